What follows belongs to an exercise in optimizing a design on an open flow for small area; a production flow would make more cautious choices. RTL that was checked went through simulation tests only; none was proved equivalent to the original. Runs are listed by start time; runs that overlapped did not see each other's results, and the first one shown may already differ from the original design. Some runs may be left out. An edit can pass the tests and still lose a function that they never use. No functional check of the RTL was part of runs 3, 11 and 12. The clock cells of runs 6 to 16 come from the design's own scripts or RTL, not from TritonCTS. The flow treats the clock pin as an ideal source. Dropping or thinning the clock tree relies on that and would not hold on a real chip. Power figures rest on the tool's default switching activity, not on a simulated workload.

--- flow/config.mk ---
export PLATFORM = sky130hd
export DESIGN_NAME = counter
export DESIGN_NICKNAME = counter
export VERILOG_FILES = /design/flow/design.v
export SDC_FILE = /design/flow/constraint.sdc
export NUM_CORES = 4
export LEC_CHECK = 0
export ABC_AREA = 1
export CAP_MARGIN = 20
export CORE_MARGIN = 2
export CORE_UTILIZATION = 40
export SLEW_MARGIN = 20
--- flow/constraint.sdc ---
create_clock -name core_clock -period 10.0 [get_ports {clk_50M}]
set_input_delay 2.0000 -clock core_clock [delete_from_list [all_inputs] [get_ports {clk_50M}]]
set_output_delay 2.0000 -clock core_clock [all_outputs]
set_load 0.01 [all_outputs]
--- flow/design.v ---
`timescale 1ns / 1ps
module debounce(
    input  lap,
    input  clk,
    input  ce,
    input  reset,
    output event_o
    );
reg [1:0] run;    
reg       s;
always @(posedge clk or posedge reset)
    if (reset) begin
        run <= 2'd0;
        s   <= 1'b0;
    end else if (ce) begin
        run <= lap ? ((&run) ? run : run + 2'd1) : 2'd0;
        s   <= &run;
    end
assign event_o = s & ~(&run);
endmodule
`timescale 1ns / 1ps
`timescale 1ns / 1ps
module decoder_2to4(
    input [1:0] in,
    output [3:0] out
    );
assign out = ~(4'b0001 << in);
endmodule
`timescale 1ns / 1ps
module hex7seg(
    input [3:0] x,
    output [6:0] a_to_g
    );
assign a_to_g[6] = (~x[3] & ~x[2] & ~x[1] & x[0]) | (x[2] & ~x[1] & ~x[0]);
assign a_to_g[5] = x[2] & (x[1] ^ x[0]);
assign a_to_g[4] = ~x[2] & x[1] & ~x[0];
assign a_to_g[3] = (~x[3] & ~x[2] & ~x[1] & x[0]) | (x[2] & ~x[1] & ~x[0]) | (x[2] & x[1] & x[0]);
assign a_to_g[2] = (x[2] & ~x[1]) | x[0];
assign a_to_g[1] = (~x[3] & ~x[2] & x[0]) | (~x[2] & x[1]) | (x[1] & x[0]);
assign a_to_g[0] = (~x[3] & ~x[2] & ~x[1]) | (x[2] & x[1] & x[0]);
endmodule
`timescale 1ns / 1ps
module counter(
        input reset,
        input pause,
        input lap,
        input lap1,
        input lap2,
        input lap3,
        input clk_50M,
        output [6:0] seven_seg,
        output [3:0] an,
        output led0,
        output led1,
        output led2,
        output led3,
        output led4,
        output led5,
        output led6,
        output led7,
        output dp
    );
    reg [5:0] m;         
    reg       started;   
    wire [5:0] ph = ~m;
    always @(posedge clk_50M or posedge reset)
        if (reset) begin
            m       <= 6'b000000;    
            started <= 1'b0;
        end else begin
            m       <= ~(ph + 6'd1);
            started <= 1'b1;
        end
    wire tick = (ph == 6'd30);
    wire [1:0] pos = started ? ph[3:2] : 2'b00;
    wire lap_event;
    debounce DB(.lap(lap), .clk(clk_50M), .ce(tick), .reset(reset), .event_o(lap_event));
    reg [3:0] cen, dec, s0, mn;
    reg [2:0] s1;
    wire e0 = tick & ~pause;
    wire e1 = e0 & cen[3] & cen[0];
    wire e2 = e1 & dec[3] & dec[0];
    wire e3 = e2 & s0[3] & s0[0];
    wire e4 = e3 & s1[2] & s1[0];
    always @(posedge clk_50M or posedge reset)
        if (reset) begin
            cen <= 4'd0; dec <= 4'd0; s0 <= 4'd0; s1 <= 3'd0; mn <= 4'd0;
        end else begin
            cen <= bcd_next(cen, e0);
            dec <= bcd_next(dec, e1);
            s0  <= bcd_next(s0,  e2);
            s1  <= {s1[2] ^ (e3 & s1[0] & (s1[1] | s1[2])),
                    s1[1] ^ (e3 & s1[0] & ~s1[2]),
                    s1[0] ^ e3};
            mn  <= {mn[3] ^ (e4 & (mn[3] | (mn[2] & mn[1] & mn[0]))),
                    mn[2] ^ (e4 & mn[1] & mn[0]),
                    mn[1] ^ (e4 & mn[0]),
                    mn[0] ^ (e4 & ~mn[3])};
        end
    function [3:0] bcd_next(input [3:0] d, input en);
        bcd_next = {d[3] ^ (en & d[0] & (d[3] | (d[2] & d[1]))),
                    d[2] ^ (en & d[1] & d[0]),
                    d[1] ^ (en & d[0] & ~d[3]),
                    d[0] ^ en};
    endfunction
    reg [1:0] lap_count;
    wire take = tick & lap_event;
    always @(posedge clk_50M or posedge reset)
        if (reset)
            lap_count <= 2'd0;
        else if (take && lap_count != 2'd3)
            lap_count <= lap_count + 2'd1;
    wire [18:0] now = {mn, s1, s0, dec, cen};
    reg  [18:0] mem1, mem2, mem3;
    always @(posedge clk_50M) begin
        if (take && lap_count == 2'd0) mem1 <= now;
        if (take && lap_count == 2'd1) mem2 <= now;
        if (take && lap_count == 2'd2) mem3 <= now;
    end
    wire v1 = lap1 & (lap_count != 2'd0);
    wire v2 = ~lap1 & lap2 & lap_count[1];
    wire v3 = ~lap1 & ~lap2 & lap3 & (lap_count == 2'd3);
    wire vt = ~lap1 & ~lap2 & ~lap3;
    wire [18:0] src = ({19{v1}} & mem1) | ({19{v2}} & mem2) |
                      ({19{v3}} & mem3) | ({19{vt}} & now);
    reg [3:0] digit;
    always @(*)
        case (pos)
            2'd0: digit = src[3:0];
            2'd1: digit = src[7:4];
            2'd2: digit = src[11:8];
            default: digit = {1'b0, src[14:12]};
        endcase
    wire [3:0] mins = src[18:15];
    decoder_2to4 D24(.in(pos), .out(an));
    hex7seg H1(.x(digit), .a_to_g(seven_seg));
    assign dp = ~(pos == 2'd2);
    assign led0 = |mins;
    assign led1 = mins[3] | mins[2] | mins[1];
    assign led2 = mins[3] | mins[2] | (mins[1] & mins[0]);
    assign led3 = mins[3] | mins[2];
    assign led4 = mins[3] | (mins[2] & (mins[1] | mins[0]));
    assign led5 = mins[3] | (mins[2] & mins[1]);
    assign led6 = mins[3] | (mins[2] & mins[1] & mins[0]);
    assign led7 = mins[3];
endmodule
--- flow/run.sh ---
#!/bin/bash
# synth_recipe.tcl (not shown) runs the flow's synth.tcl, then flattens the netlist and writes it again
# the make line also repeats each setting of config.mk as NAME=value (left out here)
make -C /OpenROAD-flow-scripts/flow DESIGN_CONFIG=/design/flow/config.mk WORK_HOME=/design/flow/orfs CLKGATE_MAP_FILE= SYNTH_SCRIPT=/design/flow/synth_recipe.tcl finish
==> results by group, run 1 <==
Placed design
  • Placer Congestion: 0.826
  • Post-DP Area: 4520 um^2
  • Port buffer count: 26
  • Detailed Place HPWL: 5840 um

Finish
  • Share of layout cells above drive strength 1: 0.117
  • Fill cells: 947
  • N_diodes: 0
  • Cell area after layout: 4670 um^2
  • # nets final: 434
  • Layout area overhead: 13.3%

Drt
  • DRC: 0
  • Final ANT Viol Nets: 0
  • Drt total wl: 8510 um
  • Wirelength per Cell: 15.3 um
  • Detailed Routing Iterations Pass 1: 4
  • Iter 0 DRT Violations: 173
  • Via density: 4.97
  • Via count: 2760

Synth
  • Top post-synthesis cells by count: nand2_1 (73), edfxtp_1 (57), inv_1 (51)
  • Mapped cell area: 4120 um^2
  • Syn nets: 399
  • Cells after Synth: 380
  • Largest area contributor in the synthesized netlist: edfxtp_1
  • Most numerous cell in the Yosys netlist: nand2_1
  • Yosys warning count: 2
  • EDFF count, synth: 57
  • Synthesized area per cell: 10.9 um^2
  • Register area share after synthesis: 0.603
  • Top-area cell type share of the netlist area: 0.415
  • Register bit total from synthesis: 88
  • Count of different cell masters after synthesis: 38
  • Ranking of synthesized cells by area: edfxtp_1 (42%), dfrtp_1 (19%), nand2_1 (6.6%)
  • Post-synth ARST share: 0.352
  • Post-synth top flop: edfxtp_1

Setup path
  • CP max stage delay: 690 ps
  • Crit path launch type: input port
  • Critical path's slowest cell: clkdlybuf4s50_1
  • CP Max Fanout: 20
  • Worst Path Required: 8000 ps
  • CP Class: in2out
  • CP arrival: 4910 ps
  • Cell chain of the critical path: clkdlybuf4s50_1 -> nor2_2 -> buf_4 -> nand2_1 -> o21ai_0 -> o21ai_1 -> nand4_2 -> ha_1 -> inv_1 -> nor2_1 -> clkdlybuf4s50_1
  • Crit path top cell by count: clkdlybuf4s50_1
  • Critical Path Sink Type: output port

Global route
  • First-pass GRT wire length: 14000 um
  • GR Overflow Total: 0
  • Tot GR Track Use: 0.166
  • Largest net degree at the start of global routing: 32
  • Number of global-route vias before repair: 2743
  • Initial antenna violation count: 0

Power and ir drop
  • Total power: 0.000607 W
  • Leakage: 1.97 nW
  • Pwr dens: 130 nW/um^2
  • IR drop worst, VDD: 0.0522 mV

Timing
  • Final hold violations: 0
  • Skew final: 13.7 ps
  • RSZ-0062 raised after global routing: no
  • Setup-failing EPs final: 0
  • Post-route minimum period: 6910 ps
  • Max-slew violations: 0
  • Setup tns final: 0 ps
  • Crit share post-route: 0.691
  • Fmax: 145 MHz
  • Worst slew pin tran: 744 ps
  • Final hold slack: 464 ps
  • Max-slew headroom: 0.501

CTS
  • Largest buffer count on any clock path: 2
  • Clock Sinks: 88
  • Clock latency on the worst-skew pair: 350 ps
  • TritonCTS Buffers: 9
  • H-tree lvl count: 3
  • Clock transition at the registers of the reported paths: 70 ps
  • CTS tree: built
  • Post-CTS setup repair buffer count: 0
  • Post-CTS Resized: 0
  • Clk root buf: clkbuf_8
  • CTS hold repair buffers: 0

Die
  • Die area: 11100 um^2
  • Die Wd: 106 um
  • Core area: 10200 um^2
  • Standard-cell rows: 37
  • I/O pin cnt: 27
  • Initial Util: 0.405
  • Die height: 106 um

Min path
  • Worst hold path class: reg2reg

Job
  • MaxCap Viol Count: 0

Outcome
  • Status: no timing/DRC/antenna violations
[metal layers]
layer  vias to the layer above  wire [um]  global-route usage
met4                         0        164              0.0865
met3                        12        311              0.0247
met1                      1341       4090               0.229
met2                        57       3940               0.254
li1                       1350          -                   -
met5                         -          0                   0
[where the power goes]
part | leakage, nW | switching (W) | internal (W)
combinational | 1.01 | 0.0000117 | 0.00000727
clock | 0.0770 | 0.000116 | 0.0000864
sequential | 0.882 | 0.000000583 | 0.000384
total | 1.97 | 0.000129 | 0.000478
[flip-flops by register name, summed over array words and instances, names as in the netlist, 2 cells and up]
name and cells:
mn 4, mem3 19, mem1 19, mem2 19, s0 4, m 6, s1 3, DB.run 2
cen 4, dec 4, lap_count 2
[kinds of logic after synthesis]
kind of cell	count (synthesis)	share of synthesized area
AND/OR/NAND/NOR	155	0.194
flip-flops	88	0.603
buffers and inverters	64	0.0698
AO/OA/AOI/OAI	48	0.0704
XOR/XNOR	12	0.0255
adder cells (fa/ha/maj)	12	0.0364
other	1	0.000909
[critical path, delay by kind of cell]
kind                     cells  cell delay, ps
AO/OA/AOI/OAI                2             340
buffers and inverters        4            1480
AND/OR/NAND/NOR              4             740
adder cells (fa/ha/maj)      1             330
[layout make-up]
class                      count  area [um^2]  share of cell area
multi-input combinational    228         1350               0.289
clock inverter                 5         25.0             0.00536
inverter                      57          214              0.0458
clock buffer                  10          128              0.0273
sequential                    88         2490               0.533
tap                          136          170              0.0364
timing repair buffer          31          298              0.0638
[metrics by stage]
step | util | std cells | worst slack, ps
floorplan | - | 380 | 4690
global placement | 0.444 | 540 | 3200
detailed placement | 0.444 | 540 | 3110
CTS | 0.459 | 555 | 3100
global route | 0.459 | 555 | 2830
finish | 0.459 | 555 | 3090
[placed cells by master (no fill, tap or decap), types with 3 or more instances in the layout]
master / instances
clkdlybuf4s50_1: 26
dfrtp_1: 31
o21ai_2: 4
nor2_1: 17
inv_1: 51
buf_4: 5
o21ai_0: 18
nor2_2: 4
nand3_1: 26
nand2_1: 73
inv_2: 6
nand4_1: 15
o21ai_1: 13
xnor2_1: 5
nand3_2: 7
clkbuf_8: 9
edfxtp_1: 57
xor2_1: 7
nor3_1: 3
a21oi_1: 6
ha_1: 12
[final timing paths]
path	depth (start not counted)	slack, ps	start	endpoint
hold / removal	1	460	m[0]$_DFF_PP0_	m[0]$_DFF_PP0_
hold reg to reg	1	460	m[0]$_DFF_PP0_	m[0]$_DFF_PP0_
max in group asynchronous	3	7650	reset	mn[0]$_DFF_PP0_
setup / recovery	11	3090	lap2	seven_seg[5]
min in group asynchronous	3	2040	reset	cen[1]$_DFF_PP0_
setup reg to reg	9	7850	m[1]$_DFF_PP0_	s1[1]$_DFF_PP0_
==> inputs of run 2 (changes only) <==
==> flow/flow/run.sh (new file) <==
#!/bin/bash
# Layout flow: the standard ORFS flow, with
#  - an area-only ABC mapping script for synthesis (registers untouched),
#  - the smallest buffer for the port buffers.
# Each tool's output goes to a log file of its own in the work folder.
set -euo pipefail
cd "$(dirname "$0")/.."
WORK=$PWD

# ORFS scripts folder identical to the original except for abc_area.script
mkdir -p "$WORK/scripts_area"
for f in "$FLOW_HOME"/scripts/*; do
    ln -sf "$f" "$WORK/scripts_area/"
done
rm -f "$WORK/scripts_area/abc_area.script"
cp "$WORK/flow/abc_area.script" "$WORK/scripts_area/abc_area.script"

bash standard.sh synth SCRIPTS_DIR="$WORK/scripts_area" ABC_AREA=1 > "$WORK/synth.log" 2>&1
bash standard.sh finish BUFFER_PORTS_ARGS="-buffer_cell sky130_fd_sc_hd__buf_1" > "$WORK/layout.log" 2>&1
==> flow/flow/abc_area.script (new file) <==
strash
&get -n
&dch -f
&nf -R 1000
&put
topo
==> flow/standard.sh (new file) <==
#!/bin/bash
# synth_recipe.tcl (not shown) runs the flow's synth.tcl, then flattens the netlist and writes it again
# the make line also repeats each setting of config.mk as NAME=value (left out here)
make -C /OpenROAD-flow-scripts/flow DESIGN_CONFIG=/design/flow/config.mk WORK_HOME=/design/flow/orfs CLKGATE_MAP_FILE= SYNTH_SCRIPT=/design/flow/synth_recipe.tcl "${@:-finish}"
removed: flow/run.sh
==> run 2 against run 1 <==
Effect of this change: final cell count fell by 24%; wire length fell by 16%; via count fell by 18%; final area fell by 12%; die area fell by 12%; clock skew fell by 2.6 ps; register-to-register slack got worse by 410 ps; setup slack improved by 260 ps; critical path depth rose by 2; synthesized cell count fell by 29%; utilization rose by 1.0 points; still clean on timing, DRC and antenna; largest power group unchanged; combinational power fell by about 50%.
==> results by group, run 2 <==
Setup path
  • Crit path launch type: input port
  • CP delay by family, top: simple AND/OR/NAND/NOR gates
  • Cell chain of the critical path: buf_1 -> nor2_1 -> buf_4 -> a222oi_1 -> a21oi_1 -> nor3_1 -> o21ai_0 -> or4_1 -> clkinv_1 -> nand2_1 -> a21boi_0 -> nand2b_1 -> buf_1
  • CP Class: in2out
  • Critical path's slowest cell: or4_1
  • Worst Path Required: 8000 ps
  • Crit path top cell by count: buf_1
  • CP max stage delay: 590 ps
  • Critical Path Sink Type: output port
  • CP Max Fanout: 19
  • CP arrival: 4650 ps
  • Crit path buffers/inverters: 4

Die
  • Core area: 8760 um^2
  • Initial Util: 0.414
  • Die area: 9840 um^2
  • I/O pin cnt: 27
  • Standard-cell rows: 34
  • Die height: 99.2 um
  • Die Wd: 99.2 um

Global route
  • Number of global-route vias before repair: 2202
  • GR Overflow Total: 0
  • First-pass GRT wire length: 11400 um
  • Tot GR Track Use: 0.153
  • Largest net degree at the start of global routing: 32
  • Initial antenna violation count: 0

Synth
  • Yosys warning count: 2
  • Largest area contributor in the synthesized netlist: edfxtp_1
  • Count of different cell masters after synthesis: 31
  • Most numerous cell in the Yosys netlist: edfxtp_1
  • Ranking of synthesized cells by area: edfxtp_1 (47%), dfrtp_1 (21%), a222oi_1 (4.7%)
  • Post-synth top flop: edfxtp_1
  • Syn nets: 287
  • Top-area cell type share of the netlist area: 0.472
  • Post-synth ARST share: 0.352
  • Mapped cell area: 3630 um^2
  • Top post-synthesis cells by count: edfxtp_1 (57), dfrtp_1 (31), nand2_1 (31)
  • Register bit total from synthesis: 88
  • Register area share after synthesis: 0.686
  • EDFF count, synth: 57
  • Synthesized area per cell: 13.5 um^2
  • Cells after Synth: 268

Timing
  • Fmax: 150 MHz
  • Setup tns final: 0 ps
  • Max-slew headroom: 0.327
  • PnR worst setup slack: 3350 ps
  • Post-route minimum period: 6650 ps
  • Final hold violations: 0
  • RSZ-0062 raised after global routing: no
  • Crit share post-route: 0.665
  • Worst slew pin tran: 1010 ps
  • Max-slew violations: 0
  • Skew final: 11.1 ps
  • Setup-failing EPs final: 0

CTS
  • CTS hold repair buffers: 0
  • CTS tree: built
  • Post-CTS setup repair buffer count: 0
  • Clock latency on the worst-skew pair: 350 ps
  • TritonCTS Buffers: 9
  • Clock transition at the registers of the reported paths: 90 ps
  • H-tree lvl count: 3
  • Post-CTS Resized: 0
  • Clock Sinks: 88
  • Largest buffer count on any clock path: 2
  • Clk root buf: clkbuf_8

Power and ir drop
  • Total power: 0.000657 W
  • Internal power: 0.000527 W
  • IR drop worst, VDD: 0.0808 mV
  • Net Sw Power: 0.000130 W
  • Net Sw Frac: 0.198
  • Clock power frac: 0.397
  • Comb pwr share: 0.014
  • Sequential share of power: 0.589
  • Pwr dens: 160 nW/um^2
  • Leakage: 1.44 nW

Finish
  • Cell area after layout: 4110 um^2
  • Regs by FF count: mem1 x19, mem2 x19, mem3 x19
  • Share of layout cells above drive strength 1: 0.0671
  • Most frequent cells in the layout: edfxtp_1 (57), dfrtp_1 (31), nand2_1 (31)
  • N_diodes: 0
  • Fill cells: 796
  • Most common cell after layout, fill and taps aside: edfxtp_1
  • # nets final: 328
  • Layout area overhead: 13.3%

Drt
  • Wirelength per Cell: 17.1 um
  • Final ANT Viol Nets: 0
  • Iter 0 DRT Violations: 177
  • Drt total wl: 7180 um
  • Via count: 2255
  • DRC: 0
  • Via density: 5.36
  • Detailed Routing Iterations Pass 1: 5

Placed design
  • Post-DP Area: 3900 um^2
  • Detailed Place HPWL: 4540 um
  • Placement Setup Slack: 3380 ps
  • Port buffer count: 26
  • Placer Congestion: 0.714

Job
  • MaxCap Viol Count: 0

Outcome
  • Status: no timing/DRC/antenna violations

Min path
  • Worst hold path class: reg2reg
-- run 2: changes by cell type in the layout (fill, tap and decap cells not counted), moves of 14 or more --
cell,before,now
clkdlybuf4s50_1,26,0
nand2_1,73,31
a222oi_1,0,17
nand3_1,26,7
inv_1,51,0
nand4_1,15,1
buf_1,0,26
-- run 2: worst paths after layout --
check / cells after the start / slack (ps) / endpoint / startpoint
max in group asynchronous: 3 / 8000 / s0[2]$_DFF_PP0_ / reset
hold / removal: 1 / 470 / m[5]$_DFF_PP0_ / m[5]$_DFF_PP0_
min in group asynchronous: 3 / 1690 / cen[0]$_DFF_PP0_ / reset
setup reg to reg: 10 / 7440 / mn[2]$_DFF_PP0_ / m[2]$_DFF_PP0_
setup / recovery: 13 / 3350 / seven_seg[3] / lap1
hold reg to reg: 1 / 470 / m[5]$_DFF_PP0_ / m[5]$_DFF_PP0_
-- run 2: cell type report --
class                           count  area (um^2)  area share
Timing Repair Buffer               31          135      0.0329
Sequential cell                    88         2490       0.606
Clock buffer                        9          124      0.0302
Tap cell                          108          135      0.0329
Inverter                           12         45.0      0.0110
Multi-Input combinational cell    167         1100       0.267
Clock inverter                      6         85.1      0.0207
-- run 2: logic make-up (layout without fill, tap and decap cells) --
group,count (synthesis),count (layout),share of synthesized area
other,1,1,0.00103
buffers and inverters,13,58,0.0145
AND/OR/NAND/NOR,85,85,0.116
flip-flops,88,88,0.686
AO/OA/AOI/OAI,54,54,0.105
adder cells (fa/ha/maj),12,12,0.0414
XOR/XNOR,15,15,0.0362
-- run 2: power by group through the flow --
stage                     Sequential, W  Clock [W]  Combinational, W
after global placement         0.000395          0        0.00000957
after floorplan                0.000394          0        0.00000527
final                          0.000387   0.000261        0.00000949
after global routing           0.000387   0.000284         0.0000111
after detailed placement       0.000395          0        0.00000982
after CTS                      0.000387   0.000265        0.00000983
-- run 2: per-stage QoR --
step                hold WS [ps]  cells   util
floorplan                    442    268      -
global placement             459    406  0.445
detailed placement           461    406  0.445
CTS                          476    421  0.469
global route                 492    421  0.469
finish                       472    421  0.469
-- run 2: metal layers --
layer	global-route usage	vias to the layer above	share of wire
li1	-	1090	-
met1	0.211	1102	0.48
met2	0.242	54	0.47
met3	0.0358	9	0.037
met4	0.0464	0	0.013
met5	0	-	0
==> inputs of run 3 (changes only) <==
--- a/flow/design.v
+++ b/flow/design.v
@@ -13,7 +13,7 @@
         run <= 2'd0;
         s   <= 1'b0;
     end else if (ce) begin
-        run <= lap ? ((&run) ? run : run + 2'd1) : 2'd0;
+        run <= {2{lap}} & {run[1] | run[0], run[1] | ~run[0]};
         s   <= &run;
     end
 assign event_o = s & ~(&run);
@@ -68,9 +68,12 @@
             m       <= 6'b000000;    
             started <= 1'b0;
         end else begin
-            m       <= ~(ph + 6'd1);
+            m       <= ~inc6(ph);
             started <= 1'b1;
         end
+    function [5:0] inc6(input [5:0] x);
+        inc6 = x ^ {&x[4:0], &x[3:0], &x[2:0], &x[1:0], x[0], 1'b1};
+    endfunction
     wire tick = (ph == 6'd30);
     wire [1:0] pos = started ? ph[3:2] : 2'b00;
     wire lap_event;
@@ -109,7 +112,7 @@
         if (reset)
             lap_count <= 2'd0;
         else if (take && lap_count != 2'd3)
-            lap_count <= lap_count + 2'd1;
+            lap_count <= {lap_count[1] ^ lap_count[0], ~lap_count[0]};
     wire [18:0] now = {mn, s1, s0, dec, cen};
     reg  [18:0] mem1, mem2, mem3;
     always @(posedge clk_50M) begin
==> flow/flow/run.sh (replaced) <==
#!/bin/bash
# Layout flow: the standard ORFS flow, with
#  - an area-only ABC mapping script for synthesis and no half-adder
#    extraction (registers are untouched by both),
#  - the smallest buffer for the port buffers,
#  - a small clock tree without dummy loads.
# Each tool's output goes to a log file of its own in the work folder.
set -euo pipefail
cd "$(dirname "$0")/.."
WORK=$PWD
CTS_BUF=${CTS_BUF:-sky130_fd_sc_hd__clkbuf_8}
CTS_SIZE=${CTS_SIZE:-30}

# ORFS scripts folder identical to the original except for abc_area.script
mkdir -p "$WORK/scripts_area"
for f in "$FLOW_HOME"/scripts/*; do
    ln -sf "$f" "$WORK/scripts_area/"
done
rm -f "$WORK/scripts_area/abc_area.script"
cp "$WORK/flow/abc_area.script" "$WORK/scripts_area/abc_area.script"

bash standard.sh synth SCRIPTS_DIR="$WORK/scripts_area" ABC_AREA=1 ADDER_MAP_FILE= \
    > "$WORK/synth.log" 2>&1
bash standard.sh finish \
    BUFFER_PORTS_ARGS="-buffer_cell sky130_fd_sc_hd__buf_1" \
    CTS_ARGS="-sink_clustering_enable -sink_clustering_size $CTS_SIZE -sink_clustering_max_diameter 200 -buf_list $CTS_BUF -root_buf $CTS_BUF -dont_use_dummy_load -repair_clock_nets" \
    > "$WORK/layout.log" 2>&1
==> run 3 against run 2 <==
Effect of this change: critical path type unchanged; still clean on timing, DRC and antenna; count of clock-buffer cells in the layout stayed put; global-route usage hardly changed; non-clock buffer count is 2 higher; highest routed layer unchanged; final area is 4.2% lower; critical path depth is 1 lower; clock skew is 13 ps higher; power is 12% lower.
==> results by group, run 3 <==
Drt
  • Drt total wl: 6820 um
  • Wirelength per Cell: 16.4 um
  • DRC: 0
  • Iter 0 DRT Violations: 230
  • WL met3: 255 um
  • Metal-1 WL: 2970 um
  • Detailed Routing Iterations Pass 1: 6
  • Via count: 2263
  • Top sig layer: met4
  • Metal2 WL: 3490 um
  • Via density: 5.45
  • Final ANT Viol Nets: 0

CTS
  • CTS tree: built
  • Clock Sinks: 88
  • H-tree lvl count: 3
  • Largest buffer count on any clock path: 2
  • Post-CTS setup repair buffer count: 0
  • Clock latency on the worst-skew pair: 340 ps
  • Clock transition at the registers of the reported paths: 70 ps
  • Post-CTS Resized: 0
  • CTS hold repair buffers: 0
  • TritonCTS Buffers: 9
  • Clk root buf: clkbuf_8

Setup path
  • CP Class: in2out
  • Critical Path Sink Type: output port
  • CP arrival: 4890 ps
  • Reg-to-reg startpoint: m[0]$_DFF_PP0_
  • Crit path launch type: input port
  • CP startpoint: lap1
  • Flop2flop setup slack: 6720 ps
  • Reg2reg end: mn[2]$_DFF_PP0_
  • Setup crit end: seven_seg[3]
  • Register-to-Register Path Depth: 11
  • CP Max Fanout: 19
  • Worst Path Required: 8000 ps

Timing
  • Final hold slack: 477 ps
  • Worst slew pin tran: 936 ps
  • PnR worst setup slack: 3110 ps
  • RSZ-0062 raised after global routing: no
  • Final hold violations: 0
  • Fmax: 145 MHz
  • Max-slew headroom: 0.370
  • Max-slew violations: 0
  • Skew final: 24.5 ps
  • Setup-failing EPs final: 0
  • Post-route minimum period: 6890 ps
  • Crit share post-route: 0.689
  • Setup tns final: 0 ps

Synth
  • Most numerous cell in the Yosys netlist: edfxtp_1
  • Register bit total from synthesis: 88
  • Ranking of synthesized cells by area: edfxtp_1 (49%), dfrtp_1 (22%), a222oi_1 (5.4%)
  • Count of different cell masters after synthesis: 28
  • Post-synth ARST share: 0.352
  • Post-synthesis mux area share: 0
  • Syn nets: 273
  • EDFF count, synth: 57
  • Xor and xnor area share after synthesis: 0.0350
  • Synth Area in Compound Gates: 0.125
  • Register area share after synthesis: 0.709
  • Post-Synth Simple-Gate Area: 0.117
  • Synthesized area per cell: 13.2 um^2
  • Top post-synthesis cells by count: edfxtp_1 (57), nand2_1 (41), dfrtp_1 (31)
  • Top-area cell type share of the netlist area: 0.488
  • Mapped cell area: 3510 um^2
  • Adder-Cell Fraction of Synth Area: 0
  • Post-synth top flop: edfxtp_1
  • Cells after Synth: 266
  • Yosys warning count: 2
  • Largest family of logic cells by synthesized area: compound AO/OA/AOI/OAI gates
  • Largest area contributor in the synthesized netlist: edfxtp_1

Power and ir drop
  • Net Sw Frac: 0.189
  • IR drop worst, VDD: 0.0676 mV
  • Total power: 0.000578 W
  • Sequential share of power: 0.670
  • Pwr dens: 147 nW/um^2
  • Leakage: 1.29 nW
  • Clock power frac: 0.314
  • Internal power: 0.000469 W
  • Comb pwr share: 0.016
  • Net Sw Power: 0.000109 W

Finish
  • Share of layout cells above drive strength 1: 0.0684
  • Multi-input logic area: 1000 um^2
  • Layout area overhead: 12.2%
  • # nets final: 316
  • Most frequent cells in the layout: edfxtp_1 (57), nand2_1 (41), dfrtp_1 (31)
  • Cell area after layout: 3930 um^2
  • Most common cell after layout, fill and taps aside: edfxtp_1
  • Fill cells: 798
  • FF+latch area: 2490 um^2
  • N_diodes: 0
  • Regs by FF count: mem1 x19, mem2 x19, mem3 x19

Die
  • Die area: 9530 um^2
  • Die Wd: 97.6 um
  • Initial Util: 0.408
  • Standard-cell rows: 34
  • I/O pin cnt: 27
  • Core area: 8590 um^2
  • Die height: 97.6 um

Placed design
  • Placement Setup Slack: 3100 ps
  • Post-DP Area: 3810 um^2
  • Placer Congestion: 0.726
  • Detailed Place HPWL: 4400 um
  • Port buffer count: 26

Global route
  • Number of global-route vias before repair: 2191
  • First-pass GRT wire length: 11300 um
  • GR Overflow Total: 0
  • Tot GR Track Use: 0.153
  • Initial antenna violation count: 0
  • Largest net degree at the start of global routing: 32

Min path
  • Worst hold path class: reg2reg

Outcome
  • Status: no timing/DRC/antenna violations

Job
  • MaxCap Viol Count: 0
==> run 3: critical path, stage by stage <==
cell,delay (ps)
buf_1,120
o21a_1,390
a222oi_1,430
a21oi_1,110
or3_1,400
a21oi_1,310
clkinv_1,150
nor4_1,350
nand2b_1,110
a21boi_0,230
nand2b_1,130
buf_1,150
==> run 3: kinds of logic after synthesis <==
kind of cell,count (synthesis)
other cells,1
xor+xnor,14
compound gates,63
buf+inv,11
flops,88
simple gates,89
==> run 3: power by group through the flow <==
stage | sequential [W] | combinational (W) | clock, W
floorplan | 0.000395 | 0.00000537 | 0
global placement | 0.000395 | 0.00000936 | 0
detailed placement | 0.000395 | 0.00000968 | 0
CTS | 0.000387 | 0.00000971 | 0.000189
global route | 0.000387 | 0.0000110 | 0.000200
finish | 0.000387 | 0.00000939 | 0.000182
==> run 3: cell type report <==
| cell class | count | area share |
|---|---|---|
| Multi-Input combinational cell | 167 | 0.254 |
| Timing Repair Buffer | 33 | 0.0382 |
| Sequential cell | 88 | 0.632 |
| Clock buffer | 9 | 0.0315 |
| Tap cell | 108 | 0.0344 |
| Inverter | 10 | 0.00954 |
==> run 3: worst min path at each step <==
stage / start / end / slack (ps) / cells after the start
6_report: m[5]$_DFF_PP0_ / m[5]$_DFF_PP0_ / 480 / 1
5_1_grt: m[5]$_DFF_PP0_ / m[5]$_DFF_PP0_ / 500 / 1
4_1_cts: m[5]$_DFF_PP0_ / m[5]$_DFF_PP0_ / 490 / 1
3_5_place_dp: m[5]$_DFF_PP0_ / m[5]$_DFF_PP0_ / 470 / 1
3_3_place_gp: m[5]$_DFF_PP0_ / m[5]$_DFF_PP0_ / 460 / 1
2_1_floorplan: m[5]$_DFF_PP0_ / m[5]$_DFF_PP0_ / 450 / 1
==> run 3: per-layer routing <==
layer / global-route usage / vias to the layer above
met5: 0 / -
met1: 0.195 / 1111
li1: - / 1087
met3: 0.0245 / 8
met4: 0.0609 / 0
met2: 0.262 / 57
==> run 3: stage by stage <==
step           std cells  utilization
2_1_floorplan        266            -
3_3_place_gp         406        0.443
3_5_place_dp         406        0.443
4_1_cts              415        0.458
5_1_grt              415        0.458
6_report             415        0.458
==> inputs of run 4 (changes only) <==
--- a/flow/design.v
+++ b/flow/design.v
@@ -78,27 +78,37 @@
     wire [1:0] pos = started ? ph[3:2] : 2'b00;
     wire lap_event;
     debounce DB(.lap(lap), .clk(clk_50M), .ce(tick), .reset(reset), .event_o(lap_event));
-    reg [3:0] cen, dec, s0, mn;
-    reg [2:0] s1;
+    reg [3:0] cen, dec, s0;
+    reg [2:0] sf, mf;
     wire e0 = tick & ~pause;
     wire e1 = e0 & cen[3] & cen[0];
     wire e2 = e1 & dec[3] & dec[0];
     wire e3 = e2 & s0[3] & s0[0];
-    wire e4 = e3 & s1[2] & s1[0];
+    wire is8 = sf[2] & sf[1];
+    wire [2:0] sf_inc = {sf[2] | (sf[1] & sf[0]), sf[1] ^ sf[0], ~sf[0]};    
+    wire [2:0] mf_inc = {mf[2] ^ (mf[1] & mf[0]), mf[1] ^ mf[0], ~mf[0]};    
     always @(posedge clk_50M or posedge reset)
         if (reset) begin
-            cen <= 4'd0; dec <= 4'd0; s0 <= 4'd0; s1 <= 3'd0; mn <= 4'd0;
+            cen <= 4'd0; dec <= 4'd0; s0 <= 4'd0; sf <= 3'd0; mf <= 3'd0;
         end else begin
             cen <= bcd_next(cen, e0);
             dec <= bcd_next(dec, e1);
             s0  <= bcd_next(s0,  e2);
-            s1  <= {s1[2] ^ (e3 & s1[0] & (s1[1] | s1[2])),
-                    s1[1] ^ (e3 & s1[0] & ~s1[2]),
-                    s1[0] ^ e3};
-            mn  <= {mn[3] ^ (e4 & (mn[3] | (mn[2] & mn[1] & mn[0]))),
-                    mn[2] ^ (e4 & mn[1] & mn[0]),
-                    mn[1] ^ (e4 & mn[0]),
-                    mn[0] ^ (e4 & ~mn[3])};
+            if (e3) begin
+                if (is8) begin
+                    if (mf[2] & mf[0]) begin           
+                        sf <= 3'd0; mf <= 3'd0;
+                    end else
+                        mf <= mf_inc;
+                end else if (sf[2] & sf[0]) begin      
+                    if (&mf) begin                     
+                        sf <= 3'd6; mf <= 3'd0;
+                    end else begin
+                        sf <= 3'd0; mf <= mf_inc;
+                    end
+                end else
+                    sf <= sf_inc;
+            end
         end
     function [3:0] bcd_next(input [3:0] d, input en);
         bcd_next = {d[3] ^ (en & d[0] & (d[3] | (d[2] & d[1]))),
@@ -113,8 +123,8 @@
             lap_count <= 2'd0;
         else if (take && lap_count != 2'd3)
             lap_count <= {lap_count[1] ^ lap_count[0], ~lap_count[0]};
-    wire [18:0] now = {mn, s1, s0, dec, cen};
-    reg  [18:0] mem1, mem2, mem3;
+    wire [17:0] now = {mf, sf, s0, dec, cen};
+    reg  [17:0] mem1, mem2, mem3;
     always @(posedge clk_50M) begin
         if (take && lap_count == 2'd0) mem1 <= now;
         if (take && lap_count == 2'd1) mem2 <= now;
@@ -124,26 +134,28 @@
     wire v2 = ~lap1 & lap2 & lap_count[1];
     wire v3 = ~lap1 & ~lap2 & lap3 & (lap_count == 2'd3);
     wire vt = ~lap1 & ~lap2 & ~lap3;
-    wire [18:0] src = ({19{v1}} & mem1) | ({19{v2}} & mem2) |
-                      ({19{v3}} & mem3) | ({19{vt}} & now);
+    wire [17:0] src = ({18{v1}} & mem1) | ({18{v2}} & mem2) |
+                      ({18{v3}} & mem3) | ({18{vt}} & now);
+    wire [2:0] src_sf = src[14:12];
+    wire [2:0] src_mf = src[17:15];
+    wire src8 = src_sf[2] & src_sf[1];
     reg [3:0] digit;
     always @(*)
         case (pos)
             2'd0: digit = src[3:0];
             2'd1: digit = src[7:4];
             2'd2: digit = src[11:8];
-            default: digit = {1'b0, src[14:12]};
+            default: digit = {1'b0, src8 ? src_mf : src_sf};
         endcase
-    wire [3:0] mins = src[18:15];
     decoder_2to4 D24(.in(pos), .out(an));
     hex7seg H1(.x(digit), .a_to_g(seven_seg));
     assign dp = ~(pos == 2'd2);
-    assign led0 = |mins;
-    assign led1 = mins[3] | mins[2] | mins[1];
-    assign led2 = mins[3] | mins[2] | (mins[1] & mins[0]);
-    assign led3 = mins[3] | mins[2];
-    assign led4 = mins[3] | (mins[2] & (mins[1] | mins[0]));
-    assign led5 = mins[3] | (mins[2] & mins[1]);
-    assign led6 = mins[3] | (mins[2] & mins[1] & mins[0]);
-    assign led7 = mins[3];
+    assign led0 = src8 | (|src_mf);
+    assign led1 = src8 | src_mf[2] | src_mf[1];
+    assign led2 = src8 | src_mf[2] | (src_mf[1] & src_mf[0]);
+    assign led3 = src8 | src_mf[2];
+    assign led4 = src8 | (src_mf[2] & (src_mf[1] | src_mf[0]));
+    assign led5 = src8 | (src_mf[2] & src_mf[1]);
+    assign led6 = src8 | (&src_mf);
+    assign led7 = src8;
 endmodule
--- a/flow/config.mk
+++ b/flow/config.mk
@@ -6,7 +6,8 @@
 export NUM_CORES = 4
 export LEC_CHECK = 0
 export ABC_AREA = 1
-export CAP_MARGIN = 20
+export CAP_MARGIN = 0
 export CORE_MARGIN = 2
 export CORE_UTILIZATION = 40
-export SLEW_MARGIN = 20
+export GPL_TIMING_DRIVEN = 0
+export SLEW_MARGIN = 0
==> run 4 against run 3 <==
Effect of this change: still clean; clock skew is 2.7 ps higher; first-iteration DRC count fell by 9.1%; maximum frequency shrank 2.7%; final area up 0.19%; critical path type unchanged; largest power group unchanged.
==> results by group, run 4 <==
Die
  • Die Wd: 96.9 um
  • Core area: 8300 um^2
  • Initial Util: 0.416
  • I/O pin cnt: 27
  • Die height: 96.9 um
  • Standard-cell rows: 33
  • Die area: 9390 um^2

Drt
  • Iter 0 DRT Violations: 209
  • Final ANT Viol Nets: 0
  • Wirelength per Cell: 17.3 um
  • Via count: 2362
  • Detailed Routing Iterations Pass 1: 5
  • DRC: 0
  • Via density: 5.60
  • Drt total wl: 7310 um

CTS
  • TritonCTS Buffers: 9
  • Clock Sinks: 84
  • Post-CTS setup repair buffer count: 0
  • Largest buffer count on any clock path: 2
  • CTS hold repair buffers: 0
  • H-tree lvl count: 3
  • Clk root buf: clkbuf_8
  • Clock transition at the registers of the reported paths: 70 ps
  • CTS tree: built
  • Post-CTS Resized: 0
  • Clock latency on the worst-skew pair: 350 ps

Finish
  • Most common cell after layout, fill and taps aside: edfxtp_1
  • Most frequent cells in the layout: edfxtp_1 (54), nand2_1 (38), dfrtp_1 (30)
  • # nets final: 326
  • Fill cells: 745
  • Regs by FF count: mem1 x18, mem2 x18, mem3 x18
  • Share of layout cells above drive strength 1: 0.0757
  • N_diodes: 0
  • Layout area overhead: 14.2%

Timing
  • Fmax: 141 MHz
  • Setup tns final: 0 ps
  • Max-slew headroom: 0.393
  • Setup-failing EPs final: 0
  • Final hold slack: 477 ps
  • Worst slew pin tran: 909 ps
  • Crit share post-route: 0.708
  • Final hold violations: 0
  • Skew final: 27.2 ps
  • RSZ-0062 raised after global routing: no
  • Post-route minimum period: 7080 ps
  • Max-slew violations: 0

Synth
  • Top-area cell type share of the netlist area: 0.470
  • Mapped cell area: 3450 um^2
  • Ranking of synthesized cells by area: edfxtp_1 (47%), dfrtp_1 (22%), a222oi_1 (5.2%)
  • Syn nets: 281
  • Largest area contributor in the synthesized netlist: edfxtp_1
  • Yosys warning count: 2
  • Synthesized area per cell: 12.6 um^2
  • Register area share after synthesis: 0.687
  • Count of different cell masters after synthesis: 29
  • Register bit total from synthesis: 84
  • EDFF count, synth: 54
  • Post-synth top flop: edfxtp_1
  • Most numerous cell in the Yosys netlist: edfxtp_1
  • Top post-synthesis cells by count: edfxtp_1 (54), nand2_1 (38), dfrtp_1 (30)
  • Cells after Synth: 274
  • Post-synth ARST share: 0.357

Job
  • MaxCap Viol Count: 0

Power and ir drop
  • Pwr dens: 142 nW/um^2
  • Total power: 0.000560 W
  • IR drop worst, VDD: 0.0613 mV
  • Leakage: 1.28 nW

Setup path
  • Critical Path Sink Type: output port
  • CP Max Fanout: 18
  • CP Class: in2out
  • Cell chain of the critical path: buf_1 -> o21a_1 -> a222oi_1 -> a21boi_0 -> a21oi_1 -> a21oi_1 -> clkinv_1 -> nor4_1 -> nand2b_1 -> a21boi_0 -> nand2b_1 -> buf_1
  • Crit path buffers/inverters: 3
  • Critical path's slowest cell: a21boi_0
  • Worst Path Required: 8000 ps
  • CP arrival: 5080 ps
  • Crit path launch type: input port
  • Reg-to-reg startpoint: m[0]$_DFF_PP0_
  • CP delay by family, top: compound AO/OA/AOI/OAI gates
  • CP startpoint: lap1
  • CP max stage delay: 520 ps

Global route
  • Tot GR Track Use: 0.160
  • Initial antenna violation count: 0
  • Number of global-route vias before repair: 2320
  • First-pass GRT wire length: 11800 um
  • GR Overflow Total: 0
  • Largest net degree at the start of global routing: 31

Placed design
  • Port buffer count: 26
  • Detailed Place HPWL: 4950 um
  • Placer Congestion: 0.733

Outcome
  • Status: no timing/DRC/antenna violations

Min path
  • Min-delay src: m[5]$_DFF_PP0_
  • Worst hold path class: reg2reg
[run 4: changes by cell type after synthesis, sizes merged, moves of 2 or more]
cell    change
clkinv      +2
a22o        +2
nor3b       -2
nor3        +2
nand2       -3
nand3       +3
xnor2       -3
o21ai       +4
a31oi       +4
edfxtp      -3
[run 4: through the flow]
step                      std cells   util  setup slack [ps]  cell area, um^2
after floorplan                 274      -              3300             3450
after global placement          405  0.443              2090             3680
after detailed placement        412  0.457              2930             3790
after CTS                       421  0.472              2920             3910
after global routing            422  0.475              2530             3940
final                           422  0.475              2920             3940
[run 4: final cells by class]
| class | count | area, um^2 | area share |
|---|---|---|---|
| Inverter | 12 | 45.0 | 0.0114 |
| Multi-Input combinational cell | 177 | 1050 | 0.267 |
| Buffer | 1 | 7.51 | 0.00190 |
| Timing Repair Buffer | 34 | 208 | 0.0527 |
| Clock buffer | 9 | 124 | 0.0314 |
| Tap cell | 105 | 131 | 0.0333 |
| Sequential cell | 84 | 2370 | 0.602 |
[run 4: layer usage]
layer / track usage / vias up / wire length [um]
li1: - / 1134 / -
met4: 0.0693 / 0 / 119
met1: 0.226 / 1149 / 3440
met5: 0 / - / 0
met3: 0.0217 / 10 / 319
met2: 0.251 / 69 / 3440
[run 4: worst register-to-register path: cells and delay by family (launching register included)]
family	cells	cell delay, ps
flip-flops	1	420
AO/OA/AOI/OAI	2	310
AND/OR/NAND/NOR	8	2240
buffers and inverters	1	100
[run 4: logic make-up (layout without fill, tap and decap cells)]
family,after synthesis,after routing,synth area share
xor+xnor,11,11,0.0279
simple gates,90,90,0.121
flops,84,84,0.687
other cells,1,1,0.00109
compound gates,75,75,0.147
buf+inv,13,56,0.0152
[run 4: worst paths after layout]
path / end / slack (ps) / depth (start not counted)
max: seven_seg[3] / 2920 / 12
min: m[5]$_DFF_PP0_ / 480 / 1
max reg2reg: mf[1]$_DFFE_PP0P_ / 6850 / 11
min reg2reg: m[5]$_DFF_PP0_ / 480 / 1
max in group asynchronous: s0[1]$_DFF_PP0_ / 7930 / 3
min in group asynchronous: dec[1]$_DFF_PP0_ / 1600 / 2
[run 4: power by group]
part | total (W) | switching [W] | internal, W
sequential | 0.000370 | 0.00000159 | 0.000368
combinational | 0.0000104 | 0.00000678 | 0.00000358
clock | 0.000180 | 0.0000998 | 0.0000805
total | 0.000560 | 0.000108 | 0.000452
==> inputs of run 5 (changes only) <==
--- a/flow/config.mk
+++ b/flow/config.mk
@@ -6,8 +6,7 @@
 export NUM_CORES = 4
 export LEC_CHECK = 0
 export ABC_AREA = 1
-export CAP_MARGIN = 0
+export CAP_MARGIN = 20
 export CORE_MARGIN = 2
 export CORE_UTILIZATION = 40
-export GPL_TIMING_DRIVEN = 0
-export SLEW_MARGIN = 0
+export SLEW_MARGIN = 20
==> run 5 against run 4 <==
Effect of this change: combinational power shrank 14%; count of clock-buffer cells in the layout is the same; final area shrank 1.7%; setup slack gained 150 ps; power grew 0.18%; largest cell class unchanged.
==> results by group, run 5 <==
Setup path
  • Cell chain of the critical path: buf_1 -> o21a_1 -> a222oi_1 -> a21boi_0 -> a21oi_1 -> a21oi_1 -> clkinv_1 -> nor4_1 -> nand2b_1 -> a21boi_0 -> nand2b_1 -> buf_1
  • Reg-to-reg startpoint: m[2]$_DFF_PP0_
  • Crit path buffers/inverters: 3
  • Crit path launch type: input port
  • Critical path's slowest cell: a222oi_1
  • CP Class: in2out
  • CP delay by family, top: compound AO/OA/AOI/OAI gates
  • Register-to-Register Path Depth: 10
  • Flop2flop setup slack: 6890 ps
  • Reg2reg end: mf[1]$_DFFE_PP0P_
  • CP Max Fanout: 18
  • CP arrival: 4930 ps
  • Critical Path Sink Type: output port
  • CP max stage delay: 440 ps
  • Worst Path Required: 8000 ps

CTS
  • CTS tree: built
  • Clock latency on the worst-skew pair: 350 ps
  • TritonCTS Buffers: 9
  • CTS hold repair buffers: 0
  • Clk root buf: clkbuf_8
  • Post-CTS setup repair buffer count: 0
  • Clock Sinks: 84
  • Post-CTS Resized: 0
  • H-tree lvl count: 3
  • Largest buffer count on any clock path: 2
  • Clock transition at the registers of the reported paths: 70 ps

Synth
  • Top post-synthesis cells by count: edfxtp_1 (54), nand2_1 (38), dfrtp_1 (30)
  • Post-synth top flop: edfxtp_1
  • Count of different cell masters after synthesis: 29
  • Register area share after synthesis: 0.687
  • Most numerous cell in the Yosys netlist: edfxtp_1
  • Post-synth ARST share: 0.357
  • Register bit total from synthesis: 84
  • Mapped cell area: 3450 um^2
  • Syn nets: 281
  • Cells after Synth: 274
  • Synthesized area per cell: 12.6 um^2
  • Top-area cell type share of the netlist area: 0.470
  • Largest area contributor in the synthesized netlist: edfxtp_1
  • Yosys warning count: 2
  • EDFF count, synth: 54
  • Ranking of synthesized cells by area: edfxtp_1 (47%), dfrtp_1 (22%), a222oi_1 (5.2%)

Power and ir drop
  • Comb pwr share: 0.016
  • Internal power: 0.000451 W
  • Net Sw Power: 0.000110 W
  • Leakage: 1.26 nW
  • IR drop worst, VDD: 0.0626 mV
  • Sequential share of power: 0.658
  • Net Sw Frac: 0.196
  • Pwr dens: 145 nW/um^2
  • Clock power frac: 0.326

Finish
  • Share of layout cells above drive strength 1: 0.0667
  • Regs by FF count: mem1 x18, mem2 x18, mem3 x18
  • Layout area overhead: 12.3%
  • Most common cell after layout, fill and taps aside: edfxtp_1
  • Cell area after layout: 3870 um^2
  • Most frequent cells in the layout: edfxtp_1 (54), nand2_1 (38), dfrtp_1 (30)
  • Final core utilization: 0.467
  • # nets final: 324
  • N_diodes: 0

Timing
  • Final hold slack: 475 ps
  • PnR worst setup slack: 3070 ps
  • Max-slew headroom: 0.458
  • Final hold violations: 0
  • RSZ-0062 raised after global routing: no
  • Setup-failing EPs final: 0
  • Post-route minimum period: 6930 ps
  • Setup tns final: 0 ps
  • Worst slew pin tran: 806 ps
  • Crit share post-route: 0.693
  • Fmax: 144 MHz
  • Skew final: 21.2 ps
  • Max-slew violations: 0

Die
  • Die height: 96.9 um
  • Standard-cell rows: 33
  • Initial Util: 0.416
  • Die area: 9390 um^2
  • Die Wd: 96.9 um
  • Core area: 8300 um^2
  • I/O pin cnt: 27

Global route
  • Number of global-route vias before repair: 2265
  • Largest net degree at the start of global routing: 31
  • First-pass GRT wire length: 11900 um
  • Initial antenna violation count: 0
  • GR Overflow Total: 0
  • Tot GR Track Use: 0.162

Drt
  • Iter 0 DRT Violations: 194
  • Detailed Routing Iterations Pass 1: 5
  • Wirelength per Cell: 17.1 um
  • Drt total wl: 7180 um
  • Final ANT Viol Nets: 0
  • Via count: 2329
  • Via density: 5.55
  • DRC: 0

Min path
  • Hold path cells: 1
  • Min-delay src: m[5]$_DFF_PP0_
  • Worst hold path class: reg2reg
  • Hold endpoint: m[5]$_DFF_PP0_

Placed design
  • Detailed Place HPWL: 4630 um
  • Post-DP Area: 3750 um^2
  • Placer Congestion: 0.729
  • Placement Setup Slack: 3070 ps
  • Port buffer count: 26

Outcome
  • Status: no timing/DRC/antenna violations

Job
  • MaxCap Viol Count: 0
[run 5: cell type report]
type | count | area [um^2]
inverters | 12 | 45.0
fillers | 775 | 4430
repair buffers | 33 | 150
multi-input cells | 177 | 1050
well taps | 105 | 131
flip-flops and latches | 84 | 2370
clock buffers | 9 | 124
[run 5: power groups by stage]
| stage | registers [W] | clock network [W] | logic (W) |
|---|---|---|---|
| CTS | 0.000370 | 0.000189 | 0.00000927 |
| detailed placement | 0.000377 | 0 | 0.00000928 |
| global route | 0.000370 | 0.000201 | 0.0000103 |
| floorplan | 0.000377 | 0 | 0.00000511 |
| finish | 0.000370 | 0.000183 | 0.00000894 |
| global placement | 0.000377 | 0 | 0.00000913 |
[run 5: metal layers]
metal / wire length [um] / up-vias / global-route usage
li1: - / 1126 / -
met1: 3470 / 1143 / 0.232
met2: 3300 / 53 / 0.244
met3: 296 / 7 / 0.0224
met4: 115 / 0 / 0.0780
met5: 0 / - / 0
[run 5: cell families after synthesis]
| family | count (synthesis) | share of synthesized area |
|---|---|---|
| buf+inv | 13 | 0.0152 |
| simple gates | 90 | 0.121 |
| xor+xnor | 11 | 0.0279 |
| compound gates | 75 | 0.147 |
| flops | 84 | 0.687 |
| other cells | 1 | 0.00109 |
[run 5: worst max-delay path by stage]
| stage | from | to | slack [ps] | cells past startpoint |
|---|---|---|---|---|
| after global placement | lap1 | seven_seg[3] | 3230 | 12 |
| after CTS | lap1 | seven_seg[3] | 3060 | 12 |
| after floorplan | lap3 | seven_seg[3] | 3300 | 12 |
| after global routing | lap1 | seven_seg[3] | 2730 | 12 |
| final | lap1 | seven_seg[3] | 3070 | 12 |
| after detailed placement | lap1 | seven_seg[3] | 3070 | 12 |
[run 5: per-stage QoR]
| step | total power [W] | instances |
|---|---|---|
| 6_report | 0.000561 | 420 |
| 3_5_place_dp | 0.000386 | 411 |
| 5_1_grt | 0.000581 | 420 |
| 2_1_floorplan | 0.000382 | 274 |
| 4_1_cts | 0.000568 | 420 |
| 3_3_place_gp | 0.000386 | 411 |
==> inputs of run 6 (changes only) <==
==> flow/flow/run.sh (replaced) <==
#!/bin/bash
# Layout flow: the standard ORFS flow (standard.sh), with
#  - an area-only ABC mapping script for synthesis and no half-adder
#    extraction (registers are untouched by both),
#  - the smallest buffer for the port buffers,
#  - a small two-level clock tree (flow/cts.tcl: ORFS's cts.tcl with
#    clock_tree_synthesis replaced by a root buffer and 5 leaf buffers,
#    each driving one cluster of registers).
# Each tool's output goes to a log file of its own in the work folder.
set -euo pipefail
cd "$(dirname "$0")/.."
WORK=$PWD
S=$WORK/scripts_custom

# ORFS scripts folder identical to the original except for two files
mkdir -p "$S"
for f in "$FLOW_HOME"/scripts/*; do
    ln -sf "$f" "$S/"
done
rm -f "$S/abc_area.script" "$S/cts.tcl"
cp "$WORK/flow/abc_area.script" "$S/abc_area.script"
cp "$WORK/flow/cts.tcl" "$S/cts.tcl"

bash standard.sh synth SCRIPTS_DIR="$S" ABC_AREA=1 ADDER_MAP_FILE= \
    > "$WORK/synth.log" 2>&1
bash standard.sh finish SCRIPTS_DIR="$S" \
    BUFFER_PORTS_ARGS="-buffer_cell sky130_fd_sc_hd__buf_1" \
    MANUAL_CTS_LEAVES=5 \
    MANUAL_CTS_LEAF=sky130_fd_sc_hd__clkbuf_8 \
    MANUAL_CTS_ROOT=sky130_fd_sc_hd__clkbuf_4 \
    > "$WORK/layout.log" 2>&1
==> flow/flow/cts.tcl (new file) <==
utl::set_metrics_stage "cts__{}"
source $::env(SCRIPTS_DIR)/load.tcl
source $::env(SCRIPTS_DIR)/lec_check.tcl
erase_non_stage_variables cts
load_design 3_place.odb 3_place.sdc
source_step_tcl PRE CTS

# Clone clock tree inverters next to register loads
# so cts does not try to buffer the inverted clocks.
repair_clock_inverters

proc save_progress { stage } {
  puts "Run 'make gui_$stage.odb' to load progress snapshot"
  orfs_write_db $::env(RESULTS_DIR)/$stage.odb
  orfs_write_sdc $::env(RESULTS_DIR)/$stage.sdc
}

# Manual clock tree: one root buffer on the clock port driving N leaf
# buffers, each driving one cluster of registers (k-means on location).
proc manual_cts {nleaf leafcell rootcell} {
  set db [ord::get_db]
  set block [ord::get_db_block]
  set clknet [$block findNet clk_50M]
  set sinks {}
  foreach it [$clknet getITerms] {
    lappend sinks $it
  }
  set n [llength $sinks]
  set xs {}; set ys {}
  foreach it $sinks {
    set inst [$it getInst]
    set bb [$inst getBBox]
    lappend xs [expr {([$bb xMin] + [$bb xMax]) / 2.0}]
    lappend ys [expr {([$bb yMin] + [$bb yMax]) / 2.0}]
  }
  # k-means, seeded by sorting on x+y
  set order [lsort -real -indices [lmap x $xs y $ys {expr {$x + 0.7 * $y}}]]
  set cx {}; set cy {}
  for {set k 0} {$k < $nleaf} {incr k} {
    set i [lindex $order [expr {int(($k + 0.5) * $n / $nleaf)}]]
    lappend cx [lindex $xs $i]; lappend cy [lindex $ys $i]
  }
  set cap [expr {int(ceil(double($n) / $nleaf)) + 2}]
  for {set iter 0} {$iter < 30} {incr iter} {
    # balanced assignment: greedy by distance with a cap per cluster
    set pairs {}
    for {set i 0} {$i < $n} {incr i} {
      for {set k 0} {$k < $nleaf} {incr k} {
        set d [expr {abs([lindex $xs $i] - [lindex $cx $k]) + abs([lindex $ys $i] - [lindex $cy $k])}]
        lappend pairs [list $d $i $k]
      }
    }
    set pairs [lsort -real -index 0 $pairs]
    set asg [lrepeat $n -1]
    set cnt [lrepeat $nleaf 0]
    foreach p $pairs {
      lassign $p d i k
      if {[lindex $asg $i] >= 0} continue
      if {[lindex $cnt $k] >= $cap} continue
      lset asg $i $k
      lset cnt $k [expr {[lindex $cnt $k] + 1}]
    }
    set sx [lrepeat $nleaf 0.0]; set sy [lrepeat $nleaf 0.0]
    for {set i 0} {$i < $n} {incr i} {
      set k [lindex $asg $i]
      lset sx $k [expr {[lindex $sx $k] + [lindex $xs $i]}]
      lset sy $k [expr {[lindex $sy $k] + [lindex $ys $i]}]
    }
    for {set k 0} {$k < $nleaf} {incr k} {
      if {[lindex $cnt $k] > 0} {
        lset cx $k [expr {[lindex $sx $k] / [lindex $cnt $k]}]
        lset cy $k [expr {[lindex $sy $k] / [lindex $cnt $k]}]
      }
    }
  }
  puts "manual_cts: $n sinks, cluster sizes $cnt"
  set lmaster [$db findMaster $leafcell]
  set rmaster [$db findMaster $rootcell]
  # root
  set rnet [odb::dbNet_create $block clknet_root]
  $rnet setSigType CLOCK
  set root [odb::dbInst_create $block $rmaster clkbuf_root]
  set ax 0.0; set ay 0.0
  foreach x $cx y $cy { set ax [expr {$ax + $x}]; set ay [expr {$ay + $y}] }
  set ax [expr {int($ax / $nleaf)}]; set ay [expr {int($ay / $nleaf)}]
  $root setLocation $ax $ay
  $root setPlacementStatus PLACED
  [$root findITerm A] connect $clknet
  [$root findITerm X] connect $rnet
  # leaves
  set nets {}
  for {set k 0} {$k < $nleaf} {incr k} {
    set net [odb::dbNet_create $block clknet_leaf_$k]
    $net setSigType CLOCK
    set b [odb::dbInst_create $block $lmaster clkbuf_leaf_$k]
    $b setLocation [expr {int([lindex $cx $k])}] [expr {int([lindex $cy $k])}]
    $b setPlacementStatus PLACED
    [$b findITerm A] connect $rnet
    [$b findITerm X] connect $net
    lappend nets $net
  }
  for {set i 0} {$i < $n} {incr i} {
    set it [lindex $sinks $i]
    $it disconnect
    $it connect [lindex $nets [lindex $asg $i]]
  }
  $clknet setSigType CLOCK
}

# Clock tree: a root buffer on the clock port and a few leaf buffers, each
# driving one cluster of registers (instead of clock_tree_synthesis).
set_dont_use $::env(DONT_USE_CELLS)
log_cmd manual_cts $::env(MANUAL_CTS_LEAVES) $::env(MANUAL_CTS_LEAF) $::env(MANUAL_CTS_ROOT)
set_propagated_clock [all_clocks]


utl::push_metrics_stage "cts__{}__pre_repair_timing"
log_cmd estimate_parasitics -placement
if { $::env(DETAILED_METRICS) } {
  report_metrics 4 "cts pre-repair-timing"
}
utl::pop_metrics_stage

set_placement_padding -global \
  -left $::env(CELL_PAD_IN_SITES_DETAIL_PLACEMENT) \
  -right $::env(CELL_PAD_IN_SITES_DETAIL_PLACEMENT)

set result [catch { detailed_placement } msg]
if { $result != 0 } {
  save_progress 4_1_error
  error "Detailed placement failed in CTS: $msg"
}

log_cmd estimate_parasitics -placement

if { $::env(CTS_SNAPSHOTS) } {
  save_progress 4_1_pre_repair_hold_setup
}

if { !$::env(SKIP_CTS_REPAIR_TIMING) } {
  if { $::env(EQUIVALENCE_CHECK) } {
    write_eqy_verilog 4_before_rsz.v
  }
  if { $::env(LEC_CHECK) } {
    write_lec_verilog 4_before_rsz_lec.v
  }

  repair_timing_helper

  if { $::env(EQUIVALENCE_CHECK) } {
    run_equivalence_test
  }
  if { $::env(LEC_CHECK) } {
    write_lec_verilog 4_after_rsz_lec.v
    run_lec_test 4_rsz 4_before_rsz_lec.v 4_after_rsz_lec.v
  }

  set result [catch { detailed_placement } msg]
  if { $result != 0 } {
    save_progress 4_1_error
    error "Detailed placement failed in CTS: $msg"
  }

  check_placement -verbose
}

report_metrics 4 "cts final"

source_step_tcl POST CTS

orfs_write_db $::env(RESULTS_DIR)/4_1_cts.odb
orfs_write_sdc $::env(RESULTS_DIR)/4_cts.sdc
==> run 6 against run 5 <==
Effect of this change: still clean on timing, DRC and antenna; die area stayed put; synthesized cell count stayed put; worst hold slack improved by 4.2 ps; clock skew grew 6.3 ps; final cell count decreased by 0.71%; sequential cell count unchanged; setup slack got worse by 5.2 ps; synthesized area unchanged; maximum frequency about the same; power down 6.9%; critical path type unchanged; largest power group unchanged.
==> results by group, run 6 <==
Setup path
  • CP startpoint: lap1
  • Worst Path Required: 8000 ps
  • CP max stage delay: 440 ps
  • Crit path launch type: input port
  • Register-to-Register Path Depth: 10
  • Cell chain of the critical path: buf_1 -> o21a_1 -> a222oi_1 -> a21boi_0 -> a21oi_1 -> a21oi_1 -> clkinv_1 -> nor4_1 -> nand2b_1 -> a21boi_0 -> nand2b_1 -> buf_1
  • CP Max Fanout: 18
  • Critical Path Sink Type: output port
  • Critical path's slowest cell: a222oi_1
  • Crit path buffers/inverters: 3
  • CP Class: in2out
  • Reg-to-reg startpoint: m[2]$_DFF_PP0_
  • CP delay by family, top: compound AO/OA/AOI/OAI gates
  • CP arrival: 4940 ps
  • CP Depth: 12

Finish
  • Most frequent cells in the layout: edfxtp_1 (54), nand2_1 (38), dfrtp_1 (30)
  • Fill cells: 775
  • Layout area overhead: 10.9%
  • Final core utilization: 0.461
  • N_diodes: 0
  • # nets final: 321
  • Regs by FF count: mem1 x18, mem2 x18, mem3 x18
  • Share of layout cells above drive strength 1: 0.0577
  • Most common cell after layout, fill and taps aside: edfxtp_1

Drt
  • Via count: 2294
  • DRC: 0
  • Detailed Routing Iterations Pass 1: 5
  • Iter 0 DRT Violations: 179
  • Via density: 5.50
  • Wirelength per Cell: 17.0 um
  • Drt total wl: 7090 um
  • Final ANT Viol Nets: 0

Timing
  • Setup-failing EPs final: 0
  • Skew final: 27.5 ps
  • Max-slew headroom: 0.464
  • Final hold violations: 0
  • Max-slew violations: 0
  • Worst slew pin tran: 798 ps
  • PnR worst setup slack: 3060 ps
  • Crit share post-route: 0.694
  • Setup tns final: 0 ps
  • Final hold slack: 479 ps
  • RSZ-0062 raised after global routing: no
  • Post-route minimum period: 6940 ps
  • Fmax: 144 MHz

Synth
  • Syn nets: 281
  • Top post-synthesis cells by count: edfxtp_1 (54), nand2_1 (38), dfrtp_1 (30)
  • Top-area cell type share of the netlist area: 0.470
  • Register bit total from synthesis: 84
  • Ranking of synthesized cells by area: edfxtp_1 (47%), dfrtp_1 (22%), a222oi_1 (5.2%)
  • Post-synth top flop: edfxtp_1
  • Post-synth ARST share: 0.357
  • EDFF count, synth: 54
  • Register area share after synthesis: 0.687
  • Cells after Synth: 274
  • Synthesized area per cell: 12.6 um^2
  • Mapped cell area: 3450 um^2
  • Largest area contributor in the synthesized netlist: edfxtp_1
  • Yosys warning count: 2
  • Count of different cell masters after synthesis: 29
  • Most numerous cell in the Yosys netlist: edfxtp_1

Min path
  • Worst hold path class: reg2reg
  • Min-delay src: m[5]$_DFF_PP0_
  • Hold path cells: 1

Power and ir drop
  • Leakage: 1.24 nW
  • Total power: 0.000522 W
  • IR drop worst, VDD: 0.0793 mV
  • Pwr dens: 137 nW/um^2

Die
  • Core area: 8300 um^2
  • Standard-cell rows: 33
  • I/O pin cnt: 27
  • Die Wd: 96.9 um
  • Die height: 96.9 um
  • Initial Util: 0.416
  • Die area: 9390 um^2

Placed design
  • Placer Congestion: 0.729
  • Placement Setup Slack: 3070 ps
  • Detailed Place HPWL: 4630 um
  • Port buffer count: 26

Global route
  • GR Overflow Total: 0
  • Initial antenna violation count: 0
  • Largest net degree at the start of global routing: 31
  • Tot GR Track Use: 0.150
  • Number of global-route vias before repair: 2252
  • First-pass GRT wire length: 11800 um

CTS
  • Post-CTS setup repair buffer count: 0
  • Post-CTS Resized: 0
  • CTS hold repair buffers: 0
  • Clock transition at the registers of the reported paths: 110 ps
  • Clock latency on the worst-skew pair: 400 ps

Job
  • MaxCap Viol Count: 0

Outcome
  • Status: no timing/DRC/antenna violations
run 6: cell counts after synthesis:
No cell type changed its count.
run 6: final timing paths:
path / end / slack [ps]
hold reg to reg: m[5]$_DFF_PP0_ / 480
max in group asynchronous: s0[3]$_DFF_PP0_ / 8050
setup / recovery: seven_seg[3] / 3060
min in group asynchronous: m[4]$_DFF_PP0_ / 1620
hold / removal: m[5]$_DFF_PP0_ / 480
setup reg to reg: mf[1]$_DFFE_PP0P_ / 6870
run 6: routing by layer:
| metal | vias up | GRT usage | part of all wire |
|---|---|---|---|
| met5 | - | 0 | 0 |
| met4 | 0 | 0.0141 | 0.0096 |
| met3 | 5 | 0.0152 | 0.043 |
| met2 | 54 | 0.249 | 0.46 |
| met1 | 1119 | 0.222 | 0.48 |
| li1 | 1116 | - | - |
run 6: through the flow:
stage	cells	cell area, um^2
after floorplan	274	3450
after global placement	411	3750
after detailed placement	411	3750
after CTS	417	3830
after global routing	417	3830
final	417	3830
run 6: report_power, final:
part           internal, W  switching, W    total, W
sequential        0.000368    0.00000149    0.000369
clock            0.0000499     0.0000942    0.000144
combinational   0.00000265    0.00000636  0.00000901
total             0.000420      0.000102    0.000522
run 6: cell type report:
type,count,area [um^2],share of cell area
multi-input combinational,177,1050,0.275
sequential,84,2370,0.620
timing repair buffer,33,150,0.0392
buffer,6,76.3,0.0199
inverter,12,45.0,0.0118
tap,105,131,0.0343
run 6: cell families after synthesis:
| logic type | after synthesis | synth area share |
|---|---|---|
| and+or+nand+nor | 90 | 0.121 |
| DFF | 84 | 0.687 |
| AOI/OAI and AO/OA | 75 | 0.147 |
| buffers and inverters | 13 | 0.0152 |
| xor gates and xnor gates | 11 | 0.0279 |
| other | 1 | 0.00109 |
==> inputs of run 7 (changes only) <==
--- a/flow/design.v
+++ b/flow/design.v
@@ -84,9 +84,12 @@
     wire e1 = e0 & cen[3] & cen[0];
     wire e2 = e1 & dec[3] & dec[0];
     wire e3 = e2 & s0[3] & s0[0];
-    wire is8 = sf[2] & sf[1];
-    wire [2:0] sf_inc = {sf[2] | (sf[1] & sf[0]), sf[1] ^ sf[0], ~sf[0]};    
-    wire [2:0] mf_inc = {mf[2] ^ (mf[1] & mf[0]), mf[1] ^ mf[0], ~mf[0]};    
+    wire [2:0] sf_t = {(sf[1] & sf[0]) | (sf[2] & sf[0] & ~(&mf)) | (sf[2] & sf[1] & mf[2] & mf[0]),
+                       (~sf[2] & sf[0]) | (sf[2] & sf[1] & mf[2] & mf[0]) | (sf[0] & (&mf)),
+                       ~(sf[2] & sf[1])};
+    wire [2:0] mf_t = {(sf[2] & sf[1] & mf[2] & mf[0]) | (sf[2] & sf[1] & mf[1] & mf[0]) | (sf[2] & sf[0] & mf[1] & mf[0]),
+                       (sf[2] & sf[0] & mf[0]) | (sf[2] & sf[1] & ~mf[2] & mf[0]),
+                       sf[2] & (sf[1] | sf[0])};
     always @(posedge clk_50M or posedge reset)
         if (reset) begin
             cen <= 4'd0; dec <= 4'd0; s0 <= 4'd0; sf <= 3'd0; mf <= 3'd0;
@@ -94,21 +97,8 @@
             cen <= bcd_next(cen, e0);
             dec <= bcd_next(dec, e1);
             s0  <= bcd_next(s0,  e2);
-            if (e3) begin
-                if (is8) begin
-                    if (mf[2] & mf[0]) begin           
-                        sf <= 3'd0; mf <= 3'd0;
-                    end else
-                        mf <= mf_inc;
-                end else if (sf[2] & sf[0]) begin      
-                    if (&mf) begin                     
-                        sf <= 3'd6; mf <= 3'd0;
-                    end else begin
-                        sf <= 3'd0; mf <= mf_inc;
-                    end
-                end else
-                    sf <= sf_inc;
-            end
+            sf  <= sf ^ ({3{e3}} & sf_t);
+            mf  <= mf ^ ({3{e3}} & mf_t);
         end
     function [3:0] bcd_next(input [3:0] d, input en);
         bcd_next = {d[3] ^ (en & d[0] & (d[3] | (d[2] & d[1]))),
--- a/flow/config.mk
+++ b/flow/config.mk
@@ -6,7 +6,7 @@
 export NUM_CORES = 4
 export LEC_CHECK = 0
 export ABC_AREA = 1
-export CAP_MARGIN = 20
+export CAP_MARGIN = 0
 export CORE_MARGIN = 2
 export CORE_UTILIZATION = 40
-export SLEW_MARGIN = 20
+export SLEW_MARGIN = 0
==> run 7 against run 6 <==
Effect of this change: register-to-register slack got worse by 50 ps; wire length shrank 3.8%; die area is 0.59% lower; worst hold slack improved by 0.72 ps; power up 0.58%; sequential power hardly changed; via count fell by 1.5%; clock skew shrank 3.5 ps.
==> results by group, run 7 <==
CTS
  • Post-CTS Resized: 0
  • CTS hold repair buffers: 0
  • Clock transition at the registers of the reported paths: 110 ps
  • Post-CTS setup repair buffer count: 0
  • Clock latency on the worst-skew pair: 400 ps

Finish
  • Share of layout cells above drive strength 1: 0.0583
  • Most frequent cells in the layout: edfxtp_1 (54), nand2_1 (42), dfrtp_1 (30)
  • # nets final: 318
  • FF+latch area: 2370 um^2
  • Most common cell after layout, fill and taps aside: edfxtp_1
  • Multi-input logic area: 1040 um^2
  • Layout Cells excl Fill: 414
  • Fill cells: 783
  • N_diodes: 0
  • Layout area overhead: 10.9%
  • Regs by FF count: mem1 x18, mem2 x18, mem3 x18

Timing
  • Fmax: 148 MHz
  • Crit share post-route: 0.677
  • Setup-failing EPs final: 0
  • PnR worst setup slack: 3230 ps
  • Setup tns final: 0 ps
  • Max-slew headroom: 0.401
  • Post-route minimum period: 6770 ps
  • Final hold slack: 480 ps
  • RSZ-0062 raised after global routing: no
  • Worst slew pin tran: 890 ps
  • Max-slew violations: 0
  • Skew final: 23.9 ps
  • Final hold violations: 0

Synth
  • Largest family of logic cells by synthesized area: compound AO/OA/AOI/OAI gates
  • Largest area contributor in the synthesized netlist: edfxtp_1
  • Post-synthesis mux area share: 0
  • Top-area cell type share of the netlist area: 0.473
  • Post-synth ARST share: 0.357
  • Cells after Synth: 271
  • Syn nets: 278
  • Xor and xnor area share after synthesis: 0.0409
  • Post-Synth Simple-Gate Area: 0.123
  • EDFF count, synth: 54
  • Register bit total from synthesis: 84
  • Register area share after synthesis: 0.692
  • Synthesized area per cell: 12.7 um^2
  • Yosys warning count: 2
  • Top post-synthesis cells by count: edfxtp_1 (54), nand2_1 (42), dfrtp_1 (30)
  • Count of different cell masters after synthesis: 26
  • Adder-Cell Fraction of Synth Area: 0
  • Mapped cell area: 3430 um^2
  • Synth Area in Compound Gates: 0.130
  • Most numerous cell in the Yosys netlist: edfxtp_1
  • Post-synth top flop: edfxtp_1
  • Ranking of synthesized cells by area: edfxtp_1 (47%), dfrtp_1 (22%), a222oi_1 (5.3%)

Setup path
  • Register-to-Register Path Depth: 12
  • CP max stage delay: 640 ps
  • CP Max Fanout: 18
  • Crit path launch type: input port
  • CP Class: in2out
  • CP delay by family, top: compound AO/OA/AOI/OAI gates
  • Critical Path Sink Type: output port
  • Reg2reg end: mf[2]$_DFF_PP0_
  • Flop2flop setup slack: 6820 ps
  • Worst Path Required: 8000 ps
  • Critical path's slowest cell: nor4_1
  • Reg-to-reg startpoint: m[0]$_DFF_PP0_
  • CP arrival: 4770 ps
  • Crit path buffers/inverters: 2
  • Cell chain of the critical path: buf_1 -> o21a_1 -> a222oi_1 -> a21boi_0 -> a21oi_1 -> nor4_1 -> nand3b_1 -> a21boi_0 -> nand2b_1 -> buf_1

Global route
  • Initial antenna violation count: 0
  • Largest net degree at the start of global routing: 31
  • Tot GR Track Use: 0.154
  • GR Overflow Total: 0
  • Number of global-route vias before repair: 2095
  • First-pass GRT wire length: 11200 um

Die
  • Die height: 96.6 um
  • Initial Util: 0.415
  • Core area: 8260 um^2
  • Die Wd: 96.6 um
  • I/O pin cnt: 27
  • Die area: 9330 um^2
  • Standard-cell rows: 33

Placed design
  • Port buffer count: 26
  • Detailed Place HPWL: 4390 um
  • Placed Instances: 408
  • Placement Setup Slack: 3240 ps
  • Placer Congestion: 0.737

Min path
  • Worst hold path class: reg2reg
  • Min-delay src: m[5]$_DFF_PP0_
  • Hold path cells: 1
  • Hold endpoint: m[5]$_DFF_PP0_

Power and ir drop
  • Leakage: 1.23 nW
  • Pwr dens: 138 nW/um^2
  • IR drop worst, VDD: 0.0609 mV

Drt
  • DRC: 0
  • Via density: 5.46
  • Final ANT Viol Nets: 0
  • Iter 0 DRT Violations: 225
  • Drt total wl: 6820 um
  • Wirelength per Cell: 16.5 um
  • Via count: 2259
  • Detailed Routing Iterations Pass 1: 7

Outcome
  • Status: no timing/DRC/antenna violations

Job
  • MaxCap Viol Count: 0
-- run 7: cell types whose count changed after synthesis, sizes merged, moves of 2 or more --
| cell | before | now |
|---|---|---|
| a22o | 2 | 0 |
| and3 | 5 | 2 |
| clkinv | 12 | 10 |
| nand2 | 38 | 42 |
| nor2 | 13 | 15 |
| nor2b | 0 | 3 |
| o211ai | 0 | 2 |
| o21ai | 12 | 10 |
| xnor2 | 9 | 11 |
| xor2 | 2 | 5 |
-- run 7: area by class of cell --
cell class | instances | area share
repair buffers | 33 | 0.0395
inverters | 10 | 0.00987
multi-input cells | 176 | 0.273
flip-flops and latches | 84 | 0.623
well taps | 105 | 0.0345
plain buffers | 6 | 0.0201
-- run 7: worst max path at each step --
stage	endpoint	startpoint	slack, ps	cells past startpoint
after floorplan	seven_seg[3]	lap2	3240	9
after global placement	seven_seg[3]	lap1	3360	10
after detailed placement	seven_seg[3]	lap1	3240	10
after CTS	seven_seg[3]	lap1	3220	10
after global routing	seven_seg[3]	lap1	2810	10
final	seven_seg[3]	lap1	3230	10
-- run 7: cell families (layout without fill, tap and decap cells) --
kind of cell    Yosys count  in the layout
simple gates             93             93
xor+xnor                 16             16
compound gates           66             66
buf+inv                  11             49
other cells               1              1
flops                    84             84
-- run 7: through the flow --
stage,util,area [um^2],power (W)
global route,0.461,3800,0.000547
CTS,0.461,3800,0.000531
floorplan,-,3430,0.000382
detailed placement,0.452,3730,0.000386
finish,0.461,3800,0.000525
global placement,0.452,3730,0.000386
-- run 7: per-layer routing --
| metal | vias up | routed length (um) | global-route usage |
|---|---|---|---|
| met5 | - | 0 | 0 |
| met4 | 0 | 95 | 0.0200 |
| met3 | 9 | 396 | 0.0132 |
| met2 | 57 | 3100 | 0.247 |
| met1 | 1098 | 3220 | 0.237 |
| li1 | 1095 | - | - |
-- run 7: worst register-to-register path, cell delays in order, from the launching register on --
cell	delay, ps
dfrtp_1	430
clkinv_1	100
nor4_1	270
nand3_1	260
nor2_1	190
and2_0	340
and3_1	360
and3_1	330
nand2_1	170
nor2_1	250
nand3_1	120
o211ai_1	110
o21ai_0	100
-- run 7: power by group --
part           switching, W  internal, W
sequential       0.00000143     0.000368
clock             0.0000970    0.0000500
combinational    0.00000646   0.00000288
total              0.000105     0.000421
==> inputs of run 8 (changes only) <==
--- a/flow/config.mk
+++ b/flow/config.mk
@@ -6,7 +6,7 @@
 export NUM_CORES = 4
 export LEC_CHECK = 0
 export ABC_AREA = 1
-export CAP_MARGIN = 0
+export CAP_MARGIN = 20
 export CORE_MARGIN = 2
 export CORE_UTILIZATION = 40
-export SLEW_MARGIN = 0
+export SLEW_MARGIN = 20
==> run 8 against run 7 <==
Effect of this change: still clean; register-to-register slack about the same; sequential share of layout area stayed put; final cell count did not move.
==> results by group, run 8 <==
Finish
  • Multi-input logic area: 1040 um^2
  • Most frequent cells in the layout: edfxtp_1 (54), nand2_1 (42), dfrtp_1 (30)
  • FF+latch area: 2370 um^2
  • Layout area overhead: 10.9%
  • Regs by FF count: mem1 x18, mem2 x18, mem3 x18
  • Most common cell after layout, fill and taps aside: edfxtp_1
  • N_diodes: 0
  • Fill cells: 783
  • Share of layout cells above drive strength 1: 0.0583
  • # nets final: 318

Synth
  • Syn nets: 278
  • Post-Synth Simple-Gate Area: 0.123
  • Count of different cell masters after synthesis: 26
  • Register bit total from synthesis: 84
  • Yosys warning count: 2
  • Post-synthesis mux area share: 0
  • Ranking of synthesized cells by area: edfxtp_1 (47%), dfrtp_1 (22%), a222oi_1 (5.3%)
  • Register area share after synthesis: 0.692
  • Largest family of logic cells by synthesized area: compound AO/OA/AOI/OAI gates
  • Largest area contributor in the synthesized netlist: edfxtp_1
  • Xor and xnor area share after synthesis: 0.0409
  • Top post-synthesis cells by count: edfxtp_1 (54), nand2_1 (42), dfrtp_1 (30)
  • Post-synth ARST share: 0.357
  • Mapped cell area: 3430 um^2
  • Synthesized area per cell: 12.7 um^2
  • Cells after Synth: 271
  • Top-area cell type share of the netlist area: 0.473
  • Post-synth top flop: edfxtp_1
  • Most numerous cell in the Yosys netlist: edfxtp_1
  • Synth Area in Compound Gates: 0.130
  • Adder-Cell Fraction of Synth Area: 0
  • EDFF count, synth: 54

Setup path
  • Reg2reg end: mf[2]$_DFF_PP0_
  • Worst Path Required: 8000 ps
  • Crit path launch type: input port
  • CP arrival: 4770 ps
  • CP Class: in2out
  • Register-to-Register Path Depth: 12
  • Reg-to-reg startpoint: m[0]$_DFF_PP0_
  • Critical Path Sink Type: output port
  • Flop2flop setup slack: 6820 ps
  • CP Max Fanout: 18
  • Setup crit end: seven_seg[3]
  • CP startpoint: lap1

CTS
  • CTS hold repair buffers: 0
  • Post-CTS Resized: 0
  • Clock latency on the worst-skew pair: 400 ps
  • Post-CTS setup repair buffer count: 0
  • Clock transition at the registers of the reported paths: 110 ps

Die
  • Die Wd: 96.6 um
  • Die area: 9330 um^2
  • Standard-cell rows: 33
  • Die height: 96.6 um
  • Core area: 8260 um^2
  • Initial Util: 0.415
  • I/O pin cnt: 27

Drt
  • DRC: 0
  • Detailed Routing Iterations Pass 1: 7
  • Via density: 5.46
  • Final ANT Viol Nets: 0
  • Drt total wl: 6820 um
  • Wirelength per Cell: 16.5 um
  • Via count: 2259
  • Iter 0 DRT Violations: 225

Placed design
  • Placer Congestion: 0.737
  • Detailed Place HPWL: 4390 um
  • Placement Setup Slack: 3240 ps
  • Port buffer count: 26

Timing
  • Final hold violations: 0
  • Crit share post-route: 0.677
  • Fmax: 148 MHz
  • Setup tns final: 0 ps
  • Post-route minimum period: 6770 ps
  • Max-slew violations: 0
  • Skew final: 23.9 ps
  • RSZ-0062 raised after global routing: no
  • Setup-failing EPs final: 0
  • Max-slew headroom: 0.401
  • Worst slew pin tran: 890 ps
  • PnR worst setup slack: 3230 ps

Global route
  • Initial antenna violation count: 0
  • Number of global-route vias before repair: 2095
  • First-pass GRT wire length: 11200 um
  • GR Overflow Total: 0
  • Tot GR Track Use: 0.154
  • Largest net degree at the start of global routing: 31

Min path
  • Hold path cells: 1
  • Worst hold path class: reg2reg

Power and ir drop
  • Total power: 0.000525 W
  • IR drop worst, VDD: 0.0609 mV
  • Leakage: 1.23 nW
  • Pwr dens: 138 nW/um^2

Outcome
  • Status: no timing/DRC/antenna violations

Job
  • MaxCap Viol Count: 0
-- run 8: worst max-delay path, stage by stage --
cell	delay [ps]
buf_1	120
o21a_1	380
a222oi_1	360
a21boi_0	440
a21oi_1	130
nor4_1	640
nand3b_1	170
a21boi_0	250
nand2b_1	130
buf_1	150
-- run 8: area by class of cell --
class	count	area share
repair buffers	33	0.0395
multi-input cells	176	0.273
inverters	10	0.00987
flip-flops and latches	84	0.623
plain buffers	6	0.0201
well taps	105	0.0345
-- run 8: layer usage --
layer / vias to the layer above / part of all wire / routed length (um) / track usage
met5: - / 0 / 0 / 0
met4: 0 / 0.014 / 95 / 0.0200
met3: 9 / 0.058 / 396 / 0.0132
met2: 57 / 0.45 / 3100 / 0.247
met1: 1098 / 0.47 / 3220 / 0.237
li1: 1095 / - / - / -
-- run 8: stage by stage --
step                      hold slack (ps)  area (um^2)  cells  utilization
after detailed placement              466         3730    408        0.452
after floorplan                       446         3430    271            -
after global routing                  517         3800    414        0.461
after CTS                             484         3800    414        0.461
final                                 480         3800    414        0.461
after global placement                460         3730    408        0.452
-- run 8: kinds of logic (layout without fill, tap and decap cells) --
group,count (synthesis),in the layout
simple gates,93,93
flops,84,84
xor+xnor,16,16
compound gates,66,66
buf+inv,11,49
other cells,1,1
-- run 8: power breakdown --
part / switching (W) / internal, W
Combinational: 0.00000646 / 0.00000288
Sequential: 0.00000143 / 0.000368
Clock: 0.0000970 / 0.0000500
-- run 8: worst min-delay path by stage --
stage	startpoint	slack, ps	endpoint
after floorplan	m[5]$_DFF_PP0_	450	m[5]$_DFF_PP0_
after global placement	m[5]$_DFF_PP0_	460	m[5]$_DFF_PP0_
after detailed placement	m[5]$_DFF_PP0_	470	m[5]$_DFF_PP0_
after CTS	m[5]$_DFF_PP0_	480	m[5]$_DFF_PP0_
after global routing	m[5]$_DFF_PP0_	520	m[5]$_DFF_PP0_
final	m[5]$_DFF_PP0_	480	m[5]$_DFF_PP0_
==> inputs of run 9 (changes only) <==
--- a/flow/config.mk
+++ b/flow/config.mk
@@ -8,5 +8,6 @@
 export ABC_AREA = 1
 export CAP_MARGIN = 20
 export CORE_MARGIN = 2
-export CORE_UTILIZATION = 40
+export CORE_UTILIZATION = 70
+export PLACE_DENSITY = 0.8
 export SLEW_MARGIN = 20
==> run 9 against run 8 <==
Effect of this change: sequential cell count unchanged; sequential power about the same; die area down 41%; global-route usage up 11 points; critical path depth unchanged; setup slack better by 24 ps; clock power about the same; worst hold slack better by 3.6 ps; sequential share of layout area up 0.92 points; critical endpoint unchanged; largest power group unchanged; highest routed layer unchanged.
==> results by group, run 9 <==
Setup path
  • Crit path launch type: input port
  • Reg2reg end: mf[2]$_DFF_PP0_
  • CP Max Fanout: 18
  • Critical path's slowest cell: nor4_1
  • Worst Path Required: 8000 ps
  • CP Class: in2out
  • Flop2flop setup slack: 6640 ps
  • Cell chain of the critical path: buf_1 -> o21a_1 -> a222oi_1 -> a21boi_0 -> a21oi_1 -> nor4_1 -> nand3b_1 -> a21boi_0 -> nand2b_1 -> buf_1
  • CP delay by family, top: compound AO/OA/AOI/OAI gates
  • CP max stage delay: 590 ps
  • Reg-to-reg startpoint: m[0]$_DFF_PP0_
  • Register-to-Register Path Depth: 12
  • Crit path buffers/inverters: 2
  • CP arrival: 4750 ps
  • Critical Path Sink Type: output port

Min path
  • Hold path cells: 1
  • Min-delay src: m[5]$_DFF_PP0_
  • Hold endpoint: m[5]$_DFF_PP0_
  • Worst hold path class: reg2reg

Synth
  • Post-synth ARST share: 0.357
  • Top post-synthesis cells by count: edfxtp_1 (54), nand2_1 (42), dfrtp_1 (30)
  • Mapped cell area: 3430 um^2
  • Count of different cell masters after synthesis: 26
  • EDFF count, synth: 54
  • Most numerous cell in the Yosys netlist: edfxtp_1
  • Ranking of synthesized cells by area: edfxtp_1 (47%), dfrtp_1 (22%), a222oi_1 (5.3%)
  • Syn nets: 278
  • Largest area contributor in the synthesized netlist: edfxtp_1
  • Cells after Synth: 271
  • Synthesized area per cell: 12.7 um^2
  • Post-synth top flop: edfxtp_1
  • Register bit total from synthesis: 84
  • Top-area cell type share of the netlist area: 0.473
  • Yosys warning count: 2
  • Register area share after synthesis: 0.692

Timing
  • Setup tns final: 0 ps
  • Skew final: 16.8 ps
  • Setup-failing EPs final: 0
  • Max-slew violations: 0
  • Max-slew headroom: 0.492
  • Crit share post-route: 0.675
  • Final hold violations: 0
  • Fmax: 148 MHz
  • RSZ-0062 raised after global routing: no
  • Worst slew pin tran: 754 ps
  • Post-route minimum period: 6750 ps
  • Final hold slack: 484 ps

Drt
  • Iter 0 DRT Violations: 283
  • Wirelength per Cell: 18.8 um
  • Via density: 6.36
  • Drt total wl: 7070 um
  • DRC: 0
  • Final ANT Viol Nets: 0
  • Detailed Routing Iterations Pass 1: 6
  • Via count: 2385

Finish
  • Fill cells: 285
  • Most common cell after layout, fill and taps aside: edfxtp_1
  • Final core utilization: 0.794
  • # nets final: 317
  • Layout area overhead: 9.34%
  • Multi-input logic area: 1040 um^2
  • FF+latch area: 2370 um^2
  • N_diodes: 0
  • Most frequent cells in the layout: edfxtp_1 (54), nand2_1 (42), dfrtp_1 (30)
  • Share of layout cells above drive strength 1: 0.0584
  • Regs by FF count: mem1 x18, mem2 x18, mem3 x18
  • Layout Cells excl Fill: 375

CTS
  • Clock latency on the worst-skew pair: 400 ps
  • CTS hold repair buffers: 0
  • Post-CTS Resized: 0
  • Post-CTS setup repair buffer count: 0
  • Clock transition at the registers of the reported paths: 100 ps

Outcome
  • Status: no timing/DRC/antenna violations

Power and ir drop
  • Total power: 0.000523 W
  • Leakage: 1.23 nW
  • IR drop worst, VDD: 0.105 mV
  • Pwr dens: 139 nW/um^2

Die
  • I/O pin cnt: 27
  • Initial Util: 0.726
  • Core area: 4720 um^2
  • Standard-cell rows: 25
  • Die Wd: 74.0 um
  • Die area: 5480 um^2
  • Die height: 74.0 um

Global route
  • First-pass GRT wire length: 11000 um
  • Initial antenna violation count: 0
  • Largest net degree at the start of global routing: 31
  • GR Overflow Total: 0
  • Number of global-route vias before repair: 2213
  • Tot GR Track Use: 0.266

Placed design
  • Placed Instances: 369
  • Placer Congestion: 0.832
  • Detailed Place HPWL: 4680 um
  • Port buffer count: 26

Job
  • MaxCap Viol Count: 0
==> run 9: changes by cell type in the layout (fill, tap and decap cells not counted) <==
cell	change
inv_2	+1
clkinv_1	-1
buf_4	-1
==> run 9: layout make-up <==
type,count,area share
Sequential cell,84,0.633
Timing Repair Buffer,32,0.0380
Buffer,6,0.0204
Multi-Input combinational cell,176,0.277
Tap cell,67,0.0224
Inverter,10,0.0100
==> run 9: power by group <==
| group | leakage [nW] | internal (W) | total (W) | switching (W) |
|---|---|---|---|---|
| registers | 0.776 | 0.000368 | 0.000369 | 0.00000155 |
| clock network | 0.0406 | 0.0000499 | 0.000144 | 0.0000943 |
| logic | 0.411 | 0.00000262 | 0.00000913 | 0.00000651 |
==> run 9: cells by family (layout without fill, tap and decap cells) <==
group / after synthesis / after routing / share of synthesized area
buffers and inverters: 11 / 48 / 0.0131
and+or+nand+nor: 93 / 93 / 0.123
xor gates and xnor gates: 16 / 16 / 0.0409
AOI/OAI and AO/OA: 66 / 66 / 0.130
DFF: 84 / 84 / 0.692
other: 1 / 1 / 0.00109
==> run 9: worst max-delay path by stage <==
stage,from,to,slack [ps],cells past startpoint
floorplan,lap2,seven_seg[3],3240,9
global placement,lap1,seven_seg[3],3420,10
detailed placement,lap1,seven_seg[3],3260,10
CTS,lap1,seven_seg[3],3250,10
global route,lap1,seven_seg[3],2890,10
finish,lap1,seven_seg[3],3250,10
==> run 9: per-layer routing <==
layer,track usage,part of all wire,up-vias
li1,-,-,1100
met1,0.417,0.43,1168
met2,0.438,0.49,113
met3,0.0203,0.075,4
met4,0.0222,0.0059,0
met5,0,0,-
==> run 9: stage by stage <==
stage,setup WS (ps),instance area [um^2]
after floorplan,3240,3430
after global placement,3420,3670
after detailed placement,3260,3670
after CTS,3250,3750
after global routing,2890,3750
final,3250,3750
==> inputs of run 10 (changes only) <==
--- a/flow/flow/run.sh
+++ b/flow/flow/run.sh
@@ -4,7 +4,7 @@
 #    extraction (registers are untouched by both),
 #  - the smallest buffer for the port buffers,
 #  - a small two-level clock tree (flow/cts.tcl: ORFS's cts.tcl with
-#    clock_tree_synthesis replaced by a root buffer and 5 leaf buffers,
+#    clock_tree_synthesis replaced by a root buffer and 4 leaf buffers,
 #    each driving one cluster of registers).
 # Each tool's output goes to a log file of its own in the work folder.
 set -euo pipefail
@@ -25,7 +25,7 @@
     > "$WORK/synth.log" 2>&1
 bash standard.sh finish SCRIPTS_DIR="$S" \
     BUFFER_PORTS_ARGS="-buffer_cell sky130_fd_sc_hd__buf_1" \
-    MANUAL_CTS_LEAVES=5 \
+    MANUAL_CTS_LEAVES=4 \
     MANUAL_CTS_LEAF=sky130_fd_sc_hd__clkbuf_8 \
     MANUAL_CTS_ROOT=sky130_fd_sc_hd__clkbuf_4 \
     > "$WORK/layout.log" 2>&1
==> run 10 against run 9 <==
Effect of this change: die area is the same; sequential share of layout area up 0.23 points; critical path depth did not move; register-to-register slack is essentially flat; power is 2.4% lower; utilization shrank 0.29 points; synthesized cell count stayed put; maximum frequency decreased by 0.53%; clock power down 8%; sequential power about the same; combinational power shrank 0.8%; sequential cell count did not move; critical endpoint unchanged; largest power group unchanged.
==> results by group, run 10 <==
Synth
  • Register bit total from synthesis: 84
  • Mapped cell area: 3430 um^2
  • Post-Synth Simple-Gate Area: 0.123
  • Most numerous cell in the Yosys netlist: edfxtp_1
  • Yosys warning count: 2
  • Synth Area in Compound Gates: 0.130
  • Post-synth ARST share: 0.357
  • Post-synth top flop: edfxtp_1
  • Top-area cell type share of the netlist area: 0.473
  • Top post-synthesis cells by count: edfxtp_1 (54), nand2_1 (42), dfrtp_1 (30)
  • Syn nets: 278
  • Largest family of logic cells by synthesized area: compound AO/OA/AOI/OAI gates
  • Ranking of synthesized cells by area: edfxtp_1 (47%), dfrtp_1 (22%), a222oi_1 (5.3%)
  • EDFF count, synth: 54
  • Post-synthesis mux area share: 0
  • Synthesized area per cell: 12.7 um^2
  • Adder-Cell Fraction of Synth Area: 0
  • Cells after Synth: 271
  • Xor and xnor area share after synthesis: 0.0409
  • Largest area contributor in the synthesized netlist: edfxtp_1
  • Register area share after synthesis: 0.692
  • Count of different cell masters after synthesis: 26

Drt
  • Final ANT Viol Nets: 0
  • Wirelength per Cell: 18.6 um
  • DRC: 0
  • Via count: 2346
  • Iter 0 DRT Violations: 305
  • Detailed Routing Iterations Pass 1: 9
  • Drt total wl: 6960 um
  • Via density: 6.27

Setup path
  • Critical path's slowest cell: nor4_1
  • CP arrival: 4780 ps
  • Critical Path Sink Type: output port
  • Worst Path Required: 8000 ps
  • Flop2flop setup slack: 6650 ps
  • CP Max Fanout: 18
  • Cell chain of the critical path: buf_1 -> o21a_1 -> a222oi_1 -> a21boi_0 -> a21oi_1 -> nor4_1 -> nand3b_1 -> a21boi_0 -> nand2b_1 -> buf_1
  • CP delay by family, top: compound AO/OA/AOI/OAI gates
  • CP Class: in2out
  • Crit path launch type: input port
  • CP max stage delay: 610 ps
  • Crit path buffers/inverters: 2

CTS
  • Clock transition at the registers of the reported paths: 110 ps
  • Post-CTS Resized: 0
  • Post-CTS setup repair buffer count: 0
  • Clock latency on the worst-skew pair: 380 ps
  • CTS hold repair buffers: 0

Timing
  • Crit share post-route: 0.678
  • Setup tns final: 0 ps
  • Post-route minimum period: 6780 ps
  • Max-slew violations: 0
  • Setup-failing EPs final: 0
  • Skew final: 9.09 ps
  • Final hold violations: 0
  • Worst slew pin tran: 781 ps
  • PnR worst setup slack: 3220 ps
  • Max-slew headroom: 0.475
  • RSZ-0062 raised after global routing: no
  • Fmax: 147 MHz

Placed design
  • Placer Congestion: 0.832
  • Detailed Place HPWL: 4680 um
  • Post-DP Area: 3670 um^2
  • Placement Setup Slack: 3260 ps
  • Port buffer count: 26

Finish
  • Most frequent cells in the layout: edfxtp_1 (54), nand2_1 (42), dfrtp_1 (30)
  • Regs by FF count: mem1 x18, mem2 x18, mem3 x18
  • Share of layout cells above drive strength 1: 0.0554
  • FF+latch area: 2370 um^2
  • Most common cell after layout, fill and taps aside: edfxtp_1
  • Multi-input logic area: 1040 um^2
  • # nets final: 316
  • Cell area after layout: 3740 um^2
  • Layout area overhead: 8.94%
  • Fill cells: 291
  • N_diodes: 0

Global route
  • GR Overflow Total: 0
  • Number of global-route vias before repair: 2209
  • Largest net degree at the start of global routing: 31
  • First-pass GRT wire length: 11000 um
  • Initial antenna violation count: 0
  • Tot GR Track Use: 0.266

Die
  • Core area: 4720 um^2
  • Standard-cell rows: 25
  • Die Wd: 74.0 um
  • I/O pin cnt: 27
  • Die area: 5480 um^2
  • Die height: 74.0 um
  • Initial Util: 0.726

Outcome
  • Status: no timing/DRC/antenna violations

Job
  • MaxCap Viol Count: 0

Power and ir drop
  • Leakage: 1.22 nW
  • Clock power frac: 0.258
  • Total power: 0.000510 W
  • IR drop worst, VDD: 0.0966 mV
  • Net Sw Frac: 0.193
  • Net Sw Power: 0.0000982 W
  • Pwr dens: 137 nW/um^2
  • Comb pwr share: 0.018
  • Sequential share of power: 0.724
  • Internal power: 0.000412 W

Min path
  • Worst hold path class: reg2reg
[run 10: cell counts after synthesis]
Identical to the previous run, type by type.
[run 10: final cells by class]
class	count	area share
Tap cell	67	0.0224
Timing Repair Buffer	32	0.0382
Inverter	10	0.0100
Sequential cell	84	0.635
Buffer	5	0.0167
Multi-Input combinational cell	176	0.278
[run 10: final timing paths]
| kind | to | depth (start not counted) | startpoint |
|---|---|---|---|
| worst max-delay path | seven_seg[3] | 10 | lap1 |
| worst min-delay path | m[5]$_DFF_PP0_ | 1 | m[5]$_DFF_PP0_ |
| worst max register to register | mf[2]$_DFF_PP0_ | 12 | m[0]$_DFF_PP0_ |
| worst min register to register | m[5]$_DFF_PP0_ | 1 | m[5]$_DFF_PP0_ |
| max in group asynchronous | m[1]$_DFF_PP0_ | 2 | reset |
| min in group asynchronous | sf[2]$_DFF_PP0_ | 2 | reset |
[run 10: kinds of logic (layout without fill, tap and decap cells)]
family,after synthesis,count (layout)
compound gates,66,66
xor+xnor,16,16
buf+inv,11,47
flops,84,84
other cells,1,1
simple gates,93,93
[run 10: through the flow]
step	hold WS (ps)	instances	utilization
6_report	486	374	0.791
3_5_place_dp	474	369	0.778
3_3_place_gp	460	369	0.778
2_1_floorplan	446	271	-
4_1_cts	492	374	0.791
5_1_grt	504	374	0.791
[run 10: worst register-to-register path: cells and delay by family, from the launching register on]
family	cells	cell delay, ps
and+or+nand+nor	9	2440
buffers and inverters	1	110
AOI/OAI and AO/OA	2	230
DFF	1	450
[run 10: metal layers]
| layer | up-vias | track usage | part of all wire |
|---|---|---|---|
| li1 | 1093 | - | - |
| met1 | 1139 | 0.417 | 0.42 |
| met2 | 105 | 0.438 | 0.49 |
| met3 | 9 | 0.0136 | 0.073 |
| met4 | 0 | 0.0283 | 0.011 |
| met5 | - | 0 | 0 |
[run 10: power by group through the flow]
stage / Sequential [W] / Combinational, W / Clock, W
6_report: 0.000369 / 0.00000906 / 0.000132
5_1_grt: 0.000370 / 0.0000104 / 0.000146
4_1_cts: 0.000369 / 0.00000919 / 0.000134
3_5_place_dp: 0.000377 / 0.00000916 / 0
3_3_place_gp: 0.000377 / 0.00000865 / 0
2_1_floorplan: 0.000376 / 0.00000538 / 0
==> inputs of run 11 (changes only) <==
==> flow/design.v (replaced) <==
`timescale 1ns / 1ps
module debounce(
    input  lap,
    input  clk,
    input  ce,
    input  reset,
    output event_o
    );
reg [1:0] run;    
reg       s;
always @(posedge clk or posedge reset)
    if (reset) begin
        run <= 2'd0;
        s   <= 1'b0;
    end else if (ce) begin
        run <= {2{lap}} & {run[1] | run[0], run[1] | ~run[0]};
        s   <= &run;
    end
assign event_o = s & ~(&run);
endmodule
`timescale 1ns / 1ps
`timescale 1ns / 1ps
module decoder_2to4(
    input [1:0] in,
    output [3:0] out
    );
assign out = ~(4'b0001 << in);
endmodule
`timescale 1ns / 1ps
module hex7seg(
    input [3:0] x,
    output [6:0] a_to_g
    );
assign a_to_g[6] = (~x[3] & ~x[2] & ~x[1] & x[0]) | (x[2] & ~x[1] & ~x[0]);
assign a_to_g[5] = x[2] & (x[1] ^ x[0]);
assign a_to_g[4] = ~x[2] & x[1] & ~x[0];
assign a_to_g[3] = (~x[3] & ~x[2] & ~x[1] & x[0]) | (x[2] & ~x[1] & ~x[0]) | (x[2] & x[1] & x[0]);
assign a_to_g[2] = (x[2] & ~x[1]) | x[0];
assign a_to_g[1] = (~x[3] & ~x[2] & x[0]) | (~x[2] & x[1]) | (x[1] & x[0]);
assign a_to_g[0] = (~x[3] & ~x[2] & ~x[1]) | (x[2] & x[1] & x[0]);
endmodule
`timescale 1ns / 1ps
module counter(
        input reset,
        input pause,
        input lap,
        input lap1,
        input lap2,
        input lap3,
        input clk_50M,
        output [6:0] seven_seg,
        output [3:0] an,
        output led0,
        output led1,
        output led2,
        output led3,
        output led4,
        output led5,
        output led6,
        output led7,
        output dp
    );
    reg [5:0] m;         
    reg       started;
    wire [5:0] q = ~m;
    wire       jl = q[1] & q[0];                  
    wire [5:0] q_next = {q[5] ^ (jl & (&q[4:2])),
                         q[4] ^ (jl & q[3] & q[2]),
                         q[3] ^ (jl & q[2]),
                         q[2] ^ jl,
                         q[0],
                         ~q[1]};
    always @(posedge clk_50M or posedge reset)
        if (reset) begin
            m       <= 6'b000000;
            started <= 1'b0;
        end else begin
            m       <= ~q_next;
            started <= 1'b1;
        end
    wire tick = (q == 6'b01_11_01);
    wire [1:0] pos = started ? q[3:2] : 2'b00;
    wire lap_event;
    debounce DB(.lap(lap), .clk(clk_50M), .ce(tick), .reset(reset), .event_o(lap_event));
    reg [3:0] cen, dec, s0, mn;
    reg [2:0] s1;
    wire e0 = tick & ~pause;
    wire e1 = e0 & cen[3] & cen[0];
    wire e2 = e1 & dec[3] & dec[0];
    wire e3 = e2 & s0[3] & s0[0];
    wire e4 = e3 & s1[2] & s1[0];
    always @(posedge clk_50M or posedge reset)
        if (reset) begin
            cen <= 4'd0; dec <= 4'd0; s0 <= 4'd0; s1 <= 3'd0; mn <= 4'd0;
        end else begin
            cen <= bcd_next(cen, e0);
            dec <= bcd_next(dec, e1);
            s0  <= bcd_next(s0,  e2);
            s1  <= {s1[2] ^ (e3 & s1[0] & (s1[1] | s1[2])),
                    s1[1] ^ (e3 & s1[0] & ~s1[2]),
                    s1[0] ^ e3};
            mn  <= {mn[3] ^ (e4 & (mn[3] | (mn[2] & mn[1] & mn[0]))),
                    mn[2] ^ (e4 & mn[1] & mn[0]),
                    mn[1] ^ (e4 & mn[0]),
                    mn[0] ^ (e4 & ~mn[3])};
        end
    function [3:0] bcd_next(input [3:0] d, input en);
        bcd_next = {d[3] ^ (en & d[0] & (d[3] | (d[2] & d[1]))),
                    d[2] ^ (en & d[1] & d[0]),
                    d[1] ^ (en & d[0] & ~d[3]),
                    d[0] ^ en};
    endfunction
    reg [1:0] lap_count;
    wire take = tick & lap_event;
    always @(posedge clk_50M or posedge reset)
        if (reset)
            lap_count <= 2'd0;
        else if (take && lap_count != 2'd3)
            lap_count <= {lap_count[1] ^ lap_count[0], ~lap_count[0]};
    wire [3:0] now_s1 = {1'b0, s1};
    wire [3:0] now_min = mn;
    wire [3:0] now_dig [0:3];
    assign now_dig[0] = cen; assign now_dig[1] = dec;
    assign now_dig[2] = s0;  assign now_dig[3] = now_s1;
    wire [1:0] jb = {q[0], ~(q[1] ^ q[0])};
    wire [3:0] nd = now_dig[pos];
    wire ent = (pos == 2'd0 - jb);
    wire ld1 = lap_event & (lap_count == 2'd0);
    wire ld2 = lap_event & (lap_count == 2'd1);
    wire ld3 = lap_event & (lap_count == 2'd2);
    reg [15:0] r1, r2, r3;
    reg [3:0]  n1, n2, n3;
    always @(posedge clk_50M) begin
        r1 <= {r1[11:0], (ld1 & ent) ? nd : r1[15:12]};
        r2 <= {r2[11:0], (ld2 & ent) ? nd : r2[15:12]};
        r3 <= {r3[11:0], (ld3 & ent) ? nd : r3[15:12]};
        if (ld1) n1 <= now_min;
        if (ld2) n2 <= now_min;
        if (ld3) n3 <= now_min;
    end
    wire v1 = lap1 & (lap_count != 2'd0);
    wire v2 = ~lap1 & lap2 & lap_count[1];
    wire v3 = ~lap1 & ~lap2 & lap3 & (lap_count == 2'd3);
    wire vt = ~lap1 & ~lap2 & ~lap3;
    wire [1:0] slot = pos - 2'd1 + jb;
    wire [15:0] rs = ({16{v1}} & r1) | ({16{v2}} & r2) | ({16{v3}} & r3);
    wire [3:0] digit = (rs >> {slot, 2'b00}) | ({4{vt}} & nd);
    wire [3:0] mins = ({4{v1}} & n1) | ({4{v2}} & n2) | ({4{v3}} & n3) | ({4{vt}} & now_min);
    decoder_2to4 D24(.in(pos), .out(an));
    hex7seg H1(.x(digit), .a_to_g(seven_seg));
    assign dp = ~(pos == 2'd2);
    assign led0 = |mins;
    assign led1 = mins[3] | mins[2] | mins[1];
    assign led2 = mins[3] | mins[2] | (mins[1] & mins[0]);
    assign led3 = mins[3] | mins[2];
    assign led4 = mins[3] | (mins[2] & (mins[1] | mins[0]));
    assign led5 = mins[3] | (mins[2] & mins[1]);
    assign led6 = mins[3] | (mins[2] & mins[1] & mins[0]);
    assign led7 = mins[3];
endmodule
--- a/flow/flow/run.sh
+++ b/flow/flow/run.sh
@@ -4,7 +4,7 @@
 #    extraction (registers are untouched by both),
 #  - the smallest buffer for the port buffers,
 #  - a small two-level clock tree (flow/cts.tcl: ORFS's cts.tcl with
-#    clock_tree_synthesis replaced by a root buffer and 4 leaf buffers,
+#    clock_tree_synthesis replaced by a root buffer and 5 leaf buffers,
 #    each driving one cluster of registers).
 # Each tool's output goes to a log file of its own in the work folder.
 set -euo pipefail
@@ -25,7 +25,7 @@
     > "$WORK/synth.log" 2>&1
 bash standard.sh finish SCRIPTS_DIR="$S" \
     BUFFER_PORTS_ARGS="-buffer_cell sky130_fd_sc_hd__buf_1" \
-    MANUAL_CTS_LEAVES=4 \
+    MANUAL_CTS_LEAVES=5 \
     MANUAL_CTS_LEAF=sky130_fd_sc_hd__clkbuf_8 \
     MANUAL_CTS_ROOT=sky130_fd_sc_hd__clkbuf_4 \
     > "$WORK/layout.log" 2>&1
--- a/flow/config.mk
+++ b/flow/config.mk
@@ -8,6 +8,5 @@
 export ABC_AREA = 1
 export CAP_MARGIN = 20
 export CORE_MARGIN = 2
-export CORE_UTILIZATION = 70
-export PLACE_DENSITY = 0.8
+export CORE_UTILIZATION = 40
 export SLEW_MARGIN = 20
==> run 11 against run 10 <==
Effect of this change: still clean; critical path depth down 1; wire length down 5.0%; sequential share of layout area down 7.4 points; sequential power about the same; die area up 68%; clock power up 14%; critical endpoint unchanged.
==> results by group, run 11 <==
Global route
  • Initial antenna violation count: 0
  • Tot GR Track Use: 0.150
  • Number of global-route vias before repair: 2237
  • First-pass GRT wire length: 11200 um
  • GR Overflow Total: 0
  • Largest net degree at the start of global routing: 22

Power and ir drop
  • IR drop worst, VDD: 0.0902 mV
  • Leakage: 1.45 nW
  • Pwr dens: 142 nW/um^2

Timing
  • Setup tns final: 0 ps
  • Fmax: 151 MHz
  • Setup-failing EPs final: 0
  • Post-route minimum period: 6610 ps
  • Worst slew pin tran: 914 ps
  • Max-slew headroom: 0.389
  • Crit share post-route: 0.661
  • Max-slew violations: 0
  • Skew final: 17.0 ps
  • Final hold violations: 0
  • RSZ-0062 raised after global routing: no

Finish
  • Most frequent cells in the layout: dfxtp_1 (48), nand2_1 (40), dfrtp_1 (31)
  • Final core utilization: 0.455
  • Most common cell after layout, fill and taps aside: dfxtp_1
  • Regs by FF count: r1 x16, r2 x16, r3 x16
  • FF+latch area: 2100 um^2
  • Multi-input logic area: 1240 um^2
  • Layout area overhead: 10.7%
  • Fill cells: 779
  • Share of layout cells above drive strength 1: 0.0363
  • # nets final: 340

Drt
  • Drt total wl: 6620 um
  • Wirelength per Cell: 15.1 um
  • Via count: 2354
  • Final ANT Viol Nets: 0
  • Detailed Routing Iterations Pass 1: 5
  • Via density: 5.39
  • Iter 0 DRT Violations: 206
  • DRC: 0

Setup path
  • Register-to-Register Path Depth: 10
  • Cell chain of the critical path: buf_1 -> o21a_1 -> a222oi_1 -> mux2_1 -> o21ai_0 -> a31o_1 -> a21boi_0 -> nand2b_1 -> buf_1
  • CP Max Fanout: 20
  • Flop2flop setup slack: 6800 ps
  • CP arrival: 4610 ps
  • CP Class: in2out
  • Reg2reg end: mn[2]$_DFF_PP0_
  • Critical path's slowest cell: o21a_1
  • CP delay by family, top: compound AO/OA/AOI/OAI gates
  • CP max stage delay: 650 ps
  • Reg-to-reg startpoint: m[2]$_DFF_PP0_
  • Crit path launch type: input port
  • Critical Path Sink Type: output port
  • Crit path buffers/inverters: 2
  • Worst Path Required: 8000 ps
  • Crit path top cell by count: buf_1

Synth
  • EDFF count, synth: 12
  • Syn nets: 303
  • Register bit total from synthesis: 91
  • Count of different cell masters after synthesis: 36
  • Synthesized area per cell: 11.4 um^2
  • Post-synth ARST share: 0.341
  • Top post-synthesis cells by count: dfxtp_1 (48), nand2_1 (40), dfrtp_1 (31)
  • Largest area contributor in the synthesized netlist: dfxtp_1
  • Cells after Synth: 296
  • Top-area cell type share of the netlist area: 0.284
  • Most numerous cell in the Yosys netlist: dfxtp_1
  • Mapped cell area: 3380 um^2
  • Yosys warning count: 2
  • Register area share after synthesis: 0.621
  • Ranking of synthesized cells by area: dfxtp_1 (28%), dfrtp_1 (23%), edfxtp_1 (11%)
  • Post-synth top flop: dfxtp_1

Min path
  • Hold endpoint: r2[6]$_DFF_P_
  • Hold path cells: 0
  • Min-delay src: r2[2]$_DFF_P_
  • Worst hold path class: reg2reg

Die
  • I/O pin cnt: 27
  • Die height: 95.9 um
  • Die area: 9200 um^2
  • Initial Util: 0.411
  • Core area: 8220 um^2
  • Standard-cell rows: 33
  • Die Wd: 95.9 um

Outcome
  • Status: no timing/DRC/antenna violations

CTS
  • Clock transition at the registers of the reported paths: 120 ps
  • Post-CTS setup repair buffer count: 0
  • Post-CTS Resized: 0
  • CTS hold repair buffers: 0
  • Clock latency on the worst-skew pair: 410 ps

Placed design
  • Port buffer count: 26
  • Detailed Place HPWL: 4740 um
  • Placer Congestion: 0.757

Job
  • MaxCap Viol Count: 0
-- run 11: changes by cell type after synthesis, sizes merged, moves of 3 or more --
cell | before | now
nor4 | 4 | 0
a221o | 0 | 3
dfxtp | 0 | 48
a21oi | 25 | 18
nand3 | 9 | 6
nor2 | 15 | 19
mux2 | 0 | 13
edfxtp | 54 | 12
a22oi | 0 | 4
-- run 11: cells by family (layout without fill, tap and decap cells) --
family	after synthesis	count (layout)	synth area share
AO/OA/AOI/OAI	69	69	0.148
XOR/XNOR	18	18	0.0467
buffers and inverters	12	47	0.0144
flip-flops	91	91	0.621
multiplexers	15	15	0.0493
other	1	2	0.00111
AND/OR/NAND/NOR	90	90	0.120
-- run 11: routing by layer --
layer,share of wire,global-route usage
met1,0.51,0.229
met3,0.039,0.0141
met4,0.014,0.0179
met2,0.44,0.240
met5,0,0
-- run 11: stage by stage --
stage	hold WS (ps)	setup WS [ps]	total power, W	instances	cell area [um^2]
floorplan	330	3100	0.000385	296	3380
global placement	334	3530	0.000389	429	3630
detailed placement	337	3410	0.000390	430	3650
CTS	345	3390	0.000537	436	3730
global route	350	3110	0.000548	436	3740
finish	343	3390	0.000532	437	3740
-- run 11: report_power, final --
part,total (W),switching [W],internal [W]
combinational,0.00000961,0.00000641,0.00000320
sequential,0.000372,0.000000831,0.000372
clock,0.000150,0.000100,0.0000500
-- run 11: worst max path at each step --
stage,slack [ps],startpoint,cells past startpoint,to
after CTS,3390,lap1,9,seven_seg[3]
final,3390,lap1,9,seven_seg[3]
after global placement,3530,lap1,9,seven_seg[3]
after floorplan,3100,lap3,8,seven_seg[3]
after detailed placement,3410,lap1,9,seven_seg[3]
after global routing,3110,lap1,9,seven_seg[3]
-- run 11: area by class of cell --
| cell class | instances | share of cell area |
|---|---|---|
| sequential | 91 | 0.561 |
| multi-input combinational | 193 | 0.332 |
| timing repair buffer | 30 | 0.0395 |
| tap | 105 | 0.0351 |
| buffer | 6 | 0.0204 |
| inverter | 11 | 0.0110 |
| antenna | 1 | 0.000669 |
==> inputs of run 12 (changes only) <==
--- a/flow/config.mk
+++ b/flow/config.mk
@@ -8,5 +8,6 @@
 export ABC_AREA = 1
 export CAP_MARGIN = 20
 export CORE_MARGIN = 2
-export CORE_UTILIZATION = 40
+export CORE_UTILIZATION = 70
+export PLACE_DENSITY = 0.8
 export SLEW_MARGIN = 20
==> run 12 against run 11 <==
Effect of this change: clock power hardly changed; final area decreased by 2.6%; global-route usage is 9.5 points higher; register-to-register slack barely moved; via count hardly changed; maximum frequency grew 0.67%; wire length decreased by 5.6%.
==> results by group, run 12 <==
Drt
  • DRC: 0
  • Detailed Routing Iterations Pass 1: 6
  • Via count: 2356
  • Iter 0 DRT Violations: 264
  • Wirelength per Cell: 16.3 um
  • Final ANT Viol Nets: 0
  • Via density: 6.14
  • Drt total wl: 6240 um

Finish
  • # nets final: 339
  • Layout area overhead: 7.74%
  • Most frequent cells in the layout: dfxtp_1 (48), nand2_1 (40), dfrtp_1 (31)
  • Share of layout cells above drive strength 1: 0.0333
  • Regs by FF count: r1 x16, r2 x16, r3 x16
  • Layout Cells excl Fill: 384
  • Most common cell after layout, fill and taps aside: dfxtp_1
  • N_diodes: 0

Power and ir drop
  • Net Sw Power: 0.000105 W
  • Comb pwr share: 0.015
  • IR drop worst, VDD: 0.0958 mV
  • Clock power frac: 0.281
  • Leakage: 1.44 nW
  • Pwr dens: 145 nW/um^2
  • Net Sw Frac: 0.198
  • Sequential share of power: 0.704
  • Internal power: 0.000424 W

Timing
  • Setup-failing EPs final: 0
  • Final hold violations: 0
  • Crit share post-route: 0.656
  • Setup tns final: 0 ps
  • Fmax: 152 MHz
  • RSZ-0062 raised after global routing: no
  • Post-route minimum period: 6560 ps
  • Max-slew headroom: 0.395
  • Worst slew pin tran: 901 ps
  • Skew final: 13.6 ps
  • Max-slew violations: 0

Job
  • MaxCap Viol Count: 0

Die
  • Die area: 5400 um^2
  • Standard-cell rows: 25
  • I/O pin cnt: 27
  • Initial Util: 0.720
  • Die height: 73.5 um
  • Core area: 4690 um^2
  • Die Wd: 73.5 um

Synth
  • Register area share after synthesis: 0.621
  • Largest area contributor in the synthesized netlist: dfxtp_1
  • Cells after Synth: 296
  • Top-area cell type share of the netlist area: 0.284
  • Ranking of synthesized cells by area: dfxtp_1 (28%), dfrtp_1 (23%), edfxtp_1 (11%)
  • Yosys warning count: 2
  • Count of different cell masters after synthesis: 36
  • Top post-synthesis cells by count: dfxtp_1 (48), nand2_1 (40), dfrtp_1 (31)
  • Register bit total from synthesis: 91
  • EDFF count, synth: 12
  • Post-synth top flop: dfxtp_1
  • Syn nets: 303
  • Mapped cell area: 3380 um^2
  • Post-synth ARST share: 0.341
  • Most numerous cell in the Yosys netlist: dfxtp_1
  • Synthesized area per cell: 11.4 um^2

Min path
  • Worst hold path class: reg2reg
  • Hold endpoint: r3[10]$_DFF_P_
  • Min-delay src: r3[6]$_DFF_P_
  • Hold path cells: 0

Placed design
  • Detailed Place HPWL: 4440 um
  • Port buffer count: 26
  • Placed Instances: 378
  • Placer Congestion: 0.789

Setup path
  • Reg2reg end: mn[2]$_DFF_PP0_
  • Critical path's slowest cell: o21a_1
  • Crit path top cell by count: buf_1
  • Crit path launch type: input port
  • Reg-to-reg startpoint: m[2]$_DFF_PP0_
  • Critical Path Sink Type: output port
  • Register-to-Register Path Depth: 10
  • CP arrival: 4560 ps
  • CP Class: in2out
  • CP Max Fanout: 20
  • CP max stage delay: 660 ps
  • Cell chain of the critical path: buf_1 -> o21a_1 -> a222oi_1 -> mux2_1 -> o21ai_0 -> a31o_1 -> a21boi_0 -> nand2b_1 -> buf_1
  • Flop2flop setup slack: 6790 ps
  • Worst Path Required: 8000 ps

CTS
  • Post-CTS Resized: 0
  • Clock transition at the registers of the reported paths: 100 ps
  • CTS hold repair buffers: 0
  • Post-CTS setup repair buffer count: 0
  • Clock latency on the worst-skew pair: 380 ps

Global route
  • First-pass GRT wire length: 10500 um
  • Tot GR Track Use: 0.245
  • Largest net degree at the start of global routing: 32
  • Initial antenna violation count: 0
  • Number of global-route vias before repair: 2239
  • GR Overflow Total: 0

Outcome
  • Status: no timing/DRC/antenna violations
run 12: worst max-delay path by stage:
stage / start / end / slack, ps / cells past startpoint
3_5_place_dp: lap1 / seven_seg[3] / 3480 / 9
4_1_cts: lap1 / seven_seg[3] / 3480 / 9
5_1_grt: lap1 / seven_seg[3] / 3120 / 9
2_1_floorplan: lap3 / seven_seg[3] / 3100 / 8
3_3_place_gp: lap1 / seven_seg[3] / 3600 / 9
6_report: lap1 / seven_seg[3] / 3440 / 9
run 12: cell families (layout without fill, tap and decap cells):
logic type	count (synthesis)	after routing	share of synthesized area
AOI/OAI and AO/OA	69	69	0.148
other	1	1	0.00111
and+or+nand+nor	90	90	0.120
DFF	91	91	0.621
xor gates and xnor gates	18	18	0.0467
buffers and inverters	12	46	0.0144
muxes	15	15	0.0493
run 12: area by class of cell:
| type | instances | area [um^2] |
|---|---|---|
| well taps | 54 | 67.6 |
| plain buffers | 6 | 76.3 |
| fillers | 333 | 1050 |
| multi-input cells | 193 | 1240 |
| repair buffers | 29 | 120 |
| inverters | 11 | 41.3 |
| flip-flops and latches | 91 | 2100 |
run 12: per-layer routing:
metal / GRT usage / up-vias / routed length [um]
met2: 0.419 / 69 / 2940
met5: 0 / - / 0
met1: 0.365 / 1129 / 3020
met3: 0.0123 / 5 / 238
li1: - / 1153 / -
met4: 0.0222 / 0 / 52
run 12: worst max-delay path, delay by kind of cell:
| family | cells | cell delay, ps |
|---|---|---|
| AO/OA/AOI/OAI | 5 | 1800 |
| buffers and inverters | 2 | 320 |
| multiplexers | 1 | 320 |
| AND/OR/NAND/NOR | 1 | 130 |
run 12: power groups by stage:
| stage | clock network (W) | logic [W] | registers (W) |
|---|---|---|---|
| 3_3_place_gp | 0 | 0.00000777 | 0.000380 |
| 5_1_grt | 0.000163 | 0.00000931 | 0.000373 |
| 4_1_cts | 0.000151 | 0.00000791 | 0.000372 |
| 2_1_floorplan | 0 | 0.00000486 | 0.000380 |
| 6_report | 0.000148 | 0.00000790 | 0.000372 |
| 3_5_place_dp | 0 | 0.00000792 | 0.000380 |
run 12: stage by stage:
stage / hold WS [ps] / util / total power (W) / setup WS, ps / instance area [um^2]
final: 350 / 0.776 / 0.000529 / 3440 / 3640
after global routing: 355 / 0.776 / 0.000545 / 3120 / 3640
after CTS: 353 / 0.776 / 0.000532 / 3480 / 3640
after detailed placement: 336 / 0.759 / 0.000388 / 3480 / 3560
after global placement: 333 / 0.759 / 0.000388 / 3600 / 3560
after floorplan: 330 / - / 0.000385 / 3100 / 3380
==> inputs of run 13 (changes only) <==
--- a/flow/design.v
+++ b/flow/design.v
@@ -82,8 +82,11 @@
     wire [1:0] pos = started ? q[3:2] : 2'b00;
     wire lap_event;
     debounce DB(.lap(lap), .clk(clk_50M), .ce(tick), .reset(reset), .event_o(lap_event));
-    reg [3:0] cen, dec, s0, mn;
-    reg [2:0] s1;
+    wire [1:0] jb = {q[0], ~(q[1] ^ q[0])};
+    reg [15:0] t;        
+    reg [3:0]  mn;       
+    wire [3:0] cen = t[7:4], dec = t[11:8], s0 = t[15:12];
+    wire [2:0] s1 = t[2:0];
     wire e0 = tick & ~pause;
     wire e1 = e0 & cen[3] & cen[0];
     wire e2 = e1 & dec[3] & dec[0];
@@ -91,18 +94,19 @@
     wire e4 = e3 & s1[2] & s1[0];
     always @(posedge clk_50M or posedge reset)
         if (reset) begin
-            cen <= 4'd0; dec <= 4'd0; s0 <= 4'd0; s1 <= 3'd0; mn <= 4'd0;
+            t  <= 16'd0;
+            mn <= 4'd0;
         end else begin
-            cen <= bcd_next(cen, e0);
-            dec <= bcd_next(dec, e1);
-            s0  <= bcd_next(s0,  e2);
-            s1  <= {s1[2] ^ (e3 & s1[0] & (s1[1] | s1[2])),
-                    s1[1] ^ (e3 & s1[0] & ~s1[2]),
-                    s1[0] ^ e3};
-            mn  <= {mn[3] ^ (e4 & (mn[3] | (mn[2] & mn[1] & mn[0]))),
-                    mn[2] ^ (e4 & mn[1] & mn[0]),
-                    mn[1] ^ (e4 & mn[0]),
-                    mn[0] ^ (e4 & ~mn[3])};
+            t  <= {bcd_next(dec, e1), bcd_next(cen, e0),
+                   t[3],
+                   s1[2] ^ (e3 & s1[0] & (s1[1] | s1[2])),
+                   s1[1] ^ (e3 & s1[0] & ~s1[2]),
+                   s1[0] ^ e3,
+                   bcd_next(s0, e2)};
+            mn <= {mn[3] ^ (e4 & (mn[3] | (mn[2] & mn[1] & mn[0]))),
+                   mn[2] ^ (e4 & mn[1] & mn[0]),
+                   mn[1] ^ (e4 & mn[0]),
+                   mn[0] ^ (e4 & ~mn[3])};
         end
     function [3:0] bcd_next(input [3:0] d, input en);
         bcd_next = {d[3] ^ (en & d[0] & (d[3] | (d[2] & d[1]))),
@@ -117,35 +121,27 @@
             lap_count <= 2'd0;
         else if (take && lap_count != 2'd3)
             lap_count <= {lap_count[1] ^ lap_count[0], ~lap_count[0]};
-    wire [3:0] now_s1 = {1'b0, s1};
-    wire [3:0] now_min = mn;
-    wire [3:0] now_dig [0:3];
-    assign now_dig[0] = cen; assign now_dig[1] = dec;
-    assign now_dig[2] = s0;  assign now_dig[3] = now_s1;
-    wire [1:0] jb = {q[0], ~(q[1] ^ q[0])};
-    wire [3:0] nd = now_dig[pos];
-    wire ent = (pos == 2'd0 - jb);
     wire ld1 = lap_event & (lap_count == 2'd0);
     wire ld2 = lap_event & (lap_count == 2'd1);
     wire ld3 = lap_event & (lap_count == 2'd2);
     reg [15:0] r1, r2, r3;
     reg [3:0]  n1, n2, n3;
     always @(posedge clk_50M) begin
-        r1 <= {r1[11:0], (ld1 & ent) ? nd : r1[15:12]};
-        r2 <= {r2[11:0], (ld2 & ent) ? nd : r2[15:12]};
-        r3 <= {r3[11:0], (ld3 & ent) ? nd : r3[15:12]};
-        if (ld1) n1 <= now_min;
-        if (ld2) n2 <= now_min;
-        if (ld3) n3 <= now_min;
+        r1 <= {r1[11:0], ld1 ? t[15:12] : r1[15:12]};
+        r2 <= {r2[11:0], ld2 ? t[15:12] : r2[15:12]};
+        r3 <= {r3[11:0], ld3 ? t[15:12] : r3[15:12]};
+        if (ld1) n1 <= mn;
+        if (ld2) n2 <= mn;
+        if (ld3) n3 <= mn;
     end
     wire v1 = lap1 & (lap_count != 2'd0);
     wire v2 = ~lap1 & lap2 & lap_count[1];
     wire v3 = ~lap1 & ~lap2 & lap3 & (lap_count == 2'd3);
     wire vt = ~lap1 & ~lap2 & ~lap3;
     wire [1:0] slot = pos - 2'd1 + jb;
-    wire [15:0] rs = ({16{v1}} & r1) | ({16{v2}} & r2) | ({16{v3}} & r3);
-    wire [3:0] digit = (rs >> {slot, 2'b00}) | ({4{vt}} & nd);
-    wire [3:0] mins = ({4{v1}} & n1) | ({4{v2}} & n2) | ({4{v3}} & n3) | ({4{vt}} & now_min);
+    wire [15:0] rs = ({16{v1}} & r1) | ({16{v2}} & r2) | ({16{v3}} & r3) | ({16{vt}} & t);
+    wire [3:0] digit = rs >> {slot, 2'b00};
+    wire [3:0] mins = ({4{v1}} & n1) | ({4{v2}} & n2) | ({4{v3}} & n3) | ({4{vt}} & mn);
     decoder_2to4 D24(.in(pos), .out(an));
     hex7seg H1(.x(digit), .a_to_g(seven_seg));
     assign dp = ~(pos == 2'd2);
==> run 13 against run 12 <==
Effect of this change: sequential cell count rose by 1; utilization grew 0.65 points; via count is 7.0% higher; global-route usage up 2.5 points; critical path depth is 2 higher; die area shrank 0.95%; combinational power is 25% higher; worst hold slack gained 2.9 ps; synthesized cell count increased by 7.1%; sequential share of layout area rose by 0.59 points; setup slack improved by 92 ps; critical endpoint unchanged; largest cell class unchanged.
==> results by group, run 13 <==
Outcome
  • Status: no timing/DRC/antenna violations

Timing
  • Fmax: 154 MHz
  • Post-route minimum period: 6470 ps
  • Max-slew violations: 0
  • RSZ-0062 raised after global routing: no
  • Setup tns final: 0 ps
  • Skew final: 24.3 ps
  • Crit share post-route: 0.647
  • Final hold slack: 353 ps
  • PnR worst setup slack: 3530 ps
  • Max-slew headroom: 0.498
  • Final hold violations: 0
  • Setup-failing EPs final: 0
  • Worst slew pin tran: 753 ps

Finish
  • # nets final: 362
  • Share of layout cells above drive strength 1: 0.0368
  • Most frequent cells in the layout: nand2_1 (79), dfxtp_1 (48), dfrtp_1 (32)
  • Most common cell after layout, fill and taps aside: nand2_1
  • N_diodes: 0
  • Layout area overhead: 9.02%

CTS
  • CTS hold repair buffers: 0
  • Clock latency on the worst-skew pair: 410 ps
  • Post-CTS setup repair buffer count: 0
  • Clock transition at the registers of the reported paths: 110 ps
  • Post-CTS Resized: 0

Setup path
  • CP Class: in2out
  • Flop2flop setup slack: 6720 ps
  • Register-to-Register Path Depth: 11
  • Cell chain of the critical path: buf_1 -> o21a_1 -> a222oi_1 -> nand3_1 -> nand2_1 -> a21oi_1 -> clkinv_1 -> a21o_1 -> a21boi_0 -> nand2b_1 -> buf_1
  • CP arrival: 4470 ps
  • Critical Path Sink Type: output port
  • Crit path top cell by count: buf_1
  • Worst Path Required: 8000 ps
  • Crit path buffers/inverters: 3
  • Reg2reg end: mn[2]$_DFF_PP0_
  • Critical path's slowest cell: o21a_1
  • Crit path launch type: input port
  • CP delay by family, top: compound AO/OA/AOI/OAI gates
  • CP max stage delay: 660 ps
  • Reg-to-reg startpoint: m[1]$_DFF_PP0_
  • CP Max Fanout: 20

Synth
  • Register bit total from synthesis: 92
  • Post-synth top flop: dfxtp_1
  • Top-area cell type share of the netlist area: 0.287
  • Syn nets: 324
  • Register area share after synthesis: 0.634
  • Top post-synthesis cells by count: nand2_1 (79), dfxtp_1 (48), dfrtp_1 (32)
  • Mapped cell area: 3340 um^2
  • Largest area contributor in the synthesized netlist: dfxtp_1
  • Synthesized area per cell: 10.6 um^2
  • Cells after Synth: 317
  • Yosys warning count: 2
  • Most numerous cell in the Yosys netlist: nand2_1
  • Ranking of synthesized cells by area: dfxtp_1 (29%), dfrtp_1 (24%), edfxtp_1 (11%)
  • Count of different cell masters after synthesis: 31
  • EDFF count, synth: 12
  • Post-synth ARST share: 0.348

Drt
  • Iter 0 DRT Violations: 262
  • Wirelength per Cell: 17.1 um
  • Drt total wl: 6970 um
  • Final ANT Viol Nets: 0
  • DRC: 0
  • Detailed Routing Iterations Pass 1: 5
  • Via density: 6.19
  • Via count: 2520

Min path
  • Hold path cells: 0
  • Hold endpoint: r2[6]$_DFF_P_
  • Worst hold path class: reg2reg
  • Min-delay src: r2[2]$_DFF_P_

Global route
  • GR Overflow Total: 0
  • First-pass GRT wire length: 11100 um
  • Initial antenna violation count: 0
  • Tot GR Track Use: 0.269
  • Largest net degree at the start of global routing: 22
  • Number of global-route vias before repair: 2330

Job
  • MaxCap Viol Count: 0

Die
  • Die Wd: 73.1 um
  • Core area: 4660 um^2
  • Standard-cell rows: 25
  • Die height: 73.1 um
  • Initial Util: 0.718
  • I/O pin cnt: 27
  • Die area: 5350 um^2

Placed design
  • Placement Setup Slack: 3550 ps
  • Detailed Place HPWL: 4860 um
  • Placer Congestion: 0.850
  • Port buffer count: 26

Power and ir drop
  • IR drop worst, VDD: 0.109 mV
  • Leakage: 1.47 nW
  • Pwr dens: 147 nW/um^2
-- run 13: routing by layer --
metal  vias to the layer above  global-route usage  routed length, um
met5                         -                   0                  0
met4                         0              0.0761                117
met3                        11              0.0345                388
met2                        95               0.426               3410
met1                      1214               0.394               3060
li1                       1200                   -                  -
-- run 13: through the flow --
stage          total power [W]   util  cells  instance area [um^2]
2_1_floorplan         0.000390      -    317                  3340
3_3_place_gp          0.000393  0.760    400                  3540
3_5_place_dp          0.000395  0.766    401                  3570
4_1_cts               0.000539  0.782    407                  3650
5_1_grt               0.000554  0.782    407                  3650
6_report              0.000536  0.782    407                  3650
-- run 13: worst max-delay path by stage --
| stage | startpoint | endpoint | slack, ps | cells after the start |
|---|---|---|---|---|
| finish | lap1 | seven_seg[3] | 3530 | 11 |
| global route | lap1 | seven_seg[3] | 3310 | 11 |
| CTS | lap1 | seven_seg[3] | 3540 | 11 |
| detailed placement | lap1 | seven_seg[3] | 3550 | 11 |
| global placement | lap1 | seven_seg[3] | 3690 | 11 |
| floorplan | lap2 | seven_seg[3] | 3330 | 7 |
-- run 13: kinds of logic (layout without fill, tap and decap cells) --
logic type                after synthesis  count (layout)  synth area share
and+or+nand+nor                       127             127             0.163
DFF                                    92              92             0.634
buffers and inverters                  13              49            0.0157
xor gates and xnor gates               16              16            0.0419
other                                   1               1           0.00112
AOI/OAI and AO/OA                      68              68             0.143
-- run 13: final cells by class --
cell class / instances / area [um^2]
multi-input cells: 212 / 1180
well taps: 54 / 67.6
repair buffers: 31 / 155
inverters: 12 / 45.0
fillers: 308 / 1010
plain buffers: 6 / 76.3
flip-flops and latches: 92 / 2120
-- run 13: where the power goes --
part / switching [W] / internal [W]
Sequential: 0.00000129 / 0.000376
Clock: 0.0000996 / 0.0000501
Combinational: 0.00000640 / 0.00000343
==> inputs of run 14 (changes only) <==
--- a/flow/config.mk
+++ b/flow/config.mk
@@ -8,6 +8,5 @@
 export ABC_AREA = 1
 export CAP_MARGIN = 20
 export CORE_MARGIN = 2
-export CORE_UTILIZATION = 70
-export PLACE_DENSITY = 0.8
+export CORE_UTILIZATION = 40
 export SLEW_MARGIN = 20
==> run 14 against run 13 <==
Effect of this change: still clean on timing, DRC and antenna; clock power is essentially flat; sequential power is essentially flat; synthesized area is the same; largest cell class unchanged; largest power group unchanged.
==> results by group, run 14 <==
Drt
  • DRC: 0
  • Drt total wl: 7140 um
  • Wirelength per Cell: 15.6 um
  • Final ANT Viol Nets: 0
  • Via count: 2444
  • Iter 0 DRT Violations: 203
  • Via density: 5.34
  • Detailed Routing Iterations Pass 1: 5

Placed design
  • Port buffer count: 26
  • Placer Congestion: 0.815
  • Detailed Place HPWL: 4910 um

Outcome
  • Status: no timing/DRC/antenna violations

CTS
  • CTS hold repair buffers: 0
  • Clock transition at the registers of the reported paths: 100 ps
  • Post-CTS Resized: 0
  • Post-CTS setup repair buffer count: 0
  • Clock latency on the worst-skew pair: 420 ps

Global route
  • Largest net degree at the start of global routing: 33
  • Tot GR Track Use: 0.160
  • Initial antenna violation count: 0
  • GR Overflow Total: 0
  • Number of global-route vias before repair: 2270
  • First-pass GRT wire length: 11600 um

Die
  • Die Wd: 95.4 um
  • Standard-cell rows: 33
  • Core area: 8180 um^2
  • I/O pin cnt: 27
  • Die height: 95.4 um
  • Die area: 9110 um^2
  • Initial Util: 0.409

Synth
  • Post-synth ARST share: 0.348
  • Largest family of logic cells by synthesized area: simple AND/OR/NAND/NOR gates
  • Yosys warning count: 2
  • Register bit total from synthesis: 92
  • Most numerous cell in the Yosys netlist: nand2_1
  • Cells after Synth: 317
  • Xor and xnor area share after synthesis: 0.0419
  • Synth Area in Compound Gates: 0.143
  • Mapped cell area: 3340 um^2
  • Top post-synthesis cells by count: nand2_1 (79), dfxtp_1 (48), dfrtp_1 (32)
  • Syn nets: 324
  • Largest area contributor in the synthesized netlist: dfxtp_1
  • Post-synthesis mux area share: 0
  • Post-Synth Simple-Gate Area: 0.163
  • Ranking of synthesized cells by area: dfxtp_1 (29%), dfrtp_1 (24%), edfxtp_1 (11%)
  • Adder-Cell Fraction of Synth Area: 0
  • Register area share after synthesis: 0.634
  • Post-synth top flop: dfxtp_1
  • Count of different cell masters after synthesis: 31
  • Synthesized area per cell: 10.6 um^2
  • EDFF count, synth: 12
  • Top-area cell type share of the netlist area: 0.287

Setup path
  • Cell chain of the critical path: buf_1 -> o21a_1 -> a222oi_1 -> nand3_1 -> a21oi_1 -> a21oi_1 -> clkinv_1 -> a21o_1 -> a21boi_0 -> nand2b_1 -> buf_1
  • CP delay by family, top: compound AO/OA/AOI/OAI gates
  • Reg-to-reg startpoint: m[1]$_DFF_PP0_
  • Critical Path Sink Type: output port
  • CP Max Fanout: 20
  • CP Class: in2out
  • Crit path launch type: input port
  • CP arrival: 4520 ps
  • Worst Path Required: 8000 ps
  • Crit path buffers/inverters: 3
  • CP max stage delay: 680 ps
  • Critical path's slowest cell: o21a_1
  • Reg2reg end: mn[2]$_DFF_PP0_
  • Register-to-Register Path Depth: 11
  • Flop2flop setup slack: 6840 ps

Power and ir drop
  • Leakage: 1.46 nW
  • Total power: 0.000539 W
  • Pwr dens: 146 nW/um^2
  • IR drop worst, VDD: 0.100 mV

Timing
  • Fmax: 153 MHz
  • Post-route minimum period: 6520 ps
  • Worst slew pin tran: 787 ps
  • RSZ-0062 raised after global routing: no
  • Crit share post-route: 0.652
  • Final hold violations: 0
  • Setup tns final: 0 ps
  • Setup-failing EPs final: 0
  • Skew final: 21.2 ps
  • Max-slew headroom: 0.471
  • Max-slew violations: 0

Finish
  • Most frequent cells in the layout: nand2_1 (79), dfxtp_1 (48), dfrtp_1 (32)
  • Most common cell after layout, fill and taps aside: nand2_1
  • # nets final: 362
  • N_diodes: 0
  • Layout area overhead: 10.3%
  • Share of layout cells above drive strength 1: 0.0368

Min path
  • Min-delay src: r1[5]$_DFF_P_
  • Hold endpoint: r1[9]$_DFF_P_
  • Worst hold path class: reg2reg
  • Hold path cells: 0

Job
  • MaxCap Viol Count: 0
[run 14: how the worst max path moves through the flow]
stage          startpoint            to  slack (ps)  depth (start not counted)
2_1_floorplan        lap2  seven_seg[3]        3330                          7
3_3_place_gp         lap1  seven_seg[3]        3630                         11
3_5_place_dp         lap1  seven_seg[3]        3520                         11
4_1_cts              lap1  seven_seg[3]        3510                         11
5_1_grt              lap1  seven_seg[3]        3230                          9
6_report             lap1  seven_seg[3]        3480                         11
[run 14: cell type report]
| class | instances | area [um^2] |
|---|---|---|
| Timing Repair Buffer | 31 | 135 |
| Sequential cell | 92 | 2120 |
| Inverter | 12 | 45.0 |
| Multi-Input combinational cell | 212 | 1180 |
| Buffer | 6 | 76.3 |
| Fill cell | 789 | 4490 |
| Tap cell | 105 | 131 |
[run 14: logic make-up (layout without fill, tap and decap cells)]
group,after synthesis,count (layout)
flip-flops,92,92
XOR/XNOR,16,16
AO/OA/AOI/OAI,68,68
other,1,1
AND/OR/NAND/NOR,127,127
buffers and inverters,13,49
[run 14: through the flow]
step	setup slack (ps)	std cells	area, um^2	utilization	hold WS [ps]
floorplan	3330	317	3340	-	330
global placement	3630	452	3610	0.442	332
detailed placement	3520	452	3610	0.442	340
CTS	3510	458	3690	0.451	351
global route	3230	458	3690	0.451	353
finish	3480	458	3690	0.451	346
[run 14: where the power goes]
part | switching, W | internal [W] | leakage [nW]
sequential | 0.00000126 | 0.000376 | 0.893
combinational | 0.00000616 | 0.00000261 | 0.525
clock | 0.000103 | 0.0000500 | 0.0406
total | 0.000111 | 0.000428 | 1.46
[run 14: layer usage]
| layer | global-route usage | vias up | wire length (um) |
|---|---|---|---|
| met5 | 0 | - | 0 |
| met4 | 0.0405 | 0 | 171 |
| met3 | 0.0174 | 13 | 471 |
| met2 | 0.251 | 77 | 3130 |
| met1 | 0.238 | 1154 | 3360 |
| li1 | - | 1200 | - |
==> inputs of run 15 (changes only) <==
--- a/flow/flow/run.sh
+++ b/flow/flow/run.sh
@@ -4,7 +4,7 @@
 #    extraction (registers are untouched by both),
 #  - the smallest buffer for the port buffers,
 #  - a small two-level clock tree (flow/cts.tcl: ORFS's cts.tcl with
-#    clock_tree_synthesis replaced by a root buffer and 5 leaf buffers,
+#    clock_tree_synthesis replaced by a root buffer and 6 leaf buffers,
 #    each driving one cluster of registers).
 # Each tool's output goes to a log file of its own in the work folder.
 set -euo pipefail
@@ -25,7 +25,7 @@
     > "$WORK/synth.log" 2>&1
 bash standard.sh finish SCRIPTS_DIR="$S" \
     BUFFER_PORTS_ARGS="-buffer_cell sky130_fd_sc_hd__buf_1" \
-    MANUAL_CTS_LEAVES=5 \
+    MANUAL_CTS_LEAVES=6 \
     MANUAL_CTS_LEAF=sky130_fd_sc_hd__clkbuf_8 \
     MANUAL_CTS_ROOT=sky130_fd_sc_hd__clkbuf_4 \
     > "$WORK/layout.log" 2>&1
==> run 15 against run 14 <==
Effect of this change: maximum frequency is 0.28% lower; highest routed layer unchanged; still clean on timing, DRC and antenna; critical path type unchanged; die area did not move; final cell count increased by 0.22%.
==> results by group, run 15 <==
Outcome
  • Status: no timing/DRC/antenna violations

Die
  • I/O pin cnt: 27
  • Die height: 95.4 um
  • Initial Util: 0.409
  • Die area: 9110 um^2
  • Core area: 8180 um^2
  • Die Wd: 95.4 um
  • Standard-cell rows: 33

Timing
  • Setup tns final: 0 ps
  • Crit share post-route: 0.654
  • Worst slew pin tran: 824 ps
  • Skew final: 20.9 ps
  • Post-route minimum period: 6540 ps
  • RSZ-0062 raised after global routing: no
  • Final hold violations: 0
  • Max-slew headroom: 0.451
  • Max-slew violations: 0
  • Fmax: 153 MHz
  • Setup-failing EPs final: 0

CTS
  • CTS hold repair buffers: 0
  • Post-CTS setup repair buffer count: 0
  • Clock transition at the registers of the reported paths: 90 ps
  • Clock latency on the worst-skew pair: 400 ps
  • Post-CTS Resized: 0

Drt
  • Drt total wl: 7050 um
  • Via density: 5.40
  • Detailed Routing Iterations Pass 1: 6
  • Via count: 2479
  • Wirelength per Cell: 15.4 um
  • Metal2 WL: 3130 um
  • WL met3: 485 um
  • Final ANT Viol Nets: 0
  • DRC: 0
  • Top sig layer: met4
  • Metal-1 WL: 3290 um
  • Iter 0 DRT Violations: 254

Synth
  • Most numerous cell in the Yosys netlist: nand2_1
  • Top post-synthesis cells by count: nand2_1 (79), dfxtp_1 (48), dfrtp_1 (32)
  • Cells after Synth: 317
  • Largest area contributor in the synthesized netlist: dfxtp_1
  • Count of different cell masters after synthesis: 31
  • Mapped cell area: 3340 um^2
  • Post-synth top flop: dfxtp_1
  • Synthesized area per cell: 10.6 um^2
  • Register area share after synthesis: 0.634
  • Ranking of synthesized cells by area: dfxtp_1 (29%), dfrtp_1 (24%), edfxtp_1 (11%)
  • Post-synth ARST share: 0.348
  • Top-area cell type share of the netlist area: 0.287
  • EDFF count, synth: 12
  • Syn nets: 324
  • Register bit total from synthesis: 92
  • Yosys warning count: 2

Setup path
  • CP arrival: 4540 ps
  • CP startpoint: lap1
  • CP Max Fanout: 20
  • Reg-to-reg startpoint: m[1]$_DFF_PP0_
  • Worst Path Required: 8000 ps
  • Critical Path Sink Type: output port
  • CP Class: in2out
  • Crit path launch type: input port

Placed design
  • Post-DP Area: 3610 um^2
  • Detailed Place HPWL: 4910 um
  • Port buffer count: 26
  • Placer Congestion: 0.815

Finish
  • Share of layout cells above drive strength 1: 0.0395
  • Fill cells: 792
  • Most frequent cells in the layout: nand2_1 (79), dfxtp_1 (48), dfrtp_1 (32)
  • Most common cell after layout, fill and taps aside: nand2_1
  • Layout area overhead: 10.7%
  • N_diodes: 0
  • # nets final: 363
  • Cell area after layout: 3700 um^2
  • Final core utilization: 0.453

Global route
  • First-pass GRT wire length: 11500 um
  • Tot GR Track Use: 0.160
  • Initial antenna violation count: 0
  • Largest net degree at the start of global routing: 33
  • GR Overflow Total: 0
  • Number of global-route vias before repair: 2270

Power and ir drop
  • Pwr dens: 148 nW/um^2
  • Leakage: 1.47 nW
  • IR drop worst, VDD: 0.0607 mV

Min path
  • Worst hold path class: reg2reg
  • Min-delay src: r1[8]$_DFF_P_

Job
  • MaxCap Viol Count: 0
-- run 15: cell families after synthesis --
family | Yosys count | share of synthesized area
XOR/XNOR | 16 | 0.0419
flip-flops | 92 | 0.634
AO/OA/AOI/OAI | 68 | 0.143
other | 1 | 0.00112
AND/OR/NAND/NOR | 127 | 0.163
buffers and inverters | 13 | 0.0157
-- run 15: final timing paths --
path / to / slack (ps) / depth (start not counted)
setup / recovery: seven_seg[3] / 3460 / 9
hold / removal: r1[12]$_DFF_P_ / 350 / 0
setup reg to reg: mn[2]$_DFF_PP0_ / 6860 / 11
hold reg to reg: r1[12]$_DFF_P_ / 350 / 0
max in group asynchronous: m[1]$_DFF_PP0_ / 8070 / 3
min in group asynchronous: t[13]$_DFF_PP0_ / 1630 / 3
-- run 15: report_power, final --
part | leakage (nW) | internal (W) | switching [W]
clock | 0.0477 | 0.0000586 | 0.000103
sequential | 0.893 | 0.000376 | 0.00000125
combinational | 0.525 | 0.00000261 | 0.00000612
-- run 15: metal layers --
layer / track usage / vias to the layer above
li1: - / 1200
met1: 0.241 / 1173
met2: 0.249 / 94
met3: 0.0166 / 12
met4: 0.0357 / 0
met5: 0 / -
-- run 15: critical path: stages --
cell and delay, ps:
buf_1 190, o21a_1 700, a222oi_1 260, a32o_1 280
o21ai_0 410, a21o_1 210, a21boi_0 210, nand2b_1 130
buf_1 150
-- run 15: metrics by stage --
step	hold slack [ps]	total power, W	cells	setup slack [ps]
finish	346	0.000547	459	3460
global route	353	0.000571	459	3220
CTS	345	0.000553	459	3510
detailed placement	340	0.000394	452	3520
global placement	332	0.000394	452	3630
floorplan	330	0.000390	317	3330
-- run 15: area by class of cell --
cell class	count	area, um^2	area share
buffer	7	90.1	0.0243
tap	105	131	0.0355
multi-input combinational	212	1180	0.319
timing repair buffer	31	135	0.0365
sequential	92	2120	0.573
inverter	12	45.0	0.0122
==> inputs of run 16 (changes only) <==
--- a/flow/flow/run.sh
+++ b/flow/flow/run.sh
@@ -4,7 +4,7 @@
 #    extraction (registers are untouched by both),
 #  - the smallest buffer for the port buffers,
 #  - a small two-level clock tree (flow/cts.tcl: ORFS's cts.tcl with
-#    clock_tree_synthesis replaced by a root buffer and 6 leaf buffers,
+#    clock_tree_synthesis replaced by a root buffer and 5 leaf buffers,
 #    each driving one cluster of registers).
 # Each tool's output goes to a log file of its own in the work folder.
 set -euo pipefail
@@ -25,7 +25,7 @@
     > "$WORK/synth.log" 2>&1
 bash standard.sh finish SCRIPTS_DIR="$S" \
     BUFFER_PORTS_ARGS="-buffer_cell sky130_fd_sc_hd__buf_1" \
-    MANUAL_CTS_LEAVES=6 \
+    MANUAL_CTS_LEAVES=5 \
     MANUAL_CTS_LEAF=sky130_fd_sc_hd__clkbuf_8 \
     MANUAL_CTS_ROOT=sky130_fd_sc_hd__clkbuf_4 \
     > "$WORK/layout.log" 2>&1
--- a/flow/config.mk
+++ b/flow/config.mk
@@ -9,4 +9,5 @@
 export CAP_MARGIN = 20
 export CORE_MARGIN = 2
 export CORE_UTILIZATION = 40
+export GPL_TIMING_DRIVEN = 0
 export SLEW_MARGIN = 20
==> run 16 against run 15 <==
Effect of this change: first-iteration DRC count rose by 4.3%; maximum frequency fell by 1.1%; global-route usage rose by 1.0 points; synthesized area did not move; setup slack got worse by 73 ps; wire length rose by 3.1%; utilization barely moved; highest routed layer unchanged; die area did not move; sequential cell count did not move; worst hold slack improved by 11 ps; largest power group unchanged.
==> results by group, run 16 <==
Synth
  • EDFF count, synth: 12
  • Syn nets: 324
  • Synthesized area per cell: 10.6 um^2
  • Most numerous cell in the Yosys netlist: nand2_1
  • Cells after Synth: 317
  • Ranking of synthesized cells by area: dfxtp_1 (29%), dfrtp_1 (24%), edfxtp_1 (11%)
  • Largest area contributor in the synthesized netlist: dfxtp_1
  • Count of different cell masters after synthesis: 31
  • Mapped cell area: 3340 um^2
  • Top post-synthesis cells by count: nand2_1 (79), dfxtp_1 (48), dfrtp_1 (32)
  • Register area share after synthesis: 0.634
  • Register bit total from synthesis: 92
  • Top-area cell type share of the netlist area: 0.287
  • Yosys warning count: 2
  • Post-synth ARST share: 0.348
  • Post-synth top flop: dfxtp_1

Global route
  • GR Overflow Total: 0
  • Tot GR Track Use: 0.170
  • First-pass GRT wire length: 12200 um
  • Initial antenna violation count: 0
  • Number of global-route vias before repair: 2304
  • Routing usage on met1: 0.248
  • Met2 usage: 0.283
  • Largest net degree at the start of global routing: 33
  • Grt peak-use layer: met2
  • M3 GR Usage: 0.0150

Timing
  • Max-slew violations: 0
  • Final hold slack: 356 ps
  • Skew final: 16.6 ps
  • Crit share post-route: 0.662
  • Max-slew headroom: 0.391
  • Final hold violations: 0
  • RSZ-0062 raised after global routing: no
  • Setup-failing EPs final: 0
  • Setup tns final: 0 ps
  • Post-route minimum period: 6620 ps
  • Worst slew pin tran: 907 ps
  • Fmax: 151 MHz

Drt
  • DRC: 0
  • Drt total wl: 7270 um
  • Detailed Routing Iterations Pass 1: 6
  • Wirelength per Cell: 15.9 um
  • Iter 0 DRT Violations: 265
  • Via count: 2427
  • Via density: 5.31
  • Final ANT Viol Nets: 0

Power and ir drop
  • Leakage: 1.47 nW
  • Pwr dens: 146 nW/um^2
  • IR drop worst, VDD: 0.0862 mV

Min path
  • Worst hold path class: reg2reg

Finish
  • Layout area overhead: 10.8%
  • Most frequent cells in the layout: nand2_1 (79), dfxtp_1 (48), dfrtp_1 (32)
  • Fill cells: 789
  • # nets final: 361
  • Share of layout cells above drive strength 1: 0.0426
  • Final core utilization: 0.453
  • Cell area after layout: 3700 um^2
  • N_diodes: 0
  • Most common cell after layout, fill and taps aside: nand2_1

Placed design
  • Port buffer count: 26
  • Placer Congestion: 0.779
  • Detailed Place HPWL: 5040 um
  • Post-DP Area: 3630 um^2

CTS
  • Post-CTS Resized: 0
  • Post-CTS setup repair buffer count: 0
  • CTS hold repair buffers: 0
  • Clock transition at the registers of the reported paths: 100 ps
  • Clock latency on the worst-skew pair: 400 ps

Die
  • Core area: 8180 um^2
  • Die area: 9110 um^2
  • Initial Util: 0.409
  • Die Wd: 95.4 um
  • Standard-cell rows: 33
  • Die height: 95.4 um
  • I/O pin cnt: 27

Setup path
  • Critical Path Sink Type: output port
  • CP arrival: 4620 ps
  • Crit path launch type: input port
  • CP Class: in2out
  • CP Max Fanout: 20
  • Worst Path Required: 8000 ps

Job
  • MaxCap Viol Count: 0

Outcome
  • Status: no timing/DRC/antenna violations
[run 16: cell counts after synthesis]
No cell type changed its count.
[run 16: cells by family after synthesis]
kind of cell | synth area share
simple gates | 0.163
compound gates | 0.143
other cells | 0.00112
buf+inv | 0.0157
xor+xnor | 0.0419
flops | 0.634
[run 16: worst paths after layout]
check | endpoint | slack, ps | cells after the start | startpoint
worst min register to register | r2[9]$_DFF_P_ | 360 | 0 | r2[5]$_DFF_P_
worst min-delay path | r2[9]$_DFF_P_ | 360 | 0 | r2[5]$_DFF_P_
min in group asynchronous | m[1]$_DFF_PP0_ | 1600 | 2 | reset
max in group asynchronous | t[13]$_DFF_PP0_ | 8030 | 2 | reset
worst max-delay path | seven_seg[3] | 3380 | 9 | lap1
worst max register to register | mn[2]$_DFF_PP0_ | 6850 | 11 | m[1]$_DFF_PP0_
[run 16: area by class of cell]
type	instances	area, um^2	share of cell area
Tap cell	105	131	0.0355
Sequential cell	92	2120	0.573
Buffer	7	83.8	0.0226
Multi-Input combinational cell	212	1190	0.321
Timing Repair Buffer	29	131	0.0355
Inverter	12	46.3	0.0125
[run 16: stage by stage]
stage	worst slack, ps	power [W]	cells
5_1_grt	3090	0.000560	457
3_5_place_dp	3400	0.000394	451
4_1_cts	3370	0.000545	457
2_1_floorplan	3330	0.000390	317
3_3_place_gp	2230	0.000393	448
6_report	3380	0.000539	457
[run 16: per-layer routing]
metal,vias to the layer above,part of all wire
met1,1162,0.48
li1,1197,-
met3,8,0.044
met5,-,0
met4,0,0.014
met2,60,0.46
[run 16: critical path, stage by stage]
cell and delay, ps:
buf_1 210, o21a_1 740, a222oi_1 270, a32o_1 300
o21ai_0 400, a21o_1 200, a21boi_0 220, nand2b_1 130
buf_1 150
[run 16: power by group]
part	internal (W)	leakage [nW]	switching (W)	total, W
registers	0.000376	0.893	0.00000116	0.000377
clock network	0.0000501	0.0406	0.000103	0.000153
logic	0.00000248	0.533	0.00000639	0.00000887

[static timing again, ports no longer ideal]
How much do the figures lean on ideal ports? The routed layouts below were timed once more, with nothing changed but the port constraints. Step 1, drivers: a clkbuf_16 drives clk_50M and a buf_2 each remaining input, both assumed. Step 2 times the ports against the registers' clock, not the clock port: input delays grow and output delays shrink by t, the midpoint of the rising clock arrivals with the driver on. Three values: ideal ports, drivers, drivers and shift; two values: the first two.
run	t, ns	setup slack, ns	worst setup path at the end	worst slew at a driven data input, ns
run 1	0.378	3.090 / 3.062 / 3.062	input to output	0.03
run 2	0.374	3.348 / 3.327 / 3.327	input to output	0.03
run 3	0.360	3.114 / 3.093 / 3.093	input to output	0.03
run 4	0.363	2.922 / 2.902 / 2.902	input to output	0.03
run 5	0.372	3.070 / 3.049 / 3.049	input to output	0.03
run 6	0.410	3.065 / 3.044 / 3.044	input to output	0.03
run 7	0.420	3.230 / 3.208 / 3.208	input to output	0.03
run 8	0.420	3.230 / 3.208 / 3.208	input to output	0.03
run 9	0.415	3.254 / 3.229 / 3.229	input to output	0.04
run 10	0.401	3.218 / 3.193 / 3.193	input to output	0.04
run 11	0.433	3.391 / 3.370 / 3.370	input to output	0.03
run 12	0.396	3.435 / 3.399 / 3.399	input to output	0.04
run 13	0.422	3.527 / 3.502 / 3.502	input to output	0.03
run 14	0.443	3.475 / 3.454 / 3.454	input to output	0.03
run 15	0.420	3.457 / 3.436 / 3.436	input to output	0.03
run 16	0.423	3.383 / 3.352 / 3.352	input to output	0.03
After both steps setup and hold are still met in every run listed. The setup slack of run 12, which loses most, moves by -0.036 ns with the drivers and by -0.036 ns with both steps.
